Source: an optimization exercise on an open RTL-to-GDS flow (aim: small area, a short achievable clock period and few clock cycles). Production flows keep margins and buffers that such runs may drop. At most, simulation tests tie the RTL to the original design; equivalence was not proved. Runs are listed by start time; runs that overlapped did not see each other's results, and the first one shown may already differ from the original design. Some runs may be left out. An edit can pass the tests and still lose a function that they never use. Function not checked in runs 2, 3 and 5: the RTL went through the layout flow alone. Power and IR drop assume default switching activity.

==> design.v <==
`default_nettype wire
module latch #(
  parameter DATA_W = 1
)(
  input clk,
  input reset,
  input en,
  input clear,
  input  [DATA_W-1:0]data_i,
  output [DATA_W-1:0]data_o
);
  reg [DATA_W-1:0]data_ff;
  assign data_o = data_ff;
  always_ff @(posedge clk or posedge reset) begin
    if (reset) begin
      data_ff <= 0;
    end else begin
      data_ff <= clear ? 0 : en ? data_i : data_ff;
    end
  end
endmodule
`default_nettype wire
`default_nettype wire
module alu #(
  parameter DATA_W   = 32,
  parameter ALU_OP_W = 3
)(
  input   [DATA_W-1:0]src_a,
  input   [DATA_W-1:0]src_b,
  input [ALU_OP_W-1:0]op,
  input               alt,
  output logic [DATA_W-1:0]res
);
  localparam SHAMT_W = 5;
  wire signed [DATA_W-1:0]a_sign;
  wire signed [DATA_W-1:0]b_sign;
  assign a_sign = src_a;
  assign b_sign = src_b;
  wire [SHAMT_W-1:0]shamt = src_b[4:0];
  always_comb begin
    case (op)
      3'b000: res = src_a + (alt ? (~src_b + 1) : src_b);
      3'b001: res = src_a << shamt;
      3'b010: res = a_sign < b_sign;
      3'b011: res = src_a < src_b;
      3'b100: res = src_a ^ src_b;
      3'b101: if (alt) res = a_sign >>> shamt;
              else res = src_a >> shamt;
      3'b110: res = src_a | src_b;
      3'b111: res = src_a & src_b;
      default: res = 0;
    endcase
  end
endmodule
`default_nettype wire
`default_nettype wire
module reg_file #(
  parameter ADDR_W = 5,
  parameter DATA_W = 32
)(
  input clk,
  input  [ADDR_W-1:0]raddr0,
  input  [ADDR_W-1:0]raddr1,
  input  [ADDR_W-1:0]waddr,
  input  [DATA_W-1:0]wdata,
  input              we,
  output [DATA_W-1:0]rdata0,
  output [DATA_W-1:0]rdata1
);
  localparam REG_NUM = 2**ADDR_W;
  reg [DATA_W-1:0]x[REG_NUM-1:0];
  wire wr0 = we && (waddr == raddr0);
  wire wr1 = we && (waddr == raddr1);
  assign rdata0 = (raddr0 == 0) ? 0 : wr0 ? wdata : x[raddr0];
  assign rdata1 = (raddr1 == 0) ? 0 : wr1 ? wdata : x[raddr1];
  always @(posedge clk) begin
    if (we) begin
      x[waddr] <= wdata;
    end
  end
endmodule
`default_nettype wire
`default_nettype wire
module control_unit #(
  parameter OP_W     = 7,
  parameter F3_W     = 3,
  parameter F7_W     = 7,
  parameter ALU_OP_W = 3
)(
  input      [OP_W-1:0]opcode,
  input      [F3_W-1:0]funct3,
  input      [F7_W-1:0]funct7,
  output logic               has_imm,
  output logic [ALU_OP_W-1:0]alu_op,
  output logic               alu_alt,
  output logic               rf_we,
  output logic               mem_we,
  output logic               mem2rf,
  output logic               branch,
  output logic               check_eq,
  output logic               jump,
  output logic               is_imm20
);
  always_comb begin
    has_imm  = 1'b0;
    alu_op   = 3'b000;
    alu_alt  = 1'b0;
    rf_we    = 1'b0;
    mem_we   = 1'b0;
    mem2rf   = 1'b0;
    branch   = 1'b0;
    check_eq = 1'b0;
    jump     = 1'b0;
    is_imm20 = 1'b0;
    casez (opcode)
      7'b0010011: begin  
        rf_we   = 1'b1;
        alu_op  = funct3;
        has_imm = 1'b1;
        alu_alt = (funct3 == 3'b101) && funct7[5];
      end
      7'b0110011: begin  
        rf_we   = 1'b1;
        alu_op  = funct3;
        alu_alt = funct7[5];
      end
      7'b0100011: begin  
        has_imm = 1'b1;
        mem_we  = (funct3 == 3'b010);
      end
      7'b0000011: begin  
        has_imm = 1'b1;
        rf_we   = 1'b1;
        mem2rf  = 1'b1;
      end
      7'b1100011: begin  
        alu_alt  = ~funct3[2];
        alu_op   = {1'b0, funct3[2:1]};
        branch   = 1'b1;
        check_eq = funct3[0] ^ ~funct3[2];
      end
      7'b1101111: begin  
        jump     = 1'b1;
        is_imm20 = 1'b1;
        rf_we    = 1'b1;
      end
      7'b1100111: begin  
        has_imm = 1'b1;
        jump    = 1'b1;
        rf_we   = 1'b1;
      end
      default: ;
    endcase
  end
endmodule
`default_nettype wire
module sign_ext #(
  parameter BASE_W = 12,
  parameter RES_W  = 32
)(
  input  [BASE_W-1:0]base_i,
  output  [RES_W-1:0]result_o
);
  localparam SIGN_W = RES_W - BASE_W;
  assign result_o = {{SIGN_W{base_i[BASE_W-1]}}, base_i};
endmodule
`default_nettype wire
module hazard_unit #(
  parameter ADDR_W        = 5,
  parameter ALU_SRC_SEL_W = 2
)(
  input [ADDR_W-1:0]rf_src0_i,
  input [ADDR_W-1:0]rf_src1_i,
  input [ADDR_W-1:0]rf_dst_m_i,
  input             rf_we_m_i,
  input [ADDR_W-1:0]rf_dst_w_i,
  input             rf_we_w_i,
  output [ALU_SRC_SEL_W-1:0]alu_src0_sel_o,
  output [ALU_SRC_SEL_W-1:0]alu_src1_sel_o,
  input [ADDR_W-1:0]rf_src0_d_i,
  input [ADDR_W-1:0]rf_src1_d_i,
  input             has_imm_d_i,
  input [ADDR_W-1:0]rf_dst_e_i,
  input             mem2rf_e_i,
  output latch_en_f_o,
  output latch_clear_d_o,
  input pc_src_i,
  output latch_clear_f_o,
  output latch_clear_e_o
);
  wire src0_bypass_m = rf_src0_i && (rf_src0_i == rf_dst_m_i) && rf_we_m_i;
  wire src0_bypass_w = rf_src0_i && (rf_src0_i == rf_dst_w_i) && rf_we_w_i;
  assign alu_src0_sel_o = src0_bypass_m ? 2'b10 : src0_bypass_w ? 2'b01 : 2'b00;
  wire src1_bypass_m = rf_src1_i && (rf_src1_i == rf_dst_m_i) && rf_we_m_i;
  wire src1_bypass_w = rf_src1_i && (rf_src1_i == rf_dst_w_i) && rf_we_w_i;
  assign alu_src1_sel_o = src1_bypass_m ? 2'b10 : src1_bypass_w ? 2'b01 : 2'b00;
  wire src0_stall_e = rf_src0_d_i && (rf_src0_d_i == rf_dst_e_i);
  wire src1_stall_e = ~has_imm_d_i && rf_src1_d_i && (rf_src1_d_i == rf_dst_e_i);
  wire is_stall     = (src0_stall_e || src1_stall_e) && mem2rf_e_i;
  assign latch_en_f_o    = ~is_stall || pc_src_i;
  assign latch_clear_d_o =  is_stall || pc_src_i;
  assign latch_clear_f_o = pc_src_i;
  assign latch_clear_e_o = pc_src_i;
endmodule
`default_nettype wire
`default_nettype wire
module fetch_stage #(
  parameter PC_W    = 32,
  parameter INSTR_W = 32
)(
  input clk,
  input reset,
  input               pc_src_i,
  input     [PC_W-1:0]pc_branch_i,
  input               latch_en_i,
  input               latch_clear_i,
  output [INSTR_W-1:0]instr_o,
  output    [PC_W-1:0]pc_plus1_o,
  output    [PC_W-1:0]imem_addr_o,
  input  [INSTR_W-1:0]imem_rdata_i
);
  reg  [PC_W-1:0]pc;
  wire [PC_W-1:0]pc_plus1 = pc + 1;
  wire [PC_W-1:0]pc_next  = pc_src_i ? pc_branch_i : pc_plus1;
  wire [INSTR_W-1:0]instr;
  always_ff @(posedge clk or posedge reset) begin
    if (reset) begin
      pc <= {PC_W{1'b0}};
    end else begin
      pc <= latch_en_i ? pc_next : pc;
    end
  end
  assign imem_addr_o = pc;
  assign instr       = imem_rdata_i;
  latch #(.DATA_W(INSTR_W)) instr_l (.clk(clk), .reset(reset), .en(latch_en_i), .clear(latch_clear_i), .data_i(instr), .data_o(instr_o   ));
  latch #(.DATA_W(INSTR_W)) pc_l    (.clk(clk), .reset(reset), .en(latch_en_i), .clear(latch_clear_i), .data_i(pc   ), .data_o(pc_plus1_o));
endmodule
`default_nettype wire
`default_nettype wire
module decode_stage #(
  parameter PC_W       = 32,
  parameter INSTR_W    = 32,
  parameter ADDR_W     = 5,
  parameter DATA_W     = 32,
  parameter ALU_OP_W   = 3,
  parameter IMM_W      = 32
)(
  input clk,
  input reset,
  input   [INSTR_W-1:0]instr_i,
  input      [PC_W-1:0]pc_plus1_i,
  input    [ADDR_W-1:0]rf_waddr_i,
  input    [DATA_W-1:0]rf_wdata_i,
  input                rf_we_i,
  input                latch_en_i,
  input                latch_clear_i,
  output               has_imm_o,
  output [ALU_OP_W-1:0]alu_op_o,
  output               alu_alt_o,
  output               rf_we_o,
  output               mem_we_o,
  output               mem2rf_o,
  output               branch_o,
  output               check_eq_o,
  output               jump_o,
  output    [IMM_W-1:0]imm32_o,
  output   [DATA_W-1:0]rf_data0_o,
  output   [DATA_W-1:0]rf_data1_o,
  output   [ADDR_W-1:0]rf_waddr_o,
  output     [PC_W-1:0]pc_plus1_o,
  output   [ADDR_W-1:0]rf_src0_o,
  output   [ADDR_W-1:0]rf_src1_o,
  output   [ADDR_W-1:0]rf_src0_hu_o,
  output   [ADDR_W-1:0]rf_src1_hu_o,
  output               has_imm_hu_o
);
  localparam IMM12_W    = 12;
  localparam IMM20_W    = 20;
  localparam F3_W       = 3;
  localparam F7_W       = 7;
  localparam OP_W       = 7;
  wire   [OP_W-1:0]opcode = instr_i[6:0];
  wire   [F3_W-1:0]funct3 = instr_i[14:12];
  wire   [F7_W-1:0]funct7 = instr_i[31:25];
  wire [ADDR_W-1:0]r_src0 = instr_i[19:15];
  wire [ADDR_W-1:0]r_src1 = instr_i[24:20];
  logic [IMM12_W-1:0]imm12_sw;
  logic [IMM12_W-1:0]imm12_branch;
  logic [IMM12_W-1:0]imm12_default;
  logic [IMM12_W-1:0]imm12;
  logic [IMM20_W-1:0]imm20;
  wire [ADDR_W-1:0]rf_waddr = instr_i[11:7];
  wire               has_imm;
  wire [ALU_OP_W-1:0]alu_op;
  wire               alu_alt;
  wire               rf_we;
  wire               mem_we;
  wire               mem2rf;
  wire               branch;
  wire               check_eq;
  wire               jump;
  wire               is_imm20;
  always_comb begin
    imm12_sw      = {instr_i[31:25], instr_i[11:7]};
    imm12_branch  = {instr_i[31], instr_i[31], instr_i[7],
                     instr_i[30:25], instr_i[11:9]};
    imm12_default = instr_i[31:20];
    imm12 = mem_we ? imm12_sw : branch ? imm12_branch : imm12_default;
    imm20 = {instr_i[31], instr_i[31], instr_i[19:12], instr_i[20], instr_i[30:22]};
  end
  control_unit #(
    .OP_W    (OP_W    ),
    .F3_W    (F3_W    ),
    .F7_W    (F7_W    ),
    .ALU_OP_W(ALU_OP_W)
  ) control_unit(
    .opcode  (opcode  ),
    .funct3  (funct3  ),
    .funct7  (funct7  ),
    .has_imm (has_imm ),
    .alu_op  (alu_op  ),
    .alu_alt (alu_alt ),
    .rf_we   (rf_we   ),
    .mem_we  (mem_we  ),
    .mem2rf  (mem2rf  ),
    .branch  (branch  ),
    .check_eq(check_eq),
    .jump    (jump    ),
    .is_imm20(is_imm20)
  );
  wire [DATA_W-1:0]rf_data0;
  wire [DATA_W-1:0]rf_data1;
  reg_file #(
    .ADDR_W(ADDR_W),
    .DATA_W(DATA_W)
  ) register_file(
    .clk   (clk       ),
    .raddr0(r_src0    ),
    .raddr1(r_src1    ),
    .waddr (rf_waddr_i),
    .wdata (rf_wdata_i),
    .we    (rf_we_i   ),
    .rdata0(rf_data0  ),
    .rdata1(rf_data1  )
  );
  wire [IMM_W-1:0]imm32;
  wire [IMM_W-1:0]imm32_12;
  wire [IMM_W-1:0]imm32_20;
  sign_ext #(.BASE_W(IMM12_W), .RES_W(IMM_W)) imm12_sext(.base_i(imm12), .result_o(imm32_12));
  sign_ext #(.BASE_W(IMM20_W), .RES_W(IMM_W)) imm20_sext(.base_i(imm20), .result_o(imm32_20));
  assign imm32 = is_imm20 ? imm32_20 : imm32_12;
  latch                      has_imm_l (.clk(clk), .reset(reset), .en(latch_en_i), .clear(latch_clear_i), .data_i(has_imm   ), .data_o(has_imm_o ));
  latch #(.DATA_W(ALU_OP_W)) alu_op_l  (.clk(clk), .reset(reset), .en(latch_en_i), .clear(latch_clear_i), .data_i(alu_op    ), .data_o(alu_op_o  ));
  latch                      alu_alt_l (.clk(clk), .reset(reset), .en(latch_en_i), .clear(latch_clear_i), .data_i(alu_alt   ), .data_o(alu_alt_o ));
  latch                      rf_we_l   (.clk(clk), .reset(reset), .en(latch_en_i), .clear(latch_clear_i), .data_i(rf_we     ), .data_o(rf_we_o   ));
  latch                      mem_we_l  (.clk(clk), .reset(reset), .en(latch_en_i), .clear(latch_clear_i), .data_i(mem_we    ), .data_o(mem_we_o  ));
  latch                      mem2rf_l  (.clk(clk), .reset(reset), .en(latch_en_i), .clear(latch_clear_i), .data_i(mem2rf    ), .data_o(mem2rf_o  ));
  latch                      branch_l  (.clk(clk), .reset(reset), .en(latch_en_i), .clear(latch_clear_i), .data_i(branch    ), .data_o(branch_o  ));
  latch                      check_eq_l(.clk(clk), .reset(reset), .en(latch_en_i), .clear(latch_clear_i), .data_i(check_eq  ), .data_o(check_eq_o));
  latch                      jump_l    (.clk(clk), .reset(reset), .en(latch_en_i), .clear(latch_clear_i), .data_i(jump      ), .data_o(jump_o    ));
  latch #(.DATA_W(IMM_W))    imm32_l   (.clk(clk), .reset(reset), .en(latch_en_i), .clear(latch_clear_i), .data_i(imm32     ), .data_o(imm32_o   ));
  latch #(.DATA_W(DATA_W))   rf_data0_l(.clk(clk), .reset(reset), .en(latch_en_i), .clear(latch_clear_i), .data_i(rf_data0  ), .data_o(rf_data0_o));
  latch #(.DATA_W(DATA_W))   rf_data1_l(.clk(clk), .reset(reset), .en(latch_en_i), .clear(latch_clear_i), .data_i(rf_data1  ), .data_o(rf_data1_o));
  latch #(.DATA_W(ADDR_W))   rf_waddr_l(.clk(clk), .reset(reset), .en(latch_en_i), .clear(latch_clear_i), .data_i(rf_waddr  ), .data_o(rf_waddr_o));
  latch #(.DATA_W(PC_W))     pc_plus1_l(.clk(clk), .reset(reset), .en(latch_en_i), .clear(latch_clear_i), .data_i(pc_plus1_i), .data_o(pc_plus1_o));
  latch #(.DATA_W(ADDR_W))   rf_src0_l (.clk(clk), .reset(reset), .en(latch_en_i), .clear(latch_clear_i), .data_i(r_src0    ), .data_o(rf_src0_o ));
  latch #(.DATA_W(ADDR_W))   rf_src1_l (.clk(clk), .reset(reset), .en(latch_en_i), .clear(latch_clear_i), .data_i(r_src1    ), .data_o(rf_src1_o ));
  assign rf_src0_hu_o = r_src0;
  assign rf_src1_hu_o = r_src1;
  assign has_imm_hu_o = has_imm && !mem_we;
endmodule
`default_nettype wire
`default_nettype wire
module execute_stage #(
  parameter ALU_OP_W      = 3,
  parameter IMM_W         = 32,
  parameter DATA_W        = 32,
  parameter ADDR_W        = 5,
  parameter PC_W          = 32,
  parameter ALU_SRC_SEL_W = 2
)(
  input clk,
  input reset,
  input                 has_imm_i,
  input   [ALU_OP_W-1:0]alu_op_i,
  input                 alu_alt_i,
  input                 rf_we_i,
  input                 mem_we_i,
  input                 mem2rf_i,
  input                 branch_i,
  input                 check_eq_i,
  input                 jump_i,
  input      [IMM_W-1:0]imm32_i,
  input     [DATA_W-1:0]rf_data0_i,
  input     [DATA_W-1:0]rf_data1_i,
  input     [ADDR_W-1:0]rf_waddr_i,
  input       [PC_W-1:0]pc_plus1_i,
  input     [ADDR_W-1:0]rf_src0_i,
  input     [ADDR_W-1:0]rf_src1_i,
  input     [DATA_W-1:0]rf_data_m_i,
  input     [DATA_W-1:0]rf_data_w_i,
  input [ALU_SRC_SEL_W-1:0]alu_src0_sel_i,
  input [ALU_SRC_SEL_W-1:0]alu_src1_sel_i,
  input latch_en_i,
  input latch_clear_i,
  output             rf_we_o,
  output             mem_we_o,
  output             mem2rf_o,
  output             branch_o,
  output             check_eq_o,
  output             jump_o,
  output [DATA_W-1:0]mem_wdata_o,
  output [ADDR_W-1:0]rf_waddr_o,
  output [DATA_W-1:0]alu_result_o,
  output   [PC_W-1:0]pc_branch_o,
  output [ADDR_W-1:0]rf_src0_o,
  output [ADDR_W-1:0]rf_src1_o,
  output [ADDR_W-1:0]rf_dst_o,
  output             mem2rf_hu_o
);
  logic [DATA_W-1:0]alu_src0_rf;
  logic [DATA_W-1:0]alu_src1_rf;
  always_comb begin
    casez(alu_src0_sel_i)
      2'b00:   alu_src0_rf = rf_data0_i;
      2'b01:   alu_src0_rf = rf_data_w_i;
      2'b10:   alu_src0_rf = rf_data_m_i;
      default: alu_src0_rf = 0;
    endcase
  end
  always_comb begin
    casez(alu_src1_sel_i)
      2'b00:   alu_src1_rf = rf_data1_i;
      2'b01:   alu_src1_rf = rf_data_w_i;
      2'b10:   alu_src1_rf = rf_data_m_i;
      default: alu_src1_rf = 0;
    endcase
  end
  wire [PC_W-1:0]pc_branch_pc = pc_plus1_i + imm32_i;
  wire [DATA_W-1:0]alu_src0 = alu_src0_rf;
  wire [DATA_W-1:0]alu_src1 = has_imm_i ? imm32_i : alu_src1_rf;
  wire [DATA_W-1:0]alu_result;
  wire [DATA_W-1:0]pc_plus1;
  wire [DATA_W-1:0]result;
  alu #(
    .DATA_W  (DATA_W  ),
    .ALU_OP_W(ALU_OP_W)
  ) alu (
    .src_a(alu_src0  ),
    .src_b(alu_src1  ),
    .op   (alu_op_i  ),
    .alt  (alu_alt_i ),
    .res  (alu_result)
  );
  assign pc_plus1 = pc_plus1_i + 1;
  assign result   = jump_i ? pc_plus1 : alu_result;
  wire [PC_W-1:0]pc_jalr    = alu_result;
  wire           pc_src_sel = has_imm_i && jump_i;
  wire [PC_W-1:0]pc_branch  = pc_src_sel ? pc_jalr : pc_branch_pc;
  latch rf_we_l   (.clk(clk), .reset(reset), .en(latch_en_i), .clear(latch_clear_i), .data_i(rf_we_i   ), .data_o(rf_we_o   ));
  latch mem_we_l  (.clk(clk), .reset(reset), .en(latch_en_i), .clear(latch_clear_i), .data_i(mem_we_i  ), .data_o(mem_we_o  ));
  latch mem2rf_l  (.clk(clk), .reset(reset), .en(latch_en_i), .clear(latch_clear_i), .data_i(mem2rf_i  ), .data_o(mem2rf_o  ));
  latch branch_l  (.clk(clk), .reset(reset), .en(latch_en_i), .clear(latch_clear_i), .data_i(branch_i  ), .data_o(branch_o  ));
  latch check_eq_l(.clk(clk), .reset(reset), .en(latch_en_i), .clear(latch_clear_i), .data_i(check_eq_i), .data_o(check_eq_o));
  latch jump_l    (.clk(clk), .reset(reset), .en(latch_en_i), .clear(latch_clear_i), .data_i(jump_i    ), .data_o(jump_o    ));
  latch #(.DATA_W(DATA_W)) mem_wdata_l (.clk(clk), .reset(reset), .en(latch_en_i), .clear(latch_clear_i), .data_i(alu_src1_rf), .data_o(mem_wdata_o ));
  latch #(.DATA_W(ADDR_W)) rf_waddr_l  (.clk(clk), .reset(reset), .en(latch_en_i), .clear(latch_clear_i), .data_i(rf_waddr_i ), .data_o(rf_waddr_o  ));
  latch #(.DATA_W(DATA_W)) alu_result_l(.clk(clk), .reset(reset), .en(latch_en_i), .clear(latch_clear_i), .data_i(result     ), .data_o(alu_result_o));
  latch #(.DATA_W(PC_W))   pc_branch_l (.clk(clk), .reset(reset), .en(latch_en_i), .clear(latch_clear_i), .data_i(pc_branch  ), .data_o(pc_branch_o  ));
  assign rf_src0_o = rf_src0_i;
  assign rf_src1_o = rf_src1_i;
  assign rf_dst_o    = rf_waddr_i;
  assign mem2rf_hu_o = mem2rf_i;
endmodule
`default_nettype wire
`default_nettype wire
module memory_stage #(
  parameter DATA_W = 32,
  parameter ADDR_W = 5,
  parameter PC_W   = 32
)(
  input clk,
  input reset,
  input              rf_we_i,
  input              mem_we_i,
  input              mem2rf_i,
  input              branch_i,
  input              check_eq_i,
  input              jump_i,
  input  [DATA_W-1:0]mem_wdata_i,
  input  [ADDR_W-1:0]rf_waddr_i,
  input  [DATA_W-1:0]alu_result_i,
  input    [PC_W-1:0]pc_branch_i,
  input latch_en_i,
  input latch_clear_i,
  output             rf_we_o,
  output [ADDR_W-1:0]rf_waddr_o,
  output             mem2rf_o,
  output [DATA_W-1:0]mem_rdata_o,
  output [DATA_W-1:0]alu_result_o,
  output             pc_src_o,
  output   [PC_W-1:0]pc_branch_o,
  output [DATA_W-1:0]rf_data_o,
  output [ADDR_W-1:0]rf_dst_o,
  output             rf_we_hu_o,
  output             pc_src_hu_o,
  output [DATA_W-1:0]dmem_addr_o,
  output [DATA_W-1:0]dmem_wdata_o,
  output             dmem_we_o,
  input  [DATA_W-1:0]dmem_rdata_i
);
  localparam MEM_ELEM_W = 8;
  assign pc_src_o    = jump_i || branch_i && (check_eq_i ^ |alu_result_i);
  assign pc_branch_o = pc_branch_i;
  wire [DATA_W-1:0]mem_rdata;
  assign dmem_addr_o  = alu_result_i;
  assign dmem_wdata_o = mem_wdata_i;
  assign dmem_we_o    = mem_we_i;
  assign mem_rdata    = dmem_rdata_i;
  latch                    rf_we_l     (.clk(clk), .reset(reset), .en(latch_en_i), .clear(latch_clear_i), .data_i(rf_we_i      ), .data_o(rf_we_o     ));
  latch #(.DATA_W(ADDR_W)) rf_waddr_l  (.clk(clk), .reset(reset), .en(latch_en_i), .clear(latch_clear_i), .data_i(rf_waddr_i   ), .data_o(rf_waddr_o  ));
  latch                    mem2rf_l    (.clk(clk), .reset(reset), .en(latch_en_i), .clear(latch_clear_i), .data_i(mem2rf_i     ), .data_o(mem2rf_o    ));
  latch #(.DATA_W(DATA_W)) mem_rdata_l (.clk(clk), .reset(reset), .en(latch_en_i), .clear(latch_clear_i), .data_i(mem_rdata    ), .data_o(mem_rdata_o ));
  latch #(.DATA_W(DATA_W)) alu_result_l(.clk(clk), .reset(reset), .en(latch_en_i), .clear(latch_clear_i), .data_i(alu_result_i ), .data_o(alu_result_o));
  assign rf_data_o   = alu_result_i;
  assign rf_dst_o    = rf_waddr_i;
  assign rf_we_hu_o  = rf_we_i;
  assign pc_src_hu_o = pc_src_o;
endmodule
`default_nettype wire
`default_nettype wire
module writeback_stage #(
  parameter ADDR_W = 5,
  parameter DATA_W = 32
)(
  input clk,
  input              rf_we_i,
  input  [ADDR_W-1:0]rf_waddr_i,
  input              mem2rf_i,
  input  [DATA_W-1:0]mem_rdata_i,
  input  [DATA_W-1:0]alu_result_i,
  output logic             rf_we_o,
  output logic [ADDR_W-1:0]rf_waddr_o,
  output logic [DATA_W-1:0]alu_result_o,
  output [DATA_W-1:0]rf_data_o,
  output [ADDR_W-1:0]rf_dst_o,
  output             rf_we_hu_o
);
  always_comb begin
    rf_we_o      = rf_we_i;
    rf_waddr_o   = rf_waddr_i;
    alu_result_o = mem2rf_i ? mem_rdata_i : alu_result_i;
  end
  assign rf_data_o  = alu_result_o;
  assign rf_dst_o   = rf_waddr_i;
  assign rf_we_hu_o = rf_we_i;
endmodule
`default_nettype wire
`default_nettype wire
module cpu #(
  parameter PC_W          = 32,
  parameter INSTR_W       = 32,
  parameter ADDR_W        = 5,
  parameter DATA_W        = 32,
  parameter ALU_OP_W      = 3,
  parameter IMM_W         = 32,
  parameter ALU_SRC_SEL_W = 2
)(
  input clk,
  input reset,
  output    [PC_W-1:0]imem_addr,
  input  [INSTR_W-1:0]imem_rdata,
  output  [DATA_W-1:0]dmem_addr,
  output  [DATA_W-1:0]dmem_wdata,
  output              dmem_we,
  input   [DATA_W-1:0]dmem_rdata,
  output              wb_we,
  output  [ADDR_W-1:0]wb_rd,
  output  [DATA_W-1:0]wb_data
);
  wire        [ADDR_W-1:0]e_rf_src0_hu;
  wire        [ADDR_W-1:0]e_rf_src1_hu;
  wire        [ADDR_W-1:0]m_rf_dst_hu;
  wire        [ADDR_W-1:0]w_rf_dst_hu;
  wire                    m_rf_we_hu;
  wire                    w_rf_we_hu;
  wire [ALU_SRC_SEL_W-1:0]hu_alu_src0_sel_e;
  wire [ALU_SRC_SEL_W-1:0]hu_alu_src1_sel_e;
  wire [ADDR_W-1:0]d_rf_src0_hu;
  wire [ADDR_W-1:0]d_rf_src1_hu;
  wire             d_has_imm_hu;
  wire [ADDR_W-1:0]e_rf_dst_hu;
  wire             e_mem2rf_hu;
  wire             hu_latch_en_f;
  wire             hu_latch_clear_d;
  wire m_pc_src_hu;
  wire hu_latch_clear_f;
  wire hu_latch_clear_e;
  hazard_unit hu(
    .rf_src0_i      (e_rf_src0_hu     ),
    .rf_src1_i      (e_rf_src1_hu     ),
    .rf_dst_m_i     (m_rf_dst_hu      ),
    .rf_dst_w_i     (w_rf_dst_hu      ),
    .rf_we_m_i      (m_rf_we_hu       ),
    .rf_we_w_i      (w_rf_we_hu       ),
    .alu_src0_sel_o (hu_alu_src0_sel_e),
    .alu_src1_sel_o (hu_alu_src1_sel_e),
    .rf_src0_d_i    (d_rf_src0_hu     ),
    .rf_src1_d_i    (d_rf_src1_hu     ),
    .has_imm_d_i    (d_has_imm_hu     ),
    .rf_dst_e_i     (e_rf_dst_hu      ),
    .mem2rf_e_i     (e_mem2rf_hu      ),
    .latch_en_f_o   (hu_latch_en_f    ),
    .latch_clear_d_o(hu_latch_clear_d ),
    .pc_src_i       (m_pc_src_hu      ),
    .latch_clear_f_o(hu_latch_clear_f ),
    .latch_clear_e_o(hu_latch_clear_e )
  );
  wire              m_pc_src_f;
  wire    [PC_W-1:0]m_pc_branch_f;
  wire [INSTR_W-1:0]f_instr_d;
  wire    [PC_W-1:0]f_pc_plus1_d;
  fetch_stage fetch(
    .clk          (clk             ),
    .reset        (reset           ),
    .pc_src_i     (m_pc_src_f      ),
    .pc_branch_i  (m_pc_branch_f   ),
    .latch_en_i   (hu_latch_en_f   ),
    .latch_clear_i(hu_latch_clear_f),
    .instr_o      (f_instr_d       ),
    .pc_plus1_o   (f_pc_plus1_d    ),
    .imem_addr_o  (imem_addr       ),
    .imem_rdata_i (imem_rdata      )
  );
  wire [ADDR_W-1:0]w_rf_waddr_d;
  wire [DATA_W-1:0]w_rf_wdata_d;
  wire             w_rf_we_d;
  wire               d_has_imm_e;
  wire [ALU_OP_W-1:0]d_alu_op_e;
  wire               d_alu_alt_e;
  wire               d_rf_we_e;
  wire               d_mem_we_e;
  wire               d_mem2rf_e;
  wire               d_branch_e;
  wire               d_check_eq_e;
  wire               d_jump_e;
  wire    [IMM_W-1:0]d_imm32_e;
  wire   [DATA_W-1:0]d_rf_data0_e;
  wire   [DATA_W-1:0]d_rf_data1_e;
  wire   [ADDR_W-1:0]d_rf_waddr_e;
  wire     [PC_W-1:0]d_pc_plus1_e;
  wire   [ADDR_W-1:0]d_rf_src0_e;
  wire   [ADDR_W-1:0]d_rf_src1_e;
  wire latch_en_d    = 1'b1;
  decode_stage decode(
    .clk          (clk             ),
    .reset        (reset           ),
    .instr_i      (f_instr_d       ),
    .pc_plus1_i   (f_pc_plus1_d    ),
    .rf_waddr_i   (w_rf_waddr_d    ),
    .rf_wdata_i   (w_rf_wdata_d    ),
    .rf_we_i      (w_rf_we_d       ),
    .latch_en_i   (latch_en_d      ),
    .latch_clear_i(hu_latch_clear_d),
    .has_imm_o    (d_has_imm_e     ),
    .alu_op_o     (d_alu_op_e      ),
    .alu_alt_o    (d_alu_alt_e     ),
    .rf_we_o      (d_rf_we_e       ),
    .mem_we_o     (d_mem_we_e      ),
    .mem2rf_o     (d_mem2rf_e      ),
    .branch_o     (d_branch_e      ),
    .check_eq_o   (d_check_eq_e    ),
    .jump_o       (d_jump_e        ),
    .imm32_o      (d_imm32_e       ),
    .rf_data0_o   (d_rf_data0_e    ),
    .rf_data1_o   (d_rf_data1_e    ),
    .rf_waddr_o   (d_rf_waddr_e    ),
    .pc_plus1_o   (d_pc_plus1_e    ),
    .rf_src0_o    (d_rf_src0_e     ),
    .rf_src1_o    (d_rf_src1_e     ),
    .rf_src0_hu_o (d_rf_src0_hu    ),
    .rf_src1_hu_o (d_rf_src1_hu    ),
    .has_imm_hu_o (d_has_imm_hu    )
  );
  wire [DATA_W-1:0]m_rf_data_e;
  wire [DATA_W-1:0]w_rf_data_e;
  wire latch_en_e    = 1'b1;
  wire             e_rf_we_m;
  wire             e_mem_we_m;
  wire             e_mem2rf_m;
  wire             e_branch_m;
  wire             e_check_eq_m;
  wire             e_jump_m;
  wire [DATA_W-1:0]e_mem_wdata_m;
  wire [ADDR_W-1:0]e_rf_waddr_m;
  wire [DATA_W-1:0]e_alu_result_m;
  wire   [PC_W-1:0]e_pc_branch_m;
  execute_stage execute(
    .clk           (clk              ),
    .reset         (reset            ),
    .has_imm_i     (d_has_imm_e      ),
    .alu_op_i      (d_alu_op_e       ),
    .alu_alt_i     (d_alu_alt_e      ),
    .rf_we_i       (d_rf_we_e        ),
    .mem_we_i      (d_mem_we_e       ),
    .mem2rf_i      (d_mem2rf_e       ),
    .branch_i      (d_branch_e       ),
    .check_eq_i    (d_check_eq_e     ),
    .jump_i        (d_jump_e         ),
    .imm32_i       (d_imm32_e        ),
    .rf_data0_i    (d_rf_data0_e     ),
    .rf_data1_i    (d_rf_data1_e     ),
    .rf_waddr_i    (d_rf_waddr_e     ),
    .pc_plus1_i    (d_pc_plus1_e     ),
    .rf_src0_i     (d_rf_src0_e      ),
    .rf_src1_i     (d_rf_src1_e      ),
    .rf_data_m_i   (m_rf_data_e      ),
    .rf_data_w_i   (w_rf_data_e      ),
    .alu_src0_sel_i(hu_alu_src0_sel_e),
    .alu_src1_sel_i(hu_alu_src1_sel_e),
    .latch_en_i    (latch_en_e       ),
    .latch_clear_i (hu_latch_clear_e ),
    .rf_we_o       (e_rf_we_m        ),
    .mem_we_o      (e_mem_we_m       ),
    .mem2rf_o      (e_mem2rf_m       ),
    .branch_o      (e_branch_m       ),
    .check_eq_o    (e_check_eq_m     ),
    .jump_o        (e_jump_m         ),
    .mem_wdata_o   (e_mem_wdata_m    ),
    .rf_waddr_o    (e_rf_waddr_m     ),
    .alu_result_o  (e_alu_result_m   ),
    .pc_branch_o   (e_pc_branch_m    ),
    .rf_src0_o     (e_rf_src0_hu     ),
    .rf_src1_o     (e_rf_src1_hu     ),
    .rf_dst_o      (e_rf_dst_hu      ),
    .mem2rf_hu_o   (e_mem2rf_hu      )
  );
  wire latch_en_m    = 1'b1;
  wire latch_clear_m = 1'b0;
  wire             m_rf_we_w;
  wire [ADDR_W-1:0]m_rf_waddr_w;
  wire             m_mem2rf_w;
  wire [DATA_W-1:0]m_mem_rdata_w;
  wire [DATA_W-1:0]m_alu_result_w;
  memory_stage memory(
    .clk          (clk           ),
    .reset        (reset         ),
    .rf_we_i      (e_rf_we_m     ),
    .mem_we_i     (e_mem_we_m    ),
    .mem2rf_i     (e_mem2rf_m    ),
    .branch_i     (e_branch_m    ),
    .check_eq_i   (e_check_eq_m  ),
    .jump_i       (e_jump_m      ),
    .mem_wdata_i  (e_mem_wdata_m ),
    .rf_waddr_i   (e_rf_waddr_m  ),
    .alu_result_i (e_alu_result_m),
    .pc_branch_i  (e_pc_branch_m ),
    .latch_en_i   (latch_en_m    ),
    .latch_clear_i(latch_clear_m ),
    .rf_we_o      (m_rf_we_w     ),
    .rf_waddr_o   (m_rf_waddr_w  ),
    .mem2rf_o     (m_mem2rf_w    ),
    .pc_src_o     (m_pc_src_f    ),
    .mem_rdata_o  (m_mem_rdata_w ),
    .alu_result_o (m_alu_result_w),
    .pc_branch_o  (m_pc_branch_f ),
    .rf_data_o    (m_rf_data_e   ),
    .rf_dst_o     (m_rf_dst_hu   ),
    .rf_we_hu_o   (m_rf_we_hu    ),
    .pc_src_hu_o  (m_pc_src_hu   ),
    .dmem_addr_o  (dmem_addr     ),
    .dmem_wdata_o (dmem_wdata    ),
    .dmem_we_o    (dmem_we       ),
    .dmem_rdata_i (dmem_rdata    )
  );
  writeback_stage writeback(
    .clk         (clk           ),
    .rf_we_i     (m_rf_we_w     ),
    .rf_waddr_i  (m_rf_waddr_w  ),
    .mem2rf_i    (m_mem2rf_w    ),
    .mem_rdata_i (m_mem_rdata_w ),
    .alu_result_i(m_alu_result_w),
    .rf_we_o     (w_rf_we_d     ),
    .rf_waddr_o  (w_rf_waddr_d  ),
    .alu_result_o(w_rf_wdata_d  ),
    .rf_data_o   (w_rf_data_e   ),
    .rf_dst_o    (w_rf_dst_hu   ),
    .rf_we_hu_o  (w_rf_we_hu    )
  );
  assign wb_we   = w_rf_we_d;
  assign wb_rd   = w_rf_waddr_d;
  assign wb_data = w_rf_wdata_d;
endmodule
`default_nettype wire
==> run.sh <==
#!/bin/bash
# synth_recipe.tcl (not shown) runs the flow's synth.tcl, then flattens the netlist and writes it again
# the make line also repeats each setting of config.mk as NAME=value (left out here)
make -C /OpenROAD-flow-scripts/flow DESIGN_CONFIG=/design/flow/config.mk WORK_HOME=/design/flow/orfs CLKGATE_MAP_FILE= SYNTH_SCRIPT=/design/flow/synth_recipe.tcl finish
==> config.mk <==
export PLATFORM = sky130hd
export DESIGN_NAME = cpu
export DESIGN_NICKNAME = cpu
export VERILOG_FILES = /design/flow/design.v
export SDC_FILE = /design/flow/constraint.sdc
export NUM_CORES = 4
export LEC_CHECK = 0
export CAP_MARGIN = 20
export CORE_MARGIN = 2
export CORE_UTILIZATION = 40
export SLEW_MARGIN = 20
==> constraint.sdc <==
create_clock -name core_clock -period 10.0 [get_ports {clk}]
set_input_delay 2.0000 -clock core_clock [delete_from_list [all_inputs] [get_ports {clk}]]
set_output_delay 2.0000 -clock core_clock [all_outputs]
set_load 0.01 [all_outputs]
==> impl_metrics.tcl, run 1 <==
set metrics [dict create \
    path_depth 23 \
    initial_utilization_pct 40.1 \
    fin_area_sq_um 85800 \
    via_per_inst 6.40 \
    ys_async_sr_fraction_pct 28.8 \
    post-cts-setup-buffer-count 0 \
    cts-root-buf "clkbuf_16" \
    leakagePower_nw 29.9 \
    grt.total_usage_pct 28.7 \
    crit_end "execute.alu_result_l.data_ff[29]" \
    grt_max_degree 139 \
    max_stage_delay_ns 0.67 \
    synthSimpleGateAreaFrac_pct 7.47 \
    critical_path_buf_inv_count 1 \
    stdcell_count 8099 \
    synth_area_leaders "edfxtp_1 41%, mux4_2 19%, dfrtp_1 14%, ha_1 2.7%, a21oi_1 2.1%" \
    gp_congestion 1.07 \
    die-area_sq_um 192000 \
    start_kind "flip-flop" \
    syn_to_final_growth_pct 14.1 \
    end_kind "flip-flop" \
    grt_first_pass_wirelength_mm 391 \
    synth_xor_area_share_pct 2.11 \
    synth_flop_cell "edfxtp_1" \
    yosys.cell_types.count 92 \
    netlist_area_sq_um 75200 \
    crit_fanout 20 \
    cts_buffers 156 \
    detail-route-antenna-nets 0 \
    use_met1_pct 36.9 \
    yosys-mux-area-fraction_pct 20.7 \
    tns_ns 0 \
    synth_common_cells "1024 x edfxtp_1, 641 x mux4_2, 415 x dfrtp_1, 327 x nor2_1, 316 x a21oi_1" \
    cp_cell_sequence "or4_4 > o211a_1 > and2_2 > o31ai_1 > o21a_1 > nor4_2 > nand4_1 > or2_1 > nand2_1 > xnor2_1 > ha_1 > and3_1 > a221oi_1 > nand4b_1 > o21ai_0 > buf_4 > a21oi_1 > o221a_2 > a211oi_1 > xor2_1 > nand2_1 > a221oi_1 > a211oi_1" \
    place_inst 7802 \
    slew_viol_final 0 \
    synth_top_cell_by_area "edfxtp_1" \
    yosysSeqAreaShare_pct 54.7 \
    post_cts_resized 0 \
    utilization_pct 45.8 \
    required_ns 10.66 \
    met3_usage_pct 5.14 \
    rsz0062_at_grt "false" \
    top_usage_layer "met2" \
    h-tree-depth 4 \
    placed_area_sq_um 80700 \
    r2r-end "execute.alu_result_l.data_ff[29]" \
    grt_pass1_vias 51300 \
    ys_seq_elements 1439 \
    hp-class "flip-flop to flip-flop" \
    grt.met2_usage_pct 46.0 \
    synth_compound_area_share_pct 9.63 \
    critPathTopFamily "compound AO/OA/AOI/OAI gates" \
    synth_top_family_by_area "multiplexers" \
    yosys_warnings 11 \
    r2r-start "decode.rf_src1_l.data_ff[3]" \
    fill_cells 16400 \
    cts.clk_slew.worst_paths_ns 0.06 \
    antenna_found_initial 7 \
    boundaryPins 201 \
    synth_edf_count 1024 \
    cts_buffer_depth 3 \
    synth.most_common_cell "edfxtp_1" \
    finalCriticalPeriod_ns 8.01 \
    slowest_stage "o31ai_1" \
    rows 159 \
    cp_data_arrival_time_ns 8.67 \
    whs_ns 0.400 \
    fin_skew_ns 0.0434 \
    finalSetupViolations 0 \
    nets 5694 \
    power_density_nw_per_um2 226 \
    hold_viol_final 0 \
    dp_hpwl_mm 183 \
    hold_buffers 0 \
    avgSynthCellArea_sq_um 14.1 \
    synthAdderAreaFrac_pct 2.73 \
    clk_latency_ns 0.84 \
    worst_slew_pin_slew_ns 1.23 \
    avgRoutedWirePerCell_um 34.2 \
    synth_top_area_share_pct 40.9 \
    die_y_um 438 \
    r2r_slack_ns 1.99 \
    startpoint "decode.rf_src1_l.data_ff[3]" \
    first_iter_violations 6372 \
    port_buffers 200 \
    maxCapViolCount 0 \
    die_w_um 438 \
    post-route-period-util_pct 80.1 \
    vdd_drop_max_v 0.000193 \
    outcome "no timing/DRC/antenna violations" \
    max_freq_ghz 0.125 \
    overflow 0 \
    core_sq_um 187000 \
    drive_gt1_share_pct 21.4 \
    drc 0 \
    vias 51800 \
    reg2reg_depth 23 \
    postSynthCellCount 5318 \
    slew-limit-headroom_pct 17.3 \
    first_pass_iters 6 \
    cts_sinks 1439 \
    cts_tree "yes" \
    critPathKind "flip-flop to flip-flop" \
    synth_nets 5547 \
    wl_mm 277 \
]
-- placed cells by master, fill, tap and decap left out, types with 21 or more instances in the layout --
cell type / count
edfxtp_1: 1024
mux4_2: 641
dfrtp_1: 403
a21oi_1: 314
nor2_1: 291
nand2_1: 251
nand3_1: 221
clkdlybuf4s50_1: 200
o21ai_0: 198
buf_4: 173
ha_1: 161
clkbuf_16: 158
xnor2_1: 112
inv_1: 110
and3_1: 95
mux2i_1: 77
nor3_1: 70
xor2_1: 69
a22o_1: 65
a211oi_1: 64
o211ai_1: 62
o31ai_1: 57
a21o_1: 41
clkbuf_1: 41
nor2_4: 36
and2_1: 35
mux2_2: 34
nand4_1: 33
a31oi_1: 31
o22ai_1: 26
clkinv_1: 26
or3_1: 24
nand2b_1: 24
o21a_1: 24
clkinv_2: 24
nor2b_1: 21
-- stage by stage --
stage	setup slack, ns	power (mW)
floorplan	2.40	10.8
global placement	2.34	13.6
detailed placement	2.23	13.6
CTS	2.24	19.4
global route	1.74	20.0
finish	1.99	19.4
-- cell families (layout without fill, tap and decap cells) --
family | after synthesis | count (layout)
simple gates | 1174 | 1174
flops | 1439 | 1439
fa+ha+maj | 163 | 163
buf+inv | 509 | 787
other cells | 0 | 8
mux | 752 | 752
xor+xnor | 181 | 181
compound gates | 1100 | 1100
-- report_power, final --
part	switching (mW)	leakage, nW	internal [mW]	total [mW]
Clock	2.51	2.48	3.29	5.79
Combinational	3.59	13.3	1.90	5.49
Sequential	0.565	14.2	7.50	8.07
-- layer usage --
metal / vias to the layer above / wire (um)
met2: 2551 / 132000
met5: - / 13
met4: 2 / 17700
met3: 580 / 20800
li1: 21500 / -
met1: 27200 / 106000
-- layout make-up --
class | count | area [sq um] | share of cell area [%]
flip-flops and latches | 1439 | 41200 | 48.0
well taps | 2495 | 3120 | 3.64
repair buffers | 381 | 3460 | 4.03
diodes | 8 | 20.0 | 0.0233
inverters | 117 | 443 | 0.516
multi-input cells | 3370 | 32500 | 37.8
clock inverters | 82 | 906 | 1.06
clock buffers | 207 | 4220 | 4.91
-- state kept, by name, summed over array words and instances, names as in the netlist, 32 cells and up --
register	flops
decode.rf_data0_l.data_ff	32
fetch.pc	32
memory.mem_rdata_l.data_ff	32
execute.pc_branch_l.data_ff	32
decode.pc_plus1_l.data_ff	32
memory.alu_result_l.data_ff	32
decode.register_file.x	1024
decode.rf_data1_l.data_ff	32
fetch.pc_l.data_ff	32
fetch.instr_l.data_ff	32
execute.alu_result_l.data_ff	32
execute.mem_wdata_l.data_ff	32
-- how the worst min path moves through the flow --
stage	from	end	slack [ns]	depth (start not counted)
final	execute.rf_we_l.data_ff	memory.rf_we_l.data_ff	0.40	0
after detailed placement	execute.rf_we_l.data_ff	memory.rf_we_l.data_ff	0.39	0
after floorplan	execute.mem2rf_l.data_ff	memory.mem2rf_l.data_ff	0.33	0
after global routing	execute.mem2rf_l.data_ff	memory.mem2rf_l.data_ff	0.41	0
after global placement	execute.rf_we_l.data_ff	memory.rf_we_l.data_ff	0.40	0
after CTS	execute.rf_we_l.data_ff	memory.rf_we_l.data_ff	0.40	0
Testbench counts, summed over its fixed seeds: cycles 25,032.
==> inputs of run 2 (changes only) <==
==> design.v (replaced) <==
`default_nettype wire
module alu (
  input  [31:0] a,
  input  [31:0] b,
  input   [2:0] f3,
  input         sub,
  input         alt,
  output reg [31:0] res,
  output [31:0] sum,
  output        taken
);
  wire [31:0] bx = sub ? ~b : b;
  wire [32:0] s  = {1'b0, a} + {1'b0, bx} + {32'b0, sub};
  assign sum = s[31:0];
  wire eq  = (a == b);
  wire ltu = ~s[32];
  wire lt  = (a[31] ^ b[31]) ? a[31] : s[31];
  assign taken = f3[0] ^ (f3[2] ? (f3[1] ? ltu : lt) : eq);
  wire [4:0] sh = b[4:0];
  wire [31:0] sr = $signed({alt & a[31], a}) >>> sh;
  always @(*) begin
    case (f3)
      3'b000: res = s[31:0];
      3'b001: res = a << sh;
      3'b010: res = {31'b0, lt};
      3'b011: res = {31'b0, ltu};
      3'b100: res = a ^ b;
      3'b101: res = sr;
      3'b110: res = a | b;
      default: res = a & b;
    endcase
  end
endmodule
`default_nettype wire
`default_nettype wire
module reg_file (
  input         clk,
  input   [4:0] raddr0,
  input   [4:0] raddr1,
  input   [4:0] waddr,
  input  [31:0] wdata,
  input         we,
  output [31:0] rdata0,
  output [31:0] rdata1
);
  reg [31:0] x [1:31];
  integer i;
  always @(posedge clk) begin
    for (i = 1; i < 32; i = i + 1)
      if (we && waddr == i) x[i] <= wdata;
  end
  reg [31:0] r0, r1;
  always @(*) begin
    r0 = 32'b0;
    r1 = 32'b0;
    for (i = 1; i < 32; i = i + 1) begin
      r0 = r0 | ({32{raddr0 == i}} & x[i]);
      r1 = r1 | ({32{raddr1 == i}} & x[i]);
    end
  end
  wire byp0 = we && waddr == raddr0;
  wire byp1 = we && waddr == raddr1;
  assign rdata0 = byp0 ? wdata : r0;
  assign rdata1 = byp1 ? wdata : r1;
endmodule
`default_nettype wire
`default_nettype wire
module cpu (
  input clk,
  input reset,
  output [31:0] imem_addr,
  input  [31:0] imem_rdata,
  output [31:0] dmem_addr,
  output [31:0] dmem_wdata,
  output        dmem_we,
  input  [31:0] dmem_rdata,
  output        wb_we,
  output  [4:0] wb_rd,
  output [31:0] wb_data
);
  reg  [31:0] pc;
  reg  [31:0] d_ins;
  reg  [31:0] d_pc;
  reg         d_valid;
  reg  [31:0] e_a, e_b, e_c;
  reg   [4:0] e_rd;
  reg   [2:0] e_f3;
  reg         e_sub, e_alt;
  reg         e_we, e_load, e_store, e_br, e_jalr, e_link, e_pred;
  reg   [1:0] e_fa, e_fb, e_fc;
  reg  [31:0] m_res, m_sdata;
  reg   [4:0] m_rd;
  reg         m_we, m_load, m_store;
  reg  [31:0] w_data;
  reg   [4:0] w_rd;
  reg         w_we;
  wire [31:0] a = e_fa[1] ? m_res : e_fa[0] ? w_data : e_a;
  wire [31:0] b = e_fb[1] ? m_res : e_fb[0] ? w_data : e_b;
  wire [31:0] c = e_fc[1] ? m_res : e_fc[0] ? w_data : e_c;
  wire [31:0] alu_res, sum;
  wire        taken;
  alu alu (
    .a    (a      ),
    .b    (b      ),
    .f3   (e_f3   ),
    .sub  (e_sub  ),
    .alt  (e_alt  ),
    .res  (alu_res),
    .sum  (sum    ),
    .taken(taken  )
  );
  wire        e_redirect = e_jalr | (e_br & (taken ^ e_pred));
  wire [31:0] e_target   = e_jalr ? sum : e_c;
  wire  [6:0] op  = d_ins[6:0];
  wire  [2:0] f3  = d_ins[14:12];
  wire  [4:0] rs1 = d_ins[19:15];
  wire  [4:0] rs2 = d_ins[24:20];
  wire  [4:0] rd  = d_ins[11:7];
  wire is_r    = op[6:2] == 5'b01100;
  wire is_i    = op[6:2] == 5'b00100;
  wire is_load = op[6:2] == 5'b00000;
  wire is_st   = op[6:2] == 5'b01000;
  wire is_br   = op[6:2] == 5'b11000;
  wire is_jal  = op[6:2] == 5'b11011;
  wire is_jalr = op[6:2] == 5'b11001;
  wire use1 = ~is_jal;
  wire use2 = is_r | is_st | is_br;
  wire wr   = (is_r | is_i | is_load | is_jal | is_jalr) && rd != 5'd0;
  wire [31:0] rf0, rf1;
  reg_file rf (
    .clk   (clk   ),
    .raddr0(rs1   ),
    .raddr1(rs2   ),
    .waddr (w_rd  ),
    .wdata (w_data),
    .we    (w_we  ),
    .rdata0(rf0   ),
    .rdata1(rf1   )
  );
  wire [31:0] imm_i  = {{20{d_ins[31]}}, d_ins[31:20]};
  wire [31:0] imm_s  = {{20{d_ins[31]}}, d_ins[31:25], d_ins[11:7]};
  wire [31:0] off_b  = {{22{d_ins[31]}}, d_ins[7], d_ins[30:25], d_ins[11:9]};
  wire [31:0] off_j  = {{14{d_ins[31]}}, d_ins[19:12], d_ins[20], d_ins[30:22]};
  wire [31:0] d_target = d_pc + (is_jal ? off_j : off_b);
  wire [31:0] d_pc1    = d_pc + 32'd1;
  wire pred = is_jal | (is_br & d_ins[31]);
  wire stall = d_valid && e_load && ((use1 && rs1 == e_rd) || (use2 && rs2 == e_rd));
  wire d_redirect = d_valid & pred & ~stall;
  wire fa_m = e_we && rs1 == e_rd;
  wire fa_w = m_we && rs1 == m_rd;
  wire fb_m = e_we && rs2 == e_rd;
  wire fb_w = m_we && rs2 == m_rd;
  wire kill_d = e_redirect | stall | ~d_valid;
  assign imem_addr = pc;
  always @(posedge clk or posedge reset) begin
    if (reset) begin
      pc      <= 32'd0;
      d_valid <= 1'b0;
    end else begin
      if (e_redirect) begin
        pc      <= e_target;
        d_valid <= 1'b0;
      end else if (!stall) begin
        pc      <= d_redirect ? d_target : pc + 32'd1;
        d_valid <= ~d_redirect;
      end
    end
  end
  always @(posedge clk) begin
    if (!stall) begin
      d_ins <= imem_rdata;
      d_pc  <= pc;
    end
  end
  always @(posedge clk or posedge reset) begin
    if (reset) begin
      e_we    <= 1'b0;
      e_load  <= 1'b0;
      e_store <= 1'b0;
      e_br    <= 1'b0;
      e_jalr  <= 1'b0;
    end else begin
      e_we    <= ~kill_d & wr;
      e_load  <= ~kill_d & is_load & (rd != 5'd0);
      e_store <= ~kill_d & is_st;
      e_br    <= ~kill_d & is_br;
      e_jalr  <= ~kill_d & is_jalr;
    end
  end
  always @(posedge clk) begin
    e_a    <= rf0;
    e_b    <= (is_r | is_br) ? rf1 : is_st ? imm_s : imm_i;
    e_c    <= is_st ? rf1 : (is_br & ~d_ins[31]) ? d_target : d_pc1;
    e_rd   <= rd;
    e_f3   <= (is_r | is_i | is_br) ? f3 : 3'b000;
    e_sub  <= is_br | (is_r & d_ins[30] & f3 == 3'b000) | ((is_r | is_i) & f3[2:1] == 2'b01);
    e_alt  <= d_ins[30];
    e_link <= is_jal | is_jalr;
    e_pred <= d_ins[31];
    e_fa   <= {fa_m, ~fa_m & fa_w};
    e_fb   <= (is_r | is_br) ? {fb_m, ~fb_m & fb_w} : 2'b00;
    e_fc   <= is_st ? {fb_m, ~fb_m & fb_w} : 2'b00;
  end
  always @(posedge clk or posedge reset) begin
    if (reset) begin
      m_we    <= 1'b0;
      m_load  <= 1'b0;
      m_store <= 1'b0;
    end else begin
      m_we    <= e_we;
      m_load  <= e_load;
      m_store <= e_store;
    end
  end
  always @(posedge clk) begin
    m_res   <= e_link ? e_c : (e_load | e_store) ? sum : alu_res;
    m_sdata <= c;
    m_rd    <= e_rd;
  end
  assign dmem_addr  = m_res;
  assign dmem_wdata = m_sdata;
  assign dmem_we    = m_store;
  always @(posedge clk or posedge reset) begin
    if (reset) w_we <= 1'b0;
    else       w_we <= m_we;
  end
  always @(posedge clk) begin
    w_data <= m_load ? dmem_rdata : m_res;
    w_rd   <= m_rd;
  end
  assign wb_we   = w_we;
  assign wb_rd   = w_rd;
  assign wb_data = w_data;
endmodule
`default_nettype wire
==> impl_metrics.tcl, run 2 <==
set metrics [dict create \
    clockPowerShare_pct 31.0 \
    die_y_um 405 \
    routed.top_layer "met5" \
    hold_viol_final 0 \
    boundaryPins 201 \
    largest_reg_flops 992 \
    end_kind "flip-flop" \
    core_sq_um 160000 \
    max_freq_ghz 0.160 \
    dp_hpwl_mm 196 \
    grt.total_usage_pct 38.5 \
    slew-limit-headroom_pct 13.5 \
    fill_cells 14400 \
    initial_utilization_pct 40.1 \
    cp_cell_sequence "buf_4 > mux2i_1 > o21a_2 > buf_4 > xnor2_1 > ha_1 > and3_1 > a221o_1 > a211oi_2 > nor2_1 > a311oi_1 > o31a_1 > o31a_1 > nor4_2 > buf_4 > a22oi_1 > o21ai_0" \
    top_register "rf.x" \
    finalSetupViolations 0 \
    die-area_sq_um 164000 \
    grt_first_pass_wirelength_mm 437 \
    cts.clk_slew.worst_paths_ns 0.06 \
    synth.most_common_cell "edfxtp_1" \
    power_density_nw_per_um2 241 \
    ys_seq_elements 1316 \
    netlist_area_sq_um 64200 \
    hp-class "flip-flop to flip-flop" \
    switching_power_mw 6.27 \
    post-route-period-util_pct 62.6 \
    synth_top_cell_by_area "edfxtp_1" \
    fin_skew_ns 0.0736 \
    synth_edf_count 1054 \
    postSynthCellCount 5450 \
    maxCapViolCount 0 \
    combPwrFrac_pct 25.6 \
    stdcell_count 7833 \
    hold_buffers 0 \
    outcome "no timing/DRC/antenna violations" \
    path_common_cell "buf_4" \
    port_buffers 198 \
    required_ns 10.64 \
    detail-route-antenna-nets 0 \
    overflow 0 \
    clk_latency_ns 0.84 \
    synth_compound_area_share_pct 21.2 \
    via_per_inst 7.37 \
    synth_nets 5647 \
    cts_tree "yes" \
    avgSynthCellArea_sq_um 11.8 \
    cts_sinks 1316 \
    synthSimpleGateAreaFrac_pct 8.71 \
    vias 57700 \
    rsz0062_at_grt "false" \
    yosys-mux-area-fraction_pct 4.62 \
    multi_input_area_sq_um 25900 \
    post-cts-setup-buffer-count 0 \
    ff_latch_area_sq_um 37100 \
    die_w_um 405 \
    cp_data_arrival_time_ns 6.90 \
    grt_pass1_vias 53900 \
    wl_met1_mm 110 \
    slew_viol_final 0 \
    met3_length_mm 53.7 \
    drc 0 \
    post_cts_resized 0 \
    avgRoutedWirePerCell_um 41.4 \
    synth_area_leaders "edfxtp_1 49%, dfxtp_1 6.9%, a22oi_1 5.1%, mux2i_1 3.6%, a221oi_1 3.5%" \
    wl_mm 324 \
    h-tree-depth 4 \
    rows 147 \
    gp_congestion 1.06 \
    slowest_stage "a22oi_1" \
    final_cell_mix "1054 x edfxtp_1, 436 x a22oi_1, 313 x nand2_1" \
    max_stage_delay_ns 0.72 \
    first_pass_iters 12 \
    p_seq_share_pct 43.4 \
    crit_fanout 54 \
    synth_top_area_share_pct 49.3 \
    synthAdderAreaFrac_pct 2.58 \
    grt_max_degree 66 \
    yosysSeqAreaShare_pct 57.8 \
    syn_to_final_growth_pct 16.2 \
    finalCriticalPeriod_ns 6.26 \
    cts_buffers 144 \
    synth_xor_area_share_pct 2.09 \
    synth_top_family_by_area "compound AO/OA/AOI/OAI gates" \
    switching_share_pct 34.8 \
    drive_gt1_share_pct 11.2 \
    place_inst 7548 \
    yosys_warnings 4 \
    nets 5808 \
    tns_ns 0 \
    cts-root-buf "clkbuf_16" \
    first_iter_violations 13400 \
    yosys.cell_types.count 83 \
    p_int_mw 11.7 \
    start_kind "flip-flop" \
    critPathKind "flip-flop to flip-flop" \
    mostFrequentLayoutCell "edfxtp_1" \
    wl_met2_mm 132 \
    ys_async_sr_fraction_pct 3.19 \
    vdd_drop_max_v 0.000204 \
    worst_slew_pin_slew_ns 1.29 \
    antenna_found_initial 23 \
    synth_common_cells "1054 x edfxtp_1, 436 x a22oi_1, 373 x nor2_1, 323 x clkbuf_1, 313 x nand2_1" \
    leakagePower_nw 25.4 \
    cts_buffer_depth 3 \
    synth_flop_cell "edfxtp_1" \
]
==> run 2: cell count changes after synthesis, moves of 115 or more <==
cell,change
mux4_2,-639
mux2i_1,+155
a221oi_1,+243
a22oi_1,+430
dfxtp_1,+220
dfrtp_1,-373
a22o_1,+184
nand4_1,+115
==> run 2: cells by family after synthesis <==
kind of cell | after synthesis
AO/OA/AOI/OAI | 1856
buffers and inverters | 502
adder cells (fa/ha/maj) | 131
XOR/XNOR | 153
AND/OR/NAND/NOR | 1205
flip-flops | 1316
multiplexers | 287
==> run 2: power by group through the flow <==
stage	sequential, mW	combinational (mW)	clock [mW]
2_1_floorplan	7.88	1.89	0
4_1_cts	7.76	4.43	5.58
5_1_grt	7.82	4.81	5.79
3_5_place_dp	7.86	4.41	0
3_3_place_gp	7.87	4.39	0
6_report	7.81	4.61	5.58
==> run 2: per-stage QoR <==
stage / hold WS [ns] / power, mW / instance area [sq um] / setup slack [ns] / utilization (%)
finish: 0.356 / 18.0 / 74600 / 3.74 / 46.6
global route: 0.378 / 18.4 / 74600 / 3.47 / 46.6
CTS: 0.353 / 17.8 / 74600 / 3.91 / 46.6
detailed placement: 0.379 / 12.3 / 69600 / 3.94 / 43.5
global placement: 0.382 / 12.3 / 69600 / 3.94 / 43.5
floorplan: 0.354 / 9.77 / 64200 / 5.05 / -
==> run 2: final timing paths <==
kind	startpoint	to	slack [ns]	cells past startpoint
min	e_rd[3]	m_rd[3]	0.36	0
max in group asynchronous	reset	e_we	7.76	3
min in group asynchronous	reset	m_store	1.34	2
min reg2reg	e_rd[3]	m_rd[3]	0.36	0
max	e_fb[0]	pc[18]	3.74	17
max reg2reg	e_fb[0]	pc[18]	3.74	17
==> run 2: cell type report <==
class                   count  share of cell area (%)
well taps                2086                    3.50
clock buffers             181                    5.21
multi-input cells        3632                    34.7
inverters                 104                   0.525
clock inverters            85                    1.41
repair buffers            413                    4.82
diodes                     16                  0.0536
flip-flops and latches   1316                    49.7
==> run 2: worst max-delay path, delay by kind of cell (launching register included) <==
family | cells | cell delay, ns
xor+xnor | 1 | 0.14
simple gates | 3 | 0.47
fa+ha+maj | 1 | 0.39
compound gates | 8 | 3.13
buf+inv | 3 | 1.36
flops | 1 | 0.31
mux | 1 | 0.27
==> run 2: routing by layer <==
layer,up-vias,global-route usage (%)
met5,-,0.0892
met4,16,25.0
met3,1729,16.0
met2,6206,54.9
met1,27700,47.8
li1,22100,-
==> inputs of run 3 (changes only) <==
--- a/design.v
+++ b/design.v
@@ -80,7 +80,7 @@
 );
   reg  [31:0] pc;
   reg  [31:0] d_ins;
-  reg  [31:0] d_pc;
+  reg  [31:0] d_alt;
   reg         d_valid;
   reg  [31:0] e_a, e_b, e_c;
   reg   [4:0] e_rd;
@@ -139,19 +139,21 @@
   );
   wire [31:0] imm_i  = {{20{d_ins[31]}}, d_ins[31:20]};
   wire [31:0] imm_s  = {{20{d_ins[31]}}, d_ins[31:25], d_ins[11:7]};
-  wire [31:0] off_b  = {{22{d_ins[31]}}, d_ins[7], d_ins[30:25], d_ins[11:9]};
-  wire [31:0] off_j  = {{14{d_ins[31]}}, d_ins[19:12], d_ins[20], d_ins[30:22]};
-  wire [31:0] d_target = d_pc + (is_jal ? off_j : off_b);
-  wire [31:0] d_pc1    = d_pc + 32'd1;
-  wire pred = is_jal | (is_br & d_ins[31]);
   wire stall = d_valid && e_load && ((use1 && rs1 == e_rd) || (use2 && rs2 == e_rd));
-  wire d_redirect = d_valid & pred & ~stall;
   wire fa_m = e_we && rs1 == e_rd;
   wire fa_w = m_we && rs1 == m_rd;
   wire fb_m = e_we && rs2 == e_rd;
   wire fb_w = m_we && rs2 == m_rd;
   wire kill_d = e_redirect | stall | ~d_valid;
   assign imem_addr = pc;
+  wire [31:0] ins = imem_rdata;
+  wire f_jal = ins[6:2] == 5'b11011;
+  wire f_br  = ins[6:2] == 5'b11000;
+  wire [31:0] off_b = {{22{ins[31]}}, ins[7], ins[30:25], ins[11:9]};
+  wire [31:0] off_j = {{14{ins[31]}}, ins[19:12], ins[20], ins[30:22]};
+  wire [31:0] f_target = pc + (f_jal ? off_j : off_b);
+  wire [31:0] f_pc1    = pc + 32'd1;
+  wire        f_pred   = f_jal | (f_br & ins[31]);
   always @(posedge clk or posedge reset) begin
     if (reset) begin
       pc      <= 32'd0;
@@ -161,15 +163,15 @@
         pc      <= e_target;
         d_valid <= 1'b0;
       end else if (!stall) begin
-        pc      <= d_redirect ? d_target : pc + 32'd1;
-        d_valid <= ~d_redirect;
+        pc      <= f_pred ? f_target : f_pc1;
+        d_valid <= 1'b1;
       end
     end
   end
   always @(posedge clk) begin
     if (!stall) begin
-      d_ins <= imem_rdata;
-      d_pc  <= pc;
+      d_ins <= ins;
+      d_alt <= (f_br & ~ins[31]) ? f_target : f_pc1;
     end
   end
   always @(posedge clk or posedge reset) begin
@@ -190,7 +192,7 @@
   always @(posedge clk) begin
     e_a    <= rf0;
     e_b    <= (is_r | is_br) ? rf1 : is_st ? imm_s : imm_i;
-    e_c    <= is_st ? rf1 : (is_br & ~d_ins[31]) ? d_target : d_pc1;
+    e_c    <= is_st ? rf1 : d_alt;
     e_rd   <= rd;
     e_f3   <= (is_r | is_i | is_br) ? f3 : 3'b000;
     e_sub  <= is_br | (is_r & d_ins[30] & f3 == 3'b000) | ((is_r | is_i) & f3[2:1] == 2'b01);
==> impl_metrics.tcl, run 3 <==
set metrics [dict create \
    outcome "no timing/DRC/antenna violations" \
    largest_reg_flops 992 \
    post-route-period-util_pct 66.2 \
    wl_mm 312 \
    cp_data_arrival_time_ns 7.29 \
    hold_buffers 0 \
    hp-class "flip-flop to flip-flop" \
    die-area_sq_um 163000 \
    die_w_um 404 \
    drive_gt1_share_pct 11.7 \
    first_iter_violations 11400 \
    netlist_area_sq_um 64100 \
    finalSetupViolations 0 \
    power_density_nw_per_um2 238 \
    synth_edf_count 1054 \
    first_pass_iters 13 \
    port_buffers 198 \
    mostFrequentLayoutCell "edfxtp_1" \
    post_cts_resized 0 \
    yosys.cell_types.count 84 \
    grt_max_degree 67 \
    fill_cells 14200 \
    tns_ns 0 \
    nets 5752 \
    synth_flop_cell "edfxtp_1" \
    cts.clk_slew.worst_paths_ns 0.06 \
    cts_tree "yes" \
    leakagePower_nw 25.4 \
    synth_area_leaders "edfxtp_1 49%, dfxtp_1 6.9%, a22oi_1 5.1%, a22o_1 3.8%, mux2i_1 3.7%" \
    antenna_found_initial 10 \
    yosys_warnings 4 \
    slowest_stage "a2111oi_0" \
    core_sq_um 159000 \
    slew-limit-headroom_pct 9.90 \
    critPathKind "primary input to flip-flop" \
    slew_viol_final 0 \
    stdcell_count 7748 \
    ys_seq_elements 1316 \
    grt_first_pass_wirelength_mm 422 \
    start_kind "primary input" \
    h-tree-depth 4 \
    overflow 0 \
    die_y_um 404 \
    dp_hpwl_mm 186 \
    avgRoutedWirePerCell_um 40.3 \
    ys_async_sr_fraction_pct 3.19 \
    critPathTopFamily "compound AO/OA/AOI/OAI gates" \
    cp_cell_sequence "clkdlybuf4s50_1 > nand3b_1 > nor2_1 > nor2_1 > a21o_1 > ha_1 > o21ai_0 > o2bb2ai_1 > nand4bb_1 > a2111oi_0 > nor3_1 > o31ai_1 > a21oi_1 > xnor2_1 > a221oi_1 > o21ai_1" \
    maxCapViolCount 0 \
    vias 56300 \
    place_inst 7480 \
    fin_skew_ns 0.0588 \
    required_ns 10.67 \
    max_stage_delay_ns 1.07 \
    synth.most_common_cell "edfxtp_1" \
    cts_buffer_depth 3 \
    gp_congestion 1.01 \
    post-cts-setup-buffer-count 0 \
    critical_path_buf_inv_count 1 \
    grt_pass1_vias 52800 \
    postSynthCellCount 5407 \
    rows 146 \
    fin_total_pwr_mw 17.7 \
    synth_top_cell_by_area "edfxtp_1" \
    drc 0 \
    via_per_inst 7.26 \
    max_freq_ghz 0.151 \
    synth_common_cells "1054 x edfxtp_1, 432 x a22oi_1, 398 x nor2_1, 328 x clkbuf_1, 319 x nand2_1" \
    final_cell_mix "1054 x edfxtp_1, 432 x a22oi_1, 318 x nand2_1" \
    grt.total_usage_pct 36.9 \
    worst_slew_pin_slew_ns 1.34 \
    finalCriticalPeriod_ns 6.62 \
    synth_top_area_share_pct 49.4 \
    initial_utilization_pct 40.4 \
    yosysSeqAreaShare_pct 57.9 \
    cts-root-buf "clkbuf_16" \
    vdd_drop_max_v 0.000259 \
    boundaryPins 201 \
    avgSynthCellArea_sq_um 11.9 \
    cts_sinks 1316 \
    rsz0062_at_grt "false" \
    detail-route-antenna-nets 0 \
    synth_nets 5603 \
    hold_viol_final 0 \
    end_kind "flip-flop" \
    setup_slack_ns 3.38 \
    crit_fanout 13 \
    cts_buffers 145 \
    clk_latency_ns 0.81 \
    syn_to_final_growth_pct 16.0 \
    top_register "rf.x" \
    dp_slack_ns 2.72 \
    path_common_cell "nor2_1" \
]
run 3: changes by cell type after synthesis, moves of 10 or more:
cell     change
a21o_1      -21
a22o_1      +29
nor3_1      +12
inv_1       -14
nand3_1     -19
o21ai_0     -31
mux2_2      +32
a21oi_1     -23
a31oi_1     -10
nor2_1      +25
run 3: routing by layer:
layer | track usage (%) | vias to the layer above | wire length [um]
met5 | 0.178 | - | 387
met4 | 22.3 | 16 | 24400
met3 | 13.7 | 1499 | 47900
met2 | 54.8 | 5580 | 132000
met1 | 45.7 | 27300 | 108000
li1 | - | 21900 | -
run 3: logic make-up after synthesis:
| group | Yosys count | synth area share, % |
|---|---|---|
| and+or+nand+nor | 1221 | 8.77 |
| adders and majority gates | 130 | 2.56 |
| AOI/OAI and AO/OA | 1773 | 20.5 |
| xor gates and xnor gates | 150 | 2.05 |
| DFF | 1316 | 57.9 |
| muxes | 325 | 5.25 |
| buffers and inverters | 492 | 2.98 |
run 3: path summary, 6_finish.rpt:
check | from | to | slack, ns | cells after the start
setup / recovery | imem_rdata[4] | pc[30] | 3.38 | 16
hold / removal | d_ins[31] | e_pred | 0.37 | 0
setup reg to reg | e_fb[0] | pc[11] | 3.61 | 15
hold reg to reg | d_ins[31] | e_pred | 0.37 | 0
max in group asynchronous | reset | pc[27] | 7.81 | 3
min in group asynchronous | reset | w_we | 1.70 | 3
run 3: cell type report:
class | instances | area, sq um | area share (%)
clock buffer | 185 | 3970 | 5.33
antenna | 3 | 7.51 | 0.0101
timing repair buffer | 402 | 3550 | 4.77
clock inverter | 79 | 878 | 1.18
inverter | 92 | 347 | 0.466
multi-input combinational | 3599 | 25900 | 34.8
sequential | 1316 | 37100 | 49.9
tap | 2072 | 2590 | 3.49
run 3: metrics by stage:
stage	hold WS [ns]	instance area [sq um]	utilization, %
after floorplan	0.339	64100	-
after global placement	0.355	69400	43.7
after detailed placement	0.358	69400	43.7
after CTS	0.372	74300	46.8
after global routing	0.377	74300	46.8
final	0.373	74300	46.8
run 3: power breakdown:
group          internal (mW)  total [mW]  switching, mW
combinational           1.59        4.53           2.94
sequential              6.99        7.67          0.679
clock                   3.13        5.49           2.37
total                   11.7        17.7           5.99
==> inputs of run 4 (changes only) <==
--- a/design.v
+++ b/design.v
@@ -17,7 +17,9 @@
   wire lt  = (a[31] ^ b[31]) ? a[31] : s[31];
   assign taken = f3[0] ^ (f3[2] ? (f3[1] ? ltu : lt) : eq);
   wire [4:0] sh = b[4:0];
-  wire [31:0] sr = $signed({alt & a[31], a}) >>> sh;
+  wire signed [32:0] a_ext = {alt & a[31], a};
+  wire signed [32:0] sr_ext = a_ext >>> sh;
+  wire [31:0] sr = sr_ext[31:0];
   always @(*) begin
     case (f3)
       3'b000: res = s[31:0];
==> impl_metrics.tcl, run 4 <==
set metrics [dict create \
    synth_top_area_share_pct 49.4 \
    synth_edf_count 1054 \
    post-cts-setup-buffer-count 0 \
    finalCriticalPeriod_ns 6.31 \
    setup_slack_ns 3.69 \
    overflow 0 \
    boundaryPins 201 \
    rows 146 \
    outcome "no timing/DRC/antenna violations" \
    finalSetupViolations 0 \
    grt_first_pass_wirelength_mm 425 \
    drc 0 \
    cts.clk_slew.worst_paths_ns 0.06 \
    ys_async_sr_fraction_pct 3.19 \
    nets 5756 \
    grt.total_usage_pct 37.2 \
    yosys.cell_types.count 84 \
    slowest_stage "a2111oi_1" \
    largest_reg_flops 992 \
    end_kind "flip-flop" \
    post-route-period-util_pct 63.1 \
    detail-route-antenna-nets 0 \
    grt_pass1_vias 52900 \
    cts_tree "yes" \
    vdd_drop_max_v 0.000225 \
    vias 56000 \
    critPathKind "primary input to flip-flop" \
    dp_slack_ns 2.50 \
    cts-root-buf "clkbuf_16" \
    slew_viol_final 0 \
    hold_viol_final 0 \
    p_seq_share_pct 43.7 \
    dp_hpwl_mm 187 \
    start_kind "primary input" \
    worst_slew_pin_slew_ns 1.41 \
    core_sq_um 159000 \
    p_int_mw 11.7 \
    cts_buffers 146 \
    synth.most_common_cell "edfxtp_1" \
    mostFrequentLayoutCell "edfxtp_1" \
    port_buffers 198 \
    synth_area_leaders "edfxtp_1 49%, dfxtp_1 6.9%, a22oi_1 5.1%, a22o_1 3.8%, mux2i_1 3.7%" \
    first_pass_iters 14 \
    yosys_warnings 4 \
    gp_congestion 0.973 \
    slew-limit-headroom_pct 5.50 \
    synth_flop_cell "edfxtp_1" \
    cp_data_arrival_time_ns 6.97 \
    hp-class "flip-flop to flip-flop" \
    h-tree-depth 4 \
    via_per_inst 7.23 \
    rsz0062_at_grt "false" \
    netlist_area_sq_um 64100 \
    fin_area_sq_um 74300 \
    maxCapViolCount 0 \
    cts_buffer_depth 3 \
    first_iter_violations 12100 \
    top_register "rf.x" \
    syn_to_final_growth_pct 15.9 \
    leakagePower_nw 25.3 \
    clk_latency_ns 0.81 \
    drive_gt1_share_pct 11.7 \
    max_freq_ghz 0.159 \
    final_cell_mix "1054 x edfxtp_1, 432 x a22oi_1, 318 x nand2_1" \
    synth_top_cell_by_area "edfxtp_1" \
    switching_power_mw 5.94 \
    path_common_cell "a21oi_1" \
    post_cts_resized 0 \
    grt_max_degree 66 \
    tns_ns 0 \
    cts_sinks 1316 \
    die_y_um 404 \
    die_w_um 404 \
    power_density_nw_per_um2 237 \
    critical_path_buf_inv_count 1 \
    wl_mm 314 \
    postSynthCellCount 5407 \
    placed_area_sq_um 69400 \
    synth_nets 5603 \
    max_stage_delay_ns 0.77 \
    cp_cell_sequence "clkdlybuf4s50_1 > nand3b_1 > nor2_2 > mux2_2 > ha_1 > a21oi_1 > o211ai_1 > nand4bb_1 > a2111oi_1 > nor3_1 > o31ai_1 > a21oi_1 > xnor2_1 > a221oi_1 > o21ai_1" \
    combPwrFrac_pct 25.5 \
    required_ns 10.66 \
    hold_buffers 0 \
    crit_fanout 13 \
    switching_share_pct 33.8 \
    die-area_sq_um 163000 \
    antenna_found_initial 9 \
    yosysSeqAreaShare_pct 57.9 \
    critPathTopFamily "compound AO/OA/AOI/OAI gates" \
    avgRoutedWirePerCell_um 40.5 \
    synth_common_cells "1054 x edfxtp_1, 432 x a22oi_1, 398 x nor2_1, 327 x clkbuf_1, 319 x nand2_1" \
    ys_seq_elements 1316 \
    fin_total_pwr_mw 17.6 \
    clockPowerShare_pct 30.8 \
    avgSynthCellArea_sq_um 11.9 \
    fin_skew_ns 0.0458 \
    initial_utilization_pct 40.4 \
    whs_ns 0.393 \
]
==> run 4: worst paths after layout <==
check / startpoint / to / slack [ns] / cells past startpoint
worst max-delay path: imem_rdata[4] / pc[30] / 3.69 / 15
worst min-delay path: m_rd[3] / w_rd[3] / 0.39 / 0
worst max register to register: e_fa[0] / pc[12] / 3.88 / 13
worst min register to register: m_rd[3] / w_rd[3] / 0.39 / 0
max in group asynchronous: reset / e_jalr / 7.78 / 3
min in group asynchronous: reset / pc[3] / 1.71 / 3
==> run 4: layout make-up <==
type                       count  area [sq um]
fill                       14200         84500
sequential                  1316         37100
multi-input combinational   3599         25900
clock buffer                 182          3930
timing repair buffer         405          3550
tap                         2072          2590
clock inverter                77           822
inverter                      92           347
antenna                        5          12.5
==> run 4: through the flow <==
step / util (%) / cells
2_1_floorplan: - / 5407
4_1_cts: 46.7 / 7743
6_report: 46.8 / 7748
3_3_place_gp: 43.7 / 7484
5_1_grt: 46.8 / 7743
3_5_place_dp: 43.7 / 7484
==> run 4: layer usage <==
layer / up-vias / GRT usage, % / wire, um / share of wire [%]
met4: 14 / 22.1 / 23700 / 7.6
met3: 1405 / 13.3 / 46800 / 15
met5: - / 0.595 / 294 / 0.094
met2: 5481 / 55.2 / 133000 / 42
li1: 21900 / - / - / -
met1: 27200 / 46.6 / 110000 / 35
==> run 4: kinds of logic (layout without fill, tap and decap cells) <==
logic type / after synthesis / count (layout) / synth area share (%)
compound gates: 1773 / 1773 / 20.5
xor+xnor: 150 / 150 / 2.05
fa+ha+maj: 130 / 130 / 2.56
buf+inv: 492 / 756 / 2.98
flops: 1316 / 1316 / 57.9
mux: 325 / 325 / 5.25
other cells: 0 / 5 / 0
simple gates: 1221 / 1221 / 8.77
==> run 4: power groups by stage <==
stage,clock (mW),combinational [mW],sequential (mW)
after global routing,5.64,4.72,7.72
after floorplan,0,1.92,7.84
final,5.42,4.48,7.69
after global placement,0,4.30,7.79
after CTS,5.42,4.34,7.67
after detailed placement,0,4.32,7.78
==> run 4: worst register-to-register path, delay by kind of cell, from the launching register on <==
family,cells,cell delay (ns)
buffers and inverters,2,0.60
multiplexers,2,0.72
flip-flops,1,1.02
AO/OA/AOI/OAI,4,2.04
AND/OR/NAND/NOR,4,1.25
adder cells (fa/ha/maj),1,0.36
Testbench counts for the RTL of run 4, summed over its fixed seeds: cycles 19,214.
==> inputs of run 5 (changes only) <==
--- a/design.v
+++ b/design.v
@@ -81,6 +81,8 @@
   output [31:0] wb_data
 );
   reg  [31:0] pc;
+  reg         r_valid;       
+  reg  [31:0] r_target;
   reg  [31:0] d_ins;
   reg  [31:0] d_alt;
   reg         d_valid;
@@ -111,7 +113,7 @@
     .sum  (sum    ),
     .taken(taken  )
   );
-  wire        e_redirect = e_jalr | (e_br & (taken ^ e_pred));
+  wire        e_redirect = ~r_valid & (e_jalr | (e_br & (taken ^ e_pred)));
   wire [31:0] e_target   = e_jalr ? sum : e_c;
   wire  [6:0] op  = d_ins[6:0];
   wire  [2:0] f3  = d_ins[14:12];
@@ -141,39 +143,44 @@
   );
   wire [31:0] imm_i  = {{20{d_ins[31]}}, d_ins[31:20]};
   wire [31:0] imm_s  = {{20{d_ins[31]}}, d_ins[31:25], d_ins[11:7]};
-  wire stall = d_valid && e_load && ((use1 && rs1 == e_rd) || (use2 && rs2 == e_rd));
+  wire d_ok = d_valid & ~r_valid;
+  wire stall = d_ok && e_load && ((use1 && rs1 == e_rd) || (use2 && rs2 == e_rd));
   wire fa_m = e_we && rs1 == e_rd;
   wire fa_w = m_we && rs1 == m_rd;
   wire fb_m = e_we && rs2 == e_rd;
   wire fb_w = m_we && rs2 == m_rd;
-  wire kill_d = e_redirect | stall | ~d_valid;
-  assign imem_addr = pc;
-  wire [31:0] ins = imem_rdata;
-  wire f_jal = ins[6:2] == 5'b11011;
-  wire f_br  = ins[6:2] == 5'b11000;
+  wire kill_d = ~d_ok | stall;
+  wire [31:0] fa = r_valid ? r_target : pc;
+  assign imem_addr = fa;
+  wire [31:0] ins   = imem_rdata;
+  wire        f_jal = ins[3];
+  wire        f_br  = ins[6] & ~ins[2];
   wire [31:0] off_b = {{22{ins[31]}}, ins[7], ins[30:25], ins[11:9]};
   wire [31:0] off_j = {{14{ins[31]}}, ins[19:12], ins[20], ins[30:22]};
-  wire [31:0] f_target = pc + (f_jal ? off_j : off_b);
-  wire [31:0] f_pc1    = pc + 32'd1;
-  wire        f_pred   = f_jal | (f_br & ins[31]);
+  wire [31:0] f_tb  = fa + off_b;
+  wire [31:0] f_tj  = fa + off_j;
+  wire [31:0] f_pc1 = fa + 32'd1;
+  wire [31:0] f_next = f_jal ? f_tj : (f_br & ins[31]) ? f_tb : f_pc1;
   always @(posedge clk or posedge reset) begin
     if (reset) begin
       pc      <= 32'd0;
+      r_valid <= 1'b0;
       d_valid <= 1'b0;
     end else begin
-      if (e_redirect) begin
-        pc      <= e_target;
-        d_valid <= 1'b0;
-      end else if (!stall) begin
-        pc      <= f_pred ? f_target : f_pc1;
+      r_valid <= e_redirect;
+      if (!stall) begin
+        pc      <= f_next;
         d_valid <= 1'b1;
       end
     end
   end
   always @(posedge clk) begin
+    r_target <= e_target;
+  end
+  always @(posedge clk) begin
     if (!stall) begin
       d_ins <= ins;
-      d_alt <= (f_br & ~ins[31]) ? f_target : f_pc1;
+      d_alt <= (f_br & ~ins[31]) ? f_tb : f_pc1;
     end
   end
   always @(posedge clk or posedge reset) begin
@@ -211,9 +218,9 @@
       m_load  <= 1'b0;
       m_store <= 1'b0;
     end else begin
-      m_we    <= e_we;
-      m_load  <= e_load;
-      m_store <= e_store;
+      m_we    <= e_we & ~r_valid;
+      m_load  <= e_load & ~r_valid;
+      m_store <= e_store & ~r_valid;
     end
   end
   always @(posedge clk) begin
--- a/config.mk
+++ b/config.mk
@@ -8,4 +8,5 @@
 export CAP_MARGIN = 20
 export CORE_MARGIN = 2
 export CORE_UTILIZATION = 40
+export SETUP_SLACK_MARGIN = 5
 export SLEW_MARGIN = 20
==> impl_metrics.tcl, run 5 <==
set metrics [dict create \
    yosys.cell_types.count 94 \
    die_w_um 411 \
    utilization_pct 46.5 \
    synthSimpleGateAreaFrac_pct 8.45 \
    vdd_drop_max_v 0.000223 \
    whs_ns 0.392 \
    cp_cell_sequence "buf_6 > mux2i_2 > inv_1 > clkdlybuf4s50_1" \
    critPathTopFamily "buffers and inverters" \
    final_cell_mix "1054 x edfxtp_1, 409 x a22oi_1, 350 x nand2_1" \
    yosys_warnings 4 \
    synth_xor_area_share_pct 2.15 \
    min_from "e_rd[3]" \
    via_per_inst 7.13 \
    nets 5962 \
    max_freq_ghz 0.204 \
    crit_fanout 27 \
    grt_pass1_vias 54600 \
    cts.clk_slew.worst_paths_ns 0.06 \
    dp_slack_ns 3.90 \
    hp-class "flip-flop to flip-flop" \
    ys_seq_elements 1349 \
    first_iter_violations 12000 \
    setup_slack_ns 5.09 \
    r2r-start "d_ins[20]" \
    grt_first_pass_wirelength_mm 435 \
    cts_tree "yes" \
    cts_buffers 145 \
    cts-root-buf "clkbuf_16" \
    end_kind "output pin" \
    critical_path_buf_inv_count 3 \
    slew_viol_final 0 \
    max_stage_delay_ns 0.61 \
    initial_utilization_pct 40.2 \
    yosysSeqAreaShare_pct 57.1 \
    netlist_area_sq_um 66100 \
    grt_max_degree 70 \
    boundaryPins 201 \
    r2r_slack_ns 5.10 \
    stdcell_count 8057 \
    hold_buffers 0 \
    synth_top_cell_by_area "edfxtp_1" \
    h-tree-depth 4 \
    cp_data_arrival_time_ns 2.91 \
    worst_slew_pin_slew_ns 1.29 \
    finalCriticalPeriod_ns 4.91 \
    dp_hpwl_mm 193 \
    slowest_stage "dfrtp_4" \
    maxCapViolCount 0 \
    power_density_nw_per_um2 242 \
    clk_latency_ns 0.82 \
    synth_nets 5811 \
    synth_flop_cell "edfxtp_1" \
    port_buffers 198 \
    fin_skew_ns 0.0425 \
    overflow 0 \
    die_y_um 411 \
    ys_async_sr_fraction_pct 3.19 \
    drc 0 \
    first_pass_iters 15 \
    leakagePower_nw 26.2 \
    slew-limit-headroom_pct 13.5 \
    postSynthCellCount 5602 \
    top_register "rf.x" \
    antenna_found_initial 7 \
    synth_area_leaders "edfxtp_1 48%, dfxtp_1 7.6%, a22oi_1 4.6%, a22o_1 3.7%, a221oi_1 3.6%" \
    mostFrequentLayoutCell "edfxtp_1" \
    place_inst 7787 \
    synth.most_common_cell "edfxtp_1" \
    avgRoutedWirePerCell_um 39.9 \
    synth_common_cells "1054 x edfxtp_1, 409 x a22oi_1, 351 x nand2_1, 344 x nor2_1, 317 x clkbuf_1" \
    drive_gt1_share_pct 12.6 \
    synth_compound_area_share_pct 20.7 \
    fill_cells 15100 \
    rows 149 \
    synth_top_family_by_area "compound AO/OA/AOI/OAI gates" \
    grt.total_usage_pct 36.8 \
    hold_viol_final 0 \
    detail-route-antenna-nets 0 \
    post-route-period-util_pct 49.1 \
    largest_reg_flops 992 \
    synth_edf_count 1054 \
    start_kind "flip-flop" \
    startpoint "r_valid" \
    critPathKind "flip-flop to output pin" \
    avgSynthCellArea_sq_um 11.8 \
    outcome "no timing/DRC/antenna violations" \
    cts_sinks 1349 \
    tns_ns 0 \
    synthAdderAreaFrac_pct 2.74 \
    core_sq_um 165000 \
    cts_buffer_depth 3 \
    syn_to_final_growth_pct 15.9 \
    vias 57400 \
    die-area_sq_um 169000 \
    rsz0062_at_grt "true" \
    wl_mm 322 \
    finalSetupViolations 0 \
    synth_top_area_share_pct 47.9 \
    yosys-mux-area-fraction_pct 5.64 \
    gp_congestion 0.998 \
    required_ns 8.00 \
]
==> run 5: changes by cell type in the layout (fill, tap and decap cells not counted), sizes merged, moves of 23 or more <==
cell   previous run  this run
o21ai           187       242
nor2            398       345
mux2             85       131
inv              96       129
dfxtp           220       252
nand2           320       351
a22oi           432       409
==> run 5: cell type report <==
cell class	count	area [sq um]	area share, %
sequential	1349	37800	49.3
multi-input combinational	3728	27200	35.5
clock buffer	183	3910	5.10
timing repair buffer	407	3600	4.70
tap	2189	2740	3.57
clock inverter	76	927	1.21
inverter	122	459	0.599
antenna	3	7.51	0.00980
==> run 5: final timing paths <==
kind                                  to  depth (start not counted)
setup / recovery           imem_addr[28]                          4
hold / removal                   m_rd[3]                          0
setup reg to reg                 e_c[22]                         10
hold reg to reg                  m_rd[3]                          0
max in group asynchronous         m_load                          3
min in group asynchronous         pc[22]                          3
==> run 5: timing repair <==
action,4_1_cts,5_1_grt
buffers inserted,5,0
gates resized for setup,20,25
endpoints found under the setup margin,45,30
pin swaps,2,0
cloned,0,0
==> run 5: logic make-up (layout without fill, tap and decap cells) <==
kind of cell / Yosys count / count (layout)
compound gates: 1862 / 1862
flops: 1349 / 1349
simple gates: 1204 / 1204
buf+inv: 525 / 788
mux: 356 / 356
xor+xnor: 162 / 162
fa+ha+maj: 143 / 143
other cells: 1 / 4
==> run 5: power breakdown <==
part           leakage [nW]  internal (mW)  total (mW)  switching, mW
combinational          11.6           1.83        5.13           3.30
clock                  2.32           3.16        5.56           2.40
sequential             12.2           7.16        7.81          0.653
total                  26.2           12.2        18.5           6.35
==> run 5: worst register-to-register path, stage by stage (launching register included) <==
cell and delay, ns:
edfxtp_1 0.72, nand2b_1 0.82, nor2_4 0.07, buf_4 0.32
buf_4 0.39, a22o_1 0.34, a221oi_1 0.21, nand3_1 0.11
nor3_1 0.89, a21oi_1 0.50, mux2_2 0.39
==> run 5: per-stage QoR <==
step | power (mW) | area [sq um]
floorplan | 10.3 | 66100
global placement | 12.8 | 71500
detailed placement | 12.8 | 71500
CTS | 18.3 | 76400
global route | 19.0 | 76600
finish | 18.5 | 76600
==> run 5: metal layers <==
layer | routed length (um) | vias to the layer above | GRT usage, % | part of all wire, %
met5 | 144 | - | 0.396 | 0.045
met4 | 25100 | 7 | 21.8 | 7.8
met3 | 47600 | 1432 | 12.9 | 15
met2 | 135000 | 5368 | 54.7 | 42
met1 | 114000 | 28100 | 46.3 | 35
li1 | - | 22500 | - | -
==> inputs of run 6 (changes only) <==
--- a/design.v
+++ b/design.v
@@ -2,36 +2,36 @@
 module alu (
   input  [31:0] a,
   input  [31:0] b,
-  input   [2:0] f3,
-  input         sub,
-  input         alt,
-  output reg [31:0] res,
+  input         sub,       
+  input         sgn,       
+  input         sra,       
+  input   [6:0] sel,       
+  output [31:0] res,
   output [31:0] sum,
-  output        taken
+  output        eq,
+  output        lt
 );
   wire [31:0] bx = sub ? ~b : b;
-  wire [32:0] s  = {1'b0, a} + {1'b0, bx} + {32'b0, sub};
-  assign sum = s[31:0];
-  wire eq  = (a == b);
-  wire ltu = ~s[32];
-  wire lt  = (a[31] ^ b[31]) ? a[31] : s[31];
-  assign taken = f3[0] ^ (f3[2] ? (f3[1] ? ltu : lt) : eq);
-  wire [4:0] sh = b[4:0];
-  wire signed [32:0] a_ext = {alt & a[31], a};
+  wire        sum_c;
+  add32 adder (.a(a), .b(bx), .cin(sub), .sum(sum), .cout(sum_c));
+  assign eq = (a == b);
+  wire [31:0] cmp_sum;
+  wire        cmp_c;
+  add32 cmp (.a({a[31] ^ sgn, a[30:0]}), .b(~{b[31] ^ sgn, b[30:0]}), .cin(1'b1),
+             .sum(cmp_sum), .cout(cmp_c));
+  assign lt = ~cmp_c;
+  wire  [4:0] sh = b[4:0];
+  wire [31:0] sl = a << sh;
+  wire signed [32:0] a_ext = {sra & a[31], a};
   wire signed [32:0] sr_ext = a_ext >>> sh;
   wire [31:0] sr = sr_ext[31:0];
-  always @(*) begin
-    case (f3)
-      3'b000: res = s[31:0];
-      3'b001: res = a << sh;
-      3'b010: res = {31'b0, lt};
-      3'b011: res = {31'b0, ltu};
-      3'b100: res = a ^ b;
-      3'b101: res = sr;
-      3'b110: res = a | b;
-      default: res = a & b;
-    endcase
-  end
+  assign res = ({32{sel[0]}} & sum)
+             | ({32{sel[1]}} & sl)
+             | {31'b0, sel[2] & lt}
+             | ({32{sel[3]}} & (a ^ b))
+             | ({32{sel[4]}} & sr)
+             | ({32{sel[5]}} & (a | b))
+             | ({32{sel[6]}} & (a & b));
 endmodule
 `default_nettype wire
 `default_nettype wire
@@ -64,6 +64,38 @@
   wire byp1 = we && waddr == raddr1;
   assign rdata0 = byp0 ? wdata : r0;
   assign rdata1 = byp1 ? wdata : r1;
+endmodule
+`default_nettype wire
+`default_nettype wire
+module add32 (
+  input  [31:0] a,
+  input  [31:0] b,
+  input         cin,
+  output [31:0] sum,
+  output        cout
+);
+  wire [31:0] p = a ^ b;
+  wire [31:0] g0 = a & b;
+  wire [31:0] gl [0:5];
+  wire [31:0] pl [0:5];
+  assign gl[0] = {g0[31:1], g0[0] | (p[0] & cin)};
+  assign pl[0] = p;
+  genvar l, i;
+  generate
+    for (l = 0; l < 5; l = l + 1) begin : lev
+      for (i = 0; i < 32; i = i + 1) begin : bitl
+        if (i >= (1 << l)) begin : comb
+          assign gl[l+1][i] = gl[l][i] | (pl[l][i] & gl[l][i - (1 << l)]);
+          assign pl[l+1][i] = pl[l][i] & pl[l][i - (1 << l)];
+        end else begin : pass
+          assign gl[l+1][i] = gl[l][i];
+          assign pl[l+1][i] = pl[l][i];
+        end
+      end
+    end
+  endgenerate
+  assign sum  = p ^ {gl[5][30:0], cin};
+  assign cout = gl[5][31];
 endmodule
 `default_nettype wire
 `default_nettype wire
@@ -88,10 +120,13 @@
   reg         d_valid;
   reg  [31:0] e_a, e_b, e_c;
   reg   [4:0] e_rd;
-  reg   [2:0] e_f3;
-  reg         e_sub, e_alt;
-  reg         e_we, e_load, e_store, e_br, e_jalr, e_link, e_pred;
+  reg         e_sub, e_sgn, e_sra;
+  reg   [6:0] e_sel;         
+  reg         e_use_eq;      
+  reg         e_inv;         
+  reg         e_we, e_load, e_store, e_br, e_jalr, e_link;
   reg   [1:0] e_fa, e_fb, e_fc;
+  reg         e_fld;         
   reg  [31:0] m_res, m_sdata;
   reg   [4:0] m_rd;
   reg         m_we, m_load, m_store;
@@ -102,18 +137,21 @@
   wire [31:0] b = e_fb[1] ? m_res : e_fb[0] ? w_data : e_b;
   wire [31:0] c = e_fc[1] ? m_res : e_fc[0] ? w_data : e_c;
   wire [31:0] alu_res, sum;
-  wire        taken;
+  wire        eq, lt;
   alu alu (
-    .a    (a      ),
-    .b    (b      ),
-    .f3   (e_f3   ),
-    .sub  (e_sub  ),
-    .alt  (e_alt  ),
-    .res  (alu_res),
-    .sum  (sum    ),
-    .taken(taken  )
+    .a  (a      ),
+    .b  (b      ),
+    .sub(e_sub  ),
+    .sgn(e_sgn  ),
+    .sra(e_sra  ),
+    .sel(e_sel  ),
+    .res(alu_res),
+    .sum(sum    ),
+    .eq (eq     ),
+    .lt (lt     )
   );
-  wire        e_redirect = ~r_valid & (e_jalr | (e_br & (taken ^ e_pred)));
+  wire        e_cond     = e_use_eq ? eq : lt;
+  wire        e_redirect = ~r_valid & (e_jalr | (e_br & (e_cond ^ e_inv)));
   wire [31:0] e_target   = e_jalr ? sum : e_c;
   wire  [6:0] op  = d_ins[6:0];
   wire  [2:0] f3  = d_ins[14:12];
@@ -128,7 +166,7 @@
   wire is_jal  = op[6:2] == 5'b11011;
   wire is_jalr = op[6:2] == 5'b11001;
   wire use1 = ~is_jal;
-  wire use2 = is_r | is_st | is_br;
+  wire use2 = is_r | is_br;
   wire wr   = (is_r | is_i | is_load | is_jal | is_jalr) && rd != 5'd0;
   wire [31:0] rf0, rf1;
   reg_file rf (
@@ -157,8 +195,10 @@
   wire        f_br  = ins[6] & ~ins[2];
   wire [31:0] off_b = {{22{ins[31]}}, ins[7], ins[30:25], ins[11:9]};
   wire [31:0] off_j = {{14{ins[31]}}, ins[19:12], ins[20], ins[30:22]};
-  wire [31:0] f_tb  = fa + off_b;
-  wire [31:0] f_tj  = fa + off_j;
+  wire [31:0] f_tb, f_tj;
+  wire        f_tb_c, f_tj_c;
+  add32 add_tb (.a(fa), .b(off_b), .cin(1'b0), .sum(f_tb), .cout(f_tb_c));
+  add32 add_tj (.a(fa), .b(off_j), .cin(1'b0), .sum(f_tj), .cout(f_tj_c));
   wire [31:0] f_pc1 = fa + 32'd1;
   wire [31:0] f_next = f_jal ? f_tj : (f_br & ins[31]) ? f_tb : f_pc1;
   always @(posedge clk or posedge reset) begin
@@ -203,14 +243,19 @@
     e_b    <= (is_r | is_br) ? rf1 : is_st ? imm_s : imm_i;
     e_c    <= is_st ? rf1 : d_alt;
     e_rd   <= rd;
-    e_f3   <= (is_r | is_i | is_br) ? f3 : 3'b000;
-    e_sub  <= is_br | (is_r & d_ins[30] & f3 == 3'b000) | ((is_r | is_i) & f3[2:1] == 2'b01);
-    e_alt  <= d_ins[30];
-    e_link <= is_jal | is_jalr;
-    e_pred <= d_ins[31];
+    e_sub    <= is_r & d_ins[30] & f3 == 3'b000;
+    e_sgn    <= is_br ? ~f3[1] : ~f3[0];
+    e_sra    <= d_ins[30];
+    e_sel    <= (is_r | is_i) ? {f3 == 3'b111, f3 == 3'b110, f3 == 3'b101, f3 == 3'b100,
+                                 f3[2:1] == 2'b01, f3 == 3'b001, f3 == 3'b000}
+                              : {6'b0, ~(is_jal | is_jalr)};
+    e_use_eq <= ~f3[2];
+    e_inv    <= f3[0] ^ d_ins[31];
+    e_link   <= is_jal | is_jalr;
     e_fa   <= {fa_m, ~fa_m & fa_w};
     e_fb   <= (is_r | is_br) ? {fb_m, ~fb_m & fb_w} : 2'b00;
-    e_fc   <= is_st ? {fb_m, ~fb_m & fb_w} : 2'b00;
+    e_fc   <= is_st ? {fb_m & ~e_load, ~fb_m & fb_w} : 2'b00;
+    e_fld  <= is_st & e_load & rs2 == e_rd;
   end
   always @(posedge clk or posedge reset) begin
     if (reset) begin
@@ -224,8 +269,8 @@
     end
   end
   always @(posedge clk) begin
-    m_res   <= e_link ? e_c : (e_load | e_store) ? sum : alu_res;
-    m_sdata <= c;
+    m_res   <= e_link ? e_c : alu_res;
+    m_sdata <= e_fld ? dmem_rdata : c;
     m_rd    <= e_rd;
   end
   assign dmem_addr  = m_res;
==> flow/run.sh (new file) <==
#!/bin/bash
set -euo pipefail
bash standard.sh SETUP_SLACK_MARGIN=6 CORE_UTILIZATION=55 \
  "BUFFER_PORTS_ARGS=-buffer_cell sky130_fd_sc_hd__buf_4" finish > flow_make.log 2>&1
==> standard.sh (new file) <==
#!/bin/bash
# synth_recipe.tcl (not shown) runs the flow's synth.tcl, then flattens the netlist and writes it again
# the make line also repeats each setting of config.mk as NAME=value (left out here)
make -C /OpenROAD-flow-scripts/flow DESIGN_CONFIG=/design/flow/config.mk WORK_HOME=/design/flow/orfs CLKGATE_MAP_FILE= SYNTH_SCRIPT=/design/flow/synth_recipe.tcl "${@:-finish}"
--- a/config.mk
+++ b/config.mk
@@ -8,5 +8,4 @@
 export CAP_MARGIN = 20
 export CORE_MARGIN = 2
 export CORE_UTILIZATION = 40
-export SETUP_SLACK_MARGIN = 5
 export SLEW_MARGIN = 20
removed: run.sh
==> impl_metrics.tcl, run 6 <==
set metrics [dict create \
    cts_sinks 1356 \
    setup_slack_ns 5.84 \
    whs_ns 0.389 \
    cts_tree "yes" \
    slew_viol_final 0 \
    mostFrequentLayoutCell "edfxtp_1" \
    yosys.cell_types.count 102 \
    final_cell_mix "1054 x edfxtp_1, 435 x buf_4, 406 x a22oi_1" \
    r2r_slack_ns 5.84 \
    grt_first_pass_wirelength_mm 437 \
    die-area_sq_um 125000 \
    fill_cells 9351 \
    netlist_area_sq_um 67300 \
    initial_utilization_pct 55.3 \
    cts.clk_slew.worst_paths_ns 0.06 \
    end_kind "flip-flop" \
    detail-route-antenna-nets 0 \
    required_ns 10.68 \
    synth_flop_cell "edfxtp_1" \
    max_freq_ghz 0.240 \
    finalSetupViolations 0 \
    via_per_inst 7.77 \
    avgSynthCellArea_sq_um 11.7 \
    cts_buffer_depth 3 \
    maxCapViolCount 0 \
    first_pass_iters 12 \
    die_y_um 354 \
    boundaryPins 201 \
    gp_congestion 1.01 \
    rows 128 \
    ff_latch_area_sq_um 38000 \
    synth.most_common_cell "edfxtp_1" \
    h-tree-depth 4 \
    leakagePower_nw 27.6 \
    core_sq_um 122000 \
    wl_mm 325 \
    hold_viol_final 0 \
    tns_ns 0 \
    synth_common_cells "1054 x edfxtp_1, 406 x a22oi_1, 383 x nor2_1, 334 x nand2_1, 322 x clkbuf_1" \
    ys_seq_elements 1356 \
    hold_buffers 0 \
    post-route-period-util_pct 41.6 \
    yosys_warnings 4 \
    vdd_drop_max_v 0.000209 \
    drc 0 \
    drive_gt1_share_pct 18.6 \
    die_w_um 354 \
    syn_to_final_growth_pct 16.5 \
    overflow 0 \
    hp-class "flip-flop to flip-flop" \
    nets 6184 \
    cts_buffers 143 \
    synth_top_cell_by_area "edfxtp_1" \
    cts-root-buf "clkbuf_16" \
    ys_async_sr_fraction_pct 3.17 \
    grt_pass1_vias 55700 \
    port_buffers 198 \
    outcome "no timing/DRC/antenna violations" \
    rsz0062_at_grt "true" \
    crit_fanout 6 \
    dp_slack_ns 3.97 \
    yosysSeqAreaShare_pct 56.4 \
    utilization_pct 64.5 \
    first_iter_violations 13100 \
    start_kind "flip-flop" \
    synth_area_leaders "edfxtp_1 47%, dfxtp_1 7.7%, a22oi_1 4.5%, a221oi_1 3.5%, mux2i_1 3.4%" \
    critPathKind "flip-flop to flip-flop" \
    largest_reg_flops 992 \
    finalCriticalPeriod_ns 4.16 \
    synth_top_area_share_pct 47.0 \
    worst_slew_pin_slew_ns 1.30 \
    grt.total_usage_pct 50.1 \
    power_density_nw_per_um2 241 \
    vias 59800 \
    fin_skew_ns 0.0563 \
    avgRoutedWirePerCell_um 42.2 \
    synth_edf_count 1054 \
    postSynthCellCount 5737 \
    top_register "rf.x" \
    dp_hpwl_mm 190 \
    antenna_found_initial 17 \
    multi_input_area_sq_um 29000 \
    cp_data_arrival_time_ns 4.84 \
    synth_nets 5977 \
    clk_latency_ns 0.82 \
    grt_max_degree 79 \
    slew-limit-headroom_pct 12.6 \
]
[run 6: cell types whose count changed in the layout (fill, tap and decap cells not counted), moves of 14 or more]
cell             before  now
clkinv_2             14   28
a22o_1              277  258
nor2_1              249  286
nor3_1               94   66
o21ai_0             232  178
clkdlybuf4s50_1     197    0
o22ai_1              10   24
buf_4               197  435
mux2_2              131  100
mux2i_4               0   18
a21oi_2               7   23
nand2_1             350  329
[run 6: report_power, final]
| part | internal [mW] | switching, mW | total (mW) |
|---|---|---|---|
| Combinational | 1.94 | 3.52 | 5.46 |
| Sequential | 7.12 | 0.654 | 7.77 |
| Clock | 3.23 | 2.41 | 5.63 |
[run 6: layout make-up]
| class | count | area share (%) |
|---|---|---|
| multi-input cells | 3829 | 37.0 |
| inverters | 139 | 0.678 |
| well taps | 1625 | 2.59 |
| diodes | 8 | 0.0255 |
| flip-flops and latches | 1356 | 48.4 |
| clock buffers | 181 | 4.96 |
| repair buffers | 475 | 5.03 |
| clock inverters | 84 | 1.31 |
[run 6: worst max-delay path: stages (launching register included)]
cell,delay [ns]
dfxtp_4,0.43
buf_12,0.15
buf_4,0.15
mux2i_1,0.19
nor2_1,0.07
a21oi_2,0.28
xnor2_1,0.17
ha_2,0.34
a21oi_2,0.17
o22ai_1,0.10
o21a_1,0.22
a2111oi_4,0.36
buf_6,0.19
a21oi_4,0.07
o31a_1,0.32
buf_6,0.16
a41oi_4,0.28
xnor2_2,0.11
mux2_4,0.26
[run 6: cells by family (layout without fill, tap and decap cells)]
family,Yosys count,in the layout,synth area share (%)
other cells,1,9,0.00557
mux,339,340,5.28
fa+ha+maj,174,174,3.27
xor+xnor,170,170,2.21
simple gates,1227,1227,8.58
flops,1356,1356,56.4
compound gates,1917,1917,21.1
buf+inv,553,879,3.22
[run 6: path summary, 6_finish.rpt]
check,start,end,cells after the start
min in group asynchronous,reset,pc[26],3
worst max-delay path,e_fb[0],r_target[28],18
worst min register to register,e_rd[2],m_rd[2],0
max in group asynchronous,reset,r_valid,3
worst max register to register,e_fb[0],r_target[28],18
worst min-delay path,e_rd[2],m_rd[2],0
[run 6: metal layers]
| layer | track usage [%] | share of wire, % | routed length, um |
|---|---|---|---|
| met5 | 0 | 0.12 | 395 |
| met4 | 37.3 | 9.9 | 32300 |
| met1 | 60.7 | 33 | 107000 |
| met2 | 71.7 | 41 | 133000 |
| met3 | 20.6 | 16 | 52200 |
[run 6: metrics by stage]
step	power [mW]	cell area, sq um	std cells
2_1_floorplan	10.4	67600	5737
3_3_place_gp	12.7	71400	7323
3_5_place_dp	12.7	71400	7323
4_1_cts	18.4	77400	7638
5_1_grt	19.3	78400	7693
6_report	18.9	78400	7697
[run 6: what timing repair did]
action | CTS | global route
endpoints found under the setup margin | 149 | 106
endpoints found under the hold margin | 0 | 0
setup buffers | 46 | 47
resized for setup | 123 | 122
cloned | 4 | 4
pin swaps | 15 | 22
Testbench counts for the RTL of run 6, summed over its fixed seeds: cycles 18,986.
==> inputs of run 7 (changes only) <==
==> run.sh (new file) <==
#!/bin/bash
# synth_recipe.tcl (not shown) runs the flow's synth.tcl, then flattens the netlist and writes it again
# the make line also repeats each setting of config.mk as NAME=value (left out here)
make -C /OpenROAD-flow-scripts/flow DESIGN_CONFIG=/design/flow/config.mk WORK_HOME=/design/flow/orfs CLKGATE_MAP_FILE= SYNTH_SCRIPT=/design/flow/synth_recipe.tcl finish
--- a/config.mk
+++ b/config.mk
@@ -7,5 +7,6 @@
 export LEC_CHECK = 0
 export CAP_MARGIN = 20
 export CORE_MARGIN = 2
-export CORE_UTILIZATION = 40
+export CORE_UTILIZATION = 55
+export SETUP_SLACK_MARGIN = 5
 export SLEW_MARGIN = 20
removed: flow/run.sh
removed: standard.sh
==> impl_metrics.tcl, run 7 <==
set metrics [dict create \
    antenna_found_initial 24 \
    worst_slew_pin_slew_ns 1.30 \
    first_iter_violations 13600 \
    required_ns 10.66 \
    synthAdderAreaFrac_pct 3.27 \
    netlist_area_sq_um 67300 \
    grt_pass1_vias 55600 \
    wl_mm 317 \
    maxCapViolCount 0 \
    post-cts-setup-buffer-count 0 \
    avgRoutedWirePerCell_um 41.8 \
    post-route-period-util_pct 50.6 \
    synth_top_cell_by_area "edfxtp_1" \
    finalSetupViolations 0 \
    boundaryPins 201 \
    dp_slack_ns 4.32 \
    startpoint "e_fa[0]" \
    cts_buffer_depth 3 \
    core_sq_um 122000 \
    h-tree-depth 4 \
    synth_common_cells "1054 x edfxtp_1, 406 x a22oi_1, 383 x nor2_1, 334 x nand2_1, 322 x clkbuf_1" \
    cts.clk_slew.worst_paths_ns 0.06 \
    dp_hpwl_mm 187 \
    finalCriticalPeriod_ns 5.06 \
    met3_length_mm 53.0 \
    hold_buffers 0 \
    clk_latency_ns 0.82 \
    synth_compound_area_share_pct 21.1 \
    min_from "e_rd[1]" \
    overflow 0 \
    r2r_slack_ns 4.94 \
    whs_ns 0.389 \
    synth_nets 5977 \
    synth_top_area_share_pct 47.0 \
    avgSynthCellArea_sq_um 11.7 \
    critPathKind "flip-flop to flip-flop" \
    ys_async_sr_fraction_pct 3.17 \
    grt.total_usage_pct 49.3 \
    cp_data_arrival_time_ns 5.72 \
    largest_reg_flops 992 \
    routed.top_layer "met5" \
    setup_slack_ns 4.94 \
    synth_xor_area_share_pct 2.21 \
    mostFrequentLayoutCell "edfxtp_1" \
    cts_sinks 1356 \
    synth.most_common_cell "edfxtp_1" \
    vias 58900 \
    via_per_inst 7.76 \
    gp_congestion 1.00 \
    synth_top_family_by_area "compound AO/OA/AOI/OAI gates" \
    holdPathEnd "m_rd[1]" \
    cts_buffers 145 \
    holdPathStages 0 \
    hp-class "flip-flop to flip-flop" \
    drive_gt1_share_pct 11.2 \
    vdd_drop_max_v 0.000232 \
    power_density_nw_per_um2 241 \
    max_freq_ghz 0.198 \
    r2r-end "r_valid" \
    yosys.cell_types.count 102 \
    yosys-mux-area-fraction_pct 5.28 \
    postSynthCellCount 5737 \
    wl_met2_mm 129 \
    nets 6085 \
    reg2reg_depth 11 \
    yosys_warnings 4 \
    die-area_sq_um 125000 \
    grt_max_degree 68 \
    synth_flop_cell "edfxtp_1" \
    initial_utilization_pct 55.3 \
    yosysSeqAreaShare_pct 56.4 \
    rsz0062_at_grt "true" \
    grt_first_pass_wirelength_mm 431 \
    fin_skew_ns 0.0354 \
    crit_fanout 32 \
    hold_viol_final 0 \
    cts_tree "yes" \
    cts-root-buf "clkbuf_16" \
    drc 0 \
    synth_area_leaders "edfxtp_1 47%, dfxtp_1 7.7%, a22oi_1 4.5%, a221oi_1 3.5%, mux2i_1 3.4%" \
    first_pass_iters 17 \
    slew-limit-headroom_pct 12.7 \
    port_buffers 198 \
    end_kind "flip-flop" \
    outcome "no timing/DRC/antenna violations" \
    leakagePower_nw 26.6 \
    ys_seq_elements 1356 \
    synthSimpleGateAreaFrac_pct 8.58 \
    rows 128 \
    start_kind "flip-flop" \
    top_register "rf.x" \
    detail-route-antenna-nets 0 \
    tns_ns 0 \
    slew_viol_final 0 \
    wl_met1_mm 104 \
    die_y_um 354 \
    synth_edf_count 1054 \
    syn_to_final_growth_pct 14.1 \
    die_w_um 354 \
    r2r-start "e_fa[0]" \
    final_cell_mix "1054 x edfxtp_1, 406 x a22oi_1, 334 x nand2_1" \
]
[run 7: cell counts after synthesis]
Identical to the previous run, type by type.
[run 7: worst max path at each step]
stage                   endpoint  depth (start not counted)
floorplan              m_res[30]                         18
global placement    r_target[30]                         15
detailed placement  r_target[30]                         15
CTS                 imem_addr[1]                          5
global route           m_res[30]                         15
finish                   r_valid                         11
[run 7: final cells by class]
cell class,count,area [sq um]
fill,9560,44800
timing repair buffer,375,3360
clock inverter,83,936
sequential,1356,37900
clock buffer,183,3910
inverter,139,526
antenna,8,20.0
multi-input combinational,3828,28000
tap,1625,2030
[run 7: where the power goes]
group	switching (mW)	internal, mW
sequential	0.518	7.12
combinational	3.44	1.82
clock	2.39	3.18
[run 7: cell families (layout without fill, tap and decap cells)]
family | after synthesis | count (layout)
compound gates | 1917 | 1917
flops | 1356 | 1356
simple gates | 1227 | 1227
buf+inv | 553 | 780
mux | 339 | 339
fa+ha+maj | 174 | 174
xor+xnor | 170 | 170
other cells | 1 | 9
[run 7: per-layer routing]
metal,up-vias,global-route usage [%]
li1,23000,-
met1,28100,59.6
met4,24,36.0
met5,-,0
met3,1747,20.2
met2,6032,70.8
[run 7: stage by stage]
| stage | cell area (sq um) | util, % | instances | power [mW] |
|---|---|---|---|---|
| floorplan | 67300 | - | 5737 | 10.3 |
| global placement | 71700 | 59.0 | 7322 | 12.7 |
| detailed placement | 71700 | 59.0 | 7322 | 12.7 |
| CTS | 76600 | 63.0 | 7588 | 18.2 |
| global route | 76700 | 63.1 | 7591 | 18.9 |
| finish | 76700 | 63.1 | 7597 | 18.5 |
[run 7: worst max-delay path, cell delays in order, from the launching register on]
cell and delay [ns]:
dfxtp_4 0.71, mux2_2 0.42, mux2i_1 0.64, ha_1 0.38, nor4_1 0.32, nand2_1 0.23
or3_1 0.57, a31oi_1 0.71, nor4_1 0.12, nor2_1 0.54, xor2_1 0.19, o22ai_1 0.09
[run 7: what timing repair did]
item / CTS / global route
setup endpoints to repair: 42 / 16
gates resized for setup: 17 / 8
pin swaps: 0 / 1
==> inputs of run 8 (changes only) <==
--- a/design.v
+++ b/design.v
@@ -98,6 +98,21 @@
   assign cout = gl[5][31];
 endmodule
 `default_nettype wire
+module add_sext #(
+  parameter LOW = 11
+)(
+  input      [31:0] a,
+  input  [LOW-1:0] b,
+  output     [31:0] sum
+);
+  wire    [LOW:0] lo   = {1'b0, a[LOW-1:0]} + {1'b0, b};
+  wire            c    = lo[LOW];
+  wire            s    = b[LOW-1];
+  wire [31-LOW:0] hi   = a[31:LOW];
+  wire [31-LOW:0] hi_p = hi + 1'b1;
+  wire [31-LOW:0] hi_m = hi - 1'b1;
+  assign sum = {(c & ~s) ? hi_p : (~c & s) ? hi_m : hi, lo[LOW-1:0]};
+endmodule
 `default_nettype wire
 module cpu (
   input clk,
@@ -114,18 +129,20 @@
 );
   reg  [31:0] pc;
   reg         r_valid;       
-  reg  [31:0] r_target;
-  reg  [31:0] d_ins;
-  reg  [31:0] d_alt;
-  reg         d_valid;
-  reg  [31:0] e_a, e_b, e_c;
+  reg         r_nvalid;      
+  reg  [31:0] e_a;           
+  reg  [31:0] e_rs2;         
+  reg  [31:0] e_alt;         
+  reg  [11:0] e_imm;         
   reg   [4:0] e_rd;
   reg         e_sub, e_sgn, e_sra;
   reg   [6:0] e_sel;         
   reg         e_use_eq;      
   reg         e_inv;         
   reg         e_we, e_load, e_store, e_br, e_jalr, e_link;
-  reg   [1:0] e_fa, e_fb, e_fc;
+  reg   [1:0] e_fa;          
+  reg   [2:0] e_fb;          
+  reg   [2:0] e_fc;          
   reg         e_fld;         
   reg  [31:0] m_res, m_sdata;
   reg   [4:0] m_rd;
@@ -133,9 +150,10 @@
   reg  [31:0] w_data;
   reg   [4:0] w_rd;
   reg         w_we;
-  wire [31:0] a = e_fa[1] ? m_res : e_fa[0] ? w_data : e_a;
-  wire [31:0] b = e_fb[1] ? m_res : e_fb[0] ? w_data : e_b;
-  wire [31:0] c = e_fc[1] ? m_res : e_fc[0] ? w_data : e_c;
+  wire [31:0] imm = {{20{e_imm[11]}}, e_imm};
+  wire [31:0] a = ({32{e_fa[1]}} & m_res) | ({32{e_fa[0]}} & e_a);
+  wire [31:0] b = ({32{e_fb[2]}} & imm) | ({32{e_fb[1]}} & m_res) | ({32{e_fb[0]}} & e_rs2);
+  wire [31:0] c = ({32{e_fc[2]}} & m_res) | ({32{e_fc[1]}} & e_rs2) | ({32{e_fc[0]}} & e_alt);
   wire [31:0] alu_res, sum;
   wire        eq, lt;
   alu alu (
@@ -151,13 +169,24 @@
     .lt (lt     )
   );
   wire        e_cond     = e_use_eq ? eq : lt;
-  wire        e_redirect = ~r_valid & (e_jalr | (e_br & (e_cond ^ e_inv)));
-  wire [31:0] e_target   = e_jalr ? sum : e_c;
-  wire  [6:0] op  = d_ins[6:0];
-  wire  [2:0] f3  = d_ins[14:12];
-  wire  [4:0] rs1 = d_ins[19:15];
-  wire  [4:0] rs2 = d_ins[24:20];
-  wire  [4:0] rd  = d_ins[11:7];
+  wire        e_redirect = r_nvalid & (e_jalr | (e_br & (e_cond ^ e_inv)));
+  wire [31:0] fa = r_nvalid ? pc : m_sdata;
+  assign imem_addr = r_valid ? m_sdata : pc;
+  wire [31:0] ins = imem_rdata;
+  wire        f_jal = ins[3];
+  wire        f_br  = ins[6] & ~ins[2];
+  wire [10:0] off_b = {ins[31], ins[7], ins[30:25], ins[11:9]};
+  wire [18:0] off_j = {ins[31], ins[19:12], ins[20], ins[30:22]};
+  wire [31:0] f_tb, f_tj;
+  add_sext #(.LOW(11)) add_tb (.a(fa), .b(off_b), .sum(f_tb));
+  add_sext #(.LOW(19)) add_tj (.a(fa), .b(off_j), .sum(f_tj));
+  wire [31:0] f_pc1  = fa + 32'd1;
+  wire [31:0] f_next = f_jal ? f_tj : (f_br & ins[31]) ? f_tb : f_pc1;
+  wire  [6:0] op  = ins[6:0];
+  wire  [2:0] f3  = ins[14:12];
+  wire  [4:0] rs1 = ins[19:15];
+  wire  [4:0] rs2 = ins[24:20];
+  wire  [4:0] rd  = ins[11:7];
   wire is_r    = op[6:2] == 5'b01100;
   wire is_i    = op[6:2] == 5'b00100;
   wire is_load = op[6:2] == 5'b00000;
@@ -169,58 +198,31 @@
   wire use2 = is_r | is_br;
   wire wr   = (is_r | is_i | is_load | is_jal | is_jalr) && rd != 5'd0;
   wire [31:0] rf0, rf1;
+  wire [31:0] m_wdata = m_load ? dmem_rdata : m_res;
   reg_file rf (
-    .clk   (clk   ),
-    .raddr0(rs1   ),
-    .raddr1(rs2   ),
-    .waddr (w_rd  ),
-    .wdata (w_data),
-    .we    (w_we  ),
-    .rdata0(rf0   ),
-    .rdata1(rf1   )
+    .clk   (clk    ),
+    .raddr0(rs1    ),
+    .raddr1(rs2    ),
+    .waddr (m_rd   ),
+    .wdata (m_wdata),
+    .we    (m_we   ),
+    .rdata0(rf0    ),
+    .rdata1(rf1    )
   );
-  wire [31:0] imm_i  = {{20{d_ins[31]}}, d_ins[31:20]};
-  wire [31:0] imm_s  = {{20{d_ins[31]}}, d_ins[31:25], d_ins[11:7]};
-  wire d_ok = d_valid & ~r_valid;
-  wire stall = d_ok && e_load && ((use1 && rs1 == e_rd) || (use2 && rs2 == e_rd));
-  wire fa_m = e_we && rs1 == e_rd;
-  wire fa_w = m_we && rs1 == m_rd;
-  wire fb_m = e_we && rs2 == e_rd;
-  wire fb_w = m_we && rs2 == m_rd;
-  wire kill_d = ~d_ok | stall;
-  wire [31:0] fa = r_valid ? r_target : pc;
-  assign imem_addr = fa;
-  wire [31:0] ins   = imem_rdata;
-  wire        f_jal = ins[3];
-  wire        f_br  = ins[6] & ~ins[2];
-  wire [31:0] off_b = {{22{ins[31]}}, ins[7], ins[30:25], ins[11:9]};
-  wire [31:0] off_j = {{14{ins[31]}}, ins[19:12], ins[20], ins[30:22]};
-  wire [31:0] f_tb, f_tj;
-  wire        f_tb_c, f_tj_c;
-  add32 add_tb (.a(fa), .b(off_b), .cin(1'b0), .sum(f_tb), .cout(f_tb_c));
-  add32 add_tj (.a(fa), .b(off_j), .cin(1'b0), .sum(f_tj), .cout(f_tj_c));
-  wire [31:0] f_pc1 = fa + 32'd1;
-  wire [31:0] f_next = f_jal ? f_tj : (f_br & ins[31]) ? f_tb : f_pc1;
+  wire e_ok_we   = e_we & r_nvalid;
+  wire e_ok_load = e_load & r_nvalid;
+  wire stall = e_ok_load && ((use1 && rs1 == e_rd) || (use2 && rs2 == e_rd));
+  wire fa_m = e_ok_we && rs1 == e_rd;
+  wire fb_m = e_ok_we && rs2 == e_rd;
   always @(posedge clk or posedge reset) begin
     if (reset) begin
-      pc      <= 32'd0;
-      r_valid <= 1'b0;
-      d_valid <= 1'b0;
+      pc       <= 32'd0;
+      r_valid  <= 1'b0;
+      r_nvalid <= 1'b1;
     end else begin
-      r_valid <= e_redirect;
-      if (!stall) begin
-        pc      <= f_next;
-        d_valid <= 1'b1;
-      end
-    end
-  end
-  always @(posedge clk) begin
-    r_target <= e_target;
-  end
-  always @(posedge clk) begin
-    if (!stall) begin
-      d_ins <= ins;
-      d_alt <= (f_br & ~ins[31]) ? f_tb : f_pc1;
+      r_valid  <= e_redirect;
+      r_nvalid <= ~e_redirect;
+      if (!stall) pc <= f_next;
     end
   end
   always @(posedge clk or posedge reset) begin
@@ -231,31 +233,32 @@
       e_br    <= 1'b0;
       e_jalr  <= 1'b0;
     end else begin
-      e_we    <= ~kill_d & wr;
-      e_load  <= ~kill_d & is_load & (rd != 5'd0);
-      e_store <= ~kill_d & is_st;
-      e_br    <= ~kill_d & is_br;
-      e_jalr  <= ~kill_d & is_jalr;
-    end
-  end
-  always @(posedge clk) begin
-    e_a    <= rf0;
-    e_b    <= (is_r | is_br) ? rf1 : is_st ? imm_s : imm_i;
-    e_c    <= is_st ? rf1 : d_alt;
-    e_rd   <= rd;
-    e_sub    <= is_r & d_ins[30] & f3 == 3'b000;
+      e_we    <= ~stall & wr;
+      e_load  <= ~stall & is_load & (rd != 5'd0);
+      e_store <= ~stall & is_st;
+      e_br    <= ~stall & is_br;
+      e_jalr  <= ~stall & is_jalr;
+    end
+  end
+  always @(posedge clk) begin
+    e_a      <= rf0;
+    e_rs2    <= rf1;
+    e_alt    <= (f_br & ~ins[31]) ? f_tb : f_pc1;
+    e_imm    <= is_st ? {ins[31:25], ins[11:7]} : ins[31:20];
+    e_rd     <= rd;
+    e_sub    <= is_r & ins[30] & f3 == 3'b000;
     e_sgn    <= is_br ? ~f3[1] : ~f3[0];
-    e_sra    <= d_ins[30];
+    e_sra    <= ins[30];
     e_sel    <= (is_r | is_i) ? {f3 == 3'b111, f3 == 3'b110, f3 == 3'b101, f3 == 3'b100,
                                  f3[2:1] == 2'b01, f3 == 3'b001, f3 == 3'b000}
                               : {6'b0, ~(is_jal | is_jalr)};
     e_use_eq <= ~f3[2];
-    e_inv    <= f3[0] ^ d_ins[31];
+    e_inv    <= f3[0] ^ ins[31];
     e_link   <= is_jal | is_jalr;
-    e_fa   <= {fa_m, ~fa_m & fa_w};
-    e_fb   <= (is_r | is_br) ? {fb_m, ~fb_m & fb_w} : 2'b00;
-    e_fc   <= is_st ? {fb_m & ~e_load, ~fb_m & fb_w} : 2'b00;
-    e_fld  <= is_st & e_load & rs2 == e_rd;
+    e_fa     <= {fa_m, ~fa_m};
+    e_fb     <= (is_r | is_br) ? {1'b0, fb_m, ~fb_m} : 3'b100;
+    e_fc     <= ~is_st ? 3'b001 : {fb_m & ~e_ok_load, ~(fb_m & ~e_ok_load), 1'b0};
+    e_fld    <= is_st & e_ok_load & rs2 == e_rd;
   end
   always @(posedge clk or posedge reset) begin
     if (reset) begin
@@ -263,14 +266,14 @@
       m_load  <= 1'b0;
       m_store <= 1'b0;
     end else begin
-      m_we    <= e_we & ~r_valid;
-      m_load  <= e_load & ~r_valid;
-      m_store <= e_store & ~r_valid;
-    end
-  end
-  always @(posedge clk) begin
-    m_res   <= e_link ? e_c : alu_res;
-    m_sdata <= e_fld ? dmem_rdata : c;
+      m_we    <= e_we & r_nvalid;
+      m_load  <= e_load & r_nvalid;
+      m_store <= e_store & r_nvalid;
+    end
+  end
+  always @(posedge clk) begin
+    m_res   <= e_link ? e_alt : alu_res;
+    m_sdata <= e_fld ? dmem_rdata : e_jalr ? sum : c;
     m_rd    <= e_rd;
   end
   assign dmem_addr  = m_res;
@@ -281,7 +284,7 @@
     else       w_we <= m_we;
   end
   always @(posedge clk) begin
-    w_data <= m_load ? dmem_rdata : m_res;
+    w_data <= m_wdata;
     w_rd   <= m_rd;
   end
   assign wb_we   = w_we;
==> flow/run.sh (new file) <==
#!/bin/bash
# The standard layout (standard.sh: ORFS from synthesis to finish,
# with the design's constraints and clock period), with these changes in how
# the layout is made:
#  - the input and output ports get sky130_fd_sc_hd__buf_2 buffers instead of
#    the delay buffers buffer_ports picks on its own;
#  - clock tree sinks are clustered 20 to a buffer (at most 150 um across),
#    which needs fewer clock buffers than the default;
#  - 65% core utilization.
# Make's full output is kept in flow_make.log; ORFS keeps each step's log
# under orfs/logs/.
set -euo pipefail
bash standard.sh SETUP_SLACK_MARGIN=6 CORE_UTILIZATION=65 MATCH_CELL_FOOTPRINT=0 \
  CTS_CLUSTER_SIZE=20 CTS_CLUSTER_DIAMETER=150 \
  "BUFFER_PORTS_ARGS=-buffer_cell sky130_fd_sc_hd__buf_2" finish > flow_make.log 2>&1
==> standard.sh (new file) <==
#!/bin/bash
# synth_recipe.tcl (not shown) runs the flow's synth.tcl, then flattens the netlist and writes it again
# the make line also repeats each setting of config.mk as NAME=value (left out here)
make -C /OpenROAD-flow-scripts/flow DESIGN_CONFIG=/design/flow/config.mk WORK_HOME=/design/flow/orfs CLKGATE_MAP_FILE= SYNTH_SCRIPT=/design/flow/synth_recipe.tcl "${@:-finish}"
--- a/config.mk
+++ b/config.mk
@@ -7,6 +7,8 @@
 export LEC_CHECK = 0
 export CAP_MARGIN = 20
 export CORE_MARGIN = 2
-export CORE_UTILIZATION = 55
+export CORE_UTILIZATION = 65
+export CTS_CLUSTER_DIAMETER = 150
+export CTS_CLUSTER_SIZE = 20
 export SETUP_SLACK_MARGIN = 5
 export SLEW_MARGIN = 20
removed: run.sh
==> impl_metrics.tcl, run 8 <==
set metrics [dict create \
    outcome "no timing/DRC/antenna violations" \
    critPathKind "primary input to flip-flop" \
    ff_latch_area_sq_um 35700 \
    rsz0062_at_grt "true" \
    wl_mm 294 \
    top_register "rf.x" \
    reg2reg_depth 15 \
    synth_xor_area_share_pct 2.09 \
    finalSetupViolations 0 \
    mostFrequentLayoutCell "edfxtp_1" \
    cts.clk_slew.worst_paths_ns 0.09 \
    die_w_um 314 \
    ys_seq_elements 1275 \
    grt_first_pass_wirelength_mm 397 \
    via_per_inst 8.72 \
    yosysSeqAreaShare_pct 57.1 \
    required_ns 10.48 \
    power_density_nw_per_um2 211 \
    rows 113 \
    drive_gt1_share_pct 15.9 \
    r2r-start "e_fb[0]" \
    grt_max_degree 69 \
    boundaryPins 201 \
    avgRoutedWirePerCell_um 44.3 \
    synth_area_leaders "edfxtp_1 48%, dfxtp_1 7.7%, a221oi_1 6.9%, a22o_1 6.8%, ha_1 3.1%" \
    grt_pass1_vias 52800 \
    final_cell_mix "992 x edfxtp_1, 480 x a22o_1, 476 x a221oi_1" \
    largest_reg_flops 992 \
    worst_slew_pin_slew_ns 1.32 \
    synth_edf_count 992 \
    first_iter_violations 15400 \
    synth.most_common_cell "edfxtp_1" \
    met3_usage_pct 32.5 \
    multi_input_area_sq_um 26300 \
    core_sq_um 95200 \
    postSynthCellCount 5162 \
    min_from "e_rd[2]" \
    finalCriticalPeriod_ns 4.33 \
    vias 57800 \
    first_pass_iters 30 \
    maxCapViolCount 0 \
    grt.met2_usage_pct 77.8 \
    crit_fanout 32 \
    cp_data_arrival_time_ns 4.81 \
    syn_to_final_growth_pct 11.5 \
    post-route-period-util_pct 43.3 \
    netlist_area_sq_um 62500 \
    cts_tree "yes" \
    hold_buffers 0 \
    initial_utilization_pct 65.6 \
    yosys_warnings 4 \
    avgSynthCellArea_sq_um 12.1 \
    vdd_drop_max_v 0.000222 \
    synth_top_cell_by_area "edfxtp_1" \
    start_kind "primary input" \
    synth_compound_area_share_pct 22.2 \
    synth_common_cells "992 x edfxtp_1, 492 x a221oi_1, 484 x a22o_1, 322 x clkbuf_1, 291 x nand2_1" \
    clk_latency_ns 0.72 \
    drc 0 \
    yosys.cell_types.count 86 \
    cts-root-buf "clkbuf_16" \
    fin_skew_ns 0.0627 \
    synthAdderAreaFrac_pct 3.22 \
    top_usage_layer "met2" \
    grt.total_usage_pct 57.7 \
    hold_viol_final 0 \
    detail-route-antenna-nets 0 \
    r2r-end "m_sdata[24]" \
    antenna_found_initial 16 \
    port_buffers 198 \
    hp-class "flip-flop to flip-flop" \
    dp_hpwl_mm 166 \
    die_y_um 314 \
    synth_flop_cell "edfxtp_1" \
    overflow 0 \
    nets 5509 \
    use_met1_pct 66.0 \
    h-tree-depth 3 \
    dp_slack_ns 4.61 \
    yosys-mux-area-fraction_pct 4.07 \
    max_freq_ghz 0.231 \
    die-area_sq_um 98600 \
    cts_buffer_depth 3 \
    synth_top_family_by_area "compound AO/OA/AOI/OAI gates" \
    tns_ns 0 \
    synthSimpleGateAreaFrac_pct 7.90 \
    r2r_slack_ns 5.94 \
    cts_sinks 1275 \
    synth_top_area_share_pct 47.7 \
    holdPathStages 0 \
    holdPathEnd "m_rd[2]" \
    ys_async_sr_fraction_pct 3.37 \
    leakagePower_nw 24.5 \
    slew-limit-headroom_pct 9.38 \
    gp_congestion 1.03 \
    end_kind "flip-flop" \
    synth_nets 5387 \
    slew_viol_final 0 \
    cts_buffers 73 \
    setup_slack_ns 5.67 \
    fill_cells 6534 \
]
## run 8: final cells by class
type	instances	area share (%)
sequential	1275	51.3
multi-input combinational	3342	37.8
timing repair buffer	425	4.56
clock buffer	128	2.95
tap	1265	2.27
inverter	166	0.945
clock inverter	6	0.149
antenna	22	0.0791
timing repair inverter	1	0.0162
## run 8: logic make-up (layout without fill, tap and decap cells)
kind of cell,count (synthesis),after routing
AOI/OAI and AO/OA,1762,1762
xor gates and xnor gates,149,149
adders and majority gates,159,159
buffers and inverters,545,726
DFF,1275,1275
muxes,245,245
other,0,22
and+or+nand+nor,1027,1027
## run 8: routing by layer
metal	vias up	wire length, um
met3	2656	57200
met1	26800	86400
met5	-	898
li1	21200	-
met4	46	37100
met2	7210	112000
## run 8: worst max-delay path, cell delays in order
cell and delay [ns]:
buf_2 0.28, nand3_1 0.38, nor2_4 0.16, buf_4 0.80, a221oi_1 0.23, nand4_1 0.15
nor3_1 0.08, a21oi_1 0.69
## run 8: what timing repair did
item,CTS,global route
pin swaps,36,35
setup endpoints to repair,160,109
setup buffers,46,32
gates cloned,2,3
gates resized for setup,153,125
## run 8: report_power, final
part	leakage (nW)	switching, mW	internal, mW	total, mW
Combinational	12.0	2.87	1.39	4.26
Sequential	11.5	0.586	6.62	7.21
Clock	1.03	1.79	1.45	3.24
## run 8: worst max path at each step
stage | start | end | slack [ns] | depth (start not counted)
2_1_floorplan | imem_rdata[30] | pc[19] | 5.95 | 11
3_3_place_gp | r_nvalid | pc[28] | 4.68 | 13
3_5_place_dp | r_nvalid | pc[24] | 4.61 | 13
4_1_cts | imem_rdata[18] | e_a[5] | 5.94 | 9
5_1_grt | e_fb[0] | m_res[24] | 5.82 | 16
6_report | imem_rdata[20] | e_rs2[5] | 5.67 | 8
## run 8: through the flow
step	cell area, sq um	hold slack (ns)	utilization, %	instances	total power, mW
2_1_floorplan	62700	0.329	-	5162	9.37
3_3_place_gp	65500	0.379	68.8	6390	11.0
3_5_place_dp	65500	0.381	68.8	6390	11.0
4_1_cts	68700	0.389	72.2	6572	14.2
5_1_grt	69600	0.404	73.2	6615	15.0
6_report	69600	0.389	73.2	6630	14.7
Testbench counts for the RTL of run 8, summed over its fixed seeds: cycles 17,712.
==> inputs of run 9 (changes only) <==
--- a/flow/run.sh
+++ b/flow/run.sh
@@ -6,10 +6,10 @@
 #    the delay buffers buffer_ports picks on its own;
 #  - clock tree sinks are clustered 20 to a buffer (at most 150 um across),
 #    which needs fewer clock buffers than the default;
-#  - 65% core utilization.
+#  - 55% core utilization.
 # Make's full output is kept in flow_make.log; ORFS keeps each step's log
 # under orfs/logs/.
 set -euo pipefail
-bash standard.sh SETUP_SLACK_MARGIN=6 CORE_UTILIZATION=65 MATCH_CELL_FOOTPRINT=0 \
+bash standard.sh SETUP_SLACK_MARGIN=6 CORE_UTILIZATION=55 MATCH_CELL_FOOTPRINT=0 \
   CTS_CLUSTER_SIZE=20 CTS_CLUSTER_DIAMETER=150 \
   "BUFFER_PORTS_ARGS=-buffer_cell sky130_fd_sc_hd__buf_2" finish > flow_make.log 2>&1
--- a/config.mk
+++ b/config.mk
@@ -7,7 +7,7 @@
 export LEC_CHECK = 0
 export CAP_MARGIN = 20
 export CORE_MARGIN = 2
-export CORE_UTILIZATION = 65
+export CORE_UTILIZATION = 55
 export CTS_CLUSTER_DIAMETER = 150
 export CTS_CLUSTER_SIZE = 20
 export SETUP_SLACK_MARGIN = 5
==> impl_metrics.tcl, run 9 <==
set metrics [dict create \
    cts-root-buf "clkbuf_16" \
    slowest_stage "buf_4" \
    required_ns 10.55 \
    hold_viol_final 0 \
    tns_ns 0 \
    antenna_found_initial 14 \
    largest_reg_flops 992 \
    die_y_um 341 \
    slew-limit-headroom_pct 13.6 \
    placed_area_sq_um 65900 \
    synth.most_common_cell "edfxtp_1" \
    syn_to_final_growth_pct 13.1 \
    initial_utilization_pct 55.5 \
    final_cell_mix "992 x edfxtp_1, 479 x a22o_1, 475 x a221oi_1" \
    r2r-start "e_fb[0]" \
    core_sq_um 112000 \
    mostFrequentLayoutCell "edfxtp_1" \
    nets 5575 \
    min_from "e_rd[2]" \
    stdcell_count 6909 \
    hold_buffers 0 \
    cp_data_arrival_time_ns 4.74 \
    cp_cell_sequence "clkbuf_4 > or3_1 > nor2_4 > buf_4 > a22o_1 > a221oi_1 > nand4_1 > nor3_1 > a21oi_1" \
    fin_area_sq_um 70600 \
    hp-class "flip-flop to flip-flop" \
    cts_buffer_depth 3 \
    ff_latch_area_sq_um 35700 \
    outcome "no timing/DRC/antenna violations" \
    wl_mm 315 \
    fill_cells 8938 \
    yosysSeqAreaShare_pct 57.1 \
    start_kind "primary input" \
    postSynthCellCount 5162 \
    ys_async_sr_fraction_pct 3.37 \
    cts_tree "yes" \
    boundaryPins 201 \
    power_density_nw_per_um2 209 \
    synth_flop_cell "edfxtp_1" \
    multi_input_area_sq_um 26500 \
    worst_slew_pin_slew_ns 1.26 \
    first_pass_iters 14 \
    cts_sinks 1275 \
    fin_total_pwr_mw 14.8 \
    vias 56900 \
    synth_top_area_share_pct 47.7 \
    yosys.cell_types.count 86 \
    avgRoutedWirePerCell_um 45.6 \
    leakagePower_nw 24.9 \
    rows 123 \
    top_register "rf.x" \
    finalSetupViolations 0 \
    post-route-period-util_pct 41.9 \
    clk_latency_ns 0.74 \
    max_stage_delay_ns 0.75 \
    max_freq_ghz 0.239 \
    maxCapViolCount 0 \
    synth_edf_count 992 \
    finalCriticalPeriod_ns 4.19 \
    drc 0 \
    slew_viol_final 0 \
    grt.total_usage_pct 52.2 \
    detail-route-antenna-nets 0 \
    overflow 0 \
    end_kind "flip-flop" \
    drive_gt1_share_pct 17.4 \
    fin_skew_ns 0.0432 \
    ys_seq_elements 1275 \
    wl_met1_mm 99.0 \
    met3_length_mm 54.9 \
    gp_congestion 1.03 \
    dp_hpwl_mm 177 \
    port_buffers 198 \
    grt_pass1_vias 51900 \
    via_per_inst 8.24 \
    place_inst 6636 \
    synth_top_cell_by_area "edfxtp_1" \
    synth_nets 5387 \
    startpoint "imem_rdata[18]" \
    critPathKind "primary input to flip-flop" \
    routed.top_layer "met5" \
    netlist_area_sq_um 62500 \
    grt_max_degree 72 \
    die-area_sq_um 116000 \
    synth_common_cells "992 x edfxtp_1, 492 x a221oi_1, 484 x a22o_1, 322 x clkbuf_1, 291 x nand2_1" \
    avgSynthCellArea_sq_um 12.1 \
    cts_buffers 74 \
    yosys_warnings 4 \
    crit_fanout 32 \
    vdd_drop_max_v 0.000195 \
    grt_first_pass_wirelength_mm 419 \
    cts.clk_slew.worst_paths_ns 0.10 \
    die_w_um 341 \
    synth_area_leaders "edfxtp_1 48%, dfxtp_1 7.7%, a221oi_1 6.9%, a22o_1 6.8%, ha_1 3.1%" \
    rsz0062_at_grt "true" \
    wl_met2_mm 126 \
    first_iter_violations 12800 \
    h-tree-depth 3 \
]
==> run 9: cells by family (layout without fill, tap and decap cells) <==
| logic type | count (synthesis) | after routing | share of synthesized area [%] |
|---|---|---|---|
| AO/OA/AOI/OAI | 1762 | 1762 | 22.2 |
| AND/OR/NAND/NOR | 1027 | 1028 | 7.90 |
| flip-flops | 1275 | 1275 | 57.1 |
| adder cells (fa/ha/maj) | 159 | 159 | 3.22 |
| XOR/XNOR | 149 | 149 | 2.09 |
| multiplexers | 245 | 245 | 4.07 |
| buffers and inverters | 545 | 783 | 3.37 |
| other | 0 | 8 | 0 |
==> run 9: final cells by class <==
class	instances	area share (%)
well taps	1500	2.66
repair buffers	490	5.33
multi-input cells	3343	37.5
clock inverters	8	0.151
clock buffers	119	2.86
diodes	8	0.0283
flip-flops and latches	1275	50.5
inverters	166	0.905
==> run 9: through the flow <==
step | setup WS [ns] | util [%] | hold WS [ns]
3_5_place_dp | 4.61 | 58.6 | 0.394
2_1_floorplan | 5.95 | - | 0.329
4_1_cts | 5.97 | 62.0 | 0.407
3_3_place_gp | 4.63 | 58.6 | 0.385
5_1_grt | 5.91 | 62.8 | 0.415
6_report | 5.81 | 62.8 | 0.402
==> run 9: final timing paths <==
kind | end | slack, ns | depth (start not counted)
min | m_rd[2] | 0.40 | 0
min in group asynchronous | pc[14] | 1.44 | 3
max | e_a[27] | 5.81 | 9
min reg2reg | m_rd[2] | 0.40 | 0
max reg2reg | m_sdata[30] | 5.87 | 17
max in group asynchronous | m_load | 8.07 | 3
==> run 9: what timing repair did <==
action / CTS / global route
gates cloned: 9 / 3
resized for setup: 209 / 107
buffers inserted: 81 / 44
pin swaps: 50 / 49
endpoints found under the setup margin: 175 / 128
==> run 9: metal layers <==
metal / GRT usage, % / vias to the layer above
met5: 3.10 / -
met2: 73.3 / 6270
met1: 61.1 / 27200
met3: 24.5 / 2107
met4: 41.3 / 31
li1: - / 21300
==> run 9: power breakdown <==
group / switching, mW / internal [mW]
clock network: 1.82 / 1.41
logic: 2.90 / 1.41
registers: 0.589 / 6.62
total: 5.31 / 9.44
==> run 9: critical path: cells and delay by family <==
family | cells | cell delay (ns)
AO/OA/AOI/OAI | 3 | 0.75
AND/OR/NAND/NOR | 4 | 0.92
buffers and inverters | 2 | 0.97
==> inputs of run 10 (changes only) <==
--- a/design.v
+++ b/design.v
@@ -273,7 +273,7 @@
   end
   always @(posedge clk) begin
     m_res   <= e_link ? e_alt : alu_res;
-    m_sdata <= e_fld ? dmem_rdata : e_jalr ? sum : c;
+    m_sdata <= e_jalr ? sum : e_fld ? dmem_rdata : c;
     m_rd    <= e_rd;
   end
   assign dmem_addr  = m_res;
==> impl_metrics.tcl, run 10 <==
set metrics [dict create \
    outcome "no timing/DRC/antenna violations" \
    multi_input_area_sq_um 26900 \
    syn_to_final_growth_pct 13.3 \
    largest_reg_flops 992 \
    avgSynthCellArea_sq_um 12.2 \
    first_iter_violations 12800 \
    die_w_um 342 \
    start_kind "primary input" \
    initial_utilization_pct 55.6 \
    overflow 0 \
    cp_data_arrival_time_ns 4.75 \
    leakagePower_nw 25.1 \
    cts_sinks 1275 \
    antenna_found_initial 12 \
    via_per_inst 8.26 \
    slew-limit-headroom_pct 10.3 \
    cp_cell_sequence "buf_2 > nand3b_1 > nor2_4 > buf_4 > a22o_1 > a221oi_1 > nand4_1 > nor3_1 > a21oi_2" \
    rows 123 \
    rsz0062_at_grt "true" \
    fin_total_pwr_mw 14.9 \
    synth_top_area_share_pct 47.5 \
    min_from "e_rd[4]" \
    finalCriticalPeriod_ns 4.23 \
    synth_top_cell_by_area "edfxtp_1" \
    vias 56900 \
    hp-class "flip-flop to flip-flop" \
    h-tree-depth 3 \
    grt_first_pass_wirelength_mm 419 \
    worst_slew_pin_slew_ns 1.31 \
    r2r-end "m_res[31]" \
    die_y_um 342 \
    top_usage_layer "met2" \
    grt.met2_usage_pct 73.1 \
    max_stage_delay_ns 0.80 \
    yosys_warnings 4 \
    end_kind "flip-flop" \
    ys_async_sr_fraction_pct 3.37 \
    slowest_stage "buf_4" \
    holdPathEnd "m_rd[4]" \
    yosysSeqAreaShare_pct 56.9 \
    cts.clk_slew.worst_paths_ns 0.10 \
    synth_edf_count 992 \
    first_pass_iters 15 \
    crit_fanout 32 \
    cts_buffers 73 \
    fin_skew_ns 0.0499 \
    met3_usage_pct 22.7 \
    cts_tree "yes" \
    vdd_drop_max_v 0.000178 \
    dp_hpwl_mm 179 \
    hold_viol_final 0 \
    synth_flop_cell "edfxtp_1" \
    avgRoutedWirePerCell_um 45.5 \
    final_cell_mix "992 x edfxtp_1, 479 x a22o_1, 465 x a221oi_1" \
    finalSetupViolations 0 \
    drive_gt1_share_pct 17.9 \
    detail-route-antenna-nets 0 \
    boundaryPins 201 \
    core_sq_um 113000 \
    use_met1_pct 61.8 \
    ys_seq_elements 1275 \
    yosys.cell_types.count 96 \
    critPathKind "primary input to flip-flop" \
    nets 5558 \
    startpoint "imem_rdata[20]" \
    synth_common_cells "992 x edfxtp_1, 488 x a22o_1, 484 x a221oi_1, 314 x clkbuf_1, 253 x nand2_1" \
    grt.total_usage_pct 51.9 \
    stdcell_count 6892 \
    critPathTopFamily "buffers and inverters" \
    grt_max_degree 72 \
    mostFrequentLayoutCell "edfxtp_1" \
    grt_pass1_vias 52100 \
    r2r-start "e_fb[1]" \
    place_inst 6621 \
    top_register "rf.x" \
    cts-root-buf "clkbuf_16" \
    clk_latency_ns 0.72 \
    die-area_sq_um 117000 \
    synth.most_common_cell "edfxtp_1" \
    max_freq_ghz 0.236 \
    maxCapViolCount 0 \
    drc 0 \
    holdPathStages 0 \
    port_buffers 198 \
    tns_ns 0 \
    post-route-period-util_pct 42.3 \
    hold_buffers 0 \
    critical_path_buf_inv_count 2 \
    slew_viol_final 0 \
    wl_mm 313 \
    r2r_slack_ns 5.96 \
    synth_area_leaders "edfxtp_1 47%, dfxtp_1 7.7%, a22o_1 6.8%, a221oi_1 6.8%, ha_1 3.1%" \
    required_ns 10.51 \
    power_density_nw_per_um2 209 \
    postSynthCellCount 5140 \
    netlist_area_sq_um 62700 \
    synth_nets 5365 \
    cts_buffer_depth 3 \
    fill_cells 8944 \
    gp_congestion 1.01 \
    ff_latch_area_sq_um 35700 \
    reg2reg_depth 11 \
]
[run 10: cell types whose count changed after synthesis, moves of 8 or more]
cell	delta
a221oi_1	-8
o211a_1	+17
xnor2_1	+10
a21o_1	+14
mux2i_1	-8
xor2_1	-12
mux2_2	+11
nand2_1	-38
a21oi_1	-9
and2_1	-8
clkbuf_1	-8
nor2_1	-31
o21ai_0	-34
[run 10: worst max path at each step]
| stage | slack (ns) | end | cells past startpoint |
|---|---|---|---|
| 6_report | 5.77 | e_rs2[21] | 9 |
| 5_1_grt | 5.88 | m_sdata[31] | 14 |
| 4_1_cts | 5.86 | m_res[22] | 12 |
| 3_5_place_dp | 4.53 | m_res[22] | 17 |
| 3_3_place_gp | 4.24 | m_res[22] | 17 |
| 2_1_floorplan | 5.70 | pc[30] | 11 |
[run 10: stage by stage]
step	area, sq um	hold slack (ns)	util (%)	worst slack [ns]
after floorplan	63000	0.329	-	5.70
after global placement	66200	0.380	58.7	4.24
after detailed placement	66200	0.383	58.7	4.53
after CTS	69900	0.399	61.9	5.86
after global routing	71100	0.414	63.0	5.88
final	71100	0.400	63.0	5.77
[run 10: timing repair]
item	4_1_cts	5_1_grt
resized for setup	191	147
pin swaps	48	55
buffers inserted	70	57
cloned	6	4
endpoints found under the setup margin	186	110
[run 10: metal layers]
layer  vias up  part of all wire [%]
met5         -                 0.088
met4        22                    11
met3      1925                    17
met2      6140                    40
met1     27400                    32
li1      21400                     -
[run 10: layout make-up]
type                       count  share of cell area (%)
timing repair inverter         1                 0.00704
tap                         1500                    2.64
sequential                  1275                    50.2
clock buffer                 121                    2.88
clock inverter                 5                   0.148
timing repair buffer         493                    5.38
multi-input combinational   3319                    37.8
inverter                     170                   0.906
antenna                        8                  0.0282
[run 10: where the power goes]
group	internal [mW]	total [mW]	switching (mW)	leakage, nW
clock network	1.45	3.26	1.81	1.03
logic	1.51	4.43	2.93	12.6
registers	6.61	7.19	0.583	11.5
[run 10: kinds of logic after synthesis]
group | after synthesis | synth area share (%)
xor gates and xnor gates | 147 | 2.05
DFF | 1275 | 56.9
muxes | 248 | 4.11
AOI/OAI and AO/OA | 1789 | 22.8
buffers and inverters | 548 | 3.40
adders and majority gates | 159 | 3.21
and+or+nand+nor | 974 | 7.61
Testbench counts for the RTL of run 10, summed over its fixed seeds: cycles 17,712.

static timing again, ports no longer ideal:
Ports are ideal in the flow. The routed layouts listed here were re-timed in OpenROAD.
Step 1 sets driving cells, clkbuf_16 on the clock port and buf_2 on the other inputs (assumed; they add their load-dependent delay and slew).
Step 2 also shifts input and output timing later by t, the mid clock arrival at the registers, as if the neighbouring blocks saw the same clock.
Slacks: no drivers / after step 1 / after step 2; pairs: no drivers / after step 1.
| run | t, ns | slack for setup (ns) | worst register clock-pin slew, ns |
|---|---|---|---|
| run 1 | 0.911 | 1.990 / 1.990 / 1.990 | 0.08 / 0.08 |
| run 2 | 0.886 | 3.745 / 3.745 / 3.745 | 0.07 / 0.07 |
| run 3 | 0.863 | 3.381 / 3.440 / 2.577 | 0.07 / 0.07 |
| run 4 | 0.874 | 3.695 / 3.744 / 2.870 | 0.07 / 0.07 |
| run 5 | 0.887 | 5.095 / 5.009 / 4.275 | 0.07 / 0.07 |
| run 6 | 0.875 | 5.840 / 5.755 / 5.232 | 0.07 / 0.07 |
| run 7 | 0.886 | 4.937 / 4.937 / 4.329 | 0.07 / 0.07 |
| run 8 | 0.758 | 5.670 / 5.718 / 4.960 | 0.10 / 0.10 |
| run 9 | 0.788 | 5.811 / 5.863 / 5.075 | 0.10 / 0.10 |
| run 10 | 0.772 | 5.766 / 5.815 / 5.043 | 0.12 / 0.12 |
After both steps every run listed still meets setup and hold. The setup slack of run 4, which loses most, moves by +0.049 ns with the drivers and by -0.825 ns with both steps.
